Source: an optimization exercise on an open RTL-to-GDS flow (aim: small area and a short achievable clock period). Production flows keep margins and buffers that such runs may drop. Where RTL was checked, it was by simulation tests only, not by an equivalence proof against the original. Order is by start time. A run may have started before the one above it ended, and the first run may already hold edits. The series may have gaps, and a smaller design here may also do less where the tests do not look. For runs 5 and 6, only the layout was checked, not whether the RTL still works. No activity file was given, so power comes from the tool's default toggle rates.

--- flow/design.v ---
module badicecream(input         Clk,                 
                             Reset,               
                             frame_clk,           
                input [10:0]   DrawX, DrawY ,    
				input [15:0]   keycode,				  
               	output logic is_BI	,			 
				output logic [10:0] BI_X, BI_Y,
				input logic up_wall, down_wall , left_wall, right_wall,
				output logic [10:0] BI_X_Pos, BI_Y_Pos,
				output logic [5:0] BI_BlkX_Pos, BI_BlkY_Pos
              );
	enum logic[2:0] { 
					 right=3'b000, 
					 left=3'b001,
					 up=3'b010,
					 down=3'b011,
					 Halted=3'b100} Dir, Dir_in, Dir_delayed, Dir_delayed_in;
    parameter [10:0] BI_X_Corner = 11'd64;   
    parameter [10:0] BI_Y_Corner = 11'd95;   
    parameter [5:0] BI_Blk_X_Corner = 6'd1;   
    parameter [5:0] BI_Blk_Y_Corner = 6'd1;   
    parameter [10:0] BI_X_Step = 10'd1;       
    parameter [10:0] BI_Y_Step = 10'd1;       
    parameter  BI_sizeX = 6'd32;         
	parameter  BI_sizeY = 6'd48;
	logic [5:0] frame_counter, per_frame_counter;   
	logic [5:0] frame_counter_in, per_frame_counter_in;
	logic [5:0] pace_counter, pace_counter_in;
    logic [10:0] BI_X_Motion, BI_Y_Motion;
    logic [10:0] BI_X_Pos_in, BI_X_Motion_in, BI_Y_Pos_in, BI_Y_Motion_in;
	logic [5:0] BI_BlkX_Pos_in, BI_BlkY_Pos_in;
	logic [2:0] health;
	assign health = 3'd1;    
    logic frame_clk_delayed, frame_clk_rising_edge;
   always_ff @ (posedge Clk) 
	begin
        frame_clk_delayed <= frame_clk;
        frame_clk_rising_edge <= (frame_clk == 1'b1) && (frame_clk_delayed == 1'b0);
		if (Reset)
		begin
			frame_counter <= 6'b0;
			per_frame_counter <= 6'b0;
		end
		else
		begin
			frame_counter <= frame_counter_in;
			per_frame_counter <=  per_frame_counter_in;
		end
    end
	always_comb
	begin
		frame_counter_in = frame_counter;
		per_frame_counter_in = per_frame_counter;
		if (frame_clk_rising_edge)    
		begin
		per_frame_counter_in = per_frame_counter+6'b1;
		if((per_frame_counter) == 6'b000111)  
			begin
				per_frame_counter_in=6'b0;
				frame_counter_in = frame_counter+6'b1;
				if((frame_counter ) == 6'b100)  
				begin
					frame_counter_in=6'b0;
				end
			end
		end
	end
    always_ff @ (posedge Clk)
    begin
        if (Reset)
        begin
            BI_X_Pos <= BI_X_Corner;
            BI_Y_Pos <= BI_Y_Corner;
			BI_BlkX_Pos <= BI_Blk_X_Corner;
			BI_BlkY_Pos <= BI_Blk_Y_Corner;
            BI_X_Motion <= 10'd0;
            BI_Y_Motion <= 10'd0;
			pace_counter <= 6'd0;
				Dir <= Halted;
				Dir_delayed <= down;
        end
        else
        begin
			pace_counter <= pace_counter_in;
            BI_X_Pos <= BI_X_Pos_in;
            BI_Y_Pos <= BI_Y_Pos_in;
            BI_X_Motion <= BI_X_Motion_in;
            BI_Y_Motion <= BI_Y_Motion_in;
			BI_BlkX_Pos <= BI_BlkX_Pos_in;
			BI_BlkY_Pos <= BI_BlkY_Pos_in;
			Dir <= Dir_in;
			Dir_delayed <= Dir_delayed_in;
        end
    end
    always_comb
    begin
		pace_counter_in = pace_counter;
        BI_X_Pos_in = BI_X_Pos;
        BI_Y_Pos_in = BI_Y_Pos;
		BI_X_Motion_in = BI_X_Motion;
		BI_Y_Motion_in = BI_Y_Motion;
        BI_BlkX_Pos_in = BI_BlkX_Pos;    
        BI_BlkY_Pos_in = BI_BlkY_Pos;
		Dir_in = Dir;
		Dir_delayed_in = Dir_delayed;
		if(health != 0)
		begin
			if (frame_clk_rising_edge)
			begin
            	BI_X_Pos_in = BI_X_Pos + BI_X_Motion_in;
            	BI_Y_Pos_in = BI_Y_Pos + BI_Y_Motion_in;
				if (Dir == Halted)  
				begin
					if ((keycode[7:0] == 8'd26) || ((keycode[15:8] == 8'd26 )))  
					begin
						Dir_delayed_in = up;
						if(up_wall)
						begin
							BI_Y_Motion_in = 0;
							BI_X_Motion_in = 0;
							Dir_in = Halted;
						end
						else
						begin
							BI_Y_Motion_in = -BI_Y_Step;
							BI_X_Motion_in = 0;
							Dir_in = up;	
						end
					end
					else if (((keycode[7:0] == 8'd4) || keycode[15:8] == 8'd4 ))  
						begin
							Dir_delayed_in = left;
							if (left_wall)			
							begin
								BI_X_Motion_in = 0;
								BI_Y_Motion_in = 0;
								Dir_in = Halted;
							end
							else
							begin
								BI_Y_Motion_in = 0;
								BI_X_Motion_in = -BI_X_Step;
								Dir_in = left;
							end
						end
					else if((keycode[7:0] == 8'd22) || ((keycode[15:8] == 8'd22 )))  
						begin
							Dir_delayed_in = down;
							if (down_wall) 
							begin
								BI_Y_Motion_in = 0;
								BI_X_Motion_in = 0;
							Dir_in = Halted;
							end
							else
							begin
								BI_Y_Motion_in = BI_Y_Step;
								BI_X_Motion_in = 0;
								Dir_in = down;
							end
						end
					else if (((keycode[7:0]) == 8'd7) || ((keycode[15:8]) == 8'd7))  
						begin
							Dir_delayed_in = right;
							if(right_wall) 
							begin
								BI_X_Motion_in = 0;
								BI_Y_Motion_in = 0;
								Dir_in = Halted;
							end
							else
							begin
								BI_Y_Motion_in = 0;
								BI_X_Motion_in = BI_X_Step;
								Dir_in = right;	
							end
						end
					else
						begin              
						end
				end
				else  
				begin
					pace_counter_in = pace_counter + 6'd1;
					if(pace_counter == 6'd31)
					begin
						pace_counter_in = 6'd0;
						case(Dir)
							left:
							begin
								BI_BlkX_Pos_in = BI_BlkX_Pos -1;
							end
							right:
							begin
								BI_BlkX_Pos_in = BI_BlkX_Pos +1;
							end
							up:
							begin
								BI_BlkY_Pos_in = BI_BlkY_Pos -1;
							end
							down:
							begin
								BI_BlkY_Pos_in = BI_BlkY_Pos +1;
							end
							default:
							begin
								BI_BlkY_Pos_in = 0;  
							end
						endcase
						Dir_in = Halted;
						BI_Y_Motion_in = 0;
						BI_X_Motion_in = 0;						
					end
				end
			end
        end
    end
    int DistX, DistY, Size;
    assign DistX = DrawX - BI_X_Pos;
    assign DistY = DrawY - BI_Y_Pos;
    always_comb begin
		   if (DistX < BI_sizeX && DistX >= 0 && DistY<=0 && -DistY < BI_sizeY)
		  begin
        is_BI = 1'b1;
				BI_X = DrawX - BI_X_Pos+({5'b0, frame_counter}*32);
				BI_Y = DrawY - BI_Y_Pos+BI_sizeY-1+ Dir_delayed_in*48;
		  end
        else
		  begin
        is_BI = 1'b0;
				BI_X = 0;
				BI_Y = 0;
        end
    end
endmodule
--- flow/config.mk ---
export PLATFORM = sky130hd
export DESIGN_NAME = badicecream
export DESIGN_NICKNAME = badicecream
export VERILOG_FILES = /design/flow/design.v
export SDC_FILE = /design/flow/constraint.sdc
export NUM_CORES = 4
export LEC_CHECK = 0
export CAP_MARGIN = 20
export CORE_MARGIN = 2
export CORE_UTILIZATION = 40
export SETUP_SLACK_MARGIN = 0.2
export SLEW_MARGIN = 20
--- flow/run.sh ---
#!/bin/bash
# synth_recipe.tcl (not shown) runs the flow's synth.tcl, then flattens the netlist and writes it again
# the make line also repeats each setting of config.mk as NAME=value (left out here)
make -C /OpenROAD-flow-scripts/flow DESIGN_CONFIG=/design/flow/config.mk WORK_HOME=/design/flow/orfs CLKGATE_MAP_FILE= SYNTH_SCRIPT=/design/flow/synth_recipe.tcl finish
--- flow/constraint.sdc ---
create_clock -name core_clock -period 8.0 [get_ports {Clk}]
set_input_delay 1.6000 -clock core_clock [delete_from_list [all_inputs] [get_ports {Clk}]]
set_output_delay 1.6000 -clock core_clock [all_outputs]
set_load 0.01 [all_outputs]
==> notes.md, run 1 <==
Slew HR=58.4%; first-pass GRT wire length=25.7 mm; clock tree sinks=63; worst vdd ir=0.0000786 V; Hold Crit Class=reg -> reg; fin util=55.9%; most common cell after layout, fill and taps aside=ha_1; Arrival @ worst endpoint=6070 ps; pwr/cell area=119 nW/um^2; DRT Pass-1 Iters=4; die area=16100 um^2; Core ar.=14600 um^2; Synth cell types=68; H-tree level count=3; Critical Path End=BI_Y[10]; Antenna Nets Post-Route=0; row cnt=44; 1st-iter DRT viols=332; largest cells by area after synthesis=dfxtp_1 21%, ha_1 17%, nor2_1 4.8%; Hold Vio Cnt, Final=0; All-Layer GR Usage=19.3%; fill cell count=1356; Lkg Pwr=3.50 nW; clk slew on worst S/H paths=60 ps; gp weighted congestion=0.892; Layout area overhead=35.3%; post-synthesis sequential area ratio=20.8%; worst r2r dst=BI_X_Pos[10]; max frequency=130 MHz; share of cells above drive strength 1=18.2%; register area=1260 um^2; nets=1047; Reg2Reg Depth=10; max_cap viols=0; crit path kind=in -> out; Post-synth EDFFs=0; r2r setup slk=5040 ps; critical path required time=6400 ps; flops & latches, synth=63; initial antenna violation count=0; vias in the first global route=5610; root buf cell=clkbuf_16; number of vias per cell=5.34; PortBufs=101; Slew @ Worst Pin=609 ps; Avg Cell Area, Syn=8.00 um^2; FFs w/ async S/R, synth=0%; Clock Skew=5.53 ps; Setup crit start kind=primary input; Slew Limit Fails=0; post-synth top area cell=dfxtp_1; Vias=5866; unrepaired setup endpoints after global routing=no; CTS Buf Count=9; status=complete, no violations; fin crit period=7670 ps; Total Wirelength=15.9 mm; Die X=127 um; Clock Path Buffers=2; area of the multi-input gates=4720 um^2; initial core utilization=41.3%; CP Capture Type=output port; pin count of the biggest net entering global routing=59; worst skew pair latency=340 ps; worst hold slack=382 ps; synthesized area=6050 um^2; Yosys top cell area share=20.8%; WL/cell=14.5 um; # setup viols final=0; Die Y=127 um; TritonCTS clock tree=built; leading cell types in the layout, fill and taps excluded=76 x ha_1, 73 x nor2_1, 73 x clkdlybuf4s50_1, 69 x inv_1, 63 x dfxtp_1; reg2reg start=BI_X_Motion[9]; # IOs=102; Final Cycle Share=95.9%; # DRC=0; cell count after synthesis=757; most used flip-flop cell after synthesis=dfxtp_1; total grt overflow=0; crit path max fanout=8; DPL Wire Length=12.2 mm; Diodes inserted=0; Critical Path Source=DrawY[3]; Ys Warns=1
-- power breakdown --
group          switching, mW  internal (mW)  total [mW]
clock                  0.156          0.209       0.365
sequential           0.00389          0.317       0.321
combinational          0.148          0.140       0.289
-- synthesized netlist by cell type (all sizes together), types with 4 or more instances --
master   instances
o21ai           24
xor2            32
a2111oi          4
nand2b          17
o31a             4
buf              4
o31ai            5
clkbuf          13
a21o            22
nor4             4
xnor2           24
o211ai           5
a31oi            7
nand3           17
a21boi           4
ha              84
nand4            7
or3             21
a211oi           7
nor2b           15
a211o            4
inv             72
fa               9
a22oi            4
nand2           43
or2              9
nor2            97
mux2i           16
a21oi           49
nor3            17
dfxtp           63
-- worst min-delay path by stage --
stage / slack [ps] / from / end / cells past startpoint
3_3_place_gp: 370 / frame_clk_delayed / frame_clk_rising_edge / 1
4_1_cts: 380 / frame_clk_delayed / frame_clk_rising_edge / 1
2_1_floorplan: 370 / frame_clk_delayed / frame_clk_rising_edge / 1
5_1_grt: 410 / frame_clk_delayed / frame_clk_rising_edge / 1
3_5_place_dp: 370 / frame_clk_delayed / frame_clk_rising_edge / 1
6_report: 380 / frame_clk_delayed / frame_clk_rising_edge / 1
-- routing by layer --
| metal | GRT usage [%] | vias to the layer above | share of wire [%] |
|---|---|---|---|
| met5 | 0 | - | 0 |
| met4 | 5.75 | 0 | 1.5 |
| met3 | 3.35 | 20 | 3.7 |
| met2 | 33.9 | 106 | 49 |
| met1 | 24.1 | 2749 | 46 |
| li1 | - | 2991 | - |
-- critical path, cell delays in order --
cell             delay [ps]
clkdlybuf4s50_1         460
ha_2                    300
nor2_4                  130
a2111oi_4                70
buf_4                   150
or3_4                   370
and2_4                  170
or3_4                   380
nor2_4                  110
nand3_2                 110
ha_4                    210
nor2_2                   90
nand3_1                  80
or4_4                   510
a2111oi_4               230
o2111ai_1               150
a221o_2                 410
buf_12                  170
nor2_1                  110
clkdlybuf4s15_2         230
-- repair_timing --
action                                 in CTS  in global routing
pin swaps                                  19                 21
setup endpoints to repair                  23                 23
setup buffers                               7                  3
endpoints found under the hold margin       0                  0
hold buffers                                0                  0
gates cloned                                1                  0
gates resized for setup                    98                 34
-- registers in the layout, indices dropped and copies added, names as in the netlist --
| name | cells |
|---|---|
| BI_Y_Pos | 11 |
| pace_counter | 6 |
| BI_X_Motion | 2 |
| frame_counter | 6 |
| frame_clk_rising_edge | 1 |
| BI_X_Pos | 11 |
| Dir | 3 |
| BI_Y_Motion | 1 |
| per_frame_counter | 6 |
| Dir_delayed | 3 |
| BI_BlkY_Pos | 6 |
| BI_BlkX_Pos | 6 |
| frame_clk_delayed | 1 |
-- metrics by stage --
stage	instances	setup slack (ps)	TNS, ps	cell area [um^2]	power, mW
after floorplan	757	709	0	6050	0.493
after global placement	1071	-442	-9450	7570	0.581
after detailed placement	1071	-580	-12500	7570	0.586
after CTS	1095	202	0	8010	0.967
after global routing	1098	166	0	8190	1.03
final	1098	325	0	8190	0.975
-- layout make-up --
class | count | area share, %
Clock buffer | 9 | 2.75
Clock inverter | 7 | 0.596
Inverter | 72 | 3.30
Multi-Input combinational cell | 605 | 57.6
Sequential cell | 63 | 15.4
Tap cell | 184 | 2.81
Timing Repair Buffer | 158 | 17.5
-- kinds of logic after synthesis --
kind of cell	synth area share, %
compound gates	20.1
xor+xnor	8.10
fa+ha+maj	20.3
buf+inv	5.79
flops	20.8
mux	3.20
simple gates	21.6
==> run 2: changes to the inputs <==
==> flow/design.v (replaced) <==
module badicecream(input         Clk,                 
                             Reset,               
                             frame_clk,           
                input [10:0]   DrawX, DrawY ,    
				input [15:0]   keycode,				  
               	output logic is_BI	,			 
				output logic [10:0] BI_X, BI_Y,
				input logic up_wall, down_wall , left_wall, right_wall,
				output logic [10:0] BI_X_Pos, BI_Y_Pos,
				output logic [5:0] BI_BlkX_Pos, BI_BlkY_Pos
              );
	localparam [1:0] RIGHT = 2'd0, LEFT = 2'd1, UP = 2'd2, DOWN = 2'd3;
	logic frame_clk_delayed, frame_clk_rising_edge;
	logic [2:0] per_frame_counter;    
	logic [2:0] frame_counter;        
	logic       walking;
	logic [1:0] facing;
	always_ff @(posedge Clk) begin
		frame_clk_delayed     <= frame_clk;
		frame_clk_rising_edge <= frame_clk & ~frame_clk_delayed;
	end
	wire kW = (keycode[7:0] == 8'd26) | (keycode[15:8] == 8'd26);
	wire kA = (keycode[7:0] == 8'd4)  | (keycode[15:8] == 8'd4);
	wire kS = (keycode[7:0] == 8'd22) | (keycode[15:8] == 8'd22);
	wire kD = (keycode[7:0] == 8'd7)  | (keycode[15:8] == 8'd7);
	wire anykey = kW | kA | kS | kD;
	logic [1:0] key_dir;
	logic       key_wall;
	always_comb begin
		if (kW)      begin key_dir = UP;    key_wall = up_wall;    end
		else if (kA) begin key_dir = LEFT;  key_wall = left_wall;  end
		else if (kS) begin key_dir = DOWN;  key_wall = down_wall;  end
		else         begin key_dir = RIGHT; key_wall = right_wall; end
	end
	wire turn = frame_clk_rising_edge & ~walking & anykey;
	wire [1:0] facing_in = turn ? key_dir : facing;
	logic walk_end;
	always_comb begin
		case (facing)
			RIGHT: walk_end = (BI_X_Pos[4:0] == 5'd31);
			LEFT:  walk_end = (BI_X_Pos[4:0] == 5'd1);
			UP:    walk_end = (BI_Y_Pos[4:0] == 5'd0);
			DOWN:  walk_end = (BI_Y_Pos[4:0] == 5'd30);
		endcase
	end
	always_ff @(posedge Clk) begin
		if (Reset) begin
			per_frame_counter <= 3'd0;
			frame_counter     <= 3'd0;
			BI_X_Pos          <= 11'd64;
			BI_Y_Pos          <= 11'd95;
			walking           <= 1'b0;
			facing            <= DOWN;
		end else if (frame_clk_rising_edge) begin
			per_frame_counter <= per_frame_counter + 3'd1;
			if (per_frame_counter == 3'd7)
				frame_counter <= frame_counter[2] ? 3'd0 : frame_counter + 3'd1;
			if (!walking) begin
				if (anykey) begin
					facing  <= key_dir;
					walking <= ~key_wall;
				end
			end else begin
				case (facing)
					RIGHT: BI_X_Pos <= BI_X_Pos + 11'd1;
					LEFT:  BI_X_Pos <= BI_X_Pos - 11'd1;
					UP:    BI_Y_Pos <= BI_Y_Pos - 11'd1;
					DOWN:  BI_Y_Pos <= BI_Y_Pos + 11'd1;
				endcase
				if (walk_end)
					walking <= 1'b0;
			end
		end
	end
	wire xoff = (facing == LEFT) & (|BI_X_Pos[4:0]);
	wire yoff = (facing == DOWN) & ~(&BI_Y_Pos[4:0]);
	assign BI_BlkX_Pos = BI_X_Pos[10:5] - {5'd0, ~xoff};
	assign BI_BlkY_Pos = BI_Y_Pos[10:5] - {4'd0, yoff, ~yoff};
	wire [11:0] dx = {1'b0, DrawX} - {1'b0, BI_X_Pos};
	wire [11:0] dy = {1'b0, BI_Y_Pos} - {1'b0, DrawY};
	wire inX = (dx[11:5] == 7'd0);
	wire inY = ~dy[11] & (dy[10:0] <= 11'd47);
	wire [5:0] t = DrawY[5:0] - BI_Y_Pos[5:0] + 6'd47;
	wire [3:0] row = {2'b00, t[5:4]} + {1'b0, facing_in, 1'b0} + {2'b00, facing_in};
	assign is_BI = inX & inY;
	assign BI_X = is_BI ? {3'b000, frame_counter, dx[4:0]} : 11'd0;
	assign BI_Y = is_BI ? {3'b000, row, t[3:0]} : 11'd0;
endmodule
==> run 2 against run 1 <==
Synthesized cell count fell by 29%; sequential cell count fell by 30; first-iteration DRC count fell by 40%; register-to-register slack got worse by 240 ps; critical path type unchanged; critical endpoint is now BI_Y[6].
==> notes.md, run 2 <==
Arrival @ worst endpoint=5850 ps; nets=732; share of cells above drive strength 1=5.62%; total grt overflow=0; max frequency=134 MHz; crit path max fanout=5; Hold Path Cell Cnt=1; Hold Crit Class=reg -> reg; crit path buf inv count=2; dominant cell by count in the synthesized netlist=ha_1; critical path required time=6400 ps; CTS hold repair buffers=0; clock tree sinks=33; initial core utilization=40.8%; CTS Buf Count=5; crit path kind=in -> out; Reg2Reg Depth=10; first-pass GRT wire length=19.3 mm; 1st-iter DRT viols=200; Avg Cell Area, Syn=7.80 um^2; initial antenna violation count=0; die area=11300 um^2; Ys Warns=1; Crit path depth=13; Synth cell types=73; TritonCTS clock tree=built; setup_tns=0 ps; clk slew on worst S/H paths=70 ps; most common cell after layout, fill and taps aside=clkdlybuf4s50_1; Vias=4180; most used flip-flop cell after synthesis=dfxtp_1; Top delay family on crit path=simple AND/OR/NAND/NOR gates; postcts setup bufs=0; register area=661 um^2; CP Capture Type=output port; # setup viols final=0; pin count of the biggest net entering global routing=31; WL/cell=15.1 um; worst vdd ir=0.0000530 V; Hold Vio Cnt, Final=0; Final Cycle Share=93.1%; All-Layer GR Usage=20.7%; Yosys top cell area share=17.0%; Die Y=106 um; top cells by count, synth=57 x ha_1, 51 x inv_1, 42 x nand2_1; gp weighted congestion=0.870; row cnt=37; Core ar.=10300 um^2; CP max-delay cell=clkdlybuf4s50_1; cts repair resizes=0; area of the multi-input gates=3220 um^2; root buf cell=clkbuf_8; leading cell types in the layout, fill and taps excluded=95 x clkdlybuf4s50_1, 57 x ha_1, 51 x inv_1, 42 x nand2_1, 39 x a21oi_1; pwr/cell area=82.4 nW/um^2; # DRC=0; unrepaired setup endpoints after global routing=no; critical-path cell list=clkdlybuf4s50_1, or3_1, or3_1, o32ai_1, nand2b_1, nand2_1, a22o_1, fa_1, ha_1, fa_1, nand3_1, nor4_2, clkdlybuf4s50_1; Total Wirelength=11.4 mm; largest registers=BI_X_Pos (11), BI_Y_Pos (11); Lkg Pwr=2.16 nW; max_cap viols=0; Slew @ Worst Pin=994 ps; Antenna Nets Post-Route=0; largest cells by area after synthesis=ha_1 17%, dfxtp_1 16%, a21oi_1 4.7%; synthesized area=4200 um^2; flops & latches, synth=33; Slew HR=33.7%; Slew Limit Fails=0; worst skew pair latency=280 ps; H-tree level count=2; DRT Pass-1 Iters=4; # IOs=102; worst hold slack=385 ps; Layout area overhead=27.3%; Diodes inserted=0; number of vias per cell=5.51; Clock Skew=13.7 ps; post-synthesis sequential area ratio=15.7%; DPL Wire Length=9.21 mm; status=complete, no violations; Post-synth EDFFs=0; post-synth top area cell=ha_1; Die X=106 um; FFs w/ async S/R, synth=0%; Setup crit start kind=primary input; fill cell count=1018; critical path's largest stage delay=570 ps; vias in the first global route=4092; PortBufs=95; fin crit period=7450 ps; cell count after synthesis=538; Clock Path Buffers=2
[run 2: cell families (layout without fill, tap and decap cells)]
family	Yosys count	in the layout	share of synthesized area [%]
buffers and inverters	79	159	7.90
multiplexers	6	6	1.43
AND/OR/NAND/NOR	191	191	25.8
flip-flops	33	33	15.7
other	1	6	0.0894
adder cells (fa/ha/maj)	66	66	21.0
XOR/XNOR	32	32	6.68
AO/OA/AOI/OAI	130	130	21.3
[run 2: path summary, 6_finish.rpt]
| path | start | end | slack [ps] |
|---|---|---|---|
| setup / recovery | keycode[15] | BI_Y[6] | 550 |
| hold / removal | frame_clk_delayed | frame_clk_rising_edge | 390 |
| setup reg to reg | facing[0] | BI_X_Pos[10] | 4800 |
| hold reg to reg | frame_clk_delayed | frame_clk_rising_edge | 390 |
[run 2: routing by layer]
metal / global-route usage, % / wire [um]
met5: 0 / 0
met4: 6.22 / 166
met3: 2.08 / 397
met2: 35.3 / 5390
met1: 27.5 / 5480
[run 2: report_power, final]
group / internal [mW] / total (mW) / switching (mW)
clock network: 0.102 / 0.165 / 0.0629
logic: 0.0509 / 0.108 / 0.0576
registers: 0.166 / 0.167 / 0.00183
total: 0.318 / 0.440 / 0.122
[run 2: final cells by class]
type                       count  area share, %
clock inverter                 1          0.562
sequential                    33           12.4
clock buffer                   7           1.62
multi-input combinational    431           60.3
inverter                      53           3.72
timing repair buffer          98           18.2
tap                          136           3.19
[run 2: per-stage QoR]
step | utilization [%] | cell area (um^2) | power [mW] | worst slack [ps] | cells
after floorplan | - | 4220 | 0.241 | 1720 | 543
after global placement | 50.9 | 5230 | 0.277 | 639 | 751
after detailed placement | 50.9 | 5230 | 0.279 | 528 | 751
after CTS | 52.0 | 5340 | 0.446 | 538 | 759
after global routing | 52.0 | 5340 | 0.465 | 347 | 759
final | 52.0 | 5340 | 0.440 | 550 | 759
==> run 3: changes to the inputs <==
--- a/flow/config.mk
+++ b/flow/config.mk
@@ -10,3 +10,3 @@
 export CORE_UTILIZATION = 40
-export SETUP_SLACK_MARGIN = 0.2
+export SETUP_SLACK_MARGIN = 4
 export SLEW_MARGIN = 20
==> run 3 against run 2 <==
Still clean on timing, DRC and antenna; die area unchanged; non-clock buffer count up 53; sequential cell count unchanged; worst setup slack better by 1100 ps; critical endpoint unchanged.
==> notes.md, run 3 <==
Avg Cell Area, Syn=7.80 um^2; dominant cell by count in the synthesized netlist=ha_1; TritonCTS clock tree=built; CTS hold repair buffers=0; post-synth top area cell=ha_1; gp weighted congestion=0.882; All-Layer GR Usage=22.9%; H-tree level count=2; max_cap viols=0; worst skew pair latency=290 ps; Hold Vio Cnt, Final=0; crit path max fanout=3; Slew Limit Fails=0; most common cell after layout, fill and taps aside=clkdlybuf4s50_1; Slew @ Worst Pin=738 ps; synthesized area=4200 um^2; initial core utilization=40.8%; fin crit period=6350 ps; Hold Crit Class=reg -> reg; nets=785; critical path required time=6400 ps; initial antenna violation count=1; status=complete, no violations; setup_tns=0 ps; CP Capture Type=output port; Core ar.=10300 um^2; Layout area overhead=54.3%; total grt overflow=0; Clock Skew=10.7 ps; top cells by count, synth=57 x ha_1, 51 x inv_1, 42 x nand2_1; # setup viols final=0; leading cell types in the layout, fill and taps excluded=42 x clkdlybuf4s50_1, 40 x buf_4, 39 x inv_1, 38 x nand2_1, 36 x ha_1; pin count of the biggest net entering global routing=31; crit path kind=in -> out; Ys Warns=1; Clock Path Buffers=2; 1st-iter DRT viols=178; row cnt=37; worst vdd ir=0.0000492 V; # DRC=0; Setup crit start kind=primary input; Antenna Nets Post-Route=0; flops & latches, synth=33; Die Y=106 um; vias in the first global route=4401; # IOs=102; unrepaired setup endpoints after global routing=yes; Arrival @ worst endpoint=4750 ps; share of cells above drive strength 1=31.4%; post-synthesis sequential area ratio=15.7%; max frequency=158 MHz; largest registers=BI_X_Pos (11), BI_Y_Pos (11); clk slew on worst S/H paths=70 ps; Yosys top cell area share=17.0%; number of vias per cell=5.42; FFs w/ async S/R, synth=0%; CTS Buf Count=5; PortBufs=95; largest cells by area after synthesis=ha_1 17%, dfxtp_1 16%, a21oi_1 4.7%; WL/cell=16.0 um; first-pass GRT wire length=21.2 mm; Final Cycle Share=79.4%; pwr/cell area=68.8 nW/um^2; Die X=106 um; Total Wirelength=13.0 mm; Vias=4404; most used flip-flop cell after synthesis=dfxtp_1; die area=11300 um^2; fin util=63.0%; clock tree sinks=33; root buf cell=clkbuf_8; Post-synth EDFFs=0; Slew HR=50.6%; Lkg Pwr=2.80 nW; cell count after synthesis=538; DPL Wire Length=9.43 mm; Synth cell types=73; DRT Pass-1 Iters=4
[run 3: cell families after synthesis]
group	share of synthesized area (%)
muxes	1.43
adders and majority gates	21.0
xor gates and xnor gates	6.68
DFF	15.7
buffers and inverters	7.90
AOI/OAI and AO/OA	21.3
and+or+nand+nor	25.8
other	0.0894
[run 3: per-layer routing]
layer / track usage (%) / part of all wire, % / vias to the layer above
met3: 2.82 / 3.6 / 14
li1: - / - / 2223
met2: 41.8 / 51 / 85
met5: 0 / 0 / -
met1: 28.6 / 45 / 2082
met4: 5.19 / 1.0 / 0
[run 3: cell type report]
class | count | area [um^2]
repair buffers | 151 | 1350
clock inverters | 2 | 10.0
flip-flops and latches | 33 | 683
inverters | 53 | 214
multi-input cells | 431 | 3970
diodes | 1 | 2.50
clock buffers | 6 | 72.6
fillers | 931 | 3800
well taps | 136 | 170
[run 3: power breakdown]
part / leakage [nW] / switching (mW) / total [mW] / internal (mW)
Combinational: 2.49 / 0.0816 / 0.155 / 0.0736
Sequential: 0.266 / 0.00183 / 0.165 / 0.164
Clock: 0.0450 / 0.0643 / 0.125 / 0.0604
[run 3: worst paths after layout]
path	startpoint	to	slack, ps	cells after the start
worst max-delay path	keycode[13]	BI_Y[6]	1650	13
worst min-delay path	frame_clk_delayed	frame_clk_rising_edge	390	1
worst max register to register	facing[1]	BI_X_Pos[10]	5150	11
worst min register to register	frame_clk_delayed	frame_clk_rising_edge	390	1
[run 3: critical path: stages]
cell and delay [ps]:
buf_6 90, or3_4 370, or3_4 350, o32ai_4 290, nand2b_4 180, nand2_2 50, a22o_4 270, fa_1 450
ha_2 200, fa_2 530, nand3_2 80, nor4_4 120, buf_2 160
[run 3: repair_timing]
action,CTS,global route
endpoints found under the setup margin,29,23
pin swaps,29,21
buffers inserted,42,10
cloned,1,0
resized for setup,176,56
[run 3: stage by stage]
step	instances	hold WS [ps]	worst slack (ps)	area, um^2	power (mW)
global placement	751	372	809	5600	0.294
finish	813	389	1650	6470	0.445
CTS	802	394	1570	6290	0.443
detailed placement	751	384	781	5600	0.296
floorplan	543	367	1900	4620	0.258
global route	813	409	1490	6470	0.468
==> run 4: changes to the inputs <==
==> flow/flow/run.sh (new file) <==
#!/bin/bash
# Standard ORFS layout, with the smallest buffer on every input and output port.
set -euo pipefail
export BUFFER_PORTS_ARGS="-buffer_cell sky130_fd_sc_hd__buf_1"
bash standard.sh > standard.log 2>&1
==> flow/standard.sh (new file) <==
#!/bin/bash
# synth_recipe.tcl (not shown) runs the flow's synth.tcl, then flattens the netlist and writes it again
# the make line also repeats each setting of config.mk as NAME=value (left out here)
make -C /OpenROAD-flow-scripts/flow DESIGN_CONFIG=/design/flow/config.mk WORK_HOME=/design/flow/orfs CLKGATE_MAP_FILE= SYNTH_SCRIPT=/design/flow/synth_recipe.tcl "${@:-finish}"
removed: flow/run.sh
==> run 4 against run 3 <==
Final cell count down 2.7%; via count down 1.0%; maximum frequency down 0.90%; still clean on timing, DRC and antenna; final area down 10%; global-route usage down 2.2 points; non-clock buffer count down 21; die area unchanged; register-to-register slack worse by 70 ps; critical path type unchanged; first-iteration DRC count down 8.4%; combinational power down 13%; critical path depth unchanged; highest routed layer unchanged; largest cell class unchanged; clock skew down 1.5 ps.
==> notes.md, run 4 <==
status=complete, no violations; Vias=4358; Synth Area in Compound Gates=21.3%; Yosys top cell area share=17.0%; FFs w/ async S/R, synth=0%; max frequency=156 MHz; register area=673 um^2; fin crit period=6410 ps; setup_tns=0 ps; Reg2Reg Depth=10; Post-synth EDFFs=0; metal3 WL=365 um; Antenna Nets Post-Route=0; # DRC=0; crit path buf inv count=2; Synth Area in Adders=21.0%; worst vdd ir=0.0000610 V; area of the multi-input gates=3810 um^2; worst r2r dst=BI_X_Pos[10]; DPL Wire Length=8.90 mm; Ys Warns=1; Hold Path Cell Cnt=1; Slew Limit Fails=0; initial core utilization=40.8%; Avg Cell Area, Syn=7.80 um^2; die area=11300 um^2; r2r setup slk=5080 ps; CTS Buf Count=5; # IOs=102; Hold Crit Start=frame_clk_delayed; top cells by count, synth=57 x ha_1, 51 x inv_1, 42 x nand2_1; largest family of logic cells by synthesized area=simple AND/OR/NAND/NOR gates; synthesized area=4200 um^2; Layout area overhead=38.1%; worst skew pair latency=290 ps; Total Wirelength=11.9 mm; critical path required time=6400 ps; Clock Path Buffers=2; Post-Place Worst Slack=1530 ps; All-Layer GR Usage=20.7%; clk slew on worst S/H paths=80 ps; Final Cycle Share=80.1%; CTS hold repair buffers=0; number of vias per cell=5.51; PortBufs=95; flops & latches, synth=33; root buf cell=clkbuf_8; TritonCTS clock tree=built; Slew HR=40.1%; Diodes inserted=0; WL/cell=15.1 um; Die X=106 um; reg2reg start=facing[1]; DRT Pass-1 Iters=4; final setup margin=1590 ps; pwr/cell area=80.0 nW/um^2; largest registers=BI_X_Pos (11), BI_Y_Pos (11); nets=764; Setup crit start kind=primary input; critical-path cell list=buf_1, or3_4, or3_4, o32ai_4, nand2b_4, nand2_2, a22o_4, fa_1, ha_4, fa_1, nand3_2, nor4_4, buf_2; critical path's largest stage delay=490 ps; largest cells by area after synthesis=ha_1 17%, dfxtp_1 16%, a21oi_1 4.7%; dominant cell by count in the synthesized netlist=ha_1; vias in the first global route=4170; Worst Hold End=frame_clk_rising_edge; # setup viols final=0; Hold Vio Cnt, Final=0; XOR/XNOR share of the synthesized area=6.68%; unrepaired setup endpoints after global routing=yes; Top delay family on crit path=simple AND/OR/NAND/NOR gates; most common cell after layout, fill and taps aside=buf_1; Cells after DPL=751; leading cell types in the layout, fill and taps excluded=72 x buf_1, 45 x inv_1, 44 x ha_1, 40 x nand2_1, 35 x a21oi_1; clock tree sinks=33; initial antenna violation count=0; Met1 Routed Length=5.51 mm; total grt overflow=0; share of cells above drive strength 1=24.3%; gp weighted congestion=0.915; fill cell count=945; DR top layer=met4; Arrival @ worst endpoint=4810 ps; crit path max fanout=3; Power Total=464 uW; H-tree level count=2; post-synthesis sequential area ratio=15.7%; pin count of the biggest net entering global routing=31; max_cap viols=0; Clock Skew=9.15 ps; Core ar.=10300 um^2; Lkg Pwr=2.40 nW; Hold Crit Class=reg -> reg; crit path kind=in -> out; Die Y=106 um; first-pass GRT wire length=19.4 mm; WL met2=5.89 mm; Synth cell types=73; most used flip-flop cell after synthesis=dfxtp_1; CP Capture Type=output port; area share of and/or/nand/nor cells after synthesis=25.8%; post-synthesis mux area share=1.43%; CP max-delay cell=fa_1; 1st-iter DRT viols=163; Non-Filler Instances=791; cell count after synthesis=538; row cnt=37; post-synth top area cell=ha_1; Slew @ Worst Pin=898 ps
## run 4: worst max-delay path by stage
stage | startpoint | end | slack [ps] | cells after the start
floorplan | keycode[15] | BI_Y[6] | 1900 | 11
global placement | keycode[15] | BI_Y[6] | 1570 | 13
detailed placement | keycode[15] | BI_Y[6] | 1530 | 13
CTS | keycode[15] | BI_Y[6] | 1630 | 13
global route | keycode[15] | BI_Y[6] | 1470 | 13
finish | keycode[15] | BI_Y[6] | 1590 | 13
## run 4: metal layers
metal	GRT usage [%]	vias up
met5	0	-
met4	5.38	0
met3	2.82	14
met2	36.5	76
met1	26.4	2080
li1	-	2188
## run 4: cell families after synthesis
kind of cell,count (synthesis)
and+or+nand+nor,191
AOI/OAI and AO/OA,130
buffers and inverters,79
adders and majority gates,66
DFF,33
xor gates and xnor gates,32
muxes,6
other,1
## run 4: cell type report
class,instances,share of cell area [%]
multi-input combinational,431,65.8
timing repair buffer,130,14.1
clock inverter,3,0.799
tap,136,2.94
clock buffer,5,1.19
inverter,53,3.65
sequential,33,11.6
## run 4: stage by stage
stage                     hold slack (ps)  cell area [um^2]  utilization [%]
after global routing                  411              5800             56.4
after global placement                372              5000             48.7
after floorplan                       367              4620                -
after detailed placement              385              5000             48.7
after CTS                             397              5560             54.1
final                                 393              5800             56.4
## run 4: power by group
part           total (mW)  switching [mW]  internal [mW]
logic               0.135          0.0773         0.0580
registers           0.167         0.00182          0.165
clock network       0.162          0.0687         0.0932
total               0.464           0.148          0.316
## run 4: repair_timing
item | CTS | global route
cloned | 3 | 0
hold endpoints to repair | 0 | 0
pin swaps | 23 | 14
setup endpoints to repair | 22 | 21
resized for setup | 54 | 37
buffers inserted | 20 | 9
==> run 5: changes to the inputs <==
--- a/flow/design.v
+++ b/flow/design.v
@@ -17,2 +17,4 @@
 	logic [1:0] facing;
+	logic [5:0] x_hi, y_hi;
+	logic [4:0] off;
 	always_ff @(posedge Clk) begin
@@ -36,11 +38,9 @@
 	wire [1:0] facing_in = turn ? key_dir : facing;
-	logic walk_end;
-	always_comb begin
-		case (facing)
-			RIGHT: walk_end = (BI_X_Pos[4:0] == 5'd31);
-			LEFT:  walk_end = (BI_X_Pos[4:0] == 5'd1);
-			UP:    walk_end = (BI_Y_Pos[4:0] == 5'd0);
-			DOWN:  walk_end = (BI_Y_Pos[4:0] == 5'd30);
-		endcase
-	end
+	wire off_up  = ~facing[0];
+	wire [4:0] off_next = off_up ? off + 5'd1 : off - 5'd1;
+	wire off_wrap = off_up ? (off == 5'd31) : (off == 5'd0);
+	wire walk_end = off_up ? (off == 5'd31) : (off == 5'd1);
+	wire hi_up = ~(facing[0] ^ facing[1]);
+	wire [5:0] hi_cur  = facing[1] ? y_hi : x_hi;
+	wire [5:0] hi_next = hi_up ? hi_cur + 6'd1 : hi_cur - 6'd1;
 	always_ff @(posedge Clk) begin
@@ -49,4 +49,5 @@
 			frame_counter     <= 3'd0;
-			BI_X_Pos          <= 11'd64;
-			BI_Y_Pos          <= 11'd95;
+			x_hi              <= 6'd2;     
+			y_hi              <= 6'd2;     
+			off               <= 5'd0;
 			walking           <= 1'b0;
@@ -63,8 +64,7 @@
 			end else begin
-				case (facing)
-					RIGHT: BI_X_Pos <= BI_X_Pos + 11'd1;
-					LEFT:  BI_X_Pos <= BI_X_Pos - 11'd1;
-					UP:    BI_Y_Pos <= BI_Y_Pos - 11'd1;
-					DOWN:  BI_Y_Pos <= BI_Y_Pos + 11'd1;
-				endcase
+				off <= off_next;
+				if (off_wrap) begin
+					if (facing[1]) y_hi <= hi_next;
+					else           x_hi <= hi_next;
+				end
 				if (walk_end)
@@ -74,6 +74,11 @@
 	end
-	wire xoff = (facing == LEFT) & (|BI_X_Pos[4:0]);
-	wire yoff = (facing == DOWN) & ~(&BI_Y_Pos[4:0]);
-	assign BI_BlkX_Pos = BI_X_Pos[10:5] - {5'd0, ~xoff};
-	assign BI_BlkY_Pos = BI_Y_Pos[10:5] - {4'd0, yoff, ~yoff};
+	wire [4:0] x_lo = off & {5{~facing[1]}};
+	wire [4:0] y_lo = ~(off & {5{facing[1]}});
+	assign BI_X_Pos = {x_hi, x_lo};
+	assign BI_Y_Pos = {y_hi, y_lo};
+	wire moved = |off;
+	wire xadj = moved & (facing == LEFT);
+	wire yadj = moved & (facing == DOWN);
+	assign BI_BlkX_Pos = x_hi - {5'd0, ~xadj};
+	assign BI_BlkY_Pos = y_hi - {4'd0, yadj, ~yadj};
 	wire [11:0] dx = {1'b0, DrawX} - {1'b0, BI_X_Pos};
==> flow/flow/run.sh (replaced) <==
#!/bin/bash
# Standard ORFS layout, with the smallest buffer on every input and output port
# and without mapping adders to the library's half/full adder cells.
set -euo pipefail
export BUFFER_PORTS_ARGS="-buffer_cell sky130_fd_sc_hd__buf_1"
export ADDER_MAP_FILE=
bash standard.sh > standard.log 2>&1
==> run 5 against run 4 <==
Still clean; via count decreased by 2.1%; critical path depth is 1 lower; maximum frequency grew 15%; final cell count fell by 3.4%; synthesized area is 7.2% lower; clock-buffer cell count fell by 2; non-clock buffer count fell by 12; die area decreased by 7.0%; global-route usage rose by 0.55 points; wire length shrank 2.8%; combinational power decreased by about 10%; critical endpoint is now BI_Y[3]; largest cell class unchanged.
==> notes.md, run 5 <==
register area=576 um^2; row cnt=36; 1st-iter DRT viols=174; Arrival @ worst endpoint=3970 ps; Hold Path Cell Cnt=1; cell count after synthesis=548; crit path kind=in -> out; largest registers=x_hi (6), y_hi (6), off (5); clock tree sinks=28; Reg2Reg Depth=7; pin count of the biggest net entering global routing=37; clk slew on worst S/H paths=100 ps; post-synth top area cell=dfxtp_1; Avg Cell Area, Syn=7.10 um^2; FFs w/ async S/R, synth=0%; flops & latches, synth=28; worst skew pair latency=270 ps; Die Y=103 um; Hold Crit Class=reg -> reg; gp weighted congestion=0.876; # DRC=0; Post-synth EDFFs=0; top cells by count, synth=48 x nor2_1, 46 x xnor2_1, 40 x nand2_1; die area=10500 um^2; leading cell types in the layout, fill and taps excluded=67 x buf_1, 45 x nor2_1, 43 x xnor2_1, 39 x nand2_1, 33 x a21oi_1; Diodes inserted=0; Design Area, Final=5000 um^2; area share of and/or/nand/nor cells after synthesis=34.5%; Total Wirelength=11.6 mm; CTS Buf Count=3; Power Total=376 uW; Synth Area in Adders=1.61%; # IOs=102; Vias=4265; most common cell after layout, fill and taps aside=buf_1; CP Capture Type=output port; share of cells above drive strength 1=21.7%; crit path max fanout=8; Slew Limit Fails=0; synthesized area=3890 um^2; WL/cell=15.2 um; post-synthesis mux area share=1.54%; Synth Area in Compound Gates=25.9%; Final Cycle Share=69.6%; pwr/cell area=75.2 nW/um^2; Slew @ Worst Pin=601 ps; largest cells by area after synthesis=dfxtp_1 14%, xnor2_1 10%, nor2_1 4.6%; Clock Skew=7.89 ps; nets=677; Setup crit start kind=primary input; Clock Path Buffers=2; dominant cell by count in the synthesized netlist=nor2_1; Post-Place Worst Slack=1620 ps; root buf cell=clkbuf_8; area of the multi-input gates=3440 um^2; fin crit period=5570 ps; All-Layer GR Usage=21.2%; XOR/XNOR share of the synthesized area=14.3%; critical path required time=6400 ps; number of vias per cell=5.58; most used flip-flop cell after synthesis=dfxtp_1; post-synthesis sequential area ratio=14.4%; setup_tns=0 ps; H-tree level count=1; total grt overflow=0; unrepaired setup endpoints after global routing=yes; vias in the first global route=3772; final setup margin=2430 ps; max_cap viols=0; fill cell count=972; Synth cell types=80; Ys Warns=1; initial core utilization=40.6%; CTS hold repair buffers=0; Layout area overhead=28.5%; largest family of logic cells by synthesized area=simple AND/OR/NAND/NOR gates; PortBufs=95; Core ar.=9590 um^2; # setup viols final=0; DRT Pass-1 Iters=4; initial antenna violation count=0; Yosys top cell area share=14.4%; TritonCTS clock tree=built; status=complete, no violations; Antenna Nets Post-Route=0; Die X=103 um; max frequency=180 MHz; Hold Vio Cnt, Final=0; worst vdd ir=0.0000597 V; DPL Wire Length=8.54 mm; Cell Area, Placed=4470 um^2; first-pass GRT wire length=18.2 mm; Slew HR=59.9%; Lkg Pwr=1.80 nW
[run 5: cell count changes after synthesis, sizes merged, moves of 7 or more]
cell,change
xnor2,+26
nand3,-17
clkbuf,+10
ha,-57
nand2b,+16
buf,+8
nor2b,+11
o21ai,+7
inv,-35
fa,-8
nor2,+20
or3,+8
[run 5: per-stage QoR]
| stage | utilization, % | hold WS, ps | cells |
|---|---|---|---|
| final | 52.1 | 389 | 764 |
| after global routing | 52.1 | 411 | 764 |
| after CTS | 50.8 | 393 | 761 |
| after detailed placement | 46.5 | 377 | 740 |
| after global placement | 46.5 | 372 | 740 |
| after floorplan | - | 367 | 553 |
[run 5: cell type report]
| class | instances | area share, % |
|---|---|---|
| multi-input cells | 461 | 68.9 |
| flip-flops and latches | 28 | 11.5 |
| well taps | 133 | 3.33 |
| clock buffers | 3 | 0.825 |
| repair buffers | 118 | 13.4 |
| inverters | 20 | 1.50 |
| clock inverters | 1 | 0.600 |
[run 5: where the power goes]
group	switching (mW)	internal, mW	total [mW]
logic	0.0715	0.0498	0.121
clock network	0.0456	0.0670	0.113
registers	0.00215	0.140	0.142
total	0.119	0.257	0.376
[run 5: logic make-up after synthesis]
group | Yosys count
other cells | 1
buf+inv | 64
xor+xnor | 62
compound gates | 146
simple gates | 235
mux | 6
flops | 28
fa+ha+maj | 6
[run 5: critical path, stage by stage]
cell and delay, ps:
buf_1 150, nor2b_2 220, a221o_1 200, and2_1 260, o22ai_2 100, a211o_1 340
a221oi_4 310, nand4_4 170, buf_12 170, buf_16 150, nor4_4 120, buf_2 160
[run 5: routing by layer]
metal / GRT usage [%] / up-vias / share of wire [%]
met5: 0 / - / 0
met3: 0.881 / 16 / 2.8
li1: - / 2131 / -
met2: 35.8 / 69 / 49
met1: 29.5 / 2049 / 46
met4: 6.15 / 0 / 2.2
[run 5: final timing paths]
kind | startpoint | to | slack, ps
worst max-delay path | DrawX[2] | BI_Y[3] | 2430
worst min-delay path | frame_clk_delayed | frame_clk_rising_edge | 390
worst max register to register | facing[0] | y_hi[1] | 5410
worst min register to register | frame_clk_delayed | frame_clk_rising_edge | 390
[run 5: repair_timing]
| item | CTS | global route |
|---|---|---|
| setup endpoints to repair | 23 | 21 |
| buffers inserted | 16 | 3 |
| pin swaps | 15 | 11 |
| gates resized for setup | 59 | 34 |
| cloned | 1 | 0 |
==> run 6: changes to the inputs <==
==> flow/flow/run.sh (replaced) <==
#!/bin/bash
# Standard ORFS layout, with the smallest buffer on every input and output port.
set -euo pipefail
export BUFFER_PORTS_ARGS="-buffer_cell sky130_fd_sc_hd__buf_1"
bash standard.sh > standard.log 2>&1
==> run 6 against run 5 <==
Still clean on timing, DRC and antenna; synthesized area is 11% lower; clock power is essentially flat; combinational power fell by 26%; core utilization up 4.3 points; critical endpoint is now BI_Y[6]; largest cell class unchanged.
==> notes.md, run 6 <==
WL/cell=14.4 um; Arrival @ worst endpoint=4560 ps; Yosys top cell area share=17.4%; Setup crit start kind=primary input; crit path max fanout=4; unrepaired setup endpoints after global routing=yes; Non-Filler Instances=664; first-pass GRT wire length=15.4 mm; row cnt=33; fin crit period=6160 ps; synthesized area=3450 um^2; Hold Path Cell Cnt=1; Sw Share=27.9%; Layout area overhead=35.8%; die area=9380 um^2; setup_tns=0 ps; # setup viols final=0; sequential power share=41.4%; cell count after synthesis=450; All-Layer GR Usage=19.3%; post-synth top area cell=ha_1; Reg2Reg Depth=10; top cells by count, synth=48 x ha_1, 48 x inv_1, 42 x nand2_1, 42 x nor2_1, 28 x dfxtp_1; # DRC=0; largest registers=x_hi (6), y_hi (6), off (5); clk slew on worst S/H paths=100 ps; Logic pwr share=26.1%; max_cap viols=0; worst skew pair latency=280 ps; critical path required time=6400 ps; Final Cycle Share=77.0%; most used flip-flop cell after synthesis=dfxtp_1; Hold Vio Cnt, Final=0; Lkg Pwr=2.06 nW; Die X=96.9 um; largest cells by area after synthesis=ha_1 17%, dfxtp_1 16%, inv_1 5.2%; Clock Path Buffers=2; Diodes inserted=0; Pint=247 uW; Ys Warns=1; Avg Cell Area, Syn=7.67 um^2; Antenna Nets Post-Route=0; Synth cell types=63; # IOs=102; clock tree sinks=28; Hold Crit Class=reg -> reg; worst vdd ir=0.0000761 V; TritonCTS clock tree=built; power share of the clock group=32.5%; pwr/cell area=73.3 nW/um^2; DRT Pass-1 Iters=4; Core ar.=8300 um^2; gp weighted congestion=0.887; Slew @ Worst Pin=710 ps; critical-path cell list=buf_1, or3_4, or3_4, or3_4, o31ai_4, o21ai_1, a22o_1, fa_1, ha_2, fa_1, and3_4, buf_6; Slew HR=52.6%; 1st-iter DRT viols=116; initial core utilization=41.6%; fill cell count=782; CP Capture Type=output port; crit path buf inv count=2; CTS Buf Count=3; max frequency=162 MHz; Vias=3529; most used cell along the critical path=or3_4; PortBufs=95; root buf cell=clkbuf_8; CTS hold repair buffers=0; status=complete, no violations; post-synthesis sequential area ratio=16.2%; H-tree level count=1; DPL Wire Length=7.30 mm; Post-synth EDFFs=0; CP max-delay cell=fa_1; total grt overflow=0; vias in the first global route=3307; initial antenna violation count=0; Clock Skew=8.62 ps; Slew Limit Fails=0; number of vias per cell=5.31; share of cells above drive strength 1=23.4%; fin util=56.5%; Top delay family on crit path=simple AND/OR/NAND/NOR gates; Die Y=96.9 um; Cells after DPL=636; pin count of the biggest net entering global routing=27; total net switching power=96.0 uW; FFs w/ async S/R, synth=0%; crit path kind=in -> out; most common cell after layout, fill and taps aside=buf_1; nets=660; leading cell types in the layout, fill and taps excluded=67 x buf_1, 40 x nand2_1, 40 x nor2_1, 40 x inv_1, 36 x ha_1; Crit path depth=12; Total Wirelength=9.54 mm; critical path's largest stage delay=480 ps; flops & latches, synth=28
[run 6: changes by cell type in the layout (fill, tap and decap cells not counted), sizes merged, moves of 12 or more]
cell	change
and3	+12
ha	+48
inv	+31
nand2b	-13
nor2b	-16
nor3	-12
nor4	-13
o21ai	-16
xnor2	-27
[run 6: cells by family (layout without fill, tap and decap cells)]
group,after synthesis,in the layout,share of synthesized area (%)
compound gates,100,100,19.8
xor+xnor,29,29,7.36
fa+ha+maj,55,55,21.5
buf+inv,68,172,8.52
flops,28,28,16.2
mux,10,10,2.90
other cells,1,6,0.109
simple gates,159,159,23.5
[run 6: cell type report]
type / instances / area (um^2) / area share, %
multi-input combinational: 359 / 2970 / 63.4
timing repair buffer: 120 / 752 / 16.0
sequential: 28 / 567 / 12.1
inverter: 48 / 193 / 4.11
tap: 105 / 131 / 2.80
clock buffer: 3 / 41.3 / 0.881
clock inverter: 1 / 30.0 / 0.641
[run 6: worst paths after layout]
check | end | startpoint | slack [ps]
hold reg to reg | frame_clk_rising_edge | frame_clk_delayed | 390
hold / removal | frame_clk_rising_edge | frame_clk_delayed | 390
setup reg to reg | x_hi[5] | facing[1] | 5360
setup / recovery | BI_Y[6] | keycode[15] | 1840
[run 6: power by group through the flow]
stage | Sequential (mW) | Clock (mW) | Combinational, mW
2_1_floorplan | 0.145 | 0 | 0.0599
3_3_place_gp | 0.146 | 0 | 0.0760
3_5_place_dp | 0.146 | 0 | 0.0777
4_1_cts | 0.142 | 0.114 | 0.0842
5_1_grt | 0.142 | 0.120 | 0.0996
6_report | 0.142 | 0.112 | 0.0896
[run 6: per-stage QoR]
stage | setup slack, ps | cell area (um^2) | total power [mW] | hold slack [ps]
floorplan | 1980 | 3660 | 0.204 | 367
global placement | 1700 | 4020 | 0.222 | 370
finish | 1840 | 4690 | 0.343 | 392
CTS | 1750 | 4550 | 0.341 | 396
global route | 1740 | 4690 | 0.362 | 420
detailed placement | 1650 | 4020 | 0.223 | 381
[run 6: timing repair]
| action | CTS | global route |
|---|---|---|
| endpoints found under the setup margin | 27 | 26 |
| buffers inserted | 19 | 5 |
| pin swaps | 22 | 14 |
| gates resized for setup | 76 | 21 |
[run 6: routing by layer]
layer  share of wire, %  vias to the layer above  wire, um  GRT usage [%]
met5                  0                        -         0              0
met4               0.44                        0        42           2.82
met3                3.2                        4       301           1.52
met2                 49                       59      4690           34.5
met1                 47                     1677      4510           26.0
li1                   -                     1789         -              -
[run 6: worst register-to-register path, stage by stage, from the launching register on]
cell and delay (ps):
dfxtp_2 590, inv_1 230, ha_1 380, inv_1 120
ha_1 300, inv_1 60, o21bai_1 70, a21oi_1 240
o21ai_0 160, xnor2_1 170, a211oi_1 230
==> run 7: changes to the inputs <==
--- a/flow/design.v
+++ b/flow/design.v
@@ -83,11 +83,27 @@
 	assign BI_BlkY_Pos = y_hi - {4'd0, yadj, ~yadj};
-	wire [11:0] dx = {1'b0, DrawX} - {1'b0, BI_X_Pos};
-	wire [11:0] dy = {1'b0, BI_Y_Pos} - {1'b0, DrawY};
-	wire inX = (dx[11:5] == 7'd0);
-	wire inY = ~dy[11] & (dy[10:0] <= 11'd47);
-	wire [5:0] t = DrawY[5:0] - BI_Y_Pos[5:0] + 6'd47;
-	wire [3:0] row = {2'b00, t[5:4]} + {1'b0, facing_in, 1'b0} + {2'b00, facing_in};
+	wire [4:0] ox = off & {5{~facing[1]}};
+	wire [4:0] oy = off & {5{facing[1]}};
+	wire [5:0] xl = {1'b0, DrawX[4:0]} - {1'b0, ox};
+	wire [5:0] yl = {1'b0, DrawY[4:0]} + {1'b0, oy};
+	wire bx = xl[5];
+	wire by = yl[5];
+	wire [5:0] xa = DrawX[10:5];
+	wire [5:0] xb = ~x_hi;
+	wire [5:0] xp = xa ^ xb;
+	wire [5:0] xq = xa | xb;
+	wire inX = (xp[0] == ~bx) & (xp[5:1] == xq[4:0]) & xq[5];
+	wire [5:0] ya = y_hi;
+	wire [5:0] yb = ~DrawY[10:5];
+	wire [5:0] yp = ya ^ yb;
+	wire [5:0] yq = ya | yb;
+	wire [5:0] yg = ya & yb;
+	wire yu = (yp[5:2] == yq[4:1]) & yq[5];
+	wire hd0 = (yp[0] == ~by) & (yp[1] == yq[0]);
+	wire hd1 = (yp[0] == by) & (yp[1] == yg[0]);
+	wire inY = yu & (hd0 | (hd1 & yl[4]));
+	wire [1:0] t54 = hd0 ? {yl[4], ~yl[4]} : 2'b00;
+	wire [3:0] row = {2'b00, t54} + {1'b0, facing_in, 1'b0} + {2'b00, facing_in};
 	assign is_BI = inX & inY;
-	assign BI_X = is_BI ? {3'b000, frame_counter, dx[4:0]} : 11'd0;
-	assign BI_Y = is_BI ? {3'b000, row, t[3:0]} : 11'd0;
+	assign BI_X = is_BI ? {3'b000, frame_counter, xl[4:0]} : 11'd0;
+	assign BI_Y = is_BI ? {3'b000, row, yl[3:0]} : 11'd0;
 endmodule
==> flow/flow/run.sh (replaced) <==
#!/bin/bash
# Standard ORFS layout, with the smallest buffer on every input and output port
# and without mapping adders to the library's half/full adder cells.
set -euo pipefail
export BUFFER_PORTS_ARGS="-buffer_cell sky130_fd_sc_hd__buf_1"
export ADDER_MAP_FILE=
bash standard.sh > standard.log 2>&1
--- a/flow/config.mk
+++ b/flow/config.mk
@@ -10,3 +10,3 @@
 export CORE_UTILIZATION = 40
-export SETUP_SLACK_MARGIN = 4
+export SETUP_SLACK_MARGIN = 3.5
 export SLEW_MARGIN = 20
==> run 7 against run 6 <==
Register-to-register slack better by 150 ps; still clean on timing, DRC and antenna; critical path type unchanged; power fell by 11%; core utilization shrank 2.6 points; sequential share of layout area increased by 2.5 points; maximum frequency up 21%; worst hold slack hardly changed; non-clock buffer count decreased by 10.
==> notes.md, run 7 <==
Hold Crit Class=reg -> reg; critical path's largest stage delay=320 ps; gp weighted congestion=0.833; Synth cell types=66; cell count after synthesis=406; nets=541; pin count of the biggest net entering global routing=27; initial core utilization=40.6%; Final Cycle Share=63.7%; CTS Buf Count=3; Worst Hold End=frame_clk_rising_edge; crit path buf inv count=3; row cnt=31; DRT Pass-1 Iters=4; unrepaired setup endpoints after global routing=yes; Avg Cell Area, Syn=7.13 um^2; crit path kind=in -> out; Die Y=89.1 um; top cells by count, synth=65 x nor2_1, 33 x xnor2_1, 28 x dfxtp_1, 28 x o21ai_0, 27 x nand2_1; vias in the first global route=2636; CTS hold repair buffers=0; critical-path cell list=buf_6, o211ai_4, a311oi_2, buf_4, o21a_4, o31a_1, or2_2, o21ai_0, nor3b_2, buf_2; FFs w/ async S/R, synth=0%; crit path max fanout=4; # DRC=0; share of cells above drive strength 1=20.0%; Layout area overhead=32.7%; most common cell after layout, fill and taps aside=buf_1; Reg2Reg Depth=8; fill cell count=706; register area=561 um^2; fin crit period=5090 ps; All-Layer GR Usage=18.7%; post-synthesis sequential area ratio=19.4%; r2r setup slk=5510 ps; 1st-iter DRT viols=97; largest registers=x_hi (6), y_hi (6), off (5); TritonCTS clock tree=built; root buf cell=clkbuf_8; reg2reg start=facing[1]; Hold Path Cell Cnt=1; # setup viols final=0; worst hold slack=392 ps; flops & latches, synth=28; Core ar.=7140 um^2; Clock Skew=3.87 ps; status=complete, no violations; PortBufs=95; most used flip-flop cell after synthesis=dfxtp_1; initial antenna violation count=0; Post-synth EDFFs=0; Slew @ Worst Pin=617 ps; post-synth top area cell=dfxtp_1; area of the multi-input gates=2430 um^2; max_cap viols=0; Lkg Pwr=1.45 nW; number of vias per cell=5.11; Vias=3037; Clock Path Buffers=2; first-pass GRT wire length=11.9 mm; leading cell types in the layout, fill and taps excluded=72 x buf_1, 57 x nor2_1, 32 x xnor2_1, 28 x dfxtp_1, 27 x nand2_1; critical path required time=6400 ps; Yosys top cell area share=19.4%; die area=7930 um^2; Arrival @ worst endpoint=3490 ps; Total Wirelength=7.95 mm; CP Capture Type=output port; total grt overflow=0; DPL Wire Length=5.66 mm; Antenna Nets Post-Route=0; Diodes inserted=0; Slew HR=58.8%; worst skew pair latency=270 ps; Setup crit start kind=primary input; pwr/cell area=79.8 nW/um^2; Die X=89.1 um; Top delay family on crit path=compound AO/OA/AOI/OAI gates; H-tree level count=1; clock tree sinks=28; worst vdd ir=0.0000845 V; clk slew on worst S/H paths=100 ps; setup_tns=0 ps; max frequency=196 MHz; Hold Crit Start=frame_clk_delayed; synthesized area=2900 um^2; Hold Vio Cnt, Final=0; Slew Limit Fails=0; CP max-delay cell=o31a_1; largest cells by area after synthesis=dfxtp_1 19%, xnor2_1 10%, nor2_1 8.4%; Crit path depth=10; # IOs=102; Ys Warns=1; dominant cell by count in the synthesized netlist=nor2_1; WL/cell=13.4 um; worst r2r dst=y_hi[5]
## run 7: report_power, final
group,switching (mW),total (mW),internal (mW)
logic,0.0290,0.0520,0.0230
registers,0.00170,0.142,0.141
clock network,0.0453,0.112,0.0670
## run 7: layout make-up
type                    count  area share, %
flip-flops and latches     28           14.6
well taps                  99           3.22
repair buffers            110           15.8
multi-input cells         340           63.3
inverters                  13           1.27
clock inverters             1          0.782
clock buffers               3           1.07
## run 7: logic make-up after synthesis
family,after synthesis,share of synthesized area (%)
compound gates,84,20.0
xor+xnor,56,16.9
fa+ha+maj,2,0.735
buf+inv,43,7.43
flops,28,19.4
mux,11,3.80
other cells,1,0.130
simple gates,181,31.6
## run 7: worst max-delay path by stage
stage,endpoint,startpoint
2_1_floorplan,BI_X[5],DrawX[1]
3_3_place_gp,BI_Y[4],DrawY[0]
3_5_place_dp,BI_Y[4],DrawY[1]
4_1_cts,BI_Y[4],DrawX[1]
5_1_grt,BI_Y[4],DrawX[1]
6_report,BI_Y[4],DrawY[1]
## run 7: metrics by stage
step / instance area, um^2 / setup WS, ps / power [mW] / instances / util, %
5_1_grt: 3840 / 2810 / 0.319 / 594 / 53.8
3_5_place_dp: 3350 / 2180 / 0.189 / 577 / 46.9
6_report: 3840 / 2910 / 0.307 / 594 / 53.8
3_3_place_gp: 3350 / 2230 / 0.188 / 577 / 46.9
2_1_floorplan: 3030 / 3190 / 0.174 / 411 / -
4_1_cts: 3590 / 2900 / 0.304 / 588 / 50.3
## run 7: routing by layer
| layer | vias to the layer above | track usage (%) | share of wire [%] |
|---|---|---|---|
| li1 | 1555 | - | - |
| met1 | 1405 | 23.0 | 45 |
| met2 | 71 | 35.5 | 51 |
| met3 | 6 | 1.94 | 3.7 |
| met4 | 0 | 2.85 | 0.48 |
| met5 | - | 0 | 0 |
## run 7: what timing repair did
action | in CTS | in global routing
gates cloned | 0 | 1
buffers inserted | 7 | 5
pin swaps | 7 | 17
setup endpoints to repair | 17 | 17
resized for setup | 24 | 67
==> run 8: changes to the inputs <==
--- a/flow/config.mk
+++ b/flow/config.mk
@@ -10,3 +10,3 @@
 export CORE_UTILIZATION = 40
-export SETUP_SLACK_MARGIN = 3.5
+export SETUP_SLACK_MARGIN = 2.5
 export SLEW_MARGIN = 20
==> run 8 against run 7 <==
Critical path depth is 1 higher; clock-buffer cell count stayed put; worst setup slack worse by 190 ps; clock power is 33% lower; global-route usage is 1.2 points lower; combinational power is 21% lower; core utilization is 7.3 points lower; critical path type unchanged; critical endpoint is now BI_X[2]; largest cell class unchanged; largest power group unchanged.
==> notes.md, run 8 <==
critical path's largest stage delay=360 ps; post-synth top area cell=dfxtp_1; CTS Buf Count=3; most used cell along the critical path=buf_1; largest family of logic cells by synthesized area=simple AND/OR/NAND/NOR gates; XOR/XNOR share of the synthesized area=16.9%; Post-Place Worst Slack=2430 ps; Cell Area, Placed=3240 um^2; Non-Filler Instances=581; Die Y=89.1 um; Avg Cell Area, Syn=7.13 um^2; fill cell count=756; Hold Crit Class=reg -> reg; pin count of the biggest net entering global routing=27; Diodes inserted=0; WL/cell=11.9 um; DPL Wire Length=5.41 mm; leading cell types in the layout, fill and taps excluded=94 x buf_1, 65 x nor2_1, 33 x xnor2_1, 28 x o21ai_0, 28 x dfxtp_1; row cnt=31; Setup crit start kind=primary input; critical-path cell list=buf_1, nand2b_1, o221ai_1, o2111ai_1, maj3_2, nor2_2, xnor2_1, nand4_4, buf_4, nor2_1, buf_1; Core ar.=7140 um^2; Final Cycle Share=66.0%; largest cells by area after synthesis=dfxtp_1 19%, xnor2_1 10%, nor2_1 8.4%; cell count after synthesis=406; max frequency=189 MHz; vias in the first global route=2525; Power Total=259 uW; die area=7930 um^2; # setup viols final=0; grt met1 use=22.9%; global routing met3 resource utilization=3.42%; worst hold slack=386 ps; worst skew pair latency=270 ps; critical path required time=6400 ps; synthesized area=2900 um^2; Lkg Pwr=1.20 nW; fin util=46.5%; crit path max fanout=12; GR Util met2=29.9%; Die X=89.1 um; crit path kind=in -> out; DRT Pass-1 Iters=4; pwr/cell area=78.1 nW/um^2; most common cell after layout, fill and taps aside=buf_1; # IOs=102; final setup margin=2720 ps; most used flip-flop cell after synthesis=dfxtp_1; Clock Path Buffers=2; initial antenna violation count=0; 1st-iter DRT viols=151; # DRC=0; unrepaired setup endpoints after global routing=yes; Ys Warns=1; top cells by count, synth=65 x nor2_1, 33 x xnor2_1, 28 x dfxtp_1, 28 x o21ai_0, 27 x nand2_1; clk slew on worst S/H paths=90 ps; Hold Vio Cnt, Final=0; flops & latches, synth=28; fin crit period=5280 ps; FFs w/ async S/R, synth=0%; grt peak-use layer=met2; Cells after DPL=576; Antenna Nets Post-Route=0; clock tree sinks=28; dominant cell by count in the synthesized netlist=nor2_1; largest registers=x_hi (6), y_hi (6), off (5); PortBufs=95; initial core utilization=40.6%; CP max-delay cell=maj3_2; gp weighted congestion=0.783; total grt overflow=0; root buf cell=clkbuf_8; Slew @ Worst Pin=899 ps; nets=529; Arrival @ worst endpoint=3680 ps; post-synthesis mux area share=3.80%; Yosys top cell area share=19.4%; setup_tns=0 ps; first-pass GRT wire length=11.3 mm; Design Area, Final=3320 um^2; status=complete, no violations; Slew Limit Fails=0; Slew HR=40.0%; Total Wirelength=6.90 mm; worst vdd ir=0.0000743 V; Vias=2928; post-synthesis sequential area ratio=19.4%; H-tree level count=1; All-Layer GR Usage=17.5%; Clock Skew=3.75 ps; Synth Area in Compound Gates=20.0%; Synth cell types=66; area share of and/or/nand/nor cells after synthesis=31.6%; number of vias per cell=5.04; CP Capture Type=output port; Layout area overhead=14.6%; Synth Area in Adders=0.735%; Top delay family on crit path=simple AND/OR/NAND/NOR gates; crit path buf inv count=3; TritonCTS clock tree=built; share of cells above drive strength 1=6.02%; max_cap viols=0; Post-synth EDFFs=0
-- run 8: changes by cell type in the layout (fill, tap and decap cells not counted), sizes merged --
cell | before | now
clkbuf | 13 | 4
buf | 100 | 97
bufinv | 1 | 0
-- run 8: worst reg2reg max path, delay by kind of cell, from the launching register on --
| family | cells | cell delay, ps |
|---|---|---|
| and+or+nand+nor | 2 | 160 |
| AOI/OAI and AO/OA | 4 | 1240 |
| xor gates and xnor gates | 1 | 180 |
| muxes | 1 | 140 |
| DFF | 1 | 920 |
-- run 8: final cells by class --
cell class              count  area [um^2]  share of cell area, %
clock buffers               3         41.3                   1.24
inverters                  13         48.8                   1.47
multi-input cells         340         2160                   65.2
flip-flops and latches     28          561                   16.9
well taps                  99          124                   3.73
repair buffers             98          380                   11.5
-- run 8: cells by family (layout without fill, tap and decap cells) --
| kind of cell | Yosys count | after routing |
|---|---|---|
| simple gates | 181 | 181 |
| compound gates | 84 | 84 |
| xor+xnor | 56 | 56 |
| buf+inv | 43 | 114 |
| flops | 28 | 28 |
| mux | 11 | 11 |
| fa+ha+maj | 2 | 2 |
| other cells | 1 | 6 |
-- run 8: path summary, 6_finish.rpt --
kind	cells past startpoint	end	start	slack (ps)
max	11	BI_X[2]	DrawX[0]	2720
min	1	frame_clk_rising_edge	frame_clk_delayed	390
min reg2reg	1	frame_clk_rising_edge	frame_clk_delayed	390
max reg2reg	8	y_hi[5]	facing[0]	5240
-- run 8: routing by layer --
metal	vias to the layer above	part of all wire [%]	wire, um
met5	-	0	0
met4	0	1.5	106
met3	8	5.7	396
met2	79	47	3240
met1	1303	46	3150
li1	1538	-	-
-- run 8: where the power goes --
part,switching (mW),internal (mW)
Sequential,0.00175,0.141
Combinational,0.0231,0.0179
Clock,0.0418,0.0338
Total,0.0666,0.192
-- run 8: timing repair --
| item | CTS | global route |
|---|---|---|
| cloned | 0 | 0 |
| buffers inserted | 0 | 2 |
| hold buffers | 0 | 0 |
| pin swaps | 0 | 1 |
| endpoints found under the hold margin | 0 | 0 |
| gates resized for setup | 1 | 3 |
| setup endpoints to repair | 2 | 14 |
==> run 9: changes to the inputs <==
--- a/flow/config.mk
+++ b/flow/config.mk
@@ -10,3 +10,3 @@
 export CORE_UTILIZATION = 40
-export SETUP_SLACK_MARGIN = 2.5
+export SETUP_SLACK_MARGIN = 3.0
 export SLEW_MARGIN = 20
==> run 9 against run 8 <==
Non-clock buffer count rose by 10; sequential cell count unchanged; die area unchanged; critical endpoint is now BI_Y[1]; register-to-register slack lost 30 ps; wire length grew 5.8%; synthesized cell count unchanged; sequential share of layout area is 1.7 points lower.
==> notes.md, run 9 <==
Final Cycle Share=63.7%; Ys Warns=1; grt met1 use=23.3%; status=complete, no violations; top cells by count, synth=65 x nor2_1, 33 x xnor2_1, 28 x dfxtp_1, 28 x o21ai_0, 27 x nand2_1; DRT Pass-1 Iters=4; GR Util met2=30.4%; CTS hold repair buffers=0; Antenna Nets Post-Route=0; grt peak-use layer=met2; pin count of the biggest net entering global routing=27; dominant cell by count in the synthesized netlist=nor2_1; Setup crit start kind=primary input; global routing met3 resource utilization=3.97%; share of cells above drive strength 1=18.7%; Core ar.=7140 um^2; Arrival @ worst endpoint=3500 ps; fin crit period=5100 ps; Die Y=89.1 um; initial core utilization=40.6%; WL/cell=12.4 um; max_cap viols=0; post-synth top area cell=dfxtp_1; TritonCTS clock tree=built; synthesized area=2900 um^2; Design Area, Final=3700 um^2; Layout area overhead=27.8%; final setup margin=2900 ps; # IOs=102; Diodes inserted=0; critical path required time=6400 ps; Total Wirelength=7.30 mm; worst vdd ir=0.0000744 V; nets=539; leading cell types in the layout, fill and taps excluded=73 x buf_1, 56 x nor2_1, 31 x xnor2_1, 28 x dfxtp_1, 26 x nand2_1; cell count after synthesis=406; Clock Path Buffers=2; max frequency=196 MHz; root buf cell=clkbuf_8; total grt overflow=0; H-tree level count=1; clk slew on worst S/H paths=90 ps; most common cell after layout, fill and taps aside=buf_1; post-synthesis sequential area ratio=19.4%; Post-synth EDFFs=0; CP Capture Type=output port; number of vias per cell=5.10; crit path max fanout=8; All-Layer GR Usage=17.9%; vias in the first global route=2595; Synth cell types=66; die area=7930 um^2; 1st-iter DRT viols=182; worst skew pair latency=270 ps; largest registers=x_hi (6), y_hi (6), off (5); Vias=3012; flops & latches, synth=28; pwr/cell area=72.3 nW/um^2; Avg Cell Area, Syn=7.13 um^2; Slew @ Worst Pin=917 ps; Hold Crit Class=reg -> reg; Die X=89.1 um; CTS Buf Count=3; fill cell count=724; crit path kind=in -> out; setup_tns=0 ps; unrepaired setup endpoints after global routing=yes; first-pass GRT wire length=11.6 mm; most used flip-flop cell after synthesis=dfxtp_1; Slew HR=38.8%; row cnt=31; Lkg Pwr=1.42 nW; Post-Place Worst Slack=2430 ps; Hold Vio Cnt, Final=0; initial antenna violation count=0; FFs w/ async S/R, synth=0%; clock tree sinks=28; # setup viols final=0; # DRC=0; PortBufs=95; DPL Wire Length=5.41 mm; largest cells by area after synthesis=dfxtp_1 19%, xnor2_1 10%, nor2_1 8.4%; Clock Skew=2.40 ps; Slew Limit Fails=0; Yosys top cell area share=19.4%; Cell Area, Placed=3240 um^2; gp weighted congestion=0.783
==> run 9: cell counts after synthesis <==
Identical to the previous run, type by type.
==> run 9: final cells by class <==
cell class                 count  area, um^2  share of cell area, %
timing repair buffer         108         549                   14.8
clock buffer                   3        41.3                   1.12
inverter                      13        48.8                   1.32
multi-input combinational    340        2380                   64.2
sequential                    28         561                   15.2
tap                           99         124                   3.35
==> run 9: logic make-up (layout without fill, tap and decap cells) <==
logic type	count (synthesis)	after routing	share of synthesized area, %
AO/OA/AOI/OAI	84	84	20.0
other	1	6	0.130
XOR/XNOR	56	56	16.9
multiplexers	11	11	3.80
buffers and inverters	43	124	7.43
AND/OR/NAND/NOR	181	181	31.6
flip-flops	28	28	19.4
adder cells (fa/ha/maj)	2	2	0.735
==> run 9: stage by stage <==
stage	hold WS (ps)	util (%)	total power [mW]	std cells
floorplan	367	-	0.173	411
global placement	372	45.3	0.185	576
detailed placement	377	45.3	0.186	576
CTS	390	48.9	0.267	585
global route	407	51.8	0.282	591
finish	386	51.8	0.268	591
==> run 9: power breakdown <==
part	total, mW	switching (mW)	internal, mW
Sequential	0.142	0.00179	0.141
Combinational	0.0492	0.0273	0.0219
Clock	0.0760	0.0421	0.0338
==> run 9: final timing paths <==
path	startpoint	end	slack [ps]	cells past startpoint
max	DrawY[1]	BI_Y[1]	2900	12
min	frame_clk_delayed	frame_clk_rising_edge	390	1
max reg2reg	facing[0]	y_hi[5]	5210	8
min reg2reg	frame_clk_delayed	frame_clk_rising_edge	390	1
==> run 9: timing repair <==
| item | in CTS | in global routing |
|---|---|---|
| endpoints found under the setup margin | 17 | 17 |
| buffers inserted | 6 | 6 |
| pin swaps | 19 | 27 |
| resized for setup | 45 | 45 |
| gates cloned | 0 | 0 |
==> run 9: critical path, cell delays in order <==
cell and delay [ps]:
buf_8 110, o211ai_4 220, o211ai_1 180, a311oi_2 320
buf_4 180, nand2_1 50, o21ai_1 80, a221o_2 180
nand4_4 170, buf_12 210, nor2_1 70, buf_2 130
==> run 9: per-layer routing <==
layer | vias up | part of all wire (%)
met3 | 6 | 5.8
met2 | 82 | 48
met4 | 0 | 1.1
met5 | - | 0
met1 | 1368 | 45
li1 | 1556 | -
==> run 10: changes to the inputs <==
--- a/flow/config.mk
+++ b/flow/config.mk
@@ -9,4 +9,4 @@
 export CORE_MARGIN = 2
-export CORE_UTILIZATION = 40
-export SETUP_SLACK_MARGIN = 3.0
+export CORE_UTILIZATION = 70
+export SETUP_SLACK_MARGIN = 2.5
 export SLEW_MARGIN = 20
==> run 10 against run 9 <==
Via count increased by 2.3%; clock-buffer cell count unchanged; combinational power decreased by 15%; synthesized cell count unchanged; wire length decreased by 3.5%; largest power group unchanged.
==> notes.md, run 10 <==
pwr/cell area=90.8 nW/um^2; Critical Path Source=keycode[7]; # DRC=0; Lkg Pwr=1.21 nW; max frequency=187 MHz; Ys Warns=1; Slew Limit Fails=0; Core ar.=4000 um^2; Antenna Nets Post-Route=0; share of cells above drive strength 1=5.61%; initial antenna violation count=0; die area=4670 um^2; top cells by count, synth=65 x nor2_1, 33 x xnor2_1, 28 x dfxtp_1, 28 x o21ai_0, 27 x nand2_1; setup_tns=0 ps; first-pass GRT wire length=10.9 mm; WL/cell=13.3 um; Clock Path Buffers=2; 1st-iter DRT viols=195; PortBufs=95; status=complete, no violations; GR Util met2=54.2%; cell count after synthesis=406; # setup viols final=0; critical path required time=6400 ps; Hold Crit Start=frame_clk_delayed; Slew @ Worst Pin=896 ps; total grt overflow=0; largest registers=x_hi (6), y_hi (6), off (5); Yosys top cell area share=19.4%; Hold Crit Class=reg -> reg; row cnt=23; Layout area overhead=12.8%; most common cell after layout, fill and taps aside=buf_1; DRT Pass-1 Iters=5; Total Wirelength=7.04 mm; FFs w/ async S/R, synth=0%; dominant cell by count in the synthesized netlist=nor2_1; nets=527; clock tree sinks=28; global routing met3 resource utilization=2.63%; Setup crit start kind=primary input; cts repair resizes=0; H-tree level count=1; leading cell types in the layout, fill and taps excluded=94 x buf_1, 65 x nor2_1, 33 x xnor2_1, 28 x o21ai_0, 28 x dfxtp_1; grt peak-use layer=met2; fin util=81.7%; CTS hold repair buffers=0; Final Cycle Share=66.7%; Clock Skew=5.45 ps; flops & latches, synth=28; Die Y=68.3 um; CP Capture Type=output port; Arrival @ worst endpoint=3740 ps; fin crit period=5340 ps; crit path max fanout=6; Post-synth EDFFs=0; post-synth top area cell=dfxtp_1; unrepaired setup endpoints after global routing=yes; Die X=68.3 um; crit path kind=in -> out; Vias=3082; root buf cell=clkbuf_8; Synth cell types=66; number of vias per cell=5.80; CTS Buf Count=3; pin count of the biggest net entering global routing=27; max_cap viols=0; synthesized area=2900 um^2; DPL Wire Length=5.31 mm; grt met1 use=37.8%; largest cells by area after synthesis=dfxtp_1 19%, xnor2_1 10%, nor2_1 8.4%; worst vdd ir=0.0000952 V; vias in the first global route=2522; most used flip-flop cell after synthesis=dfxtp_1; postcts setup bufs=0; Slew HR=40.2%; Hold Vio Cnt, Final=0; gp weighted congestion=0.899; post-synthesis sequential area ratio=19.4%; All-Layer GR Usage=29.9%; Diodes inserted=0; # IOs=102; initial core utilization=72.4%; worst hold slack=391 ps; Avg Cell Area, Syn=7.13 um^2; TritonCTS clock tree=built; clk slew on worst S/H paths=100 ps; worst skew pair latency=280 ps; reg2reg start=facing[0]
run 10: metrics by stage:
step	cell area (um^2)	setup WS (ps)	std cells	power (mW)
after floorplan	2910	3140	411	0.173
after CTS	3250	2510	531	0.296
final	3270	2660	531	0.297
after detailed placement	3170	2520	527	0.186
after global placement	3170	2600	527	0.184
after global routing	3270	2460	531	0.306
run 10: where the power goes:
group	total, mW	internal, mW	switching (mW)
sequential	0.142	0.141	0.00181
clock	0.112	0.0671	0.0453
combinational	0.0420	0.0179	0.0241
run 10: cells by family (layout without fill, tap and decap cells):
| family | Yosys count | after routing | synth area share [%] |
|---|---|---|---|
| adder cells (fa/ha/maj) | 2 | 2 | 0.735 |
| XOR/XNOR | 56 | 56 | 16.9 |
| multiplexers | 11 | 11 | 3.80 |
| flip-flops | 28 | 28 | 19.4 |
| AO/OA/AOI/OAI | 84 | 84 | 20.0 |
| AND/OR/NAND/NOR | 181 | 181 | 31.6 |
| buffers and inverters | 43 | 113 | 7.43 |
| other | 1 | 6 | 0.130 |
run 10: worst paths after layout:
path,end,slack [ps],cells past startpoint
setup / recovery,BI_Y[5],2660,10
hold / removal,frame_clk_rising_edge,390,1
setup reg to reg,x_hi[5],5150,8
hold reg to reg,frame_clk_rising_edge,390,1
run 10: critical path: stages:
cell and delay, ps:
buf_1 70, nor3_1 310, nand3b_1 170, o21ai_0 330, o21ai_0 130, a21oi_1 490
mux2i_1 290, xor2_1 90, nor2_1 110, buf_1 160
run 10: cell type report:
class | instances | area (um^2)
clock buffers | 3 | 41.3
flip-flops and latches | 28 | 561
well taps | 50 | 62.6
inverters | 13 | 48.8
clock inverters | 1 | 30.0
repair buffers | 96 | 365
multi-input cells | 340 | 2160
fillers | 314 | 733
run 10: layer usage:
layer	vias to the layer above	wire length, um
met5	-	0
met4	0	114
met3	15	520
met2	140	3450
met1	1397	2950
li1	1530	-
==> run 11: changes to the inputs <==
--- a/flow/config.mk
+++ b/flow/config.mk
@@ -9,3 +9,4 @@
 export CORE_MARGIN = 2
-export CORE_UTILIZATION = 70
+export CORE_UTILIZATION = 60
+export PLACE_DENSITY = 0.8
 export SETUP_SLACK_MARGIN = 2.5
==> run 11 against run 10 <==
Power decreased by 8.6%; critical endpoint is now BI_X[3]; still clean on timing, DRC and antenna; final cell count increased by 1.1%; first-iteration DRC count increased by 14%; clock skew about the same; die area increased by 16%; worst hold slack improved by 2.6 ps; worst setup slack improved by 53 ps; combinational power decreased by 2%; critical path depth increased by 1; via count decreased by 2.8%; wire length decreased by 2.4%.
==> notes.md, run 11 <==
max frequency=189 MHz; initial core utilization=61.7%; DRT Pass-1 Iters=5; crit path max fanout=10; nets=529; worst skew pair latency=270 ps; final setup margin=2720 ps; post-synthesis sequential area ratio=19.4%; Setup crit start kind=primary input; largest registers=x_hi (6), y_hi (6), off (5); 1st-iter DRT viols=222; pin count of the biggest net entering global routing=27; crit path kind=in -> out; fill cell count=437; worst vdd ir=0.000105 V; status=complete, no violations; gp weighted congestion=0.922; PortBufs=95; Final Cycle Share=66.0%; number of vias per cell=5.58; Diodes inserted=0; Antenna Nets Post-Route=0; top cells by count, synth=65 x nor2_1, 33 x xnor2_1, 28 x dfxtp_1, 28 x o21ai_0, 27 x nand2_1; # setup viols final=0; max_cap viols=0; most common cell after layout, fill and taps aside=buf_1; Hold Crit Class=reg -> reg; Arrival @ worst endpoint=3680 ps; Layout area overhead=12.9%; pwr/cell area=83.0 nW/um^2; Post-synth EDFFs=0; critical path required time=6400 ps; synthesized area=2900 um^2; # IOs=102; # DRC=0; All-Layer GR Usage=24.6%; die area=5400 um^2; Vias=2996; unrepaired setup endpoints after global routing=no; row cnt=25; share of cells above drive strength 1=6.00%; Slew @ Worst Pin=908 ps; Slew HR=39.4%; TritonCTS clock tree=built; WL/cell=12.8 um; first-pass GRT wire length=10.9 mm; Synth cell types=66; Non-Filler Instances=537; worst hold slack=394 ps; Die Y=73.5 um; Avg Cell Area, Syn=7.13 um^2; Die X=73.5 um; largest cells by area after synthesis=dfxtp_1 19%, xnor2_1 10%, nor2_1 8.4%; Clock Skew=5.47 ps; fin util=69.7%; Slew Limit Fails=0; vias in the first global route=2553; initial antenna violation count=0; CP Capture Type=output port; Ys Warns=1; Total Wirelength=6.87 mm; setup_tns=0 ps; total grt overflow=0; fin crit period=5280 ps; Core ar.=4690 um^2; cell count after synthesis=406; Hold Vio Cnt, Final=0; dominant cell by count in the synthesized netlist=nor2_1; H-tree level count=1; Cells after DPL=531; clock tree sinks=28; most used flip-flop cell after synthesis=dfxtp_1; post-synth top area cell=dfxtp_1; Yosys top cell area share=19.4%; leading cell types in the layout, fill and taps excluded=94 x buf_1, 65 x nor2_1, 33 x xnor2_1, 28 x o21ai_0, 28 x dfxtp_1; clk slew on worst S/H paths=90 ps; Post-Place Worst Slack=2490 ps; CTS hold repair buffers=0; flops & latches, synth=28; DPL Wire Length=5.29 mm; FFs w/ async S/R, synth=0%; Clock Path Buffers=2; root buf cell=clkbuf_8; Lkg Pwr=1.21 nW; CTS Buf Count=3
run 11: cell counts after synthesis:
No cell type changed its count.
run 11: worst paths after layout:
check | slack (ps) | endpoint | from | cells past startpoint
min reg2reg | 390 | frame_clk_rising_edge | frame_clk_delayed | 1
min | 390 | frame_clk_rising_edge | frame_clk_delayed | 1
max reg2reg | 5180 | x_hi[5] | facing[0] | 8
max | 2720 | BI_X[3] | DrawY[1] | 11
run 11: cells by family (layout without fill, tap and decap cells):
| family | Yosys count | after routing | synth area share, % |
|---|---|---|---|
| flip-flops | 28 | 28 | 19.4 |
| other | 1 | 6 | 0.130 |
| multiplexers | 11 | 11 | 3.80 |
| XOR/XNOR | 56 | 56 | 16.9 |
| buffers and inverters | 43 | 115 | 7.43 |
| AO/OA/AOI/OAI | 84 | 84 | 20.0 |
| AND/OR/NAND/NOR | 181 | 181 | 31.6 |
| adder cells (fa/ha/maj) | 2 | 2 | 0.735 |
run 11: what timing repair did:
item	4_1_cts	5_1_grt
pin swaps	0	2
buffers inserted	0	2
gates cloned	0	0
gates resized for setup	1	2
hold endpoints to repair	0	0
endpoints found under the setup margin	1	6
run 11: critical path: stages:
cell and delay, ps:
buf_1 180, nand2_1 130, a311oi_2 400, nor3_2 100, o21ba_1 200, o21ai_0 190
a221o_2 210, nand4_4 180, buf_4 240, nor2_1 110, buf_1 150
run 11: power by group:
group          total, mW  switching [mW]  internal, mW
logic             0.0412          0.0233        0.0179
clock network     0.0877          0.0437        0.0440
registers          0.142         0.00181         0.141
total              0.271          0.0688         0.203
run 11: metal layers:
| metal | up-vias | part of all wire (%) | GRT usage [%] |
|---|---|---|---|
| met4 | 0 | 0.55 | 5.66 |
| met5 | - | 0 | 0 |
| li1 | 1545 | - | - |
| met2 | 98 | 48 | 41.9 |
| met3 | 4 | 4.6 | 1.78 |
| met1 | 1349 | 47 | 33.8 |
run 11: layout make-up:
class | count | area [um^2] | share of cell area (%)
clock buffer | 4 | 55.1 | 1.68
inverter | 13 | 48.8 | 1.49
multi-input combinational | 340 | 2160 | 66.0
sequential | 28 | 561 | 17.2
tap | 54 | 67.6 | 2.07
timing repair buffer | 98 | 380 | 11.6
run 11: per-stage QoR:
| step | cell area [um^2] | total power, mW |
|---|---|---|
| after global routing | 3270 | 0.283 |
| after floorplan | 2910 | 0.173 |
| after global placement | 3180 | 0.185 |
| after CTS | 3240 | 0.271 |
| after detailed placement | 3180 | 0.186 |
| final | 3270 | 0.271 |
==> run 12: changes to the inputs <==
==> flow/flow/run.sh (replaced) <==
#!/bin/bash
# The standard ORFS layout with three changes:
#  - the smallest buffer (buf_1) on every input and output port,
#  - adders left as plain logic (no half/full adder cells),
#  - ABC maps the logic with flow/abc_map.script instead of ORFS's speed script.
# Synthesis is otherwise the standard flow's own script (synth_recipe.tcl), so registers and
# their names are those of the standard synthesis.
set -euo pipefail
here=$PWD
export BUFFER_PORTS_ARGS="-buffer_cell sky130_fd_sc_hd__buf_1"
export ADDER_MAP_FILE=
{
  head -n 1 synth_recipe.tcl
  cat <<TCL
proc abc {args} {
  set i [lsearch -exact \$args -script]
  if { \$i >= 0 } { lset args [expr {\$i + 1}] $here/flow/abc_map.script }
  yosys abc {*}\$args
}
TCL
  tail -n +2 synth_recipe.tcl
} > own_synth.tcl
sed "s#SYNTH_SCRIPT=[^ ]*#SYNTH_SCRIPT=$here/own_synth.tcl#" standard.sh > own_standard.sh
grep -q "SYNTH_SCRIPT=$here/own_synth.tcl" own_standard.sh
bash own_standard.sh > standard.log 2>&1
==> flow/flow/abc_map.script (new file) <==
strash
dch
map -D 1500
topo
stime -c
buffer -c
upsize -c
dnsize -c
--- a/flow/config.mk
+++ b/flow/config.mk
@@ -9,4 +9,3 @@
 export CORE_MARGIN = 2
-export CORE_UTILIZATION = 60
-export PLACE_DENSITY = 0.8
+export CORE_UTILIZATION = 40
 export SETUP_SLACK_MARGIN = 2.5
==> run 12 against run 11 <==
Via count down 0.77%; register-to-register slack gained 390 ps; worst hold slack worse by 12 ps; non-clock buffer count decreased by 1; still clean; clock skew up 4.3 ps; clock-buffer cell count down 1; core utilization fell by 23 points; sequential share of layout area is 0.75 points higher.
==> notes.md, run 12 <==
status=complete, no violations; row cnt=30; CTS Buf Count=3; Clock Skew=9.79 ps; FFs w/ async S/R, synth=0%; H-tree level count=1; Cell Area, Placed=3060 um^2; gp weighted congestion=0.836; first-pass GRT wire length=11.5 mm; vias in the first global route=2495; Die X=86.5 um; number of vias per cell=4.94; leading cell types in the layout, fill and taps excluded=95 x buf_1, 81 x nand2_1, 58 x inv_1, 54 x nor2_1, 38 x o21ai_0; Design Area, Final=3130 um^2; Antenna Nets Post-Route=0; Slew @ Worst Pin=755 ps; clk slew on worst S/H paths=90 ps; Diodes inserted=0; worst skew pair latency=280 ps; Die Y=86.5 um; pin count of the biggest net entering global routing=20; Vias=2973; initial antenna violation count=0; fill cell count=747; Total Wirelength=6.79 mm; Power Total=265 uW; critical path's largest stage delay=300 ps; WL/cell=11.3 um; PortBufs=95; Lkg Pwr=1.36 nW; power share of the clock group=29.2%; fin util=46.9%; share of cells above drive strength 1=6.90%; most common cell after layout, fill and taps aside=buf_1; CP Capture Type=output port; 1st-iter DRT viols=105; nets=569; Final Cycle Share=66.1%; synthesized area=2720 um^2; fin crit period=5290 ps; CTS hold repair buffers=0; total net switching power=73.4 uW; Core ar.=6680 um^2; TritonCTS clock tree=built; CP max-delay cell=or2_2; All-Layer GR Usage=18.5%; max frequency=189 MHz; Pint=191 uW; Clock Path Buffers=2; pwr/cell area=84.5 nW/um^2; # DRC=0; cell count after synthesis=436; crit path max fanout=5; # IOs=102; DRT Pass-1 Iters=4; DPL Wire Length=5.52 mm; root buf cell=clkbuf_8; Synth cell types=49; most used flip-flop cell after synthesis=dfxtp_1; Hold Crit Class=reg -> reg; Avg Cell Area, Syn=6.24 um^2; Layout area overhead=15.1%; critical path required time=6400 ps; Arrival @ worst endpoint=3690 ps; top cells by count, synth=81 x nand2_1, 58 x inv_1, 55 x nor2_1; Ys Warns=1; Post-synth EDFFs=0; most used cell along the critical path=nand2_1; post-synth top area cell=dfxtp_1; Setup crit start kind=primary input; worst vdd ir=0.000108 V; Sw Share=27.7%; crit path kind=in -> out; Yosys top cell area share=20.6%; setup_tns=0 ps; critical-path cell list=buf_1, or2_2, nor3b_1, nand4_1, o21ai_2, inv_1, nand2_1, o211ai_1, nand2_1, o21a_1, nand2_1, nand2_1, xor2_1, a21oi_2, buf_1; dominant cell by count in the synthesized netlist=nand2_1; die area=7480 um^2; Slew Limit Fails=0; Slew HR=49.5%; crit path buf inv count=3; initial core utilization=40.7%; sequential power share=53.5%; flops & latches, synth=28; unrepaired setup endpoints after global routing=yes; # setup viols final=0; clock tree sinks=28; Logic pwr share=17.3%; largest registers=x_hi (6), y_hi (6), off (5); total grt overflow=0; post-synthesis sequential area ratio=20.6%; largest cells by area after synthesis=dfxtp_1 21%, nand2_1 11%, inv_1 8.0%; Hold Vio Cnt, Final=0; Top delay family on crit path=simple AND/OR/NAND/NOR gates; max_cap viols=0
-- run 12: cell count changes after synthesis, moves of 7 or more --
cell	change
a211oi_1	+7
a21oi_1	+14
clkbuf_1	-7
inv_1	+47
mux2i_1	-10
nand2_1	+54
nand2b_1	-13
nor2_1	-10
nor2b_1	-13
o21ai_0	+11
xnor2_1	-24
xor2_1	-7
-- run 12: worst reg2reg max path, stage by stage, from the launching register on --
cell	delay (ps)
dfxtp_1	530
inv_4	70
nor2_1	100
inv_1	60
nor2_1	120
nand2_1	80
o21ai_0	220
o21ai_0	120
nor2_1	100
inv_1	60
nor2_1	570
o21ai_0	170
a21oi_1	140
-- run 12: stage by stage --
step / setup WS [ps] / hold slack (ps) / instances
floorplan: 3140 / 366 / 441
global placement: 2660 / 371 / 598
detailed placement: 2690 / 373 / 598
CTS: 2690 / 387 / 601
global route: 2490 / 396 / 602
finish: 2710 / 381 / 602
-- run 12: final timing paths --
| path | startpoint | endpoint | slack [ps] | cells past startpoint |
|---|---|---|---|---|
| hold reg to reg | frame_clk_delayed | frame_clk_rising_edge | 380 | 1 |
| setup reg to reg | off[1] | x_hi[4] | 5570 | 12 |
| hold / removal | frame_clk_delayed | frame_clk_rising_edge | 380 | 1 |
| setup / recovery | keycode[7] | BI_Y[5] | 2710 | 15 |
-- run 12: kinds of logic after synthesis --
group / share of synthesized area, %
simple gates: 31.8
compound gates: 25.3
xor+xnor: 8.05
flops: 20.6
other cells: 0.138
buf+inv: 13.7
mux: 0.368
-- run 12: final cells by class --
type                            count  area [um^2]  area share, %
Multi-Input combinational cell    333         1810           57.9
Tap cell                           80          100           3.20
Clock buffer                        3         41.3           1.32
Inverter                           61          231           7.39
Timing Repair Buffer               97          384           12.3
Sequential cell                    28          561           17.9
-- run 12: power by group through the flow --
stage | sequential (mW) | clock (mW) | combinational (mW)
2_1_floorplan | 0.144 | 0 | 0.0326
3_3_place_gp | 0.145 | 0 | 0.0448
3_5_place_dp | 0.145 | 0 | 0.0453
4_1_cts | 0.142 | 0.0791 | 0.0456
5_1_grt | 0.142 | 0.0855 | 0.0531
6_report | 0.142 | 0.0772 | 0.0458
-- run 12: per-layer routing --
metal / share of wire [%] / track usage (%) / up-vias
met5: 0 / 0 / -
met1: 49 / 28.5 / 1296
met2: 44 / 28.3 / 76
met4: 0.46 / 2.13 / 0
met3: 5.8 / 2.38 / 4
li1: - / - / 1597
-- run 12: repair_timing --
| action | in CTS | in global routing |
|---|---|---|
| setup buffers | 0 | 1 |
| gates resized for setup | 0 | 3 |
| setup endpoints to repair | 0 | 7 |
==> run 13: changes to the inputs <==
==> flow/flow/abc_map.script (replaced) <==
strash
dch
map
topo
stime -c
buffer -c
upsize -c
dnsize -c
==> run 13 against run 12 <==
Die area rose by 8.8%; non-clock buffer count fell by 1; worst setup slack improved by 150 ps; final cell count rose by 9.5%; via count rose by 8.7%; clock skew fell by 1.5 ps; critical path type unchanged.
==> notes.md, run 13 <==
worst skew pair latency=280 ps; Lkg Pwr=1.43 nW; Clock Path Buffers=2; share of cells above drive strength 1=9.11%; fill cell count=781; leading cell types in the layout, fill and taps excluded=99 x nand2_1, 95 x buf_1, 49 x inv_1, 46 x nor2_1, 34 x o21ai_0; Post-synth EDFFs=0; global routing met3 resource utilization=2.01%; All-Layer GR Usage=18.1%; first-pass GRT wire length=12.6 mm; number of vias per cell=4.91; die area=8140 um^2; most common cell after layout, fill and taps aside=nand2_1; largest cells by area after synthesis=dfxtp_1 19%, nand2_1 13%, inv_1 6.2%; post-synthesis sequential area ratio=18.9%; TritonCTS clock tree=built; fin util=47.4%; CTS hold repair buffers=0; largest family of logic cells by synthesized area=simple AND/OR/NAND/NOR gates; Ys Warns=1; crit path max fanout=15; Synth Area in Compound Gates=22.1%; critical path required time=6400 ps; Slew @ Worst Pin=668 ps; max frequency=194 MHz; Arrival @ worst endpoint=3540 ps; pin count of the biggest net entering global routing=36; nets=606; post-synth top area cell=dfxtp_1; gp weighted congestion=0.849; setup_tns=0 ps; Total Wirelength=7.46 mm; Layout area overhead=14.9%; Core ar.=7210 um^2; Die Y=90.2 um; area of the multi-input gates=2080 um^2; grt peak-use layer=met2; Hold Crit Class=reg -> reg; flops & latches, synth=28; Post-Place Worst Slack=2870 ps; final setup margin=2860 ps; postcts setup bufs=0; cell count after synthesis=472; H-tree level count=1; Synth cell types=55; DRT Pass-1 Iters=4; crit path kind=in -> out; register area=561 um^2; Diodes inserted=0; root buf cell=clkbuf_8; top cells by count, synth=99 x nand2_1, 49 x inv_1, 46 x nor2_1; post-synthesis mux area share=0%; clock tree sinks=28; XOR/XNOR share of the synthesized area=7.58%; CTS Buf Count=3; area share of and/or/nand/nor cells after synthesis=39.4%; # DRC=0; Slew Limit Fails=0; clk slew on worst S/H paths=90 ps; pwr/cell area=89.4 nW/um^2; Setup crit start kind=primary input; CP Capture Type=output port; PortBufs=95; FFs w/ async S/R, synth=0%; Final Cycle Share=64.3%; DPL Wire Length=6.16 mm; grt met1 use=25.1%; Clock Skew=8.30 ps; initial core utilization=41.2%; worst vdd ir=0.0000646 V; synthesized area=2970 um^2; Synth Area in Adders=0%; initial antenna violation count=0; cts repair resizes=0; Vias=3233; GR Util met2=30.4%; WL/cell=11.3 um; 1st-iter DRT viols=142; Hold Vio Cnt, Final=0; vias in the first global route=2813; dominant cell by count in the synthesized netlist=nand2_1; Yosys top cell area share=18.9%; Slew HR=55.3%; total grt overflow=0; # IOs=102; most used flip-flop cell after synthesis=dfxtp_1; fin crit period=5140 ps; Die X=90.2 um; largest registers=x_hi (6), y_hi (6), off (5); Avg Cell Area, Syn=6.30 um^2; max_cap viols=0; row cnt=31; unrepaired setup endpoints after global routing=no; status=complete, no violations; # setup viols final=0; Antenna Nets Post-Route=0
## run 13: changes by cell type in the layout (fill, tap and decap cells not counted), moves of 5 or more
cell,previous run,this run
a211oi_1,8,2
and2_1,1,7
and3b_1,5,0
inv_1,58,49
inv_2,2,9
nand2_1,81,99
nand3_1,10,20
nand4_1,3,20
nor2_1,54,46
nor2_4,2,12
nor2b_1,0,6
nor3_1,10,2
## run 13: power by group
| part | internal [mW] | switching, mW | leakage, nW | total [mW] |
|---|---|---|---|---|
| Clock | 0.0671 | 0.0466 | 0.0357 | 0.114 |
| Combinational | 0.0188 | 0.0315 | 1.17 | 0.0503 |
| Sequential | 0.141 | 0.00100 | 0.227 | 0.142 |
## run 13: path summary, 6_finish.rpt
check / start / to / slack (ps) / cells past startpoint
worst max-delay path: DrawY[0] / BI_X[0] / 2860 / 11
worst max register to register: facing[0] / x_hi[4] / 5770 / 8
worst min-delay path: frame_clk_delayed / frame_clk_rising_edge / 390 / 1
worst min register to register: frame_clk_delayed / frame_clk_rising_edge / 390 / 1
## run 13: cells by family after synthesis
logic type | count (synthesis)
and+or+nand+nor | 235
AOI/OAI and AO/OA | 108
buffers and inverters | 76
DFF | 28
xor gates and xnor gates | 24
other | 1
## run 13: worst max-delay path, stage by stage
cell and delay (ps):
buf_1 130, nand3_2 130, o221ai_2 210, nand4_1 140, nand2_1 100, nand3_1 100
and2_1 180, o21ai_2 150, nand2_2 380, a21oi_1 250, buf_1 170
## run 13: final cells by class
cell class | count | share of cell area [%]
Sequential cell | 28 | 16.4
Timing Repair Buffer | 96 | 10.7
Inverter | 59 | 6.48
Clock inverter | 1 | 0.879
Clock buffer | 3 | 1.21
Multi-Input combinational cell | 373 | 60.7
Tap cell | 99 | 3.63
## run 13: stage by stage
stage	cells	hold slack, ps	instance area (um^2)	total power [mW]
6_report	659	385	3420	0.306
4_1_cts	659	390	3420	0.308
2_1_floorplan	477	366	2990	0.181
3_5_place_dp	655	375	3350	0.195
5_1_grt	659	409	3420	0.321
3_3_place_gp	655	372	3350	0.194
## run 13: metal layers
| metal | part of all wire [%] | vias up |
|---|---|---|
| met1 | 50 | 1422 |
| li1 | - | 1741 |
| met5 | 0 | - |
| met4 | 0.59 | 0 |
| met3 | 4.0 | 4 |
| met2 | 45 | 66 |
==> run 14: changes to the inputs <==
--- a/flow/flow/run.sh
+++ b/flow/flow/run.sh
@@ -4,2 +4,3 @@
 #  - adders left as plain logic (no half/full adder cells),
+#  - the datapath's pins grouped on one edge (flow/io.tcl),
 #  - ABC maps the logic with flow/abc_map.script instead of ORFS's speed script.
@@ -11,2 +12,3 @@
 export ADDER_MAP_FILE=
+export PRE_IO_PLACEMENT_TCL=$here/flow/io.tcl
 {
==> flow/flow/abc_map.script (replaced) <==
strash
dch
map -D 1500
topo
stime -c
buffer -c
upsize -c
dnsize -c
==> flow/flow/io.tcl (new file) <==
# Pin placement: the sprite-pixel datapath's pins (DrawX, DrawY in; is_BI, BI_X,
# BI_Y out) side by side on the right edge, the key codes on the bottom edge.
set dp {}
foreach b {7 6 5 4 3 2 1 0} { lappend dp "BI_Y\[$b\]" }
foreach b {10 9 8 7 6 5 4 3 2 1 0} { lappend dp "DrawY\[$b\]" }
lappend dp is_BI
foreach b {0 1 2 3 4 5 6 7 8 9 10} { lappend dp "DrawX\[$b\]" }
foreach b {0 1 2 3 4 5 6 7} { lappend dp "BI_X\[$b\]" }
set_io_pin_constraint -pin_names $dp -region right:* -group -order
set kc {}
for {set b 0} {$b < 16} {incr b} { lappend kc "keycode\[$b\]" }
set_io_pin_constraint -pin_names $kc -region bottom:* -group
==> run 14 against run 13 <==
Still clean; power is 0.90% lower; combinational power shrank 8.0%; via count decreased by 5.4%; critical path depth grew 2; synthesized area decreased by 8.5%; core utilization shrank 0.29 points; worst setup slack lost 120 ps; final area shrank 7.9%; synthesized cell count shrank 7.6%; clock-buffer cell count did not move; global-route usage rose by 2.9 points; sequential cell count unchanged; critical path type unchanged; largest cell class unchanged; highest routed layer unchanged.
==> notes.md, run 14 <==
first-pass GRT wire length=12.6 mm; crit path kind=in -> out; Clock Path Buffers=2; area share of and/or/nand/nor cells after synthesis=31.8%; Setup crit start kind=primary input; largest cells by area after synthesis=dfxtp_1 21%, nand2_1 11%, inv_1 8.0%; crit path max fanout=5; WL/cell=13.0 um; worst skew pair latency=280 ps; Reg2Reg Depth=12; XOR/XNOR share of the synthesized area=8.05%; most used flip-flop cell after synthesis=dfxtp_1; pin count of the biggest net entering global routing=35; Total Wirelength=7.82 mm; Synth cell types=49; Worst Hold End=frame_clk_rising_edge; Hold Crit Class=reg -> reg; Arrival @ worst endpoint=3660 ps; CP Capture Type=output port; CTS hold repair buffers=0; Die Y=86.5 um; CTS Buf Count=3; DPL Wire Length=6.54 mm; unrepaired setup endpoints after global routing=yes; status=complete, no violations; Clock Skew=2.58 ps; synthesized area=2720 um^2; PortBufs=95; nets=568; cell count after synthesis=436; area of the multi-input gates=1820 um^2; number of vias per cell=5.08; r2r setup slk=5420 ps; gp weighted congestion=0.993; max_cap viols=0; 1st-iter DRT viols=175; die area=7480 um^2; All-Layer GR Usage=21.0%; reg2reg start=off[1]; pwr/cell area=96.3 nW/um^2; TritonCTS clock tree=built; largest registers=x_hi (6), y_hi (6), off (5); Synth Area in Compound Gates=25.3%; Die X=86.5 um; Hold Path Cell Cnt=1; Antenna Nets Post-Route=0; setup_tns=0 ps; postcts setup bufs=0; most common cell after layout, fill and taps aside=buf_1; DRT Pass-1 Iters=4; post-synthesis sequential area ratio=20.6%; Vias=3058; fin crit period=5260 ps; Post-synth EDFFs=0; critical path required time=6400 ps; Layout area overhead=15.6%; root buf cell=clkbuf_8; FFs w/ async S/R, synth=0%; vias in the first global route=2580; Power Total=303 uW; top cells by count, synth=81 x nand2_1, 58 x inv_1, 55 x nor2_1; post-synth top area cell=dfxtp_1; flops & latches, synth=28; # setup viols final=0; Yosys top cell area share=20.6%; worst vdd ir=0.0000568 V; dominant cell by count in the synthesized netlist=nand2_1; Core ar.=6680 um^2; clock tree sinks=28; # IOs=102; Ys Warns=1; Hold Vio Cnt, Final=0; Slew @ Worst Pin=827 ps; max frequency=190 MHz; initial core utilization=40.7%; clk slew on worst S/H paths=100 ps; leading cell types in the layout, fill and taps excluded=95 x buf_1, 81 x nand2_1, 58 x inv_1, 55 x nor2_1, 38 x o21ai_0; largest family of logic cells by synthesized area=simple AND/OR/NAND/NOR gates; Avg Cell Area, Syn=6.24 um^2; Slew HR=44.6%; worst r2r dst=y_hi[2]; Final Cycle Share=65.8%; Lkg Pwr=1.36 nW; initial antenna violation count=0; total grt overflow=0; H-tree level count=1; row cnt=30; fill cell count=713; Slew Limit Fails=0; share of cells above drive strength 1=6.90%; Hold Crit Start=frame_clk_delayed; register area=561 um^2; post-synthesis mux area share=0.368%; Diodes inserted=0; Synth Area in Adders=0%; # DRC=0
==> run 14: timing repair <==
action,4_1_cts,5_1_grt
resized for setup,0,3
hold endpoints to repair,0,0
setup endpoints to repair,0,2
==> run 14: layout make-up <==
class / instances / area share [%]
Sequential cell: 28 / 17.8
Clock inverter: 1 / 0.955
Clock buffer: 3 / 1.31
Tap cell: 80 / 3.18
Timing Repair Buffer: 96 / 11.6
Multi-Input combinational cell: 333 / 57.8
Inverter: 61 / 7.36
==> run 14: worst max path at each step <==
| stage | start | endpoint | slack (ps) |
|---|---|---|---|
| 4_1_cts | keycode[7] | BI_Y[5] | 2720 |
| 3_5_place_dp | keycode[7] | BI_Y[5] | 2730 |
| 2_1_floorplan | keycode[7] | BI_Y[7] | 3140 |
| 6_report | keycode[7] | BI_Y[6] | 2740 |
| 3_3_place_gp | keycode[7] | BI_Y[5] | 2760 |
| 5_1_grt | keycode[15] | BI_Y[7] | 2500 |
==> run 14: metrics by stage <==
stage               std cells  worst slack [ps]  hold WS [ps]  cell area (um^2)  util (%)
floorplan                 441              3140           366              2740         -
global placement          598              2760           370              3060      45.8
detailed placement        598              2730           380              3060      45.8
CTS                       602              2720           395              3130      46.9
global route              602              2500           419              3150      47.1
finish                    602              2740           389              3150      47.1
==> run 14: layer usage <==
metal	part of all wire [%]	GRT usage (%)	wire length, um
met1	48	28.9	3760
met2	44	34.5	3470
met3	6.8	4.38	533
met4	0.61	3.41	48
met5	0	0	0
==> run 14: kinds of logic (layout without fill, tap and decap cells) <==
kind of cell,Yosys count,in the layout
mux,1,1
simple gates,191,191
xor+xnor,25,25
flops,28,28
buf+inv,80,161
compound gates,110,110
other cells,1,6
==> run 14: worst max-delay path, cell delays in order <==
cell and delay, ps:
buf_1 70, or2_2 290, nor3b_1 240, nand4_1 160
o21ai_2 140, inv_1 60, nand2_1 70, nor2_1 40
nor3_1 130, o21ai_0 220, o21ai_0 300, and3_1 190
buf_1 150
==> run 14: report_power, final <==
group          switching, mW  internal [mW]
Combinational         0.0294         0.0168
Clock                 0.0480         0.0671
Sequential          0.000872          0.141
Total                 0.0783          0.225
==> run 15: changes to the inputs <==
==> flow/flow/abc_map.script (replaced) <==
strash
dch
map
topo
stime -c
buffer -c
upsize -c
dnsize -c
==> run 15 against run 14 <==
Still clean on timing, DRC and antenna; sequential power hardly changed; critical path depth is 2 lower; maximum frequency is 2.8% higher; highest routed layer unchanged.
==> notes.md, run 15 <==
status=complete, no violations; r2r setup slk=5810 ps; TritonCTS clock tree=built; Total Wirelength=8.82 mm; Diodes inserted=0; Sw Share=26.2%; DRT Pass-1 Iters=4; Reg2Reg Depth=8; Vias=3422; crit path buf inv count=2; Slew @ Worst Pin=616 ps; crit path max fanout=15; Avg Cell Area, Syn=6.30 um^2; WL/cell=13.4 um; unrepaired setup endpoints after global routing=no; Antenna Nets Post-Route=0; Slew HR=58.9%; number of vias per cell=5.19; cts repair resizes=0; 1st-iter DRT viols=194; # setup viols final=0; Hold Vio Cnt, Final=0; Slew Limit Fails=0; Ys Warns=1; share of cells above drive strength 1=9.11%; max frequency=195 MHz; critical-path cell list=buf_1, nand2_1, o21ai_0, nor3b_1, nand2_1, nor2_1, nand3_1, nor2_2, nand2_2, a21oi_1, buf_1; max_cap viols=0; critical path required time=6400 ps; FFs w/ async S/R, synth=0%; clock tree sinks=28; die area=8140 um^2; post-synth top area cell=dfxtp_1; H-tree level count=1; Layout area overhead=14.9%; Post-synth EDFFs=0; initial antenna violation count=0; worst vdd ir=0.0000543 V; Non-Filler Instances=659; synthesized area=2970 um^2; clk slew on worst S/H paths=110 ps; post-synthesis sequential area ratio=18.9%; nets=606; CP max-delay cell=nand2_2; CTS Buf Count=3; flops & latches, synth=28; All-Layer GR Usage=21.8%; most common cell after layout, fill and taps aside=nand2_1; DPL Wire Length=7.28 mm; gp weighted congestion=0.914; Yosys top cell area share=18.9%; Logic pwr share=17.1%; top cells by count, synth=99 x nand2_1, 49 x inv_1, 46 x nor2_1; Hold Crit Class=reg -> reg; Setup crit start kind=primary input; leading cell types in the layout, fill and taps excluded=99 x nand2_1, 95 x buf_1, 49 x inv_1, 46 x nor2_1, 34 x o21ai_0; Worst Hold End=frame_clk_rising_edge; Clock Path Buffers=2; Arrival @ worst endpoint=3520 ps; largest cells by area after synthesis=dfxtp_1 19%, nand2_1 13%, inv_1 6.2%; Hold Path Cell Cnt=1; row cnt=31; # DRC=0; worst skew pair latency=280 ps; crit path kind=in -> out; CP Capture Type=output port; fin crit period=5120 ps; Clock Skew=12.4 ps; worst hold slack=391 ps; worst r2r dst=x_hi[4]; vias in the first global route=3080; first-pass GRT wire length=14.9 mm; Cell Area, Placed=3350 um^2; fill cell count=798; Die X=90.2 um; pin count of the biggest net entering global routing=37; fin util=47.4%; postcts setup bufs=0; Design Area, Final=3420 um^2; CTS hold repair buffers=0; Top delay family on crit path=simple AND/OR/NAND/NOR gates; Core ar.=7210 um^2; Synth cell types=55; Hold Crit Start=frame_clk_delayed; Die Y=90.2 um; # IOs=102; setup_tns=0 ps; Cells after DPL=655; total grt overflow=0; cell count after synthesis=472; Lkg Pwr=1.43 nW; dominant cell by count in the synthesized netlist=nand2_1; Final Cycle Share=64.0%; sequential power share=46.2%; power share of the clock group=36.7%; initial core utilization=41.2%; Pint=226 uW; most used flip-flop cell after synthesis=dfxtp_1; root buf cell=clkbuf_8; largest registers=x_hi (6), y_hi (6), off (5); reg2reg start=facing[0]; critical path's largest stage delay=360 ps; PortBufs=95; total net switching power=80.2 uW; pwr/cell area=89.7 nW/um^2
-- run 15: cell count changes in the layout (fill, tap and decap cells not counted), sizes merged, moves of 6 or more --
cell    delta
a211oi     -6
nand2     +18
nor2b      +6
nand4     +18
nor3       -8
and2       +6
nand3     +12
-- run 15: power by group through the flow --
stage	clock (mW)	combinational [mW]	sequential, mW
after floorplan	0	0.0366	0.144
after global placement	0	0.0510	0.145
after detailed placement	0	0.0517	0.145
after CTS	0.115	0.0520	0.142
after global routing	0.121	0.0595	0.142
final	0.112	0.0526	0.142
-- run 15: layer usage --
layer	vias up	GRT usage (%)	wire, um
li1	1737	-	-
met1	1548	30.9	4240
met2	127	35.3	3860
met3	10	2.43	584
met4	0	5.51	131
met5	-	0	0
-- run 15: cell families after synthesis --
group / synth area share (%)
xor+xnor: 7.58
simple gates: 39.4
flops: 18.9
other cells: 0.126
compound gates: 22.1
buf+inv: 12.0
-- run 15: worst reg2reg max path, stage by stage (launching register included) --
cell,delay (ps)
dfxtp_1,650
inv_2,150
a31oi_1,410
or2_1,170
nor2_1,50
nand2_1,150
clkinv_1,240
o21ai_0,230
a31oi_1,60
-- run 15: how the worst max path moves through the flow --
stage | cells after the start | slack (ps) | from | to
finish | 11 | 2880 | DrawY[10] | BI_X[0]
detailed placement | 11 | 2900 | DrawY[0] | BI_X[0]
global route | 11 | 2640 | DrawY[1] | BI_X[0]
CTS | 11 | 2910 | DrawY[0] | BI_X[0]
floorplan | 9 | 3490 | keycode[10] | BI_Y[6]
global placement | 11 | 2930 | DrawY[10] | BI_X[0]
-- run 15: final cells by class --
class	count	area (um^2)	share of cell area, %
clock inverter	1	30.0	0.879
timing repair buffer	96	364	10.7
multi-input combinational	373	2080	60.7
tap	99	124	3.63
sequential	28	561	16.4
inverter	59	221	6.48
clock buffer	3	41.3	1.21
-- run 15: metrics by stage --
| step | total power [mW] | setup slack [ps] |
|---|---|---|
| finish | 0.307 | 2880 |
| CTS | 0.308 | 2910 |
| detailed placement | 0.196 | 2900 |
| global route | 0.322 | 2640 |
| floorplan | 0.181 | 3490 |
| global placement | 0.196 | 2930 |
==> run 16: changes to the inputs <==
--- a/flow/flow/run.sh
+++ b/flow/flow/run.sh
@@ -1,6 +1,5 @@
 #!/bin/bash
-# The standard ORFS layout with three changes:
+# The standard ORFS layout with these changes:
 #  - the smallest buffer (buf_1) on every input and output port,
 #  - adders left as plain logic (no half/full adder cells),
-#  - the datapath's pins grouped on one edge (flow/io.tcl),
 #  - ABC maps the logic with flow/abc_map.script instead of ORFS's speed script.
@@ -12,3 +11,2 @@
 export ADDER_MAP_FILE=
-export PRE_IO_PLACEMENT_TCL=$here/flow/io.tcl
 {
==> flow/flow/abc_map.script (replaced) <==
strash
dch
map -D 1500
topo
stime -c
buffer -c
upsize -c
dnsize -c
removed: flow/flow/io.tcl
==> run 16 against run 15 <==
Global-route usage is 3.3 points lower; via count down 13%; wire length shrank 23%; combinational power down 13%; power fell by 14%; final area is 8.3% lower; largest cell class unchanged.
==> notes.md, run 16 <==
Layout area overhead=15.1%; root buf cell=clkbuf_8; final setup margin=2710 ps; CTS Buf Count=3; Cells after DPL=598; Hold Crit Class=reg -> reg; Slew Limit Fails=0; most common cell after layout, fill and taps aside=buf_1; cell count after synthesis=436; Hold Vio Cnt, Final=0; Core ar.=6680 um^2; # DRC=0; pwr/cell area=84.5 nW/um^2; Lkg Pwr=1.36 nW; worst skew pair latency=280 ps; Non-Filler Instances=602; H-tree level count=1; FFs w/ async S/R, synth=0%; largest registers=x_hi (6), y_hi (6), off (5); Arrival @ worst endpoint=3690 ps; Post-synth EDFFs=0; Avg Cell Area, Syn=6.24 um^2; Vias=2973; dominant cell by count in the synthesized netlist=nand2_1; initial core utilization=40.7%; crit path max fanout=5; clk slew on worst S/H paths=90 ps; largest cells by area after synthesis=dfxtp_1 21%, nand2_1 11%, inv_1 8.0%; initial antenna violation count=0; Slew HR=49.5%; flops & latches, synth=28; WL/cell=11.3 um; leading cell types in the layout, fill and taps excluded=95 x buf_1, 81 x nand2_1, 58 x inv_1, 54 x nor2_1, 38 x o21ai_0; fin crit period=5290 ps; fill cell count=747; max_cap viols=0; DRT Pass-1 Iters=4; PortBufs=95; Post-Place Worst Slack=2690 ps; clock tree sinks=28; Clock Path Buffers=2; synthesized area=2720 um^2; Die Y=86.5 um; TritonCTS clock tree=built; setup_tns=0 ps; post-synth top area cell=dfxtp_1; Diodes inserted=0; Yosys top cell area share=20.6%; All-Layer GR Usage=18.5%; nets=569; Antenna Nets Post-Route=0; # IOs=102; row cnt=30; post-synthesis sequential area ratio=20.6%; 1st-iter DRT viols=105; # setup viols final=0; status=complete, no violations; Final Cycle Share=66.1%; worst hold slack=381 ps; Total Wirelength=6.79 mm; DPL Wire Length=5.52 mm; vias in the first global route=2495; Cell Area, Placed=3060 um^2; gp weighted congestion=0.836; top cells by count, synth=81 x nand2_1, 58 x inv_1, 55 x nor2_1; critical path required time=6400 ps; max frequency=189 MHz; CP Capture Type=output port; crit path kind=in -> out; Power Total=265 uW; Clock Skew=9.79 ps; most used flip-flop cell after synthesis=dfxtp_1; first-pass GRT wire length=11.5 mm; number of vias per cell=4.94; share of cells above drive strength 1=6.90%; unrepaired setup endpoints after global routing=yes; worst vdd ir=0.000108 V; Die X=86.5 um; Ys Warns=1; die area=7480 um^2; total grt overflow=0; fin util=46.9%; Slew @ Worst Pin=755 ps; pin count of the biggest net entering global routing=20; Synth cell types=49; Setup crit start kind=primary input; Design Area, Final=3130 um^2
run 16: layer usage:
| metal | global-route usage [%] | share of wire [%] | up-vias |
|---|---|---|---|
| met5 | 0 | 0 | - |
| met4 | 2.13 | 0.46 | 0 |
| met3 | 2.38 | 5.8 | 4 |
| met2 | 28.3 | 44 | 76 |
| met1 | 28.5 | 49 | 1296 |
| li1 | - | - | 1597 |
run 16: logic make-up (layout without fill, tap and decap cells):
family / Yosys count / in the layout / synth area share (%)
AND/OR/NAND/NOR: 191 / 191 / 31.8
AO/OA/AOI/OAI: 110 / 110 / 25.3
buffers and inverters: 80 / 161 / 13.7
flip-flops: 28 / 28 / 20.6
XOR/XNOR: 25 / 25 / 8.05
other: 1 / 6 / 0.138
multiplexers: 1 / 1 / 0.368
run 16: critical path: stages:
cell and delay [ps]:
buf_1 60, or2_2 300, nor3b_1 240, nand4_1 130, o21ai_2 130, inv_1 60
nand2_1 80, o211ai_1 190, nand2_1 130, o21a_1 190, nand2_1 60, nand2_1 70
xor2_1 230, a21oi_2 80, buf_1 130
run 16: cell type report:
cell class	instances	area, um^2	share of cell area [%]
well taps	80	100	3.20
inverters	61	231	7.39
multi-input cells	333	1810	57.9
flip-flops and latches	28	561	17.9
repair buffers	97	384	12.3
clock buffers	3	41.3	1.32
run 16: what timing repair did:
| item | 4_1_cts | 5_1_grt |
|---|---|---|
| setup endpoints to repair | 0 | 7 |
| hold buffers | 0 | 0 |
| buffers inserted | 0 | 1 |
| gates resized for setup | 0 | 3 |
run 16: worst paths after layout:
kind / depth (start not counted) / end / startpoint / slack, ps
worst max-delay path: 15 / BI_Y[5] / keycode[7] / 2710
worst min-delay path: 1 / frame_clk_rising_edge / frame_clk_delayed / 380
worst max register to register: 12 / x_hi[4] / off[1] / 5570
worst min register to register: 1 / frame_clk_rising_edge / frame_clk_delayed / 380
run 16: report_power, final:
part	switching [mW]	internal [mW]
clock	0.0433	0.0338
combinational	0.0289	0.0169
sequential	0.00112	0.141
==> run 17: changes to the inputs <==
==> flow/flow/abc_map.script (replaced) <==
strash
dch
map -D 1500
strash
dch
map -D 1500
topo
stime -c
buffer -c
upsize -c
dnsize -c
==> run 17 against run 16 <==
First-iteration DRC count increased by 39%; sequential power about the same; register-to-register slack got worse by 220 ps; combinational power increased by 5.0%; global-route usage increased by 0.74 points; worst setup slack got worse by 57 ps; die area decreased by 3.0%; critical endpoint is now BI_Y[1].
==> notes.md, run 17 <==
status=complete, no violations; cell count after synthesis=437; setup_tns=0 ps; die area=7250 um^2; fill cell count=709; CTS hold repair buffers=0; max_cap viols=0; Die Y=85.1 um; initial core utilization=41.5%; largest registers=x_hi (6), y_hi (6), off (5); clock tree sinks=28; Hold Path Cell Cnt=1; clk slew on worst S/H paths=100 ps; post-synth top area cell=dfxtp_1; register area=561 um^2; root buf cell=clkbuf_8; Slew @ Worst Pin=609 ps; Core ar.=6350 um^2; first-pass GRT wire length=11.7 mm; Hold Vio Cnt, Final=0; nets=579; area of the multi-input gates=1800 um^2; Power Total=303 uW; total grt overflow=0; reg2reg start=facing[1]; Vias=3082; PortBufs=95; Post-synth EDFFs=0; final setup margin=2650 ps; Clock Path Buffers=2; Hold Crit Class=reg -> reg; Reg2Reg Depth=15; FFs w/ async S/R, synth=0%; pin count of the biggest net entering global routing=33; top cells by count, synth=81 x nand2_1, 63 x nor2_1, 58 x inv_1; unrepaired setup endpoints after global routing=no; CP max-delay cell=or4_4; fin crit period=5350 ps; worst vdd ir=0.0000758 V; H-tree level count=1; flops & latches, synth=28; critical path's largest stage delay=490 ps; leading cell types in the layout, fill and taps excluded=93 x buf_1, 80 x nand2_1, 61 x nor2_1, 58 x inv_1, 39 x o21ai_0; Worst Hold End=frame_clk_rising_edge; DRT Pass-1 Iters=5; All-Layer GR Usage=19.2%; Ys Warns=1; Post-Place Worst Slack=2580 ps; dominant cell by count in the synthesized netlist=nand2_1; Slew HR=59.4%; TritonCTS clock tree=built; DPL Wire Length=5.63 mm; # setup viols final=0; Final Cycle Share=66.8%; Arrival @ worst endpoint=3750 ps; critical path required time=6400 ps; worst r2r dst=x_hi[5]; Antenna Nets Post-Route=0; # DRC=0; pwr/cell area=95.2 nW/um^2; Synth cell types=47; share of cells above drive strength 1=10.3%; r2r setup slk=5350 ps; Yosys top cell area share=21.3%; fin util=50.2%; Total Wirelength=7.28 mm; Layout area overhead=21.0%; Avg Cell Area, Syn=6.03 um^2; largest cells by area after synthesis=dfxtp_1 21%, nand2_1 12%, nor2_1 9.0%; # IOs=102; number of vias per cell=5.05; CP Capture Type=output port; most used flip-flop cell after synthesis=dfxtp_1; Diodes inserted=0; initial antenna violation count=0; row cnt=29; Hold Crit Start=frame_clk_delayed; crit path kind=in -> out; Slew Limit Fails=0; Die X=85.1 um; most common cell after layout, fill and taps aside=buf_1; Lkg Pwr=1.38 nW; WL/cell=11.9 um; worst skew pair latency=280 ps; critical-path cell list=buf_1, xnor2_1, a22oi_1, mux2_2, or4_4, a21oi_4, nand3_4, buf_4, nor3_2, clkbuf_2; CTS Buf Count=3; max frequency=187 MHz; synthesized area=2630 um^2; post-synthesis sequential area ratio=21.3%; vias in the first global route=2697; 1st-iter DRT viols=146; crit path max fanout=8; Setup crit start kind=primary input; gp weighted congestion=0.846; Clock Skew=2.52 ps
[run 17: changes by cell type in the layout (fill, tap and decap cells not counted), sizes merged, moves of 5 or more]
cell | previous run | this run
nand3 | 11 | 20
nor2 | 60 | 69
nor3 | 10 | 18
a211oi | 8 | 1
and3b | 5 | 0
nor3b | 1 | 6
o21a | 7 | 2
[run 17: repair_timing]
item                                    4_1_cts  5_1_grt
buffers inserted                              0        7
endpoints found under the setup margin        0        7
resized for setup                             0       15
[run 17: area by class of cell]
| class | count | share of cell area, % |
|---|---|---|
| clock inverters | 1 | 0.942 |
| inverters | 64 | 7.61 |
| repair buffers | 103 | 13.1 |
| flip-flops and latches | 28 | 17.6 |
| clock buffers | 3 | 1.30 |
| well taps | 77 | 3.02 |
| multi-input cells | 334 | 56.4 |
[run 17: kinds of logic (layout without fill, tap and decap cells)]
family	Yosys count	count (layout)	synth area share, %
AOI/OAI and AO/OA	100	100	21.9
xor gates and xnor gates	21	21	6.98
buffers and inverters	81	171	13.8
DFF	28	28	21.3
muxes	1	1	0.428
other	1	6	0.142
and+or+nand+nor	205	206	35.4
[run 17: worst max-delay path, delay by kind of cell]
family          cells  cell delay (ps)
compound gates      2              390
xor+xnor            1              150
buf+inv             3              440
mux                 1              360
simple gates        3              790
[run 17: power by group]
part           switching, mW  total (mW)  internal [mW]  leakage [nW]
clock network         0.0467       0.114         0.0671        0.0357
logic                 0.0311      0.0481         0.0170          1.12
registers            0.00104       0.142          0.141         0.227
total                 0.0788       0.303          0.225          1.38
[run 17: per-stage QoR]
step / cell area (um^2) / std cells / hold slack [ps]
2_1_floorplan: 2650 / 442 / 366
3_3_place_gp: 2990 / 598 / 370
3_5_place_dp: 2990 / 598 / 377
4_1_cts: 3060 / 602 / 392
6_report: 3190 / 610 / 391
5_1_grt: 3190 / 610 / 403
[run 17: worst max path at each step]
stage	startpoint	to	slack, ps	cells past startpoint
2_1_floorplan	DrawY[10]	BI_Y[6]	3100	8
6_report	DrawY[10]	BI_Y[1]	2650	10
3_3_place_gp	DrawY[1]	BI_Y[5]	2650	15
5_1_grt	keycode[7]	BI_Y[5]	2460	16
3_5_place_dp	DrawY[1]	BI_Y[5]	2580	15
4_1_cts	DrawY[1]	BI_Y[5]	2580	15
[run 17: metal layers]
| layer | track usage, % | vias up | wire length (um) |
|---|---|---|---|
| met1 | 27.4 | 1361 | 3550 |
| met2 | 31.6 | 98 | 3250 |
| met4 | 4.18 | 0 | 44 |
| met3 | 1.85 | 4 | 444 |
| li1 | - | 1619 | - |
| met5 | 0 | - | 0 |
==> run 18: changes to the inputs <==
==> flow/flow/abc_map.script (replaced) <==
strash
dch
map -D 1500
topo
stime -c
buffer -c
upsize -c
dnsize -c
--- a/flow/config.mk
+++ b/flow/config.mk
@@ -10,2 +10,4 @@
 export CORE_UTILIZATION = 40
+export CTS_CLUSTER_DIAMETER = 200
+export CTS_CLUSTER_SIZE = 30
 export SETUP_SLACK_MARGIN = 2.5
==> run 18 against run 17 <==
Non-clock buffer count shrank 6; critical path depth grew 5; worst hold slack got worse by 9.6 ps; sequential cell count unchanged; power shrank 13%; final area down 1.8%; synthesized cell count decreased by 0.23%; worst setup slack improved by 57 ps; critical endpoint is now BI_Y[5].
==> notes.md, run 18 <==
WL/cell=11.3 um; Die X=86.5 um; Layout area overhead=15.1%; Yosys top cell area share=20.6%; Die Y=86.5 um; Clock Skew=9.79 ps; Lkg Pwr=1.36 nW; top cells by count, synth=81 x nand2_1, 58 x inv_1, 55 x nor2_1; Final Cycle Share=66.1%; Post-synth EDFFs=0; CTS hold repair buffers=0; DR top layer=met4; Avg Cell Area, Syn=6.24 um^2; Arrival @ worst endpoint=3690 ps; number of vias per cell=4.94; Clock Path Buffers=2; most used flip-flop cell after synthesis=dfxtp_1; Met1 Routed Length=3.36 mm; # setup viols final=0; Core ar.=6680 um^2; crit path kind=in -> out; Hold Vio Cnt, Final=0; fill cell count=747; flops & latches, synth=28; Diodes inserted=0; initial core utilization=40.7%; worst vdd ir=0.000108 V; max frequency=189 MHz; fin crit period=5290 ps; H-tree level count=1; die area=7480 um^2; pwr/cell area=84.5 nW/um^2; FFs w/ async S/R, synth=0%; Total Wirelength=6.79 mm; unrepaired setup endpoints after global routing=yes; synthesized area=2720 um^2; All-Layer GR Usage=18.5%; pin count of the biggest net entering global routing=20; # IOs=102; TritonCTS clock tree=built; largest cells by area after synthesis=dfxtp_1 21%, nand2_1 11%, inv_1 8.0%; Setup crit start kind=primary input; Antenna Nets Post-Route=0; root buf cell=clkbuf_8; post-synthesis sequential area ratio=20.6%; clk slew on worst S/H paths=90 ps; fin util=46.9%; Hold Crit Class=reg -> reg; leading cell types in the layout, fill and taps excluded=95 x buf_1, 81 x nand2_1, 58 x inv_1, 54 x nor2_1, 38 x o21ai_0; cell count after synthesis=436; nets=569; total grt overflow=0; setup_tns=0 ps; reg2reg start=off[1]; Synth cell types=49; Critical Path Source=keycode[7]; worst skew pair latency=280 ps; DRT Pass-1 Iters=4; dominant cell by count in the synthesized netlist=nand2_1; row cnt=30; Design Area, Final=3130 um^2; DPL Wire Length=5.52 mm; crit path max fanout=5; share of cells above drive strength 1=6.90%; PortBufs=95; area of the multi-input gates=1810 um^2; max_cap viols=0; # DRC=0; Post-Place Worst Slack=2690 ps; CP Capture Type=output port; post-synth top area cell=dfxtp_1; Ys Warns=1; Slew HR=49.5%; Vias=2973; Slew @ Worst Pin=755 ps; largest registers=x_hi (6), y_hi (6), off (5); most common cell after layout, fill and taps aside=buf_1; Power Total=265 uW; Slew Limit Fails=0; metal3 WL=392 um; register area=561 um^2; 1st-iter DRT viols=105; Cell Area, Placed=3060 um^2; clock tree sinks=28; Hold Crit Start=frame_clk_delayed; final setup margin=2710 ps; vias in the first global route=2495; first-pass GRT wire length=11.5 mm; critical path required time=6400 ps; CTS Buf Count=3; WL met2=3.00 mm; initial antenna violation count=0; gp weighted congestion=0.836; status=complete, no violations
-- run 18: final cells by class --
class,instances,area share (%)
Multi-Input combinational cell,333,57.9
Sequential cell,28,17.9
Timing Repair Buffer,97,12.3
Inverter,61,7.39
Tap cell,80,3.20
Clock buffer,3,1.32
-- run 18: cells by family (layout without fill, tap and decap cells) --
family	Yosys count	after routing	share of synthesized area, %
multiplexers	1	1	0.368
XOR/XNOR	25	25	8.05
AND/OR/NAND/NOR	191	191	31.8
flip-flops	28	28	20.6
other	1	6	0.138
AO/OA/AOI/OAI	110	110	25.3
buffers and inverters	80	161	13.7
-- run 18: layer usage --
metal  vias to the layer above  GRT usage (%)
met5                         -              0
met4                         0           2.13
met3                         4           2.38
met2                        76           28.3
met1                      1296           28.5
li1                       1597              -
-- run 18: final timing paths --
| check | to | slack, ps | cells after the start |
|---|---|---|---|
| max | BI_Y[5] | 2710 | 15 |
| min | frame_clk_rising_edge | 380 | 1 |
| max reg2reg | x_hi[4] | 5570 | 12 |
| min reg2reg | frame_clk_rising_edge | 380 | 1 |
-- run 18: worst max-delay path, cell delays in order --
cell,delay [ps]
buf_1,60
or2_2,300
nor3b_1,240
nand4_1,130
o21ai_2,130
inv_1,60
nand2_1,80
o211ai_1,190
nand2_1,130
o21a_1,190
nand2_1,60
nand2_1,70
xor2_1,230
a21oi_2,80
buf_1,130
-- run 18: where the power goes --
group / switching, mW / leakage, nW / internal (mW) / total [mW]
clock network: 0.0433 / 0.0216 / 0.0338 / 0.0772
registers: 0.00112 / 0.227 / 0.141 / 0.142
logic: 0.0289 / 1.11 / 0.0169 / 0.0458
total: 0.0734 / 1.36 / 0.191 / 0.265
-- run 18: what timing repair did --
action	CTS	global route
endpoints found under the setup margin	0	7
buffers inserted	0	1
resized for setup	0	3
-- run 18: metrics by stage --
step / hold slack [ps] / cells
after global routing: 396 / 602
after detailed placement: 373 / 598
after CTS: 387 / 601
after floorplan: 366 / 441
final: 381 / 602
after global placement: 371 / 598
==> run 19: changes to the inputs <==
--- a/flow/config.mk
+++ b/flow/config.mk
@@ -10,5 +10,3 @@
 export CORE_UTILIZATION = 40
-export CTS_CLUSTER_DIAMETER = 200
-export CTS_CLUSTER_SIZE = 30
-export SETUP_SLACK_MARGIN = 2.5
+export SETUP_SLACK_MARGIN = 0.2
 export SLEW_MARGIN = 20
==> run 19 against run 18 <==
Power shrank 0.55%; first-iteration DRC count grew 5.7%; largest cell class unchanged; still clean; sequential cell count unchanged; core utilization is 0.41 points lower; die area did not move; worst setup slack got worse by 16 ps.
==> notes.md, run 19 <==
status=complete, no violations; CP max-delay cell=a22oi_1; fin crit period=5310 ps; Diodes inserted=0; Avg Cell Area, Syn=6.24 um^2; vias in the first global route=2495; most common cell after layout, fill and taps aside=buf_1; Yosys top cell area share=20.6%; gp weighted congestion=0.836; Hold Crit Start=frame_clk_delayed; FFs w/ async S/R, synth=0%; Core ar.=6680 um^2; critical path's largest stage delay=320 ps; Post-Place Worst Slack=2690 ps; cell count after synthesis=436; Die X=86.5 um; postcts setup bufs=0; post-synth top area cell=dfxtp_1; worst hold slack=382 ps; max frequency=188 MHz; cts repair resizes=0; Die Y=86.5 um; Lkg Pwr=1.35 nW; most used flip-flop cell after synthesis=dfxtp_1; 1st-iter DRT viols=111; Slew Limit Fails=0; Synth cell types=49; pin count of the biggest net entering global routing=20; dominant cell by count in the synthesized netlist=nand2_1; H-tree level count=1; clock tree sinks=28; post-synthesis sequential area ratio=20.6%; Ys Warns=1; die area=7480 um^2; Critical Path Source=keycode[7]; clk slew on worst S/H paths=90 ps; PortBufs=95; Non-Filler Instances=601; row cnt=30; Total Wirelength=6.74 mm; max_cap viols=0; DPL Wire Length=5.52 mm; first-pass GRT wire length=11.5 mm; worst r2r dst=y_hi[0]; final setup margin=2690 ps; TritonCTS clock tree=built; Vias=2940; # IOs=102; post-synthesis mux area share=0.368%; total grt overflow=0; Design Area, Final=3100 um^2; CP Capture Type=output port; area share of and/or/nand/nor cells after synthesis=31.8%; WL/cell=11.2 um; share of cells above drive strength 1=6.33%; # setup viols final=0; Reg2Reg Depth=12; r2r setup slk=5570 ps; Hold Vio Cnt, Final=0; critical path required time=6400 ps; crit path kind=in -> out; CTS hold repair buffers=0; top cells by count, synth=81 x nand2_1, 58 x inv_1, 55 x nor2_1; # DRC=0; flops & latches, synth=28; Top delay family on crit path=simple AND/OR/NAND/NOR gates; Clock Path Buffers=2; critical-path cell list=buf_1, or2_2, nor3b_1, nand4_1, o21ai_2, inv_1, nand2_1, o211ai_1, a22oi_1, nand2_1, nand2_1, xor2_1, a21oi_2, buf_1; reg2reg start=off[1]; setup_tns=0 ps; crit path max fanout=5; largest cells by area after synthesis=dfxtp_1 21%, nand2_1 11%, inv_1 8.0%; Final Cycle Share=66.3%; Slew HR=48.1%; largest family of logic cells by synthesized area=simple AND/OR/NAND/NOR gates; initial antenna violation count=0; Layout area overhead=14.1%; XOR/XNOR share of the synthesized area=8.05%; synthesized area=2720 um^2; leading cell types in the layout, fill and taps excluded=95 x buf_1, 81 x nand2_1, 58 x inv_1, 55 x nor2_1, 39 x o21ai_0; root buf cell=clkbuf_8; Hold Path Cell Cnt=1; Cells after DPL=598; All-Layer GR Usage=18.5%; worst skew pair latency=270 ps; nets=568; largest registers=x_hi (6), y_hi (6), off (5); Clock Skew=7.17 ps; initial core utilization=40.7%; Arrival @ worst endpoint=3710 ps; Synth Area in Adders=0%; Crit path depth=14; CTS Buf Count=3; most used cell along the critical path=nand2_1; worst vdd ir=0.000108 V; Hold Crit Class=reg -> reg; Post-synth EDFFs=0; crit path buf inv count=3; unrepaired setup endpoints after global routing=no; Worst Hold End=frame_clk_rising_edge; Slew @ Worst Pin=776 ps; Synth Area in Compound Gates=25.3%; Cell Area, Placed=3060 um^2; DRT Pass-1 Iters=4; pwr/cell area=84.8 nW/um^2; Antenna Nets Post-Route=0; Setup crit start kind=primary input; number of vias per cell=4.89
run 19: per-layer routing:
| layer | vias up | global-route usage [%] | share of wire, % | wire (um) |
|---|---|---|---|---|
| li1 | 1591 | - | - | - |
| met1 | 1265 | 28.5 | 50 | 3350 |
| met2 | 80 | 28.3 | 44 | 2980 |
| met3 | 4 | 2.38 | 5.6 | 379 |
| met4 | 0 | 2.13 | 0.46 | 31 |
| met5 | - | 0 | 0 | 0 |
run 19: worst max-delay path by stage:
stage,to
after floorplan,BI_Y[7]
after global placement,BI_Y[5]
after detailed placement,BI_Y[5]
after CTS,BI_Y[5]
after global routing,BI_Y[5]
final,BI_Y[5]
run 19: cell type report:
class	count	area [um^2]
clock buffers	3	41.3
inverters	61	231
flip-flops and latches	28	561
well taps	80	100
fillers	749	3580
repair buffers	96	364
multi-input cells	333	1810
run 19: kinds of logic after synthesis:
group | Yosys count
compound gates | 110
buf+inv | 80
xor+xnor | 25
other cells | 1
simple gates | 191
flops | 28
mux | 1
run 19: report_power, final:
group	internal [mW]	switching (mW)
Sequential	0.141	0.00109
Clock	0.0338	0.0423
Combinational	0.0168	0.0286
Total	0.191	0.0720
run 19: metrics by stage:
step / utilization, % / power [mW]
3_3_place_gp: 45.8 / 0.190
5_1_grt: 46.5 / 0.280
6_report: 46.5 / 0.263
3_5_place_dp: 45.8 / 0.190
2_1_floorplan: - / 0.177
4_1_cts: 46.5 / 0.266
==> run 20: changes to the inputs <==
--- a/flow/flow/run.sh
+++ b/flow/flow/run.sh
@@ -11,2 +11,4 @@
 export ADDER_MAP_FILE=
+export SETUP_MOVE_SEQUENCE=buffer,split,swap
+export SKIP_LAST_GASP=1
 {
--- a/flow/config.mk
+++ b/flow/config.mk
@@ -10,3 +10,3 @@
 export CORE_UTILIZATION = 40
-export SETUP_SLACK_MARGIN = 0.2
+export SETUP_SLACK_MARGIN = 3.0
 export SLEW_MARGIN = 20
==> run 20 against run 19 <==
Via count up 2.5%; synthesized area unchanged; sequential cell count unchanged; wire length up 3.3%; synthesized cell count unchanged; clock-buffer cell count unchanged; die area unchanged; still clean.
==> notes.md, run 20 <==
row cnt=30; Core ar.=6680 um^2; top cells by count, synth=81 x nand2_1, 58 x inv_1, 55 x nor2_1; setup_tns=0 ps; initial core utilization=40.7%; Die X=86.5 um; Final Cycle Share=65.9%; leading cell types in the layout, fill and taps excluded=95 x buf_1, 81 x nand2_1, 58 x inv_1, 55 x nor2_1, 39 x o21ai_0; # setup viols final=0; unrepaired setup endpoints after global routing=yes; Hold Vio Cnt, Final=0; Post-synth EDFFs=0; Lkg Pwr=1.43 nW; post-synth top area cell=dfxtp_1; Ys Warns=1; first-pass GRT wire length=11.7 mm; crit path kind=in -> out; Diodes inserted=0; crit path max fanout=3; die area=7480 um^2; Total Wirelength=6.96 mm; Yosys top cell area share=20.6%; WL/cell=11.3 um; Clock Path Buffers=2; grt peak-use layer=met2; initial antenna violation count=0; final setup margin=2730 ps; Hold Crit Class=reg -> reg; pin count of the biggest net entering global routing=20; clk slew on worst S/H paths=90 ps; vias in the first global route=2555; 1st-iter DRT viols=106; TritonCTS clock tree=built; FFs w/ async S/R, synth=0%; synthesized area=2720 um^2; grt met1 use=28.7%; total grt overflow=0; dominant cell by count in the synthesized netlist=nand2_1; most used flip-flop cell after synthesis=dfxtp_1; Synth cell types=49; global routing met3 resource utilization=2.38%; Setup crit start kind=primary input; critical path required time=6400 ps; Arrival @ worst endpoint=3670 ps; CTS Buf Count=3; CTS hold repair buffers=0; Clock Skew=7.53 ps; Slew HR=47.5%; max frequency=190 MHz; Slew Limit Fails=0; worst skew pair latency=270 ps; # DRC=0; max_cap viols=0; DPL Wire Length=5.52 mm; root buf cell=clkbuf_8; post-synthesis sequential area ratio=20.6%; Vias=3014; Slew @ Worst Pin=784 ps; flops & latches, synth=28; largest registers=x_hi (6), y_hi (6), off (5); H-tree level count=1; clock tree sinks=28; fin crit period=5270 ps; Post-Place Worst Slack=2690 ps; GR Util met2=29.0%; CP Capture Type=output port; Layout area overhead=19.3%; share of cells above drive strength 1=9.29%; Die Y=86.5 um; PortBufs=95; Antenna Nets Post-Route=0; nets=585; gp weighted congestion=0.836; DRT Pass-1 Iters=4; most common cell after layout, fill and taps aside=buf_1; All-Layer GR Usage=18.8%; # IOs=102; cell count after synthesis=436; Avg Cell Area, Syn=6.24 um^2; status=complete, no violations; largest cells by area after synthesis=dfxtp_1 21%, nand2_1 11%, inv_1 8.0%; number of vias per cell=4.88; worst vdd ir=0.000103 V; pwr/cell area=82.5 nW/um^2; cts repair resizes=0
-- run 20: cell counts after synthesis --
No cell type changed its count.
-- run 20: per-layer routing --
metal / vias up / routed length, um / share of wire [%]
li1: 1624 / - / -
met1: 1303 / 3460 / 50
met2: 83 / 3050 / 44
met3: 4 / 424 / 6.1
met4: 0 / 29 / 0.42
met5: - / 0 / 0
-- run 20: cell families after synthesis --
group,Yosys count,synth area share (%)
AOI/OAI and AO/OA,110,25.3
xor gates and xnor gates,25,8.05
buffers and inverters,80,13.7
DFF,28,20.6
muxes,1,0.368
other,1,0.138
and+or+nand+nor,191,31.8
-- run 20: layout make-up --
class / instances / area, um^2
flip-flops and latches: 28 / 561
inverters: 61 / 231
clock buffers: 3 / 41.3
well taps: 80 / 100
multi-input cells: 333 / 1810
repair buffers: 113 / 504
fillers: 739 / 3440
-- run 20: worst max-delay path: stages --
cell      delay [ps]
buf_1             60
or2_2            290
nor3b_1          260
a31oi_1          170
a311oi_1         340
nor2_1           100
o21ai_0          210
nand2_1           70
nand2_1          100
xor2_1           250
a21oi_2           80
buf_1            130
-- run 20: where the power goes --
group / internal (mW) / switching, mW / total [mW]
clock network: 0.0338 / 0.0422 / 0.0760
registers: 0.141 / 0.00108 / 0.142
logic: 0.0201 / 0.0298 / 0.0499
total: 0.194 / 0.0730 / 0.268
-- run 20: repair_timing --
action,in CTS,in global routing
pin swaps,9,16
buffers inserted,12,5
setup endpoints to repair,16,17
-- run 20: worst paths after layout --
path | startpoint | cells past startpoint | slack (ps) | to
setup / recovery | keycode[7] | 12 | 2730 | BI_Y[5]
hold reg to reg | frame_clk_delayed | 1 | 380 | frame_clk_rising_edge
hold / removal | frame_clk_delayed | 1 | 380 | frame_clk_rising_edge
setup reg to reg | off[1] | 12 | 5580 | y_hi[0]
-- run 20: metrics by stage --
stage                     total power [mW]  std cells  hold slack, ps  util [%]  instance area, um^2
after floorplan                      0.177        441             366         -                 2740
final                                0.268        618             381      48.6                 3240
after global routing                 0.285        618             396      48.6                 3240
after global placement               0.190        598             371      45.8                 3060
after CTS                            0.269        613             387      48.0                 3210
after detailed placement             0.190        598             373      45.8                 3060
==> run 21: changes to the inputs <==
==> flow/run.sh (new file) <==
#!/bin/bash
# synth_recipe.tcl (not shown) runs the flow's synth.tcl, then flattens the netlist and writes it again
# the make line also repeats each setting of config.mk as NAME=value (left out here)
make -C /OpenROAD-flow-scripts/flow DESIGN_CONFIG=/design/flow/config.mk WORK_HOME=/design/flow/orfs CLKGATE_MAP_FILE= SYNTH_SCRIPT=/design/flow/synth_recipe.tcl finish
--- a/flow/config.mk
+++ b/flow/config.mk
@@ -10,3 +10,3 @@
 export CORE_UTILIZATION = 40
-export SETUP_SLACK_MARGIN = 3.0
+export SETUP_SLACK_MARGIN = 0.2
 export SLEW_MARGIN = 20
removed: flow/flow/run.sh
removed: flow/flow/abc_map.script
removed: flow/standard.sh
==> run 21 against run 20 <==
Register-to-register slack worse by 550 ps; clock-buffer cell count stayed put; sequential cell count unchanged; sequential share of layout area shrank 3.2 points; clock power increased by 0.5%; worst hold slack gained 7.7 ps; non-clock buffer count down 18; still clean; clock skew down 5.3 ps; synthesized area up 7.6%.
==> notes.md, run 21 <==
power share of the clock group=27.5%; fin util=55.5%; final setup margin=916 ps; Lkg Pwr=1.78 nW; postcts setup bufs=0; Power Total=278 uW; die area=8020 um^2; post-synthesis sequential area ratio=19.1%; pin count of the biggest net entering global routing=23; pwr/cell area=69.9 nW/um^2; synthesized area=2930 um^2; largest cells by area after synthesis=dfxtp_1 19%, ha_1 18%, inv_1 6.2%; Setup crit start kind=primary input; critical path required time=6400 ps; crit path max fanout=3; Post-synth EDFFs=0; H-tree level count=1; setup_tns=0 ps; WL/cell=13.0 um; most used flip-flop cell after synthesis=dfxtp_1; clk slew on worst S/H paths=90 ps; row cnt=31; DPL Wire Length=6.00 mm; Slew @ Worst Pin=805 ps; Cell Area, Placed=3940 um^2; top cells by count, synth=48 x inv_1, 41 x ha_1, 29 x nor2_1; most common cell after layout, fill and taps aside=clkdlybuf4s50_1; share of cells above drive strength 1=2.67%; area of the multi-input gates=2120 um^2; worst skew pair latency=270 ps; fill cell count=690; Layout area overhead=35.9%; Final Cycle Share=88.5%; All-Layer GR Usage=18.0%; Slew HR=46.1%; Synth cell types=55; max_cap viols=0; Die Y=89.6 um; largest registers=x_hi (6), y_hi (6), off (5); initial core utilization=40.8%; total net switching power=69.1 uW; max frequency=141 MHz; crit path kind=in -> out; Post-Place Worst Slack=938 ps; total grt overflow=0; Logic pwr share=21.4%; cell count after synthesis=359; Yosys top cell area share=19.1%; post-synth top area cell=dfxtp_1; root buf cell=clkbuf_8; PortBufs=95; Antenna Nets Post-Route=0; worst hold slack=389 ps; Total Wirelength=7.11 mm; Hold Crit Class=reg -> reg; Cells after DPL=545; unrepaired setup endpoints after global routing=no; gp weighted congestion=0.843; worst vdd ir=0.0000766 V; TritonCTS clock tree=built; Design Area, Final=3980 um^2; leading cell types in the layout, fill and taps excluded=95 x clkdlybuf4s50_1, 48 x inv_1, 41 x ha_1, 29 x nor2_1, 28 x dfxtp_1; first-pass GRT wire length=11.4 mm; CP Capture Type=output port; CTS Buf Count=3; Hold Vio Cnt, Final=0; vias in the first global route=2513; # setup viols final=0; initial antenna violation count=0; Clock Skew=2.26 ps; 1st-iter DRT viols=48; nets=543; Slew Limit Fails=0; Clock Path Buffers=2; Vias=2665; Arrival @ worst endpoint=5480 ps; Ys Warns=1; Die X=89.6 um; Non-Filler Instances=548; fin crit period=7080 ps; Diodes inserted=0; FFs w/ async S/R, synth=0%; register area=561 um^2; number of vias per cell=4.86; Core ar.=7180 um^2; dominant cell by count in the synthesized netlist=inv_1; # DRC=0; status=complete, no violations; # IOs=102; DRT Pass-1 Iters=4; cts repair resizes=0; sequential power share=51.1%; flops & latches, synth=28; Sw Share=24.8%; Avg Cell Area, Syn=8.16 um^2; Pint=209 uW; CTS hold repair buffers=0; clock tree sinks=28
## run 21: cell type report
cell class | count | area share, %
multi-input combinational | 275 | 53.3
inverter | 48 | 4.53
sequential | 28 | 14.1
timing repair buffer | 95 | 23.9
clock buffer | 3 | 1.04
tap | 99 | 3.11
## run 21: power by group through the flow
stage	registers, mW	clock network (mW)	logic [mW]
after floorplan	0.144	0	0.0326
after global placement	0.146	0	0.0590
after detailed placement	0.146	0	0.0599
after CTS	0.142	0.0805	0.0602
after global routing	0.143	0.0848	0.0670
final	0.142	0.0764	0.0595
## run 21: cell families (layout without fill, tap and decap cells)
logic type               Yosys count  count (layout)  synth area share, %
other                              1               6                0.128
AND/OR/NAND/NOR                  113             113                 20.2
flip-flops                        28              28                 19.1
adder cells (fa/ha/maj)           48              48                 22.1
XOR/XNOR                          35              35                 10.5
multiplexers                      16              16                 5.60
AO/OA/AOI/OAI                     57              57                 13.4
buffers and inverters             61             146                 8.97
## run 21: metal layers
metal	global-route usage, %	vias to the layer above	part of all wire [%]
li1	-	1387	-
met5	0	-	0
met4	4.48	0	1.2
met1	24.6	1217	49
met3	1.85	7	3.5
met2	30.2	54	46
## run 21: worst max-delay path: stages
cell and delay (ps):
clkdlybuf4s50_1 400, nor3_1 240, or3b_1 420, o32a_1 340
a21oi_1 170, a2bb2oi_1 380, inv_1 120, fa_1 550
ha_1 140, inv_1 50, fa_1 430, nor2b_1 120
clkdlybuf4s50_1 540
## run 21: final timing paths
| check | cells past startpoint | endpoint | from | slack (ps) |
|---|---|---|---|---|
| setup reg to reg | 10 | x_hi[5] | facing[1] | 5030 |
| hold / removal | 1 | frame_clk_rising_edge | frame_clk_delayed | 390 |
| hold reg to reg | 1 | frame_clk_rising_edge | frame_clk_delayed | 390 |
| setup / recovery | 13 | BI_Y[6] | keycode[15] | 920 |

[re-timing with driven ports]
Ports are ideal in the flow. The routed layouts listed here were re-timed in OpenROAD. Step 1: set_driving_cell puts a clkbuf_16 on Clk and a buf_2 on each other input, an assumption about the parent block. Step 2 times the ports against the registers' clock, not the clock port: input delays grow and output delays shrink by t, the midpoint of the rising clock arrivals with the driver on. Slacks: ideal ports / drivers / drivers and shift; pairs: ideal ports / drivers.
run | t, ns | setup WS [ns] | latest minus earliest clock arrival (ns)
run 1 | 0.380 | 0.325 / 0.279 / 0.279 | 0.005 / 0.006
run 2 | 0.312 | 0.550 / 0.526 / 0.526 | 0.014 / 0.013
run 3 | 0.314 | 1.652 / 1.619 / 1.619 | 0.011 / 0.010
run 4 | 0.322 | 1.594 / 1.568 / 1.568 | 0.009 / 0.009
run 5 | 0.297 | 2.432 / 2.393 / 2.393 | 0.008 / 0.008
run 6 | 0.298 | 1.841 / 1.821 / 1.821 | 0.009 / 0.009
run 7 | 0.295 | 2.906 / 2.870 / 2.870 | 0.004 / 0.003
run 8 | 0.295 | 2.716 / 2.697 / 2.697 | 0.004 / 0.003
run 9 | 0.296 | 2.902 / 2.864 / 2.864 | 0.003 / 0.002
run 10 | 0.299 | 2.664 / 2.643 / 2.643 | 0.005 / 0.005
run 11 | 0.292 | 2.717 / 2.691 / 2.691 | 0.005 / 0.006
run 12 | 0.296 | 2.711 / 2.691 / 2.691 | 0.010 / 0.010
run 13 | 0.304 | 2.858 / 2.837 / 2.837 | 0.008 / 0.009
run 14 | 0.306 | 2.737 / 2.713 / 2.713 | 0.003 / 0.003
run 15 | 0.299 | 2.881 / 2.852 / 2.852 | 0.013 / 0.013
run 16 | 0.296 | 2.711 / 2.691 / 2.691 | 0.010 / 0.010
run 17 | 0.305 | 2.654 / 2.629 / 2.629 | 0.003 / 0.003
run 18 | 0.296 | 2.711 / 2.691 / 2.691 | 0.010 / 0.010
run 19 | 0.294 | 2.695 / 2.675 / 2.675 | 0.007 / 0.008
run 20 | 0.294 | 2.727 / 2.707 / 2.707 | 0.008 / 0.007
run 21 | 0.297 | 0.916 / 0.889 / 0.889 | 0.002 / 0.003
After both steps every run listed still meets setup and hold. The setup slack of run 1, which loses most, moves by -0.046 ns with the drivers and by -0.046 ns with both steps.
